Source: an optimization exercise on an open RTL-to-GDS flow (aim: small area and a short achievable clock period). Production flows keep margins and buffers that such runs may drop. At most, simulation tests tie the RTL to the original design; equivalence was not proved. Runs are listed by start time; runs that overlapped did not see each other's results, and the first one shown may already differ from the original design. The series may have gaps, and a smaller design here may also do less where the tests do not look. For runs 2 and 3, only the layout was checked, not whether the RTL still works. No activity file was given, so power comes from the tool's default toggle rates.

<file path="flow/design.v">
`timescale 1ns / 1ps
module PPU_gen2
(
    input wire[1:0] debug_in,
    input wire clk_in,				 
    input wire rst_in,				 
    input wire[2:0] ri_sel_in,		 
    input wire ri_ncs_in,			 
    input wire ri_r_nw_in,			 
    input wire[7:0] ri_d_in,		 
    input wire[7:0] vram_d_in,		 
    output wire[2:0] debug_out,
	output reg vde,
    output reg hsync_out,			 
    output reg vsync_out,			 
    output wire[1:0] r_out,          
    output wire[1:0] g_out,          
    output wire[1:0] b_out,          
    output wire[7:0] ri_d_out,       
    output wire nvbl_out,			 
    output wire[13:0] vram_a_out,	 
    output reg[7:0] vram_d_out,		 
    output reg vram_wr_out			 
);
    reg ri_address_inc;  
    reg next_ri_address_inc;
    reg ri_address_update, next_ri_address_update;   
    reg ri_inc_sel, next_ri_inc_sel;      
    reg ri_v_name, next_ri_v_name;
    reg[4:0] ri_v_tile, next_ri_v_tile;
    reg[2:0] ri_v_fine, next_ri_v_fine;  
    reg ri_h_name, next_ri_h_name;
    reg[2:0] ri_h_fine, next_ri_h_fine;
    reg[4:0] ri_h_tile, next_ri_h_tile;  
    reg ri_background_select, next_ri_background_select;   
    reg[7:0] ri_cpu_data_out, next_ri_cpu_data_out;  
    reg ri_sprite_height, next_ri_sprite_height;     
    reg ri_sprite_select, next_ri_sprite_select;     
    reg ri_vblank, next_ri_vblank;   
    reg ri_byte_sel, next_ri_byte_sel;   
    reg[7:0] ri_read_buf, next_ri_read_buf;     
    reg ri_read_buf_update, next_ri_read_buf_update;     
    reg[7:0] ri_oam_address, next_ri_oam_address;    
    reg ri_prev_ncs;     
    reg ri_prev_vblank;  
    reg[7:0] ri_oam_d;   
    reg ri_oam_wr;   
    reg ri_bg_enable, next_ri_bg_enable;    
    reg ri_spr_enable, next_ri_spr_enable;   
    reg ri_bg_clip_enable, next_ri_bg_clip_enable;  
    reg ri_spr_clip_enable, next_ri_spr_clip_enable;     
    reg ri_nmi_enable, next_ri_nmi_enable;   
    reg ri_pram_wr;  
    wire horiz_advance;
    wire vblank;     
    wire ri_spr0_hit;
    wire ri_spr_overflow;
    wire[7:0] ri_oam_q;
    wire[7:0] ri_pram_q;
    assign debug_out = {ri_spr0_hit, ri_spr_enable, ri_bg_enable};
    always @(posedge clk_in or posedge rst_in)
    begin
        if (rst_in)
        begin
            ri_v_fine <= 3'h0;
            ri_v_tile <= 5'h00;
            ri_v_name <= 1'h0;
            ri_h_fine <= 3'h0;
            ri_h_tile <= 5'h00;
            ri_h_name <= 1'h0;
            ri_background_select <= 1'h0;
            ri_cpu_data_out <= 8'h00;
            ri_address_update <= 1'h0;
            ri_nmi_enable <= 1'h0;
            ri_sprite_height <= 1'h0;
            ri_sprite_select <= 1'h0;
            ri_inc_sel <= 1'h0;
            ri_spr_enable <= 1'h0;
            ri_bg_enable <= 1'h0;
            ri_spr_clip_enable <= 1'h0;
            ri_bg_clip_enable <= 1'h0;
            ri_vblank <= 1'h0;
            ri_byte_sel <= 1'h0;
            ri_read_buf <= 8'h00;
            ri_read_buf_update <= 1'h0;
            ri_oam_address <= 8'h00;
            ri_prev_ncs <= 1'h1;
            ri_prev_vblank <= 1'h0;
            ri_address_inc <= 1'b0;
        end
        else if(horiz_advance)
        begin
            ri_v_fine            <= next_ri_v_fine;
            ri_v_tile            <= next_ri_v_tile;
            ri_v_name             <= next_ri_v_name;
            ri_h_fine            <= next_ri_h_fine;
            ri_h_tile           <= next_ri_h_tile;
            ri_h_name             <= next_ri_h_name;
            ri_background_select             <= next_ri_background_select;
            ri_cpu_data_out     <= next_ri_cpu_data_out;
            ri_address_update <= next_ri_address_update;
            ri_nmi_enable       <= next_ri_nmi_enable;
            ri_sprite_height         <= next_ri_sprite_height;
            ri_sprite_select    <= next_ri_sprite_select;
            ri_inc_sel     <= next_ri_inc_sel;
            ri_spr_enable        <= next_ri_spr_enable;
            ri_bg_enable         <= next_ri_bg_enable;
            ri_spr_clip_enable   <= next_ri_spr_clip_enable;
            ri_bg_clip_enable    <= next_ri_bg_clip_enable;
            ri_vblank        <= next_ri_vblank;
            ri_byte_sel      <= next_ri_byte_sel;
            ri_read_buf        <= next_ri_read_buf;
            ri_read_buf_update        <= next_ri_read_buf_update;
            ri_oam_address     <= next_ri_oam_address;
            ri_prev_ncs        <= ri_ncs_in;
            ri_prev_vblank     <= vblank;
            ri_address_inc <= next_ri_address_inc;
        end
    end
    always @(*)
    begin
        next_ri_v_fine = ri_v_fine;
        next_ri_v_tile          = ri_v_tile;
        next_ri_v_name           = ri_v_name;
        next_ri_h_fine          = ri_h_fine;
        next_ri_h_tile          = ri_h_tile;
        next_ri_h_name           = ri_h_name;
        next_ri_background_select           = ri_background_select;
        next_ri_cpu_data_out   = ri_cpu_data_out;
        next_ri_nmi_enable     = ri_nmi_enable;
        next_ri_sprite_height       = ri_sprite_height;
        next_ri_sprite_select  = ri_sprite_select;
        next_ri_inc_sel   = ri_inc_sel;
        next_ri_spr_enable      = ri_spr_enable;
        next_ri_bg_enable       = ri_bg_enable;
        next_ri_spr_clip_enable = ri_spr_clip_enable;
        next_ri_bg_clip_enable  = ri_bg_clip_enable;
        next_ri_byte_sel    = ri_byte_sel;
        next_ri_oam_address   = ri_oam_address;
        vram_wr_out = 1'b0;
        vram_d_out  = 8'h00;
        ri_pram_wr = 1'b0;
        next_ri_address_inc = 1'b0;
        ri_oam_d  = 8'h00;
        ri_oam_wr = 1'b0;
        next_ri_read_buf_update = 1'b0;
        next_ri_address_update = 1'b0;
        next_ri_read_buf = (ri_read_buf_update) ? vram_d_in : ri_read_buf;
        if(~ri_prev_vblank & vblank)
            next_ri_vblank = 1'b1;
        else if(~vblank)
            next_ri_vblank = 1'b0;
        else
            next_ri_vblank = ri_vblank;
        if (ri_prev_ncs & ~ri_ncs_in)
        begin
            if (ri_r_nw_in)
            begin
                case (ri_sel_in)
                    3'h2:   
                    begin
                        next_ri_cpu_data_out = {ri_vblank, ri_spr0_hit, ri_spr_overflow, 5'b00000};
                        next_ri_byte_sel = 1'b0;
                        next_ri_vblank = 1'b0;
                    end
                    3'h4:   
                    begin
                        next_ri_cpu_data_out = ri_oam_q;
                    end
                    3'h7:   
                    begin
                        next_ri_cpu_data_out  = (vram_a_out[13:8] == 6'h3F) ? ri_pram_q : ri_read_buf;
                        next_ri_read_buf_update = 1'b1;
                        next_ri_address_inc = 1'b1;
                    end
                    default: ;
                endcase
            end
            else
            begin
                case (ri_sel_in)
                    3'h0:   
                    begin
                        next_ri_nmi_enable = ri_d_in[7];
                        next_ri_sprite_height = ri_d_in[5];
                        next_ri_background_select = ri_d_in[4];
                        next_ri_sprite_select = ri_d_in[3];
                        next_ri_inc_sel  = ri_d_in[2];
                        next_ri_v_name = ri_d_in[1];
                        next_ri_h_name = ri_d_in[0];
                    end
                    3'h1:   
                    begin
                        next_ri_spr_enable = ri_d_in[4];
                        next_ri_bg_enable = ri_d_in[3];
                        next_ri_spr_clip_enable = ~ri_d_in[2];
                        next_ri_bg_clip_enable = ~ri_d_in[1];
                    end
                    3'h3:   
                    begin
                        next_ri_oam_address = ri_d_in;
                    end
                    3'h4:   
                    begin
                        ri_oam_d = ri_d_in;
                        ri_oam_wr = 1'b1;
                        next_ri_oam_address = ri_oam_address + 8'h01;
                    end
                    3'h5:   
                    begin
                        next_ri_byte_sel = ~ri_byte_sel;
                        if (~ri_byte_sel)
                        begin
                            next_ri_h_fine = ri_d_in[2:0];
                            next_ri_h_tile = ri_d_in[7:3];
                        end
                        else
                        begin
                            next_ri_v_fine = ri_d_in[2:0];
                            next_ri_v_tile = ri_d_in[7:3];
                        end
                    end
                    3'h6:   
                    begin
                        next_ri_byte_sel = ~ri_byte_sel;
                        if (~ri_byte_sel)
                        begin
                            next_ri_v_fine = {1'b0, ri_d_in[5:4]};
                            next_ri_v_name = ri_d_in[3];
                            next_ri_h_name = ri_d_in[2];
                            next_ri_v_tile[4:3] = ri_d_in[1:0];
                        end
                        else
                        begin
                            next_ri_v_tile[2:0] = ri_d_in[7:5];
                            next_ri_h_tile = ri_d_in[4:0];
                            next_ri_address_update = 1'b1;
                        end
                    end
                    3'h7:   
                    begin
                        if (vram_a_out[13:8] == 6'h3F)
                            ri_pram_wr = 1'b1;
                        else
                            vram_wr_out = 1'b1;
                        vram_d_out = ri_d_in;
                        next_ri_address_inc = 1'b1;
                    end
                    default: ;
                endcase
            end
        end
    end
    assign ri_d_out = (~ri_ncs_in & ri_r_nw_in) ? ri_cpu_data_out : 8'h00;
    reg[9:0] vesa_col;	 
    reg[9:0] vesa_line;	 
    reg active_rows;
    reg active_render_area;
    reg active_draw_area;
    reg HSYNC;
    reg VSYNC;
    reg[2:0] horiz_scaler;
    always @(posedge clk_in or posedge rst_in)
    begin
        if(rst_in)
        begin
            vesa_col <= 0;
            vesa_line <= 0;
            active_rows <= 0;
            active_render_area <= 0;
            active_draw_area <= 0;
            horiz_scaler <= 0;
            HSYNC <= 1'b0;
            VSYNC <= 1'b0;
        end
        else
        begin
            if(vesa_col == 10'd799)
                vesa_col <= 10'h00;
            else
                vesa_col <= vesa_col + 10'h01;
            if(vesa_col == 10'd799)
            begin
                if(vesa_line == 10'd524)
                    vesa_line <= 10'h00;
                else
                    vesa_line <= vesa_line + 10'h01;
            end
            if(vesa_line == 10'h00)
                active_rows <= 1'b1;
            else if(vesa_line == 10'd480)
                active_rows <= 1'b0;
            if(active_rows && vesa_col == 10'd777)
               active_render_area <= 1'b1;
            else if(vesa_col == 10'd637)
               active_render_area <= 1'b0;
            if(active_rows && vesa_col == 10'd799)
                active_draw_area <= 1'b1;
            else if(vesa_col == 10'd639)
                active_draw_area <= 1'b0;    
            if(horiz_scaler == 3'b100)
                horiz_scaler <= 3'b000;
            else
                horiz_scaler <= horiz_scaler + 3'b001;
            if(vesa_col <= 10'd751 && vesa_col >= 10'd656)
                HSYNC <= 1'b0;
            else
                HSYNC <= 1'b1;
            if(vesa_line == 10'd491 || vesa_line == 10'd492)
                VSYNC <= 1'b0;
            else
                VSYNC <= 1'b1;
        end
    end
    assign horiz_advance = (horiz_scaler == 3'b000) | (horiz_scaler == 3'b010);
    assign vblank = ~(active_rows | active_draw_area);    
    assign nvbl_out = ~(ri_vblank & ri_nmi_enable);
    reg[7:0] NES_col;
    reg[7:0] NES_row;
    reg vert_scaler;
    reg prev_active_rows;
    always @(posedge clk_in or posedge rst_in)
    begin
        if(rst_in)
        begin
            NES_col <= 0;
            NES_row <= 0;
            vert_scaler <= 0;
            prev_active_rows <= 1'b0;
        end
        else if(horiz_advance)
        begin
            if(active_render_area)
            begin
                NES_col <= NES_col + 8'd01;
                if(NES_col == 8'd255)
                begin
                    vert_scaler <= ~vert_scaler;
                    if(vert_scaler)
                    begin
                        if(NES_row == 8'd239)
                            NES_row <= 8'h00;
                        else
                            NES_row <= NES_row + 8'h01;
                    end
                end
            end
            else if(active_rows)
            begin
                NES_col <= 8'h00;
            end
            else
            begin
                NES_col <= 8'h00;
                NES_row <= 8'h00;
                vert_scaler <= 1'b0;
            end
            prev_active_rows <= active_rows;
        end
    end
    reg v_name, next_v_name;     
    reg h_name, next_h_name;     
    reg[4:0] v_tile, next_v_tile;    
    reg[4:0] h_tile, next_h_tile;    
    reg[2:0] v_fine, next_v_fine;    
    reg[7:0] picture_address, next_picture_address;  
    reg[1:0] tile_attribute, next_tile_attribute;    
    reg[7:0] pattern_data0, next_pattern_data0;      
    reg[8:0] bg_shift3, next_bg_shift3;      
    reg[8:0] bg_shift2, next_bg_shift2;      
    reg[15:0] bg_shift1, next_bg_shift1;     
    reg[15:0] bg_shift0, next_bg_shift0;     
    reg[13:0] bg_vram_a;
    always @(posedge clk_in or posedge rst_in)
    begin
        if (rst_in)
        begin
            v_fine <= 3'h0;
            v_tile <= 5'h00;
            v_name <= 1'h0;
            h_tile <= 5'h00;
            h_name <= 1'h0;
            picture_address <= 8'h00;
            tile_attribute <= 2'h0;
            pattern_data0 <= 8'h00;
            bg_shift3 <= 9'h000;
            bg_shift2 <= 9'h000;
            bg_shift1 <= 16'h0000;
            bg_shift0 <= 16'h0000;
        end
        else if(horiz_advance)
        begin
            v_fine <= next_v_fine;
            v_tile <= next_v_tile;
            v_name <= next_v_name;
            h_tile <= next_h_tile;
            h_name <= next_h_name;
            picture_address <= next_picture_address;
            tile_attribute <= next_tile_attribute;
            pattern_data0 <= next_pattern_data0;
            bg_shift3 <= next_bg_shift3;
            bg_shift2 <= next_bg_shift2;
            bg_shift1 <= next_bg_shift1;
            bg_shift0 <= next_bg_shift0;
        end
    end
    reg update_v_count;  
    reg update_h_count;  
    reg inc_v_count;     
    reg inc_h_count;     
    always @(*)
    begin
        next_v_fine = v_fine;
        next_v_name = v_name;
        next_h_name  = h_name;
        next_v_tile = v_tile;
        next_h_tile = h_tile;
        if(ri_address_inc)
        begin
            if(ri_inc_sel)
                {next_v_fine, next_v_name, next_h_name, next_v_tile} = {v_fine, v_name, h_name, v_tile} + 10'h001;
            else
                {next_v_fine, next_v_name, next_h_name, next_v_tile, next_h_tile} = {v_fine, v_name, h_name, v_tile, h_tile} + 15'h0001;
        end
        else
        begin
            if(inc_v_count)
            begin
                if(v_fine == 3'b111 && v_tile == 5'b11101)
                begin
                    next_v_name = ~v_name;
                    next_v_tile = 5'h00;
                    next_v_fine = 3'h0;
                end
                else
                begin
                    {next_v_tile, next_v_fine} = {v_tile, v_fine} + 8'h01;
                end
            end
            if(inc_h_count)
            begin
                {next_h_name, next_h_tile} = {h_name, h_tile} + 6'h01;
            end
            if(update_v_count || ri_address_update)
            begin
                next_v_name  = ri_v_name;
                next_v_tile = ri_v_tile;
                next_v_fine = ri_v_fine;
            end
            if(update_h_count || ri_address_update)
            begin
                next_h_name  = ri_h_name;
                next_h_tile = ri_h_tile;
            end
        end
    end
    always @(*)
    begin
        next_picture_address = picture_address;
        next_tile_attribute = tile_attribute;
        next_pattern_data0 = pattern_data0;
        next_bg_shift3 = bg_shift3;
        next_bg_shift2 = bg_shift2;
        next_bg_shift1 = bg_shift1;
        next_bg_shift0 = bg_shift0;
        update_v_count = 1'b0;
        inc_v_count = 1'b0;
        update_h_count = 1'b0;
        inc_h_count = 1'b0;
        bg_vram_a = {v_fine[1:0], v_name, h_name, v_tile, h_tile};
        if(ri_bg_enable && active_rows && ~prev_active_rows)
        begin
            update_h_count = 1'b1;
            update_v_count = 1'b1;
        end
        if(ri_bg_enable && active_render_area)
        begin
            if(NES_col == 8'd255)    
            begin
                update_h_count = 1'b1;
                if(vert_scaler)     
                begin
                    if(NES_row == 8'd239)   
                        update_v_count = 1'b1;
                    else
                        inc_v_count = 1'b1;
                end
            end
            else if(NES_col[2:0] == 3'h7)
            begin
                inc_h_count = 1'b1;
            end
            next_bg_shift3 = {bg_shift3[8], bg_shift3[8:1]};
            next_bg_shift2 = {bg_shift2[8], bg_shift2[8:1]};
            next_bg_shift1 = {1'b0, bg_shift1[15:1]};
            next_bg_shift0 = {1'b0, bg_shift0[15:1]};
            if(NES_col[2:0] == 3'h7)
            begin
                next_bg_shift3[8]  = tile_attribute[1];
                next_bg_shift2[8]  = tile_attribute[0];
                next_bg_shift1[15] = vram_d_in[0];
                next_bg_shift1[14] = vram_d_in[1];
                next_bg_shift1[13] = vram_d_in[2];
                next_bg_shift1[12] = vram_d_in[3];
                next_bg_shift1[11] = vram_d_in[4];
                next_bg_shift1[10] = vram_d_in[5];
                next_bg_shift1[9] = vram_d_in[6];
                next_bg_shift1[8] = vram_d_in[7];
                next_bg_shift0[15] = pattern_data0[0];
                next_bg_shift0[14] = pattern_data0[1];
                next_bg_shift0[13] = pattern_data0[2];
                next_bg_shift0[12] = pattern_data0[3];
                next_bg_shift0[11] = pattern_data0[4];
                next_bg_shift0[10] = pattern_data0[5];
                next_bg_shift0[9] = pattern_data0[6];
                next_bg_shift0[8] = pattern_data0[7];
            end
            case (NES_col[2:0])
            3'd0:
                bg_vram_a = {2'b10, v_name, h_name, v_tile, h_tile};
            3'd1:
            begin
                bg_vram_a = {2'b10, v_name, h_name, v_tile, h_tile};
                next_picture_address = vram_d_in;
            end
            3'd2:
                bg_vram_a = {2'b10, v_name, h_name, 4'b1111, v_tile[4:2], h_tile[4:2]};
            3'd3:
            begin
                bg_vram_a = {2'b10, v_name, h_name, 4'b1111, v_tile[4:2], h_tile[4:2]};
                next_tile_attribute = vram_d_in >> {v_tile[1], h_tile[1], 1'b0};
            end
            3'd4:
                bg_vram_a = {1'b0, ri_background_select, picture_address, 1'b0, v_fine};
            3'd5:
            begin
                bg_vram_a = {1'b0, ri_background_select, picture_address, 1'b0, v_fine};
                next_pattern_data0 = vram_d_in;
            end
            3'd6:
                bg_vram_a = {1'b0, ri_background_select, picture_address, 1'b1, v_fine};
            3'd7:
            begin
                bg_vram_a = {1'b0, ri_background_select, picture_address, 1'b1, v_fine};
            end
            endcase
        end
    end
    wire clip;
    wire clip_area;
    wire[3:0] bg_palette_index;
    assign clip_area = (NES_col < 8'd16) & (|NES_col[7:3]);  
    assign clip = ri_bg_clip_enable && clip_area;
    assign bg_palette_index = (~clip & ri_bg_enable & debug_in[0]) ? {bg_shift3[ri_h_fine], bg_shift2[ri_h_fine], bg_shift1[ri_h_fine], bg_shift0[ri_h_fine]} : 4'h0;
    wire[7:0] OAM_a;
    wire[7:0] OAM_d;
    wire[7:0] OAM_q;
    wire OAM_wren;
    reg[7:0] m_OAM[255:0];
    reg[7:0] OAM_a_hold;
    always @(posedge clk_in)
    begin
        OAM_a_hold <= OAM_a;
        if(OAM_wren)
        begin
            m_OAM[OAM_a] <= OAM_d;
        end
    end
    assign OAM_q = m_OAM[OAM_a_hold];
    wire[4:0] sec_OAM_a;
    wire[7:0] sec_OAM_d;
    wire[7:0] sec_OAM_q;
    wire sec_OAM_wren;
    reg[7:0] m_sec_OAM[31:0];
	reg[4:0] sec_OAM_a_hold;
    always @(posedge clk_in)
    begin
		sec_OAM_a_hold <= sec_OAM_a;
        if(sec_OAM_wren)
        begin
            m_sec_OAM[sec_OAM_a] <= sec_OAM_d;
        end
    end
	assign sec_OAM_q = m_sec_OAM[sec_OAM_a_hold];
    reg[3:0] state;
    localparam[3:0]
		S_IDLE = 4'h0,
		S_CLEAR = 4'h1,
		S_EVALUATE = 4'h2,
		S_EVALUATE_NOP = 4'h3,
		S_LOAD_NOP = 4'h4,
		S_LOAD_REGS = 4'h5,
		S_FETCH_NOP = 4'h6,
		S_FETCH_PATTERN_LOW = 4'h7,
		S_FETCH_PATTERN_HIGH = 4'h8;
    reg[7:0] OAM_address;
    reg[5:0] sec_OAM_address;
    reg gate_sec_OAM;
    reg sec_OAM_write;
    reg[12:0] spr_vram_a;
    reg[15:0] spr_shift_low[7:0];     
    reg[15:0] spr_shift_high[7:0];    
    reg[5:0] spr_attribute[7:0];     
    reg[7:0] spr_col[7:0];           
    reg[3:0] spr_row;
    reg spr_v_invert;
    reg spr_h_invert;
    reg spr_primary_exists;  
    reg sprite_overflow;
    reg[1:0] spr_timer;
    wire[8:0] spr_y_compare;
    wire spr_in_range;
    wire spr_timer_nz;
    assign spr_y_compare = NES_row + ~OAM_q + {7'h0, vert_scaler};
    assign sec_OAM_d = ((sec_OAM_address[1:0] == 2'b00) ? spr_y_compare[7:0] : OAM_q) | {8{~gate_sec_OAM}};   
    assign spr_in_range = (~|spr_y_compare[8:4]) & (~spr_y_compare[3] | ri_sprite_height);
    assign spr_timer_nz = |spr_timer;
    assign sec_OAM_wren = sec_OAM_write;
    assign sec_OAM_a = sec_OAM_address[4:0];
    assign OAM_a = (vblank | ~ri_spr_enable) ? ri_oam_address : OAM_address;
    assign OAM_wren = (vblank | ~ri_spr_enable) ? ri_oam_wr : 1'b0;
    assign OAM_d = ri_oam_d;
    assign ri_oam_q = OAM_q;
    assign ri_spr_overflow = sprite_overflow;
    always @(posedge clk_in or posedge rst_in)
    begin
        if(rst_in)
        begin
            state <= S_IDLE;
            OAM_address <= 8'h00;
            sec_OAM_address <= 6'h00;
            gate_sec_OAM <= 1'b0;
            sec_OAM_write <= 1'b0;
            spr_vram_a <= 13'h0000;
            spr_shift_low[0] <= 16'h0000;
            spr_shift_low[1] <= 16'h0000;
            spr_shift_low[2] <= 16'h0000;
            spr_shift_low[3] <= 16'h0000;
            spr_shift_low[4] <= 16'h0000;
            spr_shift_low[5] <= 16'h0000;
            spr_shift_low[6] <= 16'h0000;
            spr_shift_low[7] <= 16'h0000;
            spr_shift_high[0] <= 16'h0000;
            spr_shift_high[1] <= 16'h0000;
            spr_shift_high[2] <= 16'h0000;
            spr_shift_high[3] <= 16'h0000;
            spr_shift_high[4] <= 16'h0000;
            spr_shift_high[5] <= 16'h0000;
            spr_shift_high[6] <= 16'h0000;
            spr_shift_high[7] <= 16'h0000;
            spr_attribute[0] <= 6'h00;
            spr_attribute[1] <= 6'h00;
            spr_attribute[2] <= 6'h00;
            spr_attribute[3] <= 6'h00;
            spr_attribute[4] <= 6'h00;
            spr_attribute[5] <= 6'h00;
            spr_attribute[6] <= 6'h00;
            spr_attribute[7] <= 6'h00;
            spr_col[0] <= 8'h00;
            spr_col[1] <= 8'h00;
            spr_col[2] <= 8'h00;
            spr_col[3] <= 8'h00;
            spr_col[4] <= 8'h00;
            spr_col[5] <= 8'h00;
            spr_col[6] <= 8'h00;
            spr_col[7] <= 8'h00;
            spr_row <= 4'h0;
            spr_v_invert <= 1'b0;
            spr_h_invert <= 1'b0;
            spr_primary_exists <= 1'b0;
            sprite_overflow <= 1'b0;
            spr_timer <= 2'b00;
        end
        else
        begin
            if(active_rows && ~prev_active_rows)
                sprite_overflow <= 1'b0;
            if(active_render_area & (|NES_row[7:0]))
            begin
                if(horiz_advance)
                begin
                    spr_col[0] <= (|spr_col[0]) ? (spr_col[0] - 8'h01) : spr_col[0];
                    spr_col[1] <= (|spr_col[1]) ? (spr_col[1] - 8'h01) : spr_col[1];
                    spr_col[2] <= (|spr_col[2]) ? (spr_col[2] - 8'h01) : spr_col[2];
                    spr_col[3] <= (|spr_col[3]) ? (spr_col[3] - 8'h01) : spr_col[3];
                    spr_col[4] <= (|spr_col[4]) ? (spr_col[4] - 8'h01) : spr_col[4];
                    spr_col[5] <= (|spr_col[5]) ? (spr_col[5] - 8'h01) : spr_col[5];
                    spr_col[6] <= (|spr_col[6]) ? (spr_col[6] - 8'h01) : spr_col[6];
                    spr_col[7] <= (|spr_col[7]) ? (spr_col[7] - 8'h01) : spr_col[7];
                    spr_shift_low[0] <= ~(|spr_col[0]) ? ({1'b0, spr_shift_low[0][15:1]}) : spr_shift_low[0];
                    spr_shift_low[1] <= ~(|spr_col[1]) ? ({1'b0, spr_shift_low[1][15:1]}) : spr_shift_low[1];
                    spr_shift_low[2] <= ~(|spr_col[2]) ? ({1'b0, spr_shift_low[2][15:1]}) : spr_shift_low[2];
                    spr_shift_low[3] <= ~(|spr_col[3]) ? ({1'b0, spr_shift_low[3][15:1]}) : spr_shift_low[3];
                    spr_shift_low[4] <= ~(|spr_col[4]) ? ({1'b0, spr_shift_low[4][15:1]}) : spr_shift_low[4];
                    spr_shift_low[5] <= ~(|spr_col[5]) ? ({1'b0, spr_shift_low[5][15:1]}) : spr_shift_low[5];
                    spr_shift_low[6] <= ~(|spr_col[6]) ? ({1'b0, spr_shift_low[6][15:1]}) : spr_shift_low[6];
                    spr_shift_low[7] <= ~(|spr_col[7]) ? ({1'b0, spr_shift_low[7][15:1]}) : spr_shift_low[7];
                    spr_shift_high[0] <= ~(|spr_col[0]) ? ({1'b0, spr_shift_high[0][15:1]}) : spr_shift_high[0];
                    spr_shift_high[1] <= ~(|spr_col[1]) ? ({1'b0, spr_shift_high[1][15:1]}) : spr_shift_high[1];
                    spr_shift_high[2] <= ~(|spr_col[2]) ? ({1'b0, spr_shift_high[2][15:1]}) : spr_shift_high[2];
                    spr_shift_high[3] <= ~(|spr_col[3]) ? ({1'b0, spr_shift_high[3][15:1]}) : spr_shift_high[3];
                    spr_shift_high[4] <= ~(|spr_col[4]) ? ({1'b0, spr_shift_high[4][15:1]}) : spr_shift_high[4];
                    spr_shift_high[5] <= ~(|spr_col[5]) ? ({1'b0, spr_shift_high[5][15:1]}) : spr_shift_high[5];
                    spr_shift_high[6] <= ~(|spr_col[6]) ? ({1'b0, spr_shift_high[6][15:1]}) : spr_shift_high[6];
                    spr_shift_high[7] <= ~(|spr_col[7]) ? ({1'b0, spr_shift_high[7][15:1]}) : spr_shift_high[7];
                end
            end
            else
            begin
                spr_shift_low[0][7:0] <= 8'h00;
                spr_shift_low[1][7:0] <= 8'h00;
                spr_shift_low[2][7:0] <= 8'h00;
                spr_shift_low[3][7:0] <= 8'h00;
                spr_shift_low[4][7:0] <= 8'h00;
                spr_shift_low[5][7:0] <= 8'h00;
                spr_shift_low[6][7:0] <= 8'h00;
                spr_shift_low[7][7:0] <= 8'h00;
                spr_shift_high[0][7:0] <= 8'h00;
                spr_shift_high[1][7:0] <= 8'h00;
                spr_shift_high[2][7:0] <= 8'h00;
                spr_shift_high[3][7:0] <= 8'h00;
                spr_shift_high[4][7:0] <= 8'h00;
                spr_shift_high[5][7:0] <= 8'h00;
                spr_shift_high[6][7:0] <= 8'h00;
                spr_shift_high[7][7:0] <= 8'h00;
            end
            if(spr_timer_nz)
                spr_timer <= spr_timer - 2'b01;
            case(state)
                S_IDLE:
                begin
                    OAM_address <= 8'h00;
                    sec_OAM_address <= 6'h00;
                    gate_sec_OAM <= 1'b0;
                    sec_OAM_write <= 1'b0;
                    if(active_render_area & ri_spr_enable)
                    begin
                        sec_OAM_write <= 1'b1;
                        state <= S_CLEAR;
                    end
                end
                S_CLEAR:
                begin
                    sec_OAM_address[4:0] <= sec_OAM_address[4:0] + 5'h01;
                    if(&sec_OAM_address[4:0])
                    begin
                        gate_sec_OAM <= 1'b1;
                        state <= S_EVALUATE;
                    end
                end
                S_EVALUATE:
                begin
                    sec_OAM_write <= 1'b0;
                    state <= S_EVALUATE_NOP;
                    if(spr_in_range | (|sec_OAM_address[1:0]))    
                    begin
                        OAM_address <= OAM_address + 8'h01;
                        sec_OAM_address <= sec_OAM_address[4:0] + 5'h01;
                        if(~(|sec_OAM_address[5:2]))
                            spr_primary_exists <= 1'b1;
                    end
                    else     
                    begin
                        OAM_address <= OAM_address + 8'h04;
                        if(~(|sec_OAM_address[5:2]))
                            spr_primary_exists <= 1'b0;
                    end
                    if(sec_OAM_address[5] && spr_in_range)
                    begin
                        sec_OAM_address <= 6'h00;
                        sprite_overflow <= 1'b1;
                        state <= S_LOAD_NOP;
                    end
                end
                S_EVALUATE_NOP:
                begin
                    sec_OAM_write <= ~sec_OAM_address[5];    
                    state <= S_EVALUATE;
                    if(OAM_address == 8'h00)     
                    begin
                        sec_OAM_write <= 1'b0;
                        sec_OAM_address <= 6'h00;
                        state <= S_LOAD_NOP;
                    end
                end
                S_LOAD_NOP:
                begin
                    if(~active_render_area)    
                        state <= S_LOAD_REGS;
                end
                S_LOAD_REGS:
                begin
                    case(sec_OAM_address[1:0])
                        2'b00:
                        begin
                            sec_OAM_address <= sec_OAM_address + 5'h01;
                            spr_row <= sec_OAM_q[3:0];   
                            state <= S_LOAD_NOP;
                        end
                        2'b01:
                        begin
                            sec_OAM_address <= sec_OAM_address + 5'h01;
                            if(ri_sprite_height)
                                spr_vram_a[12:5] <= {sec_OAM_q[0], sec_OAM_q[7:1]};
                            else
                                spr_vram_a[12:4] <= {ri_sprite_select, sec_OAM_q[7:0]};  
                            state <= S_LOAD_NOP;
                        end
                        2'b10:
                        begin
                            sec_OAM_address <= sec_OAM_address + 5'h01;
                            spr_attribute[sec_OAM_address[4:2]] <= sec_OAM_q[5:0];    
                            spr_v_invert <= sec_OAM_q[7];    
                            spr_h_invert <= sec_OAM_q[6];
                            state <= S_LOAD_NOP;
                        end
                        2'b11:
                        begin
                            spr_col[sec_OAM_address[4:2]] <= sec_OAM_q;  
                            if(ri_sprite_height)
                                spr_vram_a[4] <= spr_v_invert ^ spr_row[3];
                            spr_vram_a[2:0] <= {3{spr_v_invert}} ^ spr_row[2:0];   
                            state <= S_FETCH_PATTERN_LOW;
                        end
                    endcase
                    spr_timer <= 2'h3;
                    spr_vram_a[3] <= 1'b0;
                end
                S_FETCH_PATTERN_LOW:
                begin
                    if(~spr_timer_nz)
                    begin
                        spr_vram_a[3] <= 1'b1;
                        if(spr_h_invert)
                            spr_shift_low[sec_OAM_address[4:2]][15:8] <= vram_d_in[7:0];
                        else
                        begin
                            spr_shift_low[sec_OAM_address[4:2]][15] <= vram_d_in[0];
                            spr_shift_low[sec_OAM_address[4:2]][14] <= vram_d_in[1];
                            spr_shift_low[sec_OAM_address[4:2]][13] <= vram_d_in[2];
                            spr_shift_low[sec_OAM_address[4:2]][12] <= vram_d_in[3];
                            spr_shift_low[sec_OAM_address[4:2]][11] <= vram_d_in[4];
                            spr_shift_low[sec_OAM_address[4:2]][10] <= vram_d_in[5];
                            spr_shift_low[sec_OAM_address[4:2]][9] <= vram_d_in[6];
                            spr_shift_low[sec_OAM_address[4:2]][8] <= vram_d_in[7];
                        end
                        spr_timer <= 2'h3;
                        state <= S_FETCH_PATTERN_HIGH;
                    end
                end
                S_FETCH_PATTERN_HIGH:
                begin
                    if(~spr_timer_nz)
                    begin
                        sec_OAM_address <= sec_OAM_address + 5'h01;
                        if(spr_h_invert)
                            spr_shift_high[sec_OAM_address[4:2]][15:8] <= vram_d_in[7:0];
                        else
                        begin
                            spr_shift_high[sec_OAM_address[4:2]][15] <= vram_d_in[0];
                            spr_shift_high[sec_OAM_address[4:2]][14] <= vram_d_in[1];
                            spr_shift_high[sec_OAM_address[4:2]][13] <= vram_d_in[2];
                            spr_shift_high[sec_OAM_address[4:2]][12] <= vram_d_in[3];
                            spr_shift_high[sec_OAM_address[4:2]][11] <= vram_d_in[4];
                            spr_shift_high[sec_OAM_address[4:2]][10] <= vram_d_in[5];
                            spr_shift_high[sec_OAM_address[4:2]][9] <= vram_d_in[6];
                            spr_shift_high[sec_OAM_address[4:2]][8] <= vram_d_in[7];
                        end
                        if(&sec_OAM_address[4:2])
                            state <= S_IDLE;
                        else
                            state <= S_LOAD_NOP;
                    end
                end
                default: ;
            endcase
        end
    end
    wire[3:0] spr_palette_index;
    wire spr_priority;
    wire spr_primary;
    assign spr_palette_index = (!(ri_spr_enable & debug_in[1]) || (ri_spr_clip_enable & clip_area)) ? 4'h0 : 
        (spr_shift_high[0][0] | spr_shift_low[0][0]) ? {spr_attribute[0][1:0], spr_shift_high[0][0], spr_shift_low[0][0]} : 
        (spr_shift_high[1][0] | spr_shift_low[1][0]) ? {spr_attribute[1][1:0], spr_shift_high[1][0], spr_shift_low[1][0]} : 
        (spr_shift_high[2][0] | spr_shift_low[2][0]) ? {spr_attribute[2][1:0], spr_shift_high[2][0], spr_shift_low[2][0]} : 
        (spr_shift_high[3][0] | spr_shift_low[3][0]) ? {spr_attribute[3][1:0], spr_shift_high[3][0], spr_shift_low[3][0]} : 
        (spr_shift_high[4][0] | spr_shift_low[4][0]) ? {spr_attribute[4][1:0], spr_shift_high[4][0], spr_shift_low[4][0]} : 
        (spr_shift_high[5][0] | spr_shift_low[5][0]) ? {spr_attribute[5][1:0], spr_shift_high[5][0], spr_shift_low[5][0]} : 
        (spr_shift_high[6][0] | spr_shift_low[6][0]) ? {spr_attribute[6][1:0], spr_shift_high[6][0], spr_shift_low[6][0]} : 
        (spr_shift_high[7][0] | spr_shift_low[7][0]) ? {spr_attribute[7][1:0], spr_shift_high[7][0], spr_shift_low[7][0]} : 4'h0;
    assign spr_priority = (!(ri_spr_enable & debug_in[1]) || (ri_spr_clip_enable & clip_area)) ? 1'b0 : 
        (spr_shift_high[0][0] | spr_shift_low[0][0]) ? spr_attribute[0][5] : 
        (spr_shift_high[1][0] | spr_shift_low[1][0]) ? spr_attribute[1][5] : 
        (spr_shift_high[2][0] | spr_shift_low[2][0]) ? spr_attribute[2][5] : 
        (spr_shift_high[3][0] | spr_shift_low[3][0]) ? spr_attribute[3][5] : 
        (spr_shift_high[4][0] | spr_shift_low[4][0]) ? spr_attribute[4][5] : 
        (spr_shift_high[5][0] | spr_shift_low[5][0]) ? spr_attribute[5][5] : 
        (spr_shift_high[6][0] | spr_shift_low[6][0]) ? spr_attribute[6][5] : 
        (spr_shift_high[7][0] | spr_shift_low[7][0]) ? spr_attribute[7][5] : 1'b0;
    assign spr_primary = (!(ri_spr_enable & debug_in[1]) || (ri_spr_clip_enable & clip_area)) ? 1'b0 : 
        (spr_shift_high[0][0] | spr_shift_low[0][0]) ? spr_primary_exists : 1'b0;
    reg[5:0] palette_ram [31:0];   
    reg[4:0] pram_a_hold;    
    wire[5:0] pram_q;
    wire[4:0] pram_a;    
    wire[4:0] pram_address;  
    assign pram_a = (vblank | ~(ri_spr_enable | ri_bg_enable)) ? ((vram_a_out[4:0] & 5'h03) ? (vram_a_out[4:0]) : (vram_a_out[4:0] & 5'h0f)) : (pram_address);
    always @(posedge clk_in)
    begin
        pram_a_hold <= pram_a;
        if(ri_pram_wr)
            palette_ram[pram_a] <= vram_d_out[5:0];
    end
    assign pram_q = palette_ram[pram_a_hold];
    assign ri_pram_q = {2'b00, pram_q};
    reg[5:0] rgb_reg;
    reg[5:0] rgb_buf;
    reg spr0_hit;
    wire spr_foreground;
    wire spr_trans;
    wire bg_trans;
    assign spr_foreground  = ~spr_priority;
    assign spr_trans       = ~(|spr_palette_index[1:0]);
    assign bg_trans        = ~(|bg_palette_index[1:0]);
    assign ri_spr0_hit = spr0_hit;
    always @(posedge clk_in or posedge rst_in)
    begin
        if (rst_in)
            spr0_hit <= 1'b0;
        else
        begin
            if(active_rows & ~prev_active_rows)
                spr0_hit <= 1'b0;
            else if(spr_primary && !spr_trans && !bg_trans)
                spr0_hit <= 1'b1;
        end
    end
    assign pram_address = ((spr_foreground || bg_trans) && !spr_trans) ? {1'b1, spr_palette_index} : (!bg_trans) ? {1'b0, bg_palette_index} : 5'h00;
    always @(posedge clk_in)
    begin
    	 case (pram_q)
            6'h00: rgb_reg <= 6'o25;
            6'h01: rgb_reg <= 6'o02;
            6'h02: rgb_reg <= 6'o03;
            6'h03: rgb_reg <= 6'o22;
            6'h04: rgb_reg <= 6'o41;
            6'h05: rgb_reg <= 6'o42;
            6'h06: rgb_reg <= 6'o44;
            6'h07: rgb_reg <= 6'o45;
            6'h08: rgb_reg <= 6'o24;
            6'h09: rgb_reg <= 6'o04;
            6'h0a: rgb_reg <= 6'o10;
            6'h0b: rgb_reg <= 6'o10;
            6'h0c: rgb_reg <= 6'o05;
            6'h0d: rgb_reg <= 6'o00;
            6'h0e: rgb_reg <= 6'o00;
            6'h0f: rgb_reg <= 6'o00;
            6'h10: rgb_reg <= 6'o52;
            6'h11: rgb_reg <= 6'o13;
            6'h12: rgb_reg <= 6'o07;
            6'h13: rgb_reg <= 6'o23;
            6'h14: rgb_reg <= 6'o43;
            6'h15: rgb_reg <= 6'o62;
            6'h16: rgb_reg <= 6'o60;
            6'h17: rgb_reg <= 6'o64;
            6'h18: rgb_reg <= 6'o44;
            6'h19: rgb_reg <= 6'o30;
            6'h1a: rgb_reg <= 6'o10;
            6'h1b: rgb_reg <= 6'o11;
            6'h1c: rgb_reg <= 6'o12;
            6'h1d: rgb_reg <= 6'o00;
            6'h1e: rgb_reg <= 6'o00;
            6'h1f: rgb_reg <= 6'o00;
            6'h20: rgb_reg <= 6'o77;
            6'h21: rgb_reg <= 6'o37;
            6'h22: rgb_reg <= 6'o33;
            6'h23: rgb_reg <= 6'o67;
            6'h24: rgb_reg <= 6'o63;
            6'h25: rgb_reg <= 6'o73;
            6'h26: rgb_reg <= 6'o70;
            6'h27: rgb_reg <= 6'o71;
            6'h28: rgb_reg <= 6'o74;
            6'h29: rgb_reg <= 6'o54;
            6'h2a: rgb_reg <= 6'o14;
            6'h2b: rgb_reg <= 6'o37;
            6'h2c: rgb_reg <= 6'o17;
            6'h2d: rgb_reg <= 6'o25;
            6'h2e: rgb_reg <= 6'o00;
            6'h2f: rgb_reg <= 6'o00;
            6'h30: rgb_reg <= 6'o77;
            6'h31: rgb_reg <= 6'o57;
            6'h32: rgb_reg <= 6'o53;
            6'h33: rgb_reg <= 6'o66;
            6'h34: rgb_reg <= 6'o46;
            6'h35: rgb_reg <= 6'o72;
            6'h36: rgb_reg <= 6'o74;
            6'h37: rgb_reg <= 6'o75;
            6'h38: rgb_reg <= 6'o76;
            6'h39: rgb_reg <= 6'o55;
            6'h3a: rgb_reg <= 6'o35;
            6'h3b: rgb_reg <= 6'o37;
            6'h3c: rgb_reg <= 6'o57;
            6'h3d: rgb_reg <= 6'o52;
            6'h3e: rgb_reg <= 6'o00;
            6'h3f: rgb_reg <= 6'o00;
        endcase
    end
    always @(posedge clk_in or posedge rst_in)
    begin
        if(rst_in)
        begin
            rgb_buf <= 6'h00;
			vde <= 1'b0;
            hsync_out <= 1'b0;
            vsync_out <= 1'b0;
        end
        else
        begin
            if(~active_draw_area | (~ri_spr_enable & ~ri_bg_enable))
                rgb_buf <= 6'h00;
            else
                rgb_buf <= rgb_reg;
			vde <= active_draw_area;
            hsync_out <= HSYNC;
            vsync_out <= VSYNC;
        end
    end
    assign {r_out, g_out, b_out} = rgb_buf;
    assign vram_a_out  = (ri_spr_enable && ~active_render_area && ~vblank) ? {1'b0, spr_vram_a} : bg_vram_a;
endmodule
</file>
<file path="flow/run.sh">
#!/bin/bash
# synth_recipe.tcl (not shown) runs the flow's synth.tcl, then flattens the netlist and writes it again
# the make line also repeats each setting of config.mk as NAME=value (left out here)
make -C /OpenROAD-flow-scripts/flow DESIGN_CONFIG=/design/flow/config.mk WORK_HOME=/design/flow/orfs CLKGATE_MAP_FILE= SYNTH_SCRIPT=/design/flow/synth_recipe.tcl finish
</file>
<file path="flow/config.mk">
export PLATFORM = sky130hd
export DESIGN_NAME = PPU_gen2
export DESIGN_NICKNAME = PPU_gen2
export VERILOG_FILES = /design/flow/design.v
export SDC_FILE = /design/flow/constraint.sdc
export NUM_CORES = 4
export LEC_CHECK = 0
export CAP_MARGIN = 20
export CORE_MARGIN = 2
export CORE_UTILIZATION = 30
export SLEW_MARGIN = 20
</file>
<file path="flow/constraint.sdc">
create_clock -name core_clock -period 10.0 [get_ports {clk_in}]
set_input_delay 2.0000 -clock core_clock [delete_from_list [all_inputs] [get_ports {clk_in}]]
set_output_delay 2.0000 -clock core_clock [all_outputs]
set_load 0.01 [all_outputs]
</file>
==> results.toml, run 1 <==
[final_layout]
largest_reg_flops = 2048
final_nets = 7584
top_register = "m_OAM"
post_route_cells_drive_above_1_share_pct = 18.7
areaGrowthSynthToFinish_pct = 13.7
biggestRegsByFlops = "m_OAM (2048), m_sec_OAM (256), palette_ram (192)"

[critical_path]
crit_path_max_fanout = 24
start_kind = "input pin"
path_class = "input pin to output pin"
timing.critical_path.to_type = "output pin"
path_cells = "clkdlybuf4s50_1, and3_1, nand2_1, nor2_1, clkdlybuf4s50_1"
critical-path-top-cell-by-count = "clkdlybuf4s50_1"
cp_data_arrival_time_ns = 5.43
crit_path_max_incr_delay_ns = 1.15
cp_required_ns = 8.00
crit_slowest_cell = "clkdlybuf4s50_1"

[timing]
finClkSkew_ns = 0.0916
finalWorstPathRequiredPeriod_ns = 7.43
maxSlewHeadroom_pct = 21.3
total_count_of_max_transition_violations_in_the_final_report = 0
final-setup-viol-count = 0
finalHoldViolCount = 0
hold_ws_ns = 0.353
final_critical_path_setup_slack_ns = 2.57
fmax_mhz = 135
rsz_0062_raised_after_global_routing = "false"
layout_worst_path_cycle_share_pct = 74.3
tns_ns = 0
timing_worst_slew_pin_value_ns = 1.16

[route]
drtPass1Iterations = 6
first_iter_violations = 7835
final_antenna_net_count = 0
detail_route.drc_violations = 0
overall_routed_net_length_um = 324000
dr_total_vias = 68890
avgRoutedWirePerCell_um = 24.2
post_drt_via_cell_ratio = 5.15

[synth]
syn_area_cell_sq_um = 17.3
synth_enable_flop_cells = 2496
post_synth_inst_count = 7331
yosysSeqAreaShare_pct = 71.0
synth-main-ff-cell = "edfxtp_1"
mappedNetlistArea_sq_mm = 0.127
yosysWarnings = 5
synth_async_sr_flop_share_pct = 18.8
postSynthRegisterBits = 3104
netlist-cell-type-count = 104

[global_route]
antenna_found_initial = 14
met1_usage_pct = 19.9
globalRoute.busiestLayer = "met2"
grtUsageMet3_pct = 2.22
overall_global_routing_resource_usage_pct = 14.7
largest_net_degree_at_the_start_of_global_routing = 217
grt_first_pass_wirelength_um = 474000
grt-ovfl-total = 0
grt_pass1_vias = 69275
met2_usage_pct = 24.4

[run]
timing.max_cap.violations = 0

[clock_tree]
cts_resized = 0
clock_tree.htree_level_count = 5
clock_latency_ns = 0.92
clockRootBuffer = "clkbuf_16"
cts_hold_repair.buffers = 0
cts_num_sinks = 3104
cts_made_buffers = 311
clock_tree_from_tritoncts = "built"
ctsLongestPathBuffers = 4
path_clk_slew_ns = 0.06
cts_post_setup_buffers_inserted = 0

[floorplan]
floorplan.rows = 238
initial_utilization_pct = 30.2
io-pin-count = 69
floorplan.die_area_sq_mm = 0.428
die_h_um = 654
design.core.area_sq_mm = 0.421
die_x_um = 654

[power]
total_leakage_power_nw = 48.6
power.ir.vdd_worst_uv = 127
p_per_area_mw_per_mm2 = 202

[place]
place_worst_setup_slack_ns = 2.55
port-buffer-count = 68
hpwl_um = 204000
place.gp.congestion = 0.849

[run_status]
run_status = "timing/DRC/antenna clean"

[worst_hold_path]
min-delay-path-class = "register to register"
layer usage:
layer | vias up | routed length [um]
met4 | 0 | 10600
li1 | 29495 | -
met5 | - | 0
met3 | 518 | 21200
met1 | 36314 | 135000
met2 | 2563 | 157000
kinds of logic (layout without fill, tap and decap cells):
group / after synthesis / count (layout) / synth area share [%]
AND/OR/NAND/NOR: 1508 / 1508 / 5.23
XOR/XNOR: 53 / 53 / 0.366
multiplexers: 1039 / 1039 / 15.1
other: 1 / 28 / 0.00296
buffers and inverters: 500 / 878 / 2.06
flip-flops: 3104 / 3104 / 71.0
adder cells (fa/ha/maj): 68 / 68 / 0.682
AO/OA/AOI/OAI: 1058 / 1058 / 5.59
layout by cell type, fill, tap and decap left out, types with 20 or more instances in the layout:
cell type	count
a211oi_1	20
nand4_1	23
clkinv_1	51
xnor2_1	34
mux4_1	27
o22ai_1	198
inv_1	84
ha_1	66
o21ai_0	195
nand2b_1	36
and2_1	29
a22o_1	145
mux4_2	656
clkdlybuf4s50_1	68
o211ai_1	24
nand2_1	490
clkinv_2	56
clkbuf_16	320
nor4_1	21
nor2_1	540
a22oi_1	73
o21a_1	20
nand3_1	114
buf_4	140
nor3_1	89
nor2b_1	26
a21oi_1	186
mux2_2	80
conb_1	24
clkbuf_1	54
dfrtp_1	583
mux2i_1	269
and3_1	41
a31oi_1	30
bufinv_16	26
edfxtp_1	2496
power breakdown:
group | total [mW] | internal, mW | switching, mW
logic | 3.45 | 1.43 | 2.02
clock network | 11.6 | 6.69 | 4.95
registers | 14.0 | 13.9 | 0.145
worst paths after layout:
check / start / to / slack, ns / cells after the start
setup / recovery: ri_sel_in[1] / vram_wr_out / 2.57 / 5
hold / removal: VSYNC$_DFF_PP0_ / vsync_out$_DFF_PP0_ / 0.35 / 0
setup reg to reg: register / sec_OAM_address[1]$_DFFE_PP0P_ / 2.81 / 19
hold reg to reg: VSYNC$_DFF_PP0_ / vsync_out$_DFF_PP0_ / 0.35 / 0
max in group asynchronous: rst_in / spr_shift_low[1][5]$_DFFE_PP0P_ / 6.16 / 5
min in group asynchronous: rst_in / rgb_buf[2]$_DFF_PP0_ / 1.59 / 3
Yosys cell counts, drive strengths merged (29+ instances only):
cell type     n  area (sq um)
mux2i       271          2720
xnor2        34           298
o21ai       207          1040
a21oi       189           957
ha           66           826
buf         186          1440
clkbuf      221           833
a22oi        75           573
nor2        552          2070
a31oi        30           188
o22ai       198          1240
dfrtp       583         14600
a22o        145          1270
and3         49           307
edfxtp     2496         75000
and2         29           181
inv          87           327
nand3       114           571
nand2       496          1860
nor2b        31           201
mux2         85           957
nor3         94           470
nand2b       36           225
mux4        683         15500
worst max-delay path, delay by kind of cell:
| kind | cells | cell delay, ns |
|---|---|---|
| buf+inv | 2 | 1.77 |
| simple gates | 3 | 1.61 |
through the flow:
stage	instances	total power, mW	area, sq um	util, %
4_1_cts	13367	29.3	144000	34.2
6_report	13376	29.1	144000	34.3
3_3_place_gp	12812	17.7	134000	31.8
5_1_grt	13373	30.0	144000	34.3
2_1_floorplan	7354	16.7	127000	-
3_5_place_dp	12813	17.7	134000	31.8
final cells by class:
| class | count | area (sq um) |
|---|---|---|
| Fill cell | 39266 | 277000 |
| Inverter | 93 | 354 |
| Clock buffer | 393 | 8470 |
| Multi-Input combinational cell | 3750 | 34500 |
| Timing Repair Buffer | 231 | 2170 |
| Clock inverter | 161 | 1590 |
| Sequential cell | 3104 | 90100 |
| Tap cell | 5640 | 7060 |
| Antenna cell | 4 | 10.0 |
==> run 2, diff against run 1 <==
--- a/flow/design.v
+++ b/flow/design.v
@@ -556,15 +556,22 @@
     wire[7:0] OAM_d;
-    wire[7:0] OAM_q;
+    reg[7:0] OAM_q;
     wire OAM_wren;
     reg[7:0] m_OAM[255:0];
-    reg[7:0] OAM_a_hold;
+    wire[15:0] OAM_sel_hi = 16'h0001 << OAM_a[7:4];
+    wire[15:0] OAM_sel_lo = 16'h0001 << OAM_a[3:0];
+    reg[7:0] OAM_rd;
+    integer oi;
+    always @(*)
+    begin
+        OAM_rd = 8'h00;
+        for(oi = 0; oi < 256; oi = oi + 1)
+            OAM_rd = OAM_rd | (m_OAM[oi] & {8{OAM_sel_hi[oi >> 4] & OAM_sel_lo[oi & 15]}});
+    end
     always @(posedge clk_in)
     begin
-        OAM_a_hold <= OAM_a;
-        if(OAM_wren)
-        begin
-            m_OAM[OAM_a] <= OAM_d;
-        end
+        OAM_q <= OAM_wren ? OAM_d : OAM_rd;
+        for(oi = 0; oi < 256; oi = oi + 1)
+            if(OAM_wren & OAM_sel_hi[oi >> 4] & OAM_sel_lo[oi & 15])
+                m_OAM[oi] <= OAM_d;
     end
-    assign OAM_q = m_OAM[OAM_a_hold];
     wire[4:0] sec_OAM_a;
@@ -573,13 +580,25 @@
     wire sec_OAM_wren;
-    reg[7:0] m_sec_OAM[31:0];
-	reg[4:0] sec_OAM_a_hold;
+    reg[3:0] m_sec_y[7:0];
+    reg[7:0] m_sec_tile[7:0];
+    reg[4:0] m_sec_attr[7:0];
+    reg[7:0] m_sec_x[7:0];
+    reg[4:0] sec_attr_q;
     always @(posedge clk_in)
     begin
-		sec_OAM_a_hold <= sec_OAM_a;
         if(sec_OAM_wren)
         begin
-            m_sec_OAM[sec_OAM_a] <= sec_OAM_d;
+            case(sec_OAM_a[1:0])
+                2'b00: m_sec_y[sec_OAM_a[4:2]] <= sec_OAM_d[3:0];
+                2'b01: m_sec_tile[sec_OAM_a[4:2]] <= sec_OAM_d;
+                2'b10: m_sec_attr[sec_OAM_a[4:2]] <= {sec_OAM_d[7:5], sec_OAM_d[1:0]};
+                2'b11: m_sec_x[sec_OAM_a[4:2]] <= sec_OAM_d;
+            endcase
         end
     end
-	assign sec_OAM_q = m_sec_OAM[sec_OAM_a_hold];
+    always @(*)
+        sec_attr_q = m_sec_attr[sec_OAM_a[4:2]];
+    assign sec_OAM_q = (sec_OAM_a[1:0] == 2'b00) ? {4'h0, m_sec_y[sec_OAM_a[4:2]]} :
+                       (sec_OAM_a[1:0] == 2'b01) ? m_sec_tile[sec_OAM_a[4:2]] :
+                       (sec_OAM_a[1:0] == 2'b10) ? {sec_attr_q[4:2], 3'b000, sec_attr_q[1:0]} :
+                       m_sec_x[sec_OAM_a[4:2]];
     reg[3:0] state;
@@ -910,6 +929,6 @@
         pram_a_hold <= pram_a;
-        if(ri_pram_wr)
+        if(ri_pram_wr && !(pram_a[4] && pram_a[1:0] == 2'b00))
             palette_ram[pram_a] <= vram_d_out[5:0];
     end
-    assign pram_q = palette_ram[pram_a_hold];
+    assign pram_q = (pram_a_hold[4] && pram_a_hold[1:0] == 2'b00) ? 6'h00 : palette_ram[pram_a_hold];
     assign ri_pram_q = {2'b00, pram_q};
--- a/flow/config.mk
+++ b/flow/config.mk
@@ -9,3 +9,4 @@
 export CORE_MARGIN = 2
-export CORE_UTILIZATION = 30
+export CORE_UTILIZATION = 45
+export SETUP_SLACK_MARGIN = 4.5
 export SLEW_MARGIN = 20
==> run 2 against run 1 <==
Utilization up 18 points. Fmax up 25%. Count of clock-buffer cells in the layout up 29. Global-route usage up 31 points. Routed wire length up 98%. Sequential share of layout area down 0.41 points. Synthesized cell count up 13%. Setup slack better by 1.5 ns. Non-clock buffer count up 302. Critical endpoint is now OAM_q[4]$_DFF_P_. Worst hold slack better by 0.0069 ns.
==> results.toml, run 2 <==
[run_status]
run_status = "timing/DRC/antenna clean"

[timing]
fmax_mhz = 168
finClkSkew_ns = 0.0876
final-setup-viol-count = 0
tns_ns = 0
finalWorstPathRequiredPeriod_ns = 5.96
maxSlewHeadroom_pct = 4.49
rsz_0062_raised_after_global_routing = "true"
timing_worst_slew_pin_value_ns = 1.43
finalHoldViolCount = 0
total_count_of_max_transition_violations_in_the_final_report = 0
layout_worst_path_cycle_share_pct = 59.6

[route]
met3_length_um = 96300
routed-wl-met2_um = 262000
post_drt_via_cell_ratio = 7.34
first_iter_violations = 18297
final_antenna_net_count = 0
avgRoutedWirePerCell_um = 50.9
drtPass1Iterations = 9
detail_route.wirelength.met1_um = 214000
overall_routed_net_length_um = 640000
highest_routing_layer_actually_used = "met5"
dr_total_vias = 92378
detail_route.drc_violations = 0

[synth]
post_synth_inst_count = 8300
yosysSeqAreaShare_pct = 71.9
synth_top_family_by_area = "compound AO/OA/AOI/OAI gates"
synth_top_area_share_pct = 59.7
synthXorXnorAreaFrac_pct = 0.485
postSynthRegisterBits = 3043
synth-main-ff-cell = "edfxtp_1"
mappedNetlistArea_sq_mm = 0.123
dominant_cell_type_by_area_after_synthesis = "edfxtp_1"
synth.cells.most_frequent = "2440 x edfxtp_1, 629 x nand2_1, 593 x nor2_1"
post-synth-top-count-cell = "edfxtp_1"
synth_async_sr_flop_share_pct = 19.2
synthAdderAreaFrac_pct = 0.726
netlist-cell-type-count = 92
synth_top_cells_by_area = "edfxtp_1 60%, dfrtp_1 12%, a22oi_1 3.0%, mux4_2 2.2%, nand2_1 1.9%"
synth_enable_flop_cells = 2440
synthMuxAreaShare_pct = 5.04
yosysWarnings = 6
synth_compound_area_share_pct = 12.2
syn_area_cell_sq_um = 14.8
basic_gate_share_of_the_synthesized_area_counting_and_or_nand_and_nor_cells_pct = 7.62

[power]
power.ir.vdd_worst_uv = 149
p_per_area_mw_per_mm2 = 205
total_leakage_power_nw = 48.1

[critical_path]
cp_data_arrival_time_ns = 6.82
cp_required_ns = 10.86
critical_path.reg2reg.startpoint = "OAM_address[7]$_DFFE_PP0P_"
termination_of_the_worst_setup_path = "OAM_q[4]$_DFF_P_"
path_cells = "nand4bb_1, mux2_2, buf_4, nor2_1, a32oi_1, nand4_1, nor4_2, nand2_1, nor4_1, a31oi_1"
critical-path-top-delay-family = "simple AND/OR/NAND/NOR gates"
r2r_end = "OAM_q[4]$_DFF_P_"
path_depth = 10
timing.critical_path.from = "OAM_address[7]$_DFFE_PP0P_"
path_class = "register to register"
crit_slowest_cell = "nor4_2"
timing.critical_path.to_type = "register"
critical_path.n_buffers_inverters = 1
crit_path_max_fanout = 22
worst-r2r-cell-count = 10
ff2ff_setup_slack_ns = 4.04
start_kind = "register"
crit_path_max_incr_delay_ns = 0.86

[clock_tree]
path_clk_slew_ns = 0.06
clock_tree_from_tritoncts = "built"
clock_tree.htree_level_count = 5
cts_hold_repair.buffers = 0
cts_made_buffers = 329
cts_num_sinks = 3043
ctsLongestPathBuffers = 4
clock_latency_ns = 1.02
clockRootBuffer = "clkbuf_16"

[floorplan]
io-pin-count = 69
die_h_um = 526
floorplan.rows = 191
design.core.area_sq_mm = 0.271
floorplan.die_area_sq_mm = 0.277
die_x_um = 526
initial_utilization_pct = 45.3

[global_route]
grt-ovfl-total = 0
overall_global_routing_resource_usage_pct = 45.6
grt_pass1_vias = 83462
grt_first_pass_wirelength_um = 826000
largest_net_degree_at_the_start_of_global_routing = 155
antenna_found_initial = 96

[final_layout]
final_nets = 8772
biggestRegsByFlops = "m_OAM (2048), palette_ram (192)"
fin_cells = 12582
mostFrequentLayoutCells = "2440 x edfxtp_1, 620 x nand2_1, 577 x dfrtp_1, 507 x nor2_1, 492 x a22oi_1"
mostFrequentLayoutCell = "edfxtp_1"
top_register = "m_OAM"
largest_reg_flops = 2048
areaGrowthSynthToFinish_pct = 15.9
post_route_cells_drive_above_1_share_pct = 16.5
filler_cell_count = 22261
final_util_pct = 52.5

[run]
timing.max_cap.violations = 0

[worst_hold_path]
min-delay-path-class = "register to register"

[place]
port-buffer-count = 68
placed_cells = 11864
hpwl_um = 439000
place.gp.congestion = 1.14
run 2: repair_timing:
action                                  in CTS  in global routing
buffers inserted                            25                  5
resized for setup                           85                 21
gates cloned                                 7                  0
pin swaps                                    8                  8
endpoints found under the setup margin      68                 24
run 2: logic make-up after synthesis:
family / after synthesis
DFF: 3043
AOI/OAI and AO/OA: 2079
and+or+nand+nor: 1987
buffers and inverters: 602
muxes: 450
adders and majority gates: 70
xor gates and xnor gates: 68
other: 1
run 2: where the power goes:
group / leakage, nW / switching [mW] / internal (mW) / total (mW)
clock network: 5.17 / 5.32 / 6.98 / 12.3
logic: 12.0 / 2.26 / 0.783 / 3.04
registers: 31.0 / 0.204 / 13.6 / 13.8
run 2: final cells by class:
cell class	instances	area [sq um]	area share, %
flip-flops and latches	3043	88300	62.0
well taps	3570	4470	3.14
inverters	90	342	0.240
multi-input cells	4680	33700	23.7
diodes	76	190	0.134
repair buffers	533	4770	3.36
clock inverters	168	1730	1.21
clock buffers	422	8830	6.21
run 2: worst min-delay path by stage:
stage / start / end / slack (ns) / cells past startpoint
after global routing: VSYNC$_DFF_PP0_ / vsync_out$_DFF_PP0_ / 0.37 / 0
after CTS: VSYNC$_DFF_PP0_ / vsync_out$_DFF_PP0_ / 0.36 / 0
after detailed placement: VSYNC$_DFF_PP0_ / vsync_out$_DFF_PP0_ / 0.35 / 0
after floorplan: HSYNC$_DFF_PP0_ / hsync_out$_DFF_PP0_ / 0.33 / 0
after global placement: VSYNC$_DFF_PP0_ / vsync_out$_DFF_PP0_ / 0.34 / 0
final: VSYNC$_DFF_PP0_ / vsync_out$_DFF_PP0_ / 0.36 / 0
run 2: stage by stage:
stage,setup slack [ns],power [mW],area [sq um],hold slack (ns)
6_report,4.04,29.2,142000,0.360
3_5_place_dp,2.45,16.8,131000,0.347
5_1_grt,4.44,29.5,142000,0.370
4_1_cts,4.50,28.9,142000,0.357
3_3_place_gp,2.67,16.8,130000,0.336
2_1_floorplan,0.0414,15.2,123000,0.331
run 2: routing by layer:
layer,global-route usage (%),vias up
li1,-,34034
met1,53.4,47070
met2,62.8,8853
met3,21.6,2395
met4,38.4,26
met5,1.42,-
run 2: worst register-to-register path, cell delays in order (launching register included):
cell and delay (ns):
dfrtp_1 0.83, nand4bb_1 0.57, mux2_2 0.52, buf_4 0.59, nor2_1 0.27, a32oi_1 0.72, nand4_1 0.25, nor4_2 0.86
nand2_1 0.38, nor4_1 0.70, a31oi_1 0.18
==> run 3, diff against run 2 <==
--- a/flow/design.v
+++ b/flow/design.v
@@ -54,2 +54,3 @@
     wire horiz_advance;
+    wire vram_pal;       
     wire vblank;     
@@ -171,3 +172,3 @@
                     begin
-                        next_ri_cpu_data_out  = (vram_a_out[13:8] == 6'h3F) ? ri_pram_q : ri_read_buf;
+                        next_ri_cpu_data_out  = vram_pal ? ri_pram_q : ri_read_buf;
                         next_ri_read_buf_update = 1'b1;
@@ -241,3 +242,3 @@
                     begin
-                        if (vram_a_out[13:8] == 6'h3F)
+                        if (vram_pal)
                             ri_pram_wr = 1'b1;
@@ -254,2 +255,6 @@
     assign ri_d_out = (~ri_ncs_in & ri_r_nw_in) ? ri_cpu_data_out : 8'h00;
+    wire ri_spr_enable_nx = horiz_advance ? next_ri_spr_enable : ri_spr_enable;
+    wire ri_bg_enable_nx = horiz_advance ? next_ri_bg_enable : ri_bg_enable;
+    wire ri_background_select_nx = horiz_advance ? next_ri_background_select : ri_background_select;
+    wire[7:0] ri_oam_address_nx = horiz_advance ? next_ri_oam_address : ri_oam_address;
     reg[9:0] vesa_col;	 
@@ -262,2 +267,12 @@
     reg[2:0] horiz_scaler;
+    wire col_last = (vesa_col == 10'd799);
+    wire[9:0] vesa_col_nx = col_last ? 10'h00 : vesa_col + 10'h01;
+    wire[9:0] vesa_line_nx = col_last ? ((vesa_line == 10'd524) ? 10'h00 : vesa_line + 10'h01) : vesa_line;
+    wire active_rows_nx = (vesa_line == 10'h00) ? 1'b1 : (vesa_line == 10'd480) ? 1'b0 : active_rows;
+    wire active_render_nx = (active_rows && vesa_col == 10'd777) ? 1'b1 : (vesa_col == 10'd637) ? 1'b0 : active_render_area;
+    wire active_draw_nx = (active_rows && col_last) ? 1'b1 : (vesa_col == 10'd639) ? 1'b0 : active_draw_area;
+    wire[2:0] horiz_scaler_nx = (horiz_scaler == 3'b100) ? 3'b000 : horiz_scaler + 3'b001;
+    wire vblank_nx = ~(active_rows_nx | active_draw_nx);
+    reg vblank_r;
+    reg horiz_advance_r;
     always @(posedge clk_in or posedge rst_in)
@@ -274,2 +289,4 @@
             VSYNC <= 1'b0;
+            vblank_r <= 1'b1;
+            horiz_advance_r <= 1'b1;
         end
@@ -277,29 +294,10 @@
         begin
-            if(vesa_col == 10'd799)
-                vesa_col <= 10'h00;
-            else
-                vesa_col <= vesa_col + 10'h01;
-            if(vesa_col == 10'd799)
-            begin
-                if(vesa_line == 10'd524)
-                    vesa_line <= 10'h00;
-                else
-                    vesa_line <= vesa_line + 10'h01;
-            end
-            if(vesa_line == 10'h00)
-                active_rows <= 1'b1;
-            else if(vesa_line == 10'd480)
-                active_rows <= 1'b0;
-            if(active_rows && vesa_col == 10'd777)
-               active_render_area <= 1'b1;
-            else if(vesa_col == 10'd637)
-               active_render_area <= 1'b0;
-            if(active_rows && vesa_col == 10'd799)
-                active_draw_area <= 1'b1;
-            else if(vesa_col == 10'd639)
-                active_draw_area <= 1'b0;    
-            if(horiz_scaler == 3'b100)
-                horiz_scaler <= 3'b000;
-            else
-                horiz_scaler <= horiz_scaler + 3'b001;
+            vesa_col <= vesa_col_nx;
+            vesa_line <= vesa_line_nx;
+            active_rows <= active_rows_nx;
+            active_render_area <= active_render_nx;
+            active_draw_area <= active_draw_nx;
+            horiz_scaler <= horiz_scaler_nx;
+            vblank_r <= vblank_nx;
+            horiz_advance_r <= (horiz_scaler_nx == 3'b000) | (horiz_scaler_nx == 3'b010);
             if(vesa_col <= 10'd751 && vesa_col >= 10'd656)
@@ -314,4 +312,4 @@
     end
-    assign horiz_advance = (horiz_scaler == 3'b000) | (horiz_scaler == 3'b010);
-    assign vblank = ~(active_rows | active_draw_area);    
+    assign horiz_advance = horiz_advance_r;
+    assign vblank = vblank_r;    
     assign nvbl_out = ~(ri_vblank & ri_nmi_enable);
@@ -360,2 +358,3 @@
     end
+    wire[7:0] NES_col_nx = ~horiz_advance ? NES_col : active_render_area ? NES_col + 8'd01 : 8'h00;
     reg v_name, next_v_name;     
@@ -548,2 +547,22 @@
     end
+    wire v_name_nx = horiz_advance ? next_v_name : v_name;
+    wire h_name_nx = horiz_advance ? next_h_name : h_name;
+    wire[4:0] v_tile_nx = horiz_advance ? next_v_tile : v_tile;
+    wire[4:0] h_tile_nx = horiz_advance ? next_h_tile : h_tile;
+    wire[2:0] v_fine_nx = horiz_advance ? next_v_fine : v_fine;
+    wire[7:0] picture_address_nx = horiz_advance ? next_picture_address : picture_address;
+    reg[13:0] bg_vram_a_nx;
+    always @(*)
+    begin
+        bg_vram_a_nx = {v_fine_nx[1:0], v_name_nx, h_name_nx, v_tile_nx, h_tile_nx};
+        if(ri_bg_enable_nx && active_render_nx)
+        begin
+            case (NES_col_nx[2:1])
+            2'd0: bg_vram_a_nx = {2'b10, v_name_nx, h_name_nx, v_tile_nx, h_tile_nx};
+            2'd1: bg_vram_a_nx = {2'b10, v_name_nx, h_name_nx, 4'b1111, v_tile_nx[4:2], h_tile_nx[4:2]};
+            2'd2: bg_vram_a_nx = {1'b0, ri_background_select_nx, picture_address_nx, 1'b0, v_fine_nx};
+            2'd3: bg_vram_a_nx = {1'b0, ri_background_select_nx, picture_address_nx, 1'b1, v_fine_nx};
+            endcase
+        end
+    end
     wire clip;
@@ -554,3 +573,2 @@
     assign bg_palette_index = (~clip & ri_bg_enable & debug_in[0]) ? {bg_shift3[ri_h_fine], bg_shift2[ri_h_fine], bg_shift1[ri_h_fine], bg_shift0[ri_h_fine]} : 4'h0;
-    wire[7:0] OAM_a;
     wire[7:0] OAM_d;
@@ -559,12 +577,20 @@
     reg[7:0] m_OAM[255:0];
-    wire[15:0] OAM_sel_hi = 16'h0001 << OAM_a[7:4];
-    wire[15:0] OAM_sel_lo = 16'h0001 << OAM_a[3:0];
+    reg[15:0] OAM_sel_hi;
+    reg[15:0] OAM_sel_lo;
+    reg[7:0] OAM_grp[15:0];
     reg[7:0] OAM_rd;
-    integer oi;
+    integer oi, oj;
     always @(*)
     begin
+        for(oi = 0; oi < 16; oi = oi + 1)
+        begin
+            OAM_grp[oi] = 8'h00;
+            for(oj = 0; oj < 16; oj = oj + 1)
+                OAM_grp[oi] = OAM_grp[oi] | (m_OAM[oi * 16 + oj] & {8{OAM_sel_lo[oj]}});
+        end
         OAM_rd = 8'h00;
-        for(oi = 0; oi < 256; oi = oi + 1)
-            OAM_rd = OAM_rd | (m_OAM[oi] & {8{OAM_sel_hi[oi >> 4] & OAM_sel_lo[oi & 15]}});
+        for(oi = 0; oi < 16; oi = oi + 1)
+            OAM_rd = OAM_rd | (OAM_grp[oi] & {8{OAM_sel_hi[oi]}});
     end
+    wire[15:0] OAM_wr_hi = OAM_sel_hi & {16{OAM_wren}};
     always @(posedge clk_in)
@@ -573,3 +599,3 @@
         for(oi = 0; oi < 256; oi = oi + 1)
-            if(OAM_wren & OAM_sel_hi[oi >> 4] & OAM_sel_lo[oi & 15])
+            if(OAM_wr_hi[oi >> 4] & OAM_sel_lo[oi & 15])
                 m_OAM[oi] <= OAM_d;
@@ -629,2 +655,4 @@
     reg[1:0] spr_timer;
+    reg[7:0] OAM_address_nx;
+    reg[12:0] spr_vram_a_nx;
     wire[8:0] spr_y_compare;
@@ -638,5 +666,22 @@
     assign sec_OAM_a = sec_OAM_address[4:0];
-    assign OAM_a = (vblank | ~ri_spr_enable) ? ri_oam_address : OAM_address;
-    assign OAM_wren = (vblank | ~ri_spr_enable) ? ri_oam_wr : 1'b0;
-    assign OAM_d = ri_oam_d;
+    wire OAM_cpu_nx = vblank_nx | ~ri_spr_enable_nx;
+    reg OAM_cpu_r;
+    wire[7:0] OAM_a_nx = OAM_cpu_nx ? ri_oam_address_nx : OAM_address_nx;
+    always @(posedge clk_in or posedge rst_in)
+    begin
+        if(rst_in)
+        begin
+            OAM_cpu_r <= 1'b1;
+            OAM_sel_hi <= 16'h0001;
+            OAM_sel_lo <= 16'h0001;
+        end
+        else
+        begin
+            OAM_cpu_r <= OAM_cpu_nx;
+            OAM_sel_hi <= 16'h0001 << OAM_a_nx[7:4];
+            OAM_sel_lo <= 16'h0001 << OAM_a_nx[3:0];
+        end
+    end
+    assign OAM_wren = OAM_cpu_r ? ri_oam_wr : 1'b0;
+    assign OAM_d = ri_d_in;     
     assign ri_oam_q = OAM_q;
@@ -694,2 +739,4 @@
         begin
+            OAM_address <= OAM_address_nx;
+            spr_vram_a <= spr_vram_a_nx;
             if(active_rows && ~prev_active_rows)
@@ -750,3 +797,2 @@
                 begin
-                    OAM_address <= 8'h00;
                     sec_OAM_address <= 6'h00;
@@ -775,3 +821,2 @@
                     begin
-                        OAM_address <= OAM_address + 8'h01;
                         sec_OAM_address <= sec_OAM_address[4:0] + 5'h01;
@@ -782,3 +827,2 @@
                     begin
-                        OAM_address <= OAM_address + 8'h04;
                         if(~(|sec_OAM_address[5:2]))
@@ -821,6 +865,2 @@
                             sec_OAM_address <= sec_OAM_address + 5'h01;
-                            if(ri_sprite_height)
-                                spr_vram_a[12:5] <= {sec_OAM_q[0], sec_OAM_q[7:1]};
-                            else
-                                spr_vram_a[12:4] <= {ri_sprite_select, sec_OAM_q[7:0]};  
                             state <= S_LOAD_NOP;
@@ -838,5 +878,2 @@
                             spr_col[sec_OAM_address[4:2]] <= sec_OAM_q;  
-                            if(ri_sprite_height)
-                                spr_vram_a[4] <= spr_v_invert ^ spr_row[3];
-                            spr_vram_a[2:0] <= {3{spr_v_invert}} ^ spr_row[2:0];   
                             state <= S_FETCH_PATTERN_LOW;
@@ -845,3 +882,2 @@
                     spr_timer <= 2'h3;
-                    spr_vram_a[3] <= 1'b0;
                 end
@@ -851,3 +887,2 @@
                     begin
-                        spr_vram_a[3] <= 1'b1;
                         if(spr_h_invert)
@@ -897,2 +932,37 @@
     end
+    always @(*)
+    begin
+        OAM_address_nx = OAM_address;
+        spr_vram_a_nx = spr_vram_a;
+        case(state)
+            S_IDLE:
+                OAM_address_nx = 8'h00;
+            S_EVALUATE:
+                OAM_address_nx = (spr_in_range | (|sec_OAM_address[1:0])) ? OAM_address + 8'h01 : OAM_address + 8'h04;
+            S_LOAD_REGS:
+            begin
+                case(sec_OAM_address[1:0])
+                    2'b01:
+                    begin
+                        if(ri_sprite_height)
+                            spr_vram_a_nx[12:5] = {sec_OAM_q[0], sec_OAM_q[7:1]};
+                        else
+                            spr_vram_a_nx[12:4] = {ri_sprite_select, sec_OAM_q[7:0]};
+                    end
+                    2'b11:
+                    begin
+                        if(ri_sprite_height)
+                            spr_vram_a_nx[4] = spr_v_invert ^ spr_row[3];
+                        spr_vram_a_nx[2:0] = {3{spr_v_invert}} ^ spr_row[2:0];
+                    end
+                    default: ;
+                endcase
+                spr_vram_a_nx[3] = 1'b0;
+            end
+            S_FETCH_PATTERN_LOW:
+                if(~spr_timer_nz)
+                    spr_vram_a_nx[3] = 1'b1;
+            default: ;
+        endcase
+    end
     wire[3:0] spr_palette_index;
@@ -925,3 +995,11 @@
     wire[4:0] pram_address;  
-    assign pram_a = (vblank | ~(ri_spr_enable | ri_bg_enable)) ? ((vram_a_out[4:0] & 5'h03) ? (vram_a_out[4:0]) : (vram_a_out[4:0] & 5'h0f)) : (pram_address);
+    reg pram_cpu_r;
+    always @(posedge clk_in or posedge rst_in)
+    begin
+        if(rst_in)
+            pram_cpu_r <= 1'b1;
+        else
+            pram_cpu_r <= vblank_nx | ~(ri_spr_enable_nx | ri_bg_enable_nx);
+    end
+    assign pram_a = pram_cpu_r ? ((vram_a_out[4:0] & 5'h03) ? (vram_a_out[4:0]) : (vram_a_out[4:0] & 5'h0f)) : (pram_address);
     always @(posedge clk_in)
@@ -930,3 +1008,3 @@
         if(ri_pram_wr && !(pram_a[4] && pram_a[1:0] == 2'b00))
-            palette_ram[pram_a] <= vram_d_out[5:0];
+            palette_ram[pram_a] <= ri_d_in[5:0];     
     end
@@ -1047,3 +1125,12 @@
     assign {r_out, g_out, b_out} = rgb_buf;
-    assign vram_a_out  = (ri_spr_enable && ~active_render_area && ~vblank) ? {1'b0, spr_vram_a} : bg_vram_a;
+    reg[13:0] vram_a_r;
+    always @(posedge clk_in or posedge rst_in)
+    begin
+        if(rst_in)
+            vram_a_r <= 14'h0000;
+        else
+            vram_a_r <= (ri_spr_enable_nx && ~active_render_nx && ~vblank_nx) ? {1'b0, spr_vram_a_nx} : bg_vram_a_nx;
+    end
+    assign vram_a_out = vram_a_r;
+    assign vram_pal = (vram_a_r[13:8] == 6'h3F);
 endmodule
--- a/flow/config.mk
+++ b/flow/config.mk
@@ -9,4 +9,6 @@
 export CORE_MARGIN = 2
-export CORE_UTILIZATION = 45
-export SETUP_SLACK_MARGIN = 4.5
+export CORE_UTILIZATION = 40
+export CTS_BUF_LIST = sky130_fd_sc_hd__clkbuf_8
+export CTS_CLUSTER_SIZE = 30
+export SETUP_SLACK_MARGIN = 5
 export SLEW_MARGIN = 20
==> run 3 against run 2 <==
Power shrank 7.2%. Utilization decreased by 7.4 points. Worst hold slack better by 0.055 ns. Clock skew up 0.091 ns. Synthesized area down 0.80%. Sequential cell count grew 46. Global-route usage shrank 23 points. Register-to-register slack improved by 1.2 ns. Critical path depth down 5. Cell count fell by 0.29%. Non-clock buffer count fell by 305. Highest routed layer unchanged. Setup slack gained 1.0 ns.
==> results.toml, run 3 <==
[synth]
synth-main-ff-cell = "edfxtp_1"
syn_area_cell_sq_um = 15.3
postSynthRegisterBits = 3089
post_synth_inst_count = 7937
yosysSeqAreaShare_pct = 73.4
dominant_cell_type_by_area_after_synthesis = "edfxtp_1"
synth_top_area_share_pct = 60.1
yosysWarnings = 7
synth_enable_flop_cells = 2436
netlist-cell-type-count = 102
synth.cells.most_frequent = "2436 x edfxtp_1, 627 x dfrtp_1, 580 x nand2_1"
post-synth-top-count-cell = "edfxtp_1"
synth_top_cells_by_area = "edfxtp_1 60%, dfrtp_1 13%, a22o_1 2.8%, a221oi_1 2.6%, a22oi_1 2.2%"
synth_async_sr_flop_share_pct = 20.5
mappedNetlistArea_sq_mm = 0.122

[final_layout]
post_route_cells_drive_above_1_share_pct = 12.5
areaGrowthSynthToFinish_pct = 12.0
largest_reg_flops = 2048
mostFrequentLayoutCell = "edfxtp_1"
biggestRegsByFlops = "m_OAM (2048), palette_ram (188)"
mostFrequentLayoutCells = "2436 x edfxtp_1, 610 x dfrtp_1, 580 x nand2_1, 510 x clkbuf_8, 388 x a22o_1"
final_util_pct = 45.1
top_register = "m_OAM"
final_nets = 8241

[place]
hpwl_um = 212000
place.gp.congestion = 0.902
port-buffer-count = 68

[critical_path]
timing.critical_path.to_type = "output pin"
crit_slowest_cell = "dlygate4sd2_1"
ff2ff_setup_slack_ns = 5.28
path_class = "input pin to output pin"
crit_path_max_fanout = 5
critical_path.reg2reg.startpoint = "OAM_sel_lo[14]$_DFF_PP0_"
crit_path_max_incr_delay_ns = 0.25
r2r_end = "OAM_q[7]$_DFF_P_"
worst-r2r-cell-count = 8
critical_path.n_buffers_inverters = 3
cp_required_ns = 8.00
start_kind = "input pin"
critical-path-top-delay-family = "buffers and inverters"
timing.critical_path.from = "ri_sel_in[2]"
path_cells = "dlygate4sd2_1, buf_6, and3_4, and3_1, clkdlybuf4s15_2"
cp_data_arrival_time_ns = 2.96

[global_route]
met2_usage_pct = 34.8
grt-ovfl-total = 0
overall_global_routing_resource_usage_pct = 22.3
met1_usage_pct = 31.4
antenna_found_initial = 13
globalRoute.busiestLayer = "met2"
grtUsageMet3_pct = 4.86
grt_pass1_vias = 74465
largest_net_degree_at_the_start_of_global_routing = 184
grt_first_pass_wirelength_um = 515000

[timing]
rsz_0062_raised_after_global_routing = "false"
maxSlewHeadroom_pct = 19.2
final-setup-viol-count = 0
fmax_mhz = 201
finalWorstPathRequiredPeriod_ns = 4.96
timing_worst_slew_pin_value_ns = 1.20
finalHoldViolCount = 0
finClkSkew_ns = 0.179
layout_worst_path_cycle_share_pct = 49.6
total_count_of_max_transition_violations_in_the_final_report = 0

[run]
timing.max_cap.violations = 0

[worst_hold_path]
holdCritStartpoint = "HSYNC$_DFF_PP0_"
min_path_cells = 0
min-delay-path-class = "register to register"
timing.hold.worst_endpoint = "hsync_out$_DFF_PP0_"

[run_status]
run_status = "timing/DRC/antenna clean"

[power]
sw_frac_of_total_pct = 26.4
total_power_of_the_final_layout_mw = 27.1
power.ir.vdd_worst_uv = 112
power.net_switching_mw = 7.16
clockPowerShare_pct = 37.8
p_per_area_mw_per_mm2 = 199
seq_power_share_pct = 52.5
total_leakage_power_nw = 47.5
power_report.internal_total_mw = 19.9
power_frac_comb_pct = 9.7

[floorplan]
io-pin-count = 69
die_x_um = 556
floorplan.die_area_sq_mm = 0.309
design.core.area_sq_mm = 0.303
initial_utilization_pct = 40.2
floorplan.rows = 202
die_h_um = 556

[clock_tree]
cts_made_buffers = 480
clock_latency_ns = 1.20
clock_tree.htree_level_count = 5
cts_hold_repair.buffers = 0
clock_tree_from_tritoncts = "built"
path_clk_slew_ns = 0.06
clockRootBuffer = "clkbuf_8"
cts_num_sinks = 3089
ctsLongestPathBuffers = 4

[route]
drtPass1Iterations = 8
avgRoutedWirePerCell_um = 28.2
post_drt_via_cell_ratio = 6.06
overall_routed_net_length_um = 353000
dr_total_vias = 76002
final_antenna_net_count = 0
detail_route.drc_violations = 0
first_iter_violations = 10183
==> run 3: timing repair <==
| action | in CTS | in global routing |
|---|---|---|
| gates resized for setup | 62 | 7 |
| pin swaps | 2 | 0 |
| setup buffers | 8 | 0 |
| setup endpoints to repair | 17 | 11 |
| cloned | 3 | 0 |
==> run 3: power by group through the flow <==
stage | clock network, mW | registers, mW | logic (mW)
6_report | 10.2 | 14.2 | 2.63
4_1_cts | 10.4 | 14.2 | 2.59
2_1_floorplan | 0 | 14.3 | 1.51
3_3_place_gp | 0 | 14.5 | 2.57
3_5_place_dp | 0 | 14.5 | 2.58
5_1_grt | 11.0 | 14.2 | 2.76
==> run 3: routing by layer <==
layer | up-vias | routed length [um]
li1 | 32161 | -
met1 | 38710 | 144000
met2 | 4464 | 163000
met3 | 661 | 36300
met4 | 6 | 9980
met5 | - | 41
==> run 3: worst max-delay path by stage <==
| stage | to | slack, ns | cells past startpoint |
|---|---|---|---|
| 6_report | vram_d_out[6] | 5.04 | 5 |
| 5_1_grt | vram_d_out[7] | 5.01 | 5 |
| 4_1_cts | vram_wr_out | 4.96 | 4 |
| 3_5_place_dp | vram_d_out[4] | 4.05 | 4 |
| 3_3_place_gp | vram_d_out[7] | 4.14 | 4 |
| 2_1_floorplan | HSYNC$_DFF_PP0_ | -0.65 | 1 |
==> run 3: layout make-up <==
class	count	area, sq um
repair buffers	228	2200
multi-input cells	4246	30200
well taps	3978	4980
diodes	8	20.0
clock inverters	386	2240
inverters	101	383
fillers	26370	166000
clock buffers	509	7010
flip-flops and latches	3089	89500
==> run 3: cells by family after synthesis <==
group | share of synthesized area [%]
other | 0.00308
AND/OR/NAND/NOR | 7.12
flip-flops | 73.4
multiplexers | 4.44
buffers and inverters | 2.00
adder cells (fa/ha/maj) | 0.731
AO/OA/AOI/OAI | 11.8
XOR/XNOR | 0.489
==> run 3: metrics by stage <==
step	area, sq um	setup slack [ns]	std cells	TNS, ns	hold slack [ns]
6_report	136000	5.04	12545	0	0.415
5_1_grt	136000	5.01	12540	0	0.434
2_1_floorplan	122000	-0.653	7956	-409.49	0.331
3_3_place_gp	127000	4.14	11629	0	0.413
4_1_cts	136000	4.96	12537	0	0.407
3_5_place_dp	127000	4.05	11631	0	0.410
==> run 4, diff against run 3 <==
--- a/flow/design.v
+++ b/flow/design.v
@@ -645,6 +645,2 @@
     reg[12:0] spr_vram_a;
-    reg[15:0] spr_shift_low[7:0];     
-    reg[15:0] spr_shift_high[7:0];    
-    reg[5:0] spr_attribute[7:0];     
-    reg[7:0] spr_col[7:0];           
     reg[3:0] spr_row;
@@ -698,38 +694,2 @@
             spr_vram_a <= 13'h0000;
-            spr_shift_low[0] <= 16'h0000;
-            spr_shift_low[1] <= 16'h0000;
-            spr_shift_low[2] <= 16'h0000;
-            spr_shift_low[3] <= 16'h0000;
-            spr_shift_low[4] <= 16'h0000;
-            spr_shift_low[5] <= 16'h0000;
-            spr_shift_low[6] <= 16'h0000;
-            spr_shift_low[7] <= 16'h0000;
-            spr_shift_high[0] <= 16'h0000;
-            spr_shift_high[1] <= 16'h0000;
-            spr_shift_high[2] <= 16'h0000;
-            spr_shift_high[3] <= 16'h0000;
-            spr_shift_high[4] <= 16'h0000;
-            spr_shift_high[5] <= 16'h0000;
-            spr_shift_high[6] <= 16'h0000;
-            spr_shift_high[7] <= 16'h0000;
-            spr_attribute[0] <= 6'h00;
-            spr_attribute[1] <= 6'h00;
-            spr_attribute[2] <= 6'h00;
-            spr_attribute[3] <= 6'h00;
-            spr_attribute[4] <= 6'h00;
-            spr_attribute[5] <= 6'h00;
-            spr_attribute[6] <= 6'h00;
-            spr_attribute[7] <= 6'h00;
-            spr_col[0] <= 8'h00;
-            spr_col[1] <= 8'h00;
-            spr_col[2] <= 8'h00;
-            spr_col[3] <= 8'h00;
-            spr_col[4] <= 8'h00;
-            spr_col[5] <= 8'h00;
-            spr_col[6] <= 8'h00;
-            spr_col[7] <= 8'h00;
-            spr_row <= 4'h0;
-            spr_v_invert <= 1'b0;
-            spr_h_invert <= 1'b0;
-            spr_primary_exists <= 1'b0;
             sprite_overflow <= 1'b0;
@@ -743,51 +703,2 @@
                 sprite_overflow <= 1'b0;
-            if(active_render_area & (|NES_row[7:0]))
-            begin
-                if(horiz_advance)
-                begin
-                    spr_col[0] <= (|spr_col[0]) ? (spr_col[0] - 8'h01) : spr_col[0];
-                    spr_col[1] <= (|spr_col[1]) ? (spr_col[1] - 8'h01) : spr_col[1];
-                    spr_col[2] <= (|spr_col[2]) ? (spr_col[2] - 8'h01) : spr_col[2];
-                    spr_col[3] <= (|spr_col[3]) ? (spr_col[3] - 8'h01) : spr_col[3];
-                    spr_col[4] <= (|spr_col[4]) ? (spr_col[4] - 8'h01) : spr_col[4];
-                    spr_col[5] <= (|spr_col[5]) ? (spr_col[5] - 8'h01) : spr_col[5];
-                    spr_col[6] <= (|spr_col[6]) ? (spr_col[6] - 8'h01) : spr_col[6];
-                    spr_col[7] <= (|spr_col[7]) ? (spr_col[7] - 8'h01) : spr_col[7];
-                    spr_shift_low[0] <= ~(|spr_col[0]) ? ({1'b0, spr_shift_low[0][15:1]}) : spr_shift_low[0];
-                    spr_shift_low[1] <= ~(|spr_col[1]) ? ({1'b0, spr_shift_low[1][15:1]}) : spr_shift_low[1];
-                    spr_shift_low[2] <= ~(|spr_col[2]) ? ({1'b0, spr_shift_low[2][15:1]}) : spr_shift_low[2];
-                    spr_shift_low[3] <= ~(|spr_col[3]) ? ({1'b0, spr_shift_low[3][15:1]}) : spr_shift_low[3];
-                    spr_shift_low[4] <= ~(|spr_col[4]) ? ({1'b0, spr_shift_low[4][15:1]}) : spr_shift_low[4];
-                    spr_shift_low[5] <= ~(|spr_col[5]) ? ({1'b0, spr_shift_low[5][15:1]}) : spr_shift_low[5];
-                    spr_shift_low[6] <= ~(|spr_col[6]) ? ({1'b0, spr_shift_low[6][15:1]}) : spr_shift_low[6];
-                    spr_shift_low[7] <= ~(|spr_col[7]) ? ({1'b0, spr_shift_low[7][15:1]}) : spr_shift_low[7];
-                    spr_shift_high[0] <= ~(|spr_col[0]) ? ({1'b0, spr_shift_high[0][15:1]}) : spr_shift_high[0];
-                    spr_shift_high[1] <= ~(|spr_col[1]) ? ({1'b0, spr_shift_high[1][15:1]}) : spr_shift_high[1];
-                    spr_shift_high[2] <= ~(|spr_col[2]) ? ({1'b0, spr_shift_high[2][15:1]}) : spr_shift_high[2];
-                    spr_shift_high[3] <= ~(|spr_col[3]) ? ({1'b0, spr_shift_high[3][15:1]}) : spr_shift_high[3];
-                    spr_shift_high[4] <= ~(|spr_col[4]) ? ({1'b0, spr_shift_high[4][15:1]}) : spr_shift_high[4];
-                    spr_shift_high[5] <= ~(|spr_col[5]) ? ({1'b0, spr_shift_high[5][15:1]}) : spr_shift_high[5];
-                    spr_shift_high[6] <= ~(|spr_col[6]) ? ({1'b0, spr_shift_high[6][15:1]}) : spr_shift_high[6];
-                    spr_shift_high[7] <= ~(|spr_col[7]) ? ({1'b0, spr_shift_high[7][15:1]}) : spr_shift_high[7];
-                end
-            end
-            else
-            begin
-                spr_shift_low[0][7:0] <= 8'h00;
-                spr_shift_low[1][7:0] <= 8'h00;
-                spr_shift_low[2][7:0] <= 8'h00;
-                spr_shift_low[3][7:0] <= 8'h00;
-                spr_shift_low[4][7:0] <= 8'h00;
-                spr_shift_low[5][7:0] <= 8'h00;
-                spr_shift_low[6][7:0] <= 8'h00;
-                spr_shift_low[7][7:0] <= 8'h00;
-                spr_shift_high[0][7:0] <= 8'h00;
-                spr_shift_high[1][7:0] <= 8'h00;
-                spr_shift_high[2][7:0] <= 8'h00;
-                spr_shift_high[3][7:0] <= 8'h00;
-                spr_shift_high[4][7:0] <= 8'h00;
-                spr_shift_high[5][7:0] <= 8'h00;
-                spr_shift_high[6][7:0] <= 8'h00;
-                spr_shift_high[7][7:0] <= 8'h00;
-            end
             if(spr_timer_nz)
@@ -822,4 +733,2 @@
                         sec_OAM_address <= sec_OAM_address[4:0] + 5'h01;
-                        if(~(|sec_OAM_address[5:2]))
-                            spr_primary_exists <= 1'b1;
                     end
@@ -827,4 +736,2 @@
                     begin
-                        if(~(|sec_OAM_address[5:2]))
-                            spr_primary_exists <= 1'b0;
                     end
@@ -859,3 +766,2 @@
                             sec_OAM_address <= sec_OAM_address + 5'h01;
-                            spr_row <= sec_OAM_q[3:0];   
                             state <= S_LOAD_NOP;
@@ -870,5 +776,2 @@
                             sec_OAM_address <= sec_OAM_address + 5'h01;
-                            spr_attribute[sec_OAM_address[4:2]] <= sec_OAM_q[5:0];    
-                            spr_v_invert <= sec_OAM_q[7];    
-                            spr_h_invert <= sec_OAM_q[6];
                             state <= S_LOAD_NOP;
@@ -877,3 +780,2 @@
                         begin
-                            spr_col[sec_OAM_address[4:2]] <= sec_OAM_q;  
                             state <= S_FETCH_PATTERN_LOW;
@@ -887,15 +789,2 @@
                     begin
-                        if(spr_h_invert)
-                            spr_shift_low[sec_OAM_address[4:2]][15:8] <= vram_d_in[7:0];
-                        else
-                        begin
-                            spr_shift_low[sec_OAM_address[4:2]][15] <= vram_d_in[0];
-                            spr_shift_low[sec_OAM_address[4:2]][14] <= vram_d_in[1];
-                            spr_shift_low[sec_OAM_address[4:2]][13] <= vram_d_in[2];
-                            spr_shift_low[sec_OAM_address[4:2]][12] <= vram_d_in[3];
-                            spr_shift_low[sec_OAM_address[4:2]][11] <= vram_d_in[4];
-                            spr_shift_low[sec_OAM_address[4:2]][10] <= vram_d_in[5];
-                            spr_shift_low[sec_OAM_address[4:2]][9] <= vram_d_in[6];
-                            spr_shift_low[sec_OAM_address[4:2]][8] <= vram_d_in[7];
-                        end
                         spr_timer <= 2'h3;
@@ -909,15 +798,2 @@
                         sec_OAM_address <= sec_OAM_address + 5'h01;
-                        if(spr_h_invert)
-                            spr_shift_high[sec_OAM_address[4:2]][15:8] <= vram_d_in[7:0];
-                        else
-                        begin
-                            spr_shift_high[sec_OAM_address[4:2]][15] <= vram_d_in[0];
-                            spr_shift_high[sec_OAM_address[4:2]][14] <= vram_d_in[1];
-                            spr_shift_high[sec_OAM_address[4:2]][13] <= vram_d_in[2];
-                            spr_shift_high[sec_OAM_address[4:2]][12] <= vram_d_in[3];
-                            spr_shift_high[sec_OAM_address[4:2]][11] <= vram_d_in[4];
-                            spr_shift_high[sec_OAM_address[4:2]][10] <= vram_d_in[5];
-                            spr_shift_high[sec_OAM_address[4:2]][9] <= vram_d_in[6];
-                            spr_shift_high[sec_OAM_address[4:2]][8] <= vram_d_in[7];
-                        end
                         if(&sec_OAM_address[4:2])
@@ -967,2 +843,81 @@
     end
+    wire spr_shift_area = active_render_area & (|NES_row[7:0]);
+    wire spr_fetch_low = (state == S_FETCH_PATTERN_LOW) & ~spr_timer_nz;
+    wire spr_fetch_high = (state == S_FETCH_PATTERN_HIGH) & ~spr_timer_nz;
+    wire spr_load_regs = (state == S_LOAD_REGS);
+    wire[7:0] spr_pattern = spr_h_invert ? vram_d_in : {vram_d_in[0], vram_d_in[1], vram_d_in[2], vram_d_in[3], vram_d_in[4], vram_d_in[5], vram_d_in[6], vram_d_in[7]};
+    wire[7:0] spr_bit_low;       
+    wire[7:0] spr_bit_high;      
+    wire[7:0] spr_pal0;          
+    wire[7:0] spr_pal1;          
+    wire[7:0] spr_prio;          
+    genvar gk;
+    generate
+        for(gk = 0; gk < 8; gk = gk + 1)
+        begin : g_spr
+            reg[7:0] low_hi;     
+            reg[7:0] low_lo;     
+            reg[7:0] high_hi;    
+            reg[7:0] high_lo;    
+            reg[7:0] col;        
+            reg[5:0] attr;       
+            wire sel_k = (sec_OAM_address[4:2] == gk);
+            wire shift_k = spr_shift_area & horiz_advance & ~(|col);
+            always @(posedge clk_in or posedge rst_in)
+            begin
+                if(rst_in)
+                begin
+                    low_hi <= 8'h00;
+                    high_hi <= 8'h00;
+                end
+                else
+                begin
+                    if(spr_fetch_low & sel_k)
+                        low_hi <= spr_pattern;
+                    else if(shift_k)
+                        low_hi <= {1'b0, low_hi[7:1]};
+                    if(spr_fetch_high & sel_k)
+                        high_hi <= spr_pattern;
+                    else if(shift_k)
+                        high_hi <= {1'b0, high_hi[7:1]};
+                end
+            end
+            always @(posedge clk_in)
+            begin
+                if(~spr_shift_area)
+                begin
+                    low_lo <= 8'h00;
+                    high_lo <= 8'h00;
+                end
+                else if(shift_k)
+                begin
+                    low_lo <= {low_hi[0], low_lo[7:1]};
+                    high_lo <= {high_hi[0], high_lo[7:1]};
+                end
+                if(spr_load_regs & (sec_OAM_address[1:0] == 2'b11) & sel_k)
+                    col <= sec_OAM_q;    
+                else if(spr_shift_area & horiz_advance & (|col))
+                    col <= col - 8'h01;
+                if(spr_load_regs & (sec_OAM_address[1:0] == 2'b10) & sel_k)
+                    attr <= sec_OAM_q[5:0];    
+            end
+            assign spr_bit_low[gk] = low_lo[0];
+            assign spr_bit_high[gk] = high_lo[0];
+            assign spr_pal0[gk] = attr[0];
+            assign spr_pal1[gk] = attr[1];
+            assign spr_prio[gk] = attr[5];
+        end
+    endgenerate
+    always @(posedge clk_in)
+    begin
+        if(spr_load_regs & (sec_OAM_address[1:0] == 2'b00))
+            spr_row <= sec_OAM_q[3:0];   
+        if(spr_load_regs & (sec_OAM_address[1:0] == 2'b10))
+        begin
+            spr_v_invert <= sec_OAM_q[7];
+            spr_h_invert <= sec_OAM_q[6];
+        end
+        if((state == S_EVALUATE) & ~(|sec_OAM_address[5:2]))
+            spr_primary_exists <= spr_in_range | (|sec_OAM_address[1:0]);
+    end
     wire[3:0] spr_palette_index;
@@ -971,21 +926,21 @@
     assign spr_palette_index = (!(ri_spr_enable & debug_in[1]) || (ri_spr_clip_enable & clip_area)) ? 4'h0 : 
-        (spr_shift_high[0][0] | spr_shift_low[0][0]) ? {spr_attribute[0][1:0], spr_shift_high[0][0], spr_shift_low[0][0]} : 
-        (spr_shift_high[1][0] | spr_shift_low[1][0]) ? {spr_attribute[1][1:0], spr_shift_high[1][0], spr_shift_low[1][0]} : 
-        (spr_shift_high[2][0] | spr_shift_low[2][0]) ? {spr_attribute[2][1:0], spr_shift_high[2][0], spr_shift_low[2][0]} : 
-        (spr_shift_high[3][0] | spr_shift_low[3][0]) ? {spr_attribute[3][1:0], spr_shift_high[3][0], spr_shift_low[3][0]} : 
-        (spr_shift_high[4][0] | spr_shift_low[4][0]) ? {spr_attribute[4][1:0], spr_shift_high[4][0], spr_shift_low[4][0]} : 
-        (spr_shift_high[5][0] | spr_shift_low[5][0]) ? {spr_attribute[5][1:0], spr_shift_high[5][0], spr_shift_low[5][0]} : 
-        (spr_shift_high[6][0] | spr_shift_low[6][0]) ? {spr_attribute[6][1:0], spr_shift_high[6][0], spr_shift_low[6][0]} : 
-        (spr_shift_high[7][0] | spr_shift_low[7][0]) ? {spr_attribute[7][1:0], spr_shift_high[7][0], spr_shift_low[7][0]} : 4'h0;
+        (spr_bit_high[0] | spr_bit_low[0]) ? {spr_pal1[0], spr_pal0[0], spr_bit_high[0], spr_bit_low[0]} : 
+        (spr_bit_high[1] | spr_bit_low[1]) ? {spr_pal1[1], spr_pal0[1], spr_bit_high[1], spr_bit_low[1]} : 
+        (spr_bit_high[2] | spr_bit_low[2]) ? {spr_pal1[2], spr_pal0[2], spr_bit_high[2], spr_bit_low[2]} : 
+        (spr_bit_high[3] | spr_bit_low[3]) ? {spr_pal1[3], spr_pal0[3], spr_bit_high[3], spr_bit_low[3]} : 
+        (spr_bit_high[4] | spr_bit_low[4]) ? {spr_pal1[4], spr_pal0[4], spr_bit_high[4], spr_bit_low[4]} : 
+        (spr_bit_high[5] | spr_bit_low[5]) ? {spr_pal1[5], spr_pal0[5], spr_bit_high[5], spr_bit_low[5]} : 
+        (spr_bit_high[6] | spr_bit_low[6]) ? {spr_pal1[6], spr_pal0[6], spr_bit_high[6], spr_bit_low[6]} : 
+        (spr_bit_high[7] | spr_bit_low[7]) ? {spr_pal1[7], spr_pal0[7], spr_bit_high[7], spr_bit_low[7]} : 4'h0;
     assign spr_priority = (!(ri_spr_enable & debug_in[1]) || (ri_spr_clip_enable & clip_area)) ? 1'b0 : 
-        (spr_shift_high[0][0] | spr_shift_low[0][0]) ? spr_attribute[0][5] : 
-        (spr_shift_high[1][0] | spr_shift_low[1][0]) ? spr_attribute[1][5] : 
-        (spr_shift_high[2][0] | spr_shift_low[2][0]) ? spr_attribute[2][5] : 
-        (spr_shift_high[3][0] | spr_shift_low[3][0]) ? spr_attribute[3][5] : 
-        (spr_shift_high[4][0] | spr_shift_low[4][0]) ? spr_attribute[4][5] : 
-        (spr_shift_high[5][0] | spr_shift_low[5][0]) ? spr_attribute[5][5] : 
-        (spr_shift_high[6][0] | spr_shift_low[6][0]) ? spr_attribute[6][5] : 
-        (spr_shift_high[7][0] | spr_shift_low[7][0]) ? spr_attribute[7][5] : 1'b0;
+        (spr_bit_high[0] | spr_bit_low[0]) ? spr_prio[0] : 
+        (spr_bit_high[1] | spr_bit_low[1]) ? spr_prio[1] : 
+        (spr_bit_high[2] | spr_bit_low[2]) ? spr_prio[2] : 
+        (spr_bit_high[3] | spr_bit_low[3]) ? spr_prio[3] : 
+        (spr_bit_high[4] | spr_bit_low[4]) ? spr_prio[4] : 
+        (spr_bit_high[5] | spr_bit_low[5]) ? spr_prio[5] : 
+        (spr_bit_high[6] | spr_bit_low[6]) ? spr_prio[6] : 
+        (spr_bit_high[7] | spr_bit_low[7]) ? spr_prio[7] : 1'b0;
     assign spr_primary = (!(ri_spr_enable & debug_in[1]) || (ri_spr_clip_enable & clip_area)) ? 1'b0 : 
-        (spr_shift_high[0][0] | spr_shift_low[0][0]) ? spr_primary_exists : 1'b0;
+        (spr_bit_high[0] | spr_bit_low[0]) ? spr_primary_exists : 1'b0;
     reg[5:0] palette_ram [31:0];   
--- a/flow/config.mk
+++ b/flow/config.mk
@@ -10,4 +10,5 @@
 export CORE_UTILIZATION = 40
-export CTS_BUF_LIST = sky130_fd_sc_hd__clkbuf_8
-export CTS_CLUSTER_SIZE = 30
+export CTS_BUF_LIST = sky130_fd_sc_hd__clkbuf_16
+export CTS_CLUSTER_DIAMETER = 80
+export CTS_CLUSTER_SIZE = 24
 export SETUP_SLACK_MARGIN = 5
==> run 4 against run 3 <==
Utilization is 1.5 points lower. Clock skew is 0.066 ns lower. Worst hold slack worse by 0.063 ns. Via count is 2.9% lower. Sequential share of layout area is 2.3 points higher. Clock power is 29% lower. Global-route usage is 0.72 points lower. Cell count is 4.1% lower. Combinational power is 35% lower.
==> results.toml, run 4 <==
[power]
p_per_area_mw_per_mm2 = 176
seq_power_share_pct = 61.4
power.ir.vdd_worst_uv = 127
power_frac_comb_pct = 7.3
total_power_of_the_final_layout_mw = 23.1
power.net_switching_mw = 5.52
total_leakage_power_nw = 44.2
sw_frac_of_total_pct = 23.9
clockPowerShare_pct = 31.3
power_report.internal_total_mw = 17.6

[floorplan]
floorplan.die_area_sq_mm = 0.308
initial_utilization_pct = 40.2
io-pin-count = 69
design.core.area_sq_mm = 0.303
die_x_um = 555
floorplan.rows = 202
die_h_um = 555

[critical_path]
critical-path-top-delay-family = "buffers and inverters"
path_class = "input pin to output pin"
critical_path.n_buffers_inverters = 5
critical_path.reg2reg.startpoint = "g_spr[6].high_lo[0]$_SDFFE_PN0P_"
cp_data_arrival_time_ns = 3.00
path_cells = "buf_8, buf_12, nand3_4, nor3_4, buf_4, buf_4, and2_1, buf_2"
start_kind = "input pin"
critical-path-top-cell-by-count = "buf_4"
r2r_end = "palette_ram[0][2]$_DFFE_PP_"
cp_required_ns = 8.00
crit_path_max_incr_delay_ns = 0.23
timing.critical_path.to_type = "output pin"
ff2ff_setup_slack_ns = 5.45
worst-r2r-cell-count = 9
crit_path_max_fanout = 7
crit_slowest_cell = "nor3_4"

[clock_tree]
clock_tree_from_tritoncts = "built"
clock_latency_ns = 0.93
cts_hold_repair.buffers = 0
cts_num_sinks = 3093
ctsLongestPathBuffers = 4
cts_made_buffers = 160
clock_tree.htree_level_count = 4
path_clk_slew_ns = 0.10
clockRootBuffer = "clkbuf_16"

[synth]
netlist-cell-type-count = 105
synth-main-ff-cell = "edfxtp_1"
post_synth_inst_count = 8112
postSynthRegisterBits = 3093
synth.cells.most_frequent = "2535 x edfxtp_1, 666 x nand2_1, 424 x a22o_1"
synth_top_cells_by_area = "edfxtp_1 63%, dfrtp_1 8.3%, a22o_1 3.1%, a221oi_1 3.0%, dfxtp_1 2.4%"
yosysWarnings = 3
synth_top_area_share_pct = 62.6
yosysSeqAreaShare_pct = 73.5
post-synth-top-count-cell = "edfxtp_1"
synth_async_sr_flop_share_pct = 13.3
dominant_cell_type_by_area_after_synthesis = "edfxtp_1"
syn_area_cell_sq_um = 15.0
mappedNetlistArea_sq_mm = 0.122
synth_enable_flop_cells = 2535

[timing]
maxSlewHeadroom_pct = 23.9
layout_worst_path_cycle_share_pct = 50.0
final-setup-viol-count = 0
finalHoldViolCount = 0
fmax_mhz = 200
rsz_0062_raised_after_global_routing = "true"
finClkSkew_ns = 0.113
total_count_of_max_transition_violations_in_the_final_report = 0
timing_worst_slew_pin_value_ns = 1.13
finalWorstPathRequiredPeriod_ns = 5.00
tns_ns = 0

[global_route]
grt_first_pass_wirelength_um = 498000
grt-ovfl-total = 0
largest_net_degree_at_the_start_of_global_routing = 174
antenna_found_initial = 16
grt_pass1_vias = 70649
overall_global_routing_resource_usage_pct = 21.6

[route]
drtPass1Iterations = 8
detail_route.drc_violations = 0
overall_routed_net_length_um = 342000
first_iter_violations = 10162
dr_total_vias = 73770
post_drt_via_cell_ratio = 6.13
avgRoutedWirePerCell_um = 28.4
final_antenna_net_count = 0

[worst_hold_path]
min_path_cells = 0
timing.hold.worst_endpoint = "vsync_out$_DFF_PP0_"
min-delay-path-class = "register to register"
holdCritStartpoint = "VSYNC$_DFF_PP0_"

[final_layout]
largest_reg_flops = 2048
top_register = "m_OAM"
filler_cell_count = 26503
post_route_cells_drive_above_1_share_pct = 7.82
areaGrowthSynthToFinish_pct = 8.36
mostFrequentLayoutCells = "2535 x edfxtp_1, 666 x nand2_1, 424 x a22o_1, 422 x a221oi_1, 384 x dfrtp_1"
mostFrequentLayoutCell = "edfxtp_1"
final_nets = 8059
biggestRegsByFlops = "m_OAM (2048), palette_ram (192)"

[place]
hpwl_um = 209000
place.gp.congestion = 0.898
port-buffer-count = 68

[run]
timing.max_cap.violations = 0

[run_status]
run_status = "timing/DRC/antenna clean"
-- run 4: cell count changes in the layout (fill, tap and decap cells not counted), sizes merged, moves of 95 or more --
cell	delta
clkbuf	-341
clkinv	-187
dfrtp	-223
dfxtp	+128
edfxtp	+99
inv	-99
o21ai	+95
o22ai	-137
-- run 4: cells by family (layout without fill, tap and decap cells) --
group / Yosys count / count (layout) / synth area share, %
simple gates: 1865 / 1865 / 7.42
buf+inv: 662 / 571 / 2.11
flops: 3093 / 3093 / 73.5
fa+ha+maj: 69 / 69 / 0.722
xor+xnor: 76 / 76 / 0.547
compound gates: 1999 / 1999 / 12.1
mux: 347 / 347 / 3.60
other cells: 1 / 28 / 0.00308
-- run 4: how the worst max path moves through the flow --
stage | start | end | slack [ns] | depth (start not counted)
after floorplan | rst_in | HSYNC$_DFF_PP0_ | 2.47 | 1
after global placement | ri_sel_in[1] | vram_d_out[2] | 3.59 | 5
after detailed placement | ri_sel_in[1] | vram_d_out[0] | 3.49 | 5
after CTS | debug_in[0] | palette_ram[3][0]$_DFFE_PP_ | 4.78 | 10
after global routing | debug_in[0] | palette_ram[2][2]$_DFFE_PP_ | 4.85 | 10
final | ri_sel_in[0] | vram_d_out[4] | 5.00 | 8
-- run 4: metal layers --
metal / vias to the layer above / track usage (%) / wire length [um]
li1: 31532 / - / -
met1: 37672 / 31.5 / 143000
met2: 4130 / 33.3 / 156000
met3: 432 / 4.00 / 34300
met4: 4 / 5.23 / 8580
met5: - / 0 / 27
-- run 4: what timing repair did --
item | in CTS | in global routing
pin swaps | 2 | 2
buffers inserted | 7 | 3
gates resized for setup | 75 | 23
endpoints found under the setup margin | 90 | 59
gates cloned | 1 | 0
-- run 4: worst reg2reg max path: cells and delay by family, from the launching register on --
kind	cells	cell delay [ns]
simple gates	4	2.04
compound gates	5	1.72
flops	1	0.44
-- run 4: power groups by stage --
| stage | Clock [mW] | Sequential (mW) | Combinational, mW |
|---|---|---|---|
| after floorplan | 0 | 14.3 | 0.943 |
| after global placement | 0 | 14.5 | 1.64 |
| after detailed placement | 0 | 14.5 | 1.66 |
| after CTS | 7.34 | 14.2 | 1.67 |
| after global routing | 7.78 | 14.2 | 1.80 |
| final | 7.24 | 14.2 | 1.70 |
-- run 4: cell type report --
class | instances | area, sq um | area share, %
inverter | 107 | 405 | 0.308
timing repair buffer | 223 | 2170 | 1.65
clock inverter | 77 | 587 | 0.445
clock buffer | 164 | 4100 | 3.11
sequential | 3093 | 89400 | 67.9
tap | 3978 | 4980 | 3.78
antenna | 4 | 10.0 | 0.00760
multi-input combinational | 4380 | 30100 | 22.8
-- run 4: through the flow --
| step | util (%) | hold WS (ns) | setup slack (ns) | cells | instance area, sq um |
|---|---|---|---|---|---|
| finish | 43.5 | 0.352 | 5.00 | 12026 | 132000 |
| global route | 43.5 | 0.367 | 4.85 | 12023 | 132000 |
| CTS | 43.4 | 0.356 | 4.78 | 12012 | 131000 |
| detailed placement | 41.8 | 0.336 | 3.49 | 11763 | 127000 |
| global placement | 41.8 | 0.334 | 3.59 | 11763 | 127000 |
| floorplan | - | 0.331 | 2.47 | 8135 | 122000 |
==> run 5, diff against run 4 <==
--- a/flow/config.mk
+++ b/flow/config.mk
@@ -10,5 +10,5 @@
 export CORE_UTILIZATION = 40
-export CTS_BUF_LIST = sky130_fd_sc_hd__clkbuf_16
-export CTS_CLUSTER_DIAMETER = 80
-export CTS_CLUSTER_SIZE = 24
+export CTS_BUF_LIST = sky130_fd_sc_hd__clkbuf_8
+export CTS_CLUSTER_DIAMETER = 60
+export CTS_CLUSTER_SIZE = 16
 export SETUP_SLACK_MARGIN = 5
==> run 5 against run 4 <==
Still clean. Synthesized area did not move. Worst hold slack got worse by 0.038 ns. Routed wire length rose by 0.61%. Die area unchanged. Non-clock buffer count shrank 2. Register-to-register slack improved by 0.06 ns. Largest cell class unchanged. Highest routed layer unchanged.
==> results.toml, run 5 <==
[run_status]
run_status = "timing/DRC/antenna clean"

[timing]
final_critical_path_setup_slack_ns = 5.02
final-setup-viol-count = 0
finalWorstPathRequiredPeriod_ns = 4.98
timing_worst_slew_pin_value_ns = 1.21
rsz_0062_raised_after_global_routing = "true"
layout_worst_path_cycle_share_pct = 49.8
finalHoldViolCount = 0
maxSlewHeadroom_pct = 19.4
fmax_mhz = 201
tns_ns = 0
total_count_of_max_transition_violations_in_the_final_report = 0
hold_ws_ns = 0.314
finClkSkew_ns = 0.209

[floorplan]
floorplan.die_area_sq_mm = 0.308
die_h_um = 555
design.core.area_sq_mm = 0.303
initial_utilization_pct = 40.2
die_x_um = 555
io-pin-count = 69
floorplan.rows = 202

[synth]
dominant_cell_type_by_area_after_synthesis = "edfxtp_1"
synth.cells.most_frequent = "2535 x edfxtp_1, 666 x nand2_1, 424 x a22o_1"
yosysWarnings = 3
yosysSeqAreaShare_pct = 73.5
syn_area_cell_sq_um = 15.0
mappedNetlistArea_sq_mm = 0.122
post_synth_inst_count = 8112
synth_top_cells_by_area = "edfxtp_1 63%, dfrtp_1 8.3%, a22o_1 3.1%, a221oi_1 3.0%, dfxtp_1 2.4%"
postSynthRegisterBits = 3093
synth_enable_flop_cells = 2535
netlist-cell-type-count = 105
synth-main-ff-cell = "edfxtp_1"
post-synth-top-count-cell = "edfxtp_1"
synth_async_sr_flop_share_pct = 13.3
synth_top_area_share_pct = 62.6

[run]
timing.max_cap.violations = 0

[route]
final_antenna_net_count = 0
drtPass1Iterations = 7
avgRoutedWirePerCell_um = 28.3
overall_routed_net_length_um = 344000
dr_total_vias = 74088
first_iter_violations = 10374
detail_route.drc_violations = 0
post_drt_via_cell_ratio = 6.10

[global_route]
overall_global_routing_resource_usage_pct = 21.7
antenna_found_initial = 14
largest_net_degree_at_the_start_of_global_routing = 174
grt_first_pass_wirelength_um = 501000
grt_pass1_vias = 71400
grt-ovfl-total = 0

[power]
power_report.internal_total_mw = 17.0
total_leakage_power_nw = 44.0
power_frac_comb_pct = 7.5
total_power_of_the_final_layout_mw = 22.6
power.net_switching_mw = 5.59
sw_frac_of_total_pct = 24.7
seq_power_share_pct = 62.8
clockPowerShare_pct = 29.7
p_per_area_mw_per_mm2 = 172
power.ir.vdd_worst_uv = 127

[place]
place.gp.congestion = 0.898
hpwl_um = 209000
port-buffer-count = 68
place_worst_setup_slack_ns = 3.49

[clock_tree]
ctsLongestPathBuffers = 4
cts_num_sinks = 3093
cts_made_buffers = 238
clock_latency_ns = 1.14
clock_tree.htree_level_count = 4
path_clk_slew_ns = 0.09
cts_hold_repair.buffers = 0
clockRootBuffer = "clkbuf_8"
clock_tree_from_tritoncts = "built"

[final_layout]
top_register = "m_OAM"
biggestRegsByFlops = "m_OAM (2048), palette_ram (192)"
mostFrequentLayoutCells = "2535 x edfxtp_1, 666 x nand2_1, 424 x a22o_1, 422 x a221oi_1, 384 x dfrtp_1"
final_nets = 8135
mostFrequentLayoutCell = "edfxtp_1"
post_route_cells_drive_above_1_share_pct = 8.96
largest_reg_flops = 2048
register_area_sq_mm = 0.0894
filler_cell_count = 26534
areaGrowthSynthToFinish_pct = 7.95
multi_input_area_sq_mm = 0.0301

[critical_path]
cp_required_ns = 8.00
timing.critical_path.to_type = "output pin"
path_class = "input pin to output pin"
cp_data_arrival_time_ns = 2.98
crit_path_max_fanout = 7
start_kind = "input pin"

[worst_hold_path]
min-delay-path-class = "register to register"
==> run 5: cell types whose count changed in the layout (fill, tap and decap cells not counted), moves of 5 or more <==
cell and delta:
bufinv_16 +5, clkbuf_16 -164, clkbuf_8 +246, clkinv_4 +10, clkinv_8 -5, clkinvlp_4 +11, inv_1 +10
==> run 5: cells by family after synthesis <==
logic type / after synthesis / share of synthesized area (%)
buf+inv: 662 / 2.11
fa+ha+maj: 69 / 0.722
flops: 3093 / 73.5
xor+xnor: 76 / 0.547
mux: 347 / 3.60
simple gates: 1865 / 7.42
compound gates: 1999 / 12.1
other cells: 1 / 0.00308
==> run 5: worst paths after layout <==
path                                                       start                     endpoint  slack, ns  cells after the start
worst max-delay path                                ri_sel_in[0]                vram_d_out[0]       5.02                      7
worst min-delay path                             VSYNC$_DFF_PP0_          vsync_out$_DFF_PP0_       0.31                      0
min in group asynchronous                                 rst_in     bg_shift1[7]$_DFFE_PP0P_       1.54                      3
max in group asynchronous                                 rst_in      OAM_sel_lo[1]$_DFF_PP0_       6.80                      4
worst max register to register  g_spr[6].high_lo[0]$_SDFFE_PN0P_  palette_ram[2][0]$_DFFE_PP_       5.51                      9
worst min register to register                   VSYNC$_DFF_PP0_          vsync_out$_DFF_PP0_       0.31                      0
==> run 5: critical path: stages <==
cell	delay, ns
buf_4	0.12
buf_12	0.10
nand3_4	0.10
nor3_4	0.24
buf_4	0.15
and2_1	0.12
clkbuf_2	0.14
==> run 5: per-stage QoR <==
stage                     cell area, sq um  utilization [%]  cells
after floorplan                     122000                -   8135
after CTS                           131000             43.3  12129
final                               131000             43.4  12141
after global placement              127000             41.8  11763
after global routing                131000             43.4  12140
after detailed placement            127000             41.8  11763
==> run 5: power by group through the flow <==
stage / clock network, mW / logic [mW] / registers [mW]
after floorplan: 0 / 0.943 / 14.3
after global placement: 0 / 1.64 / 14.5
after detailed placement: 0 / 1.66 / 14.5
after CTS: 6.83 / 1.67 / 14.2
after global routing: 7.27 / 1.79 / 14.2
final: 6.71 / 1.70 / 14.2
==> run 5: area by class of cell <==
type | instances | share of cell area (%)
timing repair buffer | 221 | 1.62
antenna | 4 | 0.00762
clock inverter | 112 | 0.661
multi-input combinational | 4380 | 22.9
tap | 3978 | 3.79
inverter | 107 | 0.309
sequential | 3093 | 68.1
clock buffer | 246 | 2.58
==> run 5: routing by layer <==
| metal | vias to the layer above | global-route usage, % | share of wire, % |
|---|---|---|---|
| met2 | 4055 | 33.3 | 45 |
| met3 | 554 | 4.23 | 10 |
| met5 | - | 0 | 0.020 |
| li1 | 31686 | - | - |
| met1 | 37783 | 31.5 | 42 |
| met4 | 10 | 5.57 | 2.7 |
==> run 5: what timing repair did <==
action                                  4_1_cts  5_1_grt
cloned                                        1        0
pin swaps                                     2        1
buffers inserted                              7        0
gates resized for setup                      73        8
endpoints found under the setup margin       23       16
==> run 6, diff against run 5 <==
==> flow/flow/run.sh (new file) <==
#!/bin/bash
# Own flow: the standard synthesis (standard.sh synth, unchanged), then the combinational
# logic between the registers is mapped again by ABC for area (registers, their names and cell
# types kept as the standard synthesis made them), then the standard layout steps.
# Each tool's full output goes to a log file of its own in the work folder.
set -euo pipefail
cd "$(dirname "$0")/.."
WORK=$PWD
RES=$WORK/orfs/results/${FLOW_PLATFORM:-sky130hd}/PPU_gen2/base
LIB=$FLOW_HOME/platforms/sky130hd/lib/sky130_fd_sc_hd__tt_025C_1v80.lib

bash standard.sh synth > flow_synth.log 2>&1
cp $RES/1_2_yosys.v $WORK/standard_synth.v

# the register cell types of the standard netlist stay black boxes that ABC cannot touch
SEQ=$(grep -oE '^\s*sky130_fd_sc_hd__(df|edf|sdf|dl)[a-z0-9_]+' $WORK/standard_synth.v | sort -u | tr -d ' ' | tr '\n' ' ')
cat > $WORK/remap.ys <<EOF
read_liberty -ignore_miss_func $LIB
blackbox $SEQ sky130_fd_sc_hd__conb_1
read_verilog $WORK/standard_synth.v
hierarchy -check -top $FLOW_TOP
setattr -set keep 1 t:sky130_fd_sc_hd__df* t:sky130_fd_sc_hd__edf* t:sky130_fd_sc_hd__sdf* t:sky130_fd_sc_hd__dl*
flatten
rename -hide w:*.*
opt -purge
abc -liberty $LIB -dont_use sky130_fd_sc_hd__probe_p_8 -dont_use sky130_fd_sc_hd__probec_p_8 -dont_use sky130_fd_sc_hd__lpflow_bleeder_1 -dont_use sky130_fd_sc_hd__lpflow_clkbufkapwr_1 -dont_use sky130_fd_sc_hd__lpflow_clkbufkapwr_16 -dont_use sky130_fd_sc_hd__lpflow_clkbufkapwr_2 -dont_use sky130_fd_sc_hd__lpflow_clkbufkapwr_4 -dont_use sky130_fd_sc_hd__lpflow_clkbufkapwr_8 -dont_use sky130_fd_sc_hd__lpflow_clkinvkapwr_1 -dont_use sky130_fd_sc_hd__lpflow_clkinvkapwr_16 -dont_use sky130_fd_sc_hd__lpflow_clkinvkapwr_2 -dont_use sky130_fd_sc_hd__lpflow_clkinvkapwr_4 -dont_use sky130_fd_sc_hd__lpflow_clkinvkapwr_8 -dont_use sky130_fd_sc_hd__lpflow_decapkapwr_12 -dont_use sky130_fd_sc_hd__lpflow_decapkapwr_3 -dont_use sky130_fd_sc_hd__lpflow_decapkapwr_4 -dont_use sky130_fd_sc_hd__lpflow_decapkapwr_6 -dont_use sky130_fd_sc_hd__lpflow_decapkapwr_8 -dont_use sky130_fd_sc_hd__lpflow_inputiso0n_1 -dont_use sky130_fd_sc_hd__lpflow_inputiso0p_1 -dont_use sky130_fd_sc_hd__lpflow_inputiso1n_1 -dont_use sky130_fd_sc_hd__lpflow_inputiso1p_1 -dont_use sky130_fd_sc_hd__lpflow_inputisolatch_1 -dont_use sky130_fd_sc_hd__lpflow_isobufsrc_1 -dont_use sky130_fd_sc_hd__lpflow_isobufsrc_16 -dont_use sky130_fd_sc_hd__lpflow_isobufsrc_2 -dont_use sky130_fd_sc_hd__lpflow_isobufsrc_4 -dont_use sky130_fd_sc_hd__lpflow_isobufsrc_8 -dont_use sky130_fd_sc_hd__lpflow_isobufsrckapwr_16 -dont_use sky130_fd_sc_hd__lpflow_lsbuf_lh_hl_isowell_tap_1 -dont_use sky130_fd_sc_hd__lpflow_lsbuf_lh_hl_isowell_tap_2 -dont_use sky130_fd_sc_hd__lpflow_lsbuf_lh_hl_isowell_tap_4 -dont_use sky130_fd_sc_hd__lpflow_lsbuf_lh_isowell_4 -dont_use sky130_fd_sc_hd__lpflow_lsbuf_lh_isowell_tap_1 -dont_use sky130_fd_sc_hd__lpflow_lsbuf_lh_isowell_tap_2 -dont_use sky130_fd_sc_hd__lpflow_lsbuf_lh_isowell_tap_4 -dont_use sky130_fd_sc_hd__fill_1 -dont_use sky130_fd_sc_hd__fill_2 -dont_use sky130_fd_sc_hd__fill_4 -dont_use sky130_fd_sc_hd__fill_8
opt_clean -purge
hilomap -singleton -hicell sky130_fd_sc_hd__conb_1 HI -locell sky130_fd_sc_hd__conb_1 LO
insbuf -buf sky130_fd_sc_hd__buf_4 A X
splitnets
opt_clean -purge
rename -enumerate -pattern remap_% w:\$* c:\$*
tee -o $WORK/remap_stat.txt stat -liberty $LIB
write_verilog -noattr -nohex -nodec $WORK/remapped.v
EOF
yosys -s $WORK/remap.ys > flow_remap.log 2>&1
cat > $WORK/remap_check.ys <<EOF
read_liberty -lib $LIB
read_verilog $WORK/remapped.v
hierarchy -check -top $FLOW_TOP
check -assert -mapped
EOF
yosys -s $WORK/remap_check.ys > flow_remap_check.log 2>&1

grep -oE '^\s*sky130_fd_sc_hd__(df|edf|sdf|dl)[a-z0-9_]+\s+\S+' $WORK/standard_synth.v | awk '{print $1, $2}' | sort > $WORK/regs_standard.txt
grep -oE '^\s*sky130_fd_sc_hd__(df|edf|sdf|dl)[a-z0-9_]+\s+\S+' $WORK/remapped.v | awk '{print $1, $2}' | sort > $WORK/regs_remapped.txt
cmp $WORK/regs_standard.txt $WORK/regs_remapped.txt

# the layout steps read the remapped netlist in place of the standard one
cp $WORK/remapped.v $RES/1_2_yosys.v
rm -f $RES/1_synth.odb
bash standard.sh finish > flow_layout.log 2>&1
==> flow/standard.sh (new file) <==
#!/bin/bash
# synth_recipe.tcl (not shown) runs the flow's synth.tcl, then flattens the netlist and writes it again
# the make line also repeats each setting of config.mk as NAME=value (left out here)
make -C /OpenROAD-flow-scripts/flow DESIGN_CONFIG=/design/flow/config.mk WORK_HOME=/design/flow/orfs CLKGATE_MAP_FILE= SYNTH_SCRIPT=/design/flow/synth_recipe.tcl "${@:-finish}"
removed: flow/run.sh
==> run 6 against run 5 <==
Combinational power is 68% higher. Routed wire length up 1.5%. Utilization rose by 0.67 points. Cell count down 2.5%. Largest cell class unchanged. Synthesized area down 5.1%. Sequential power about the same. Clock power down 3.9%. Power rose by 3.9%. Worst hold slack better by 0.049 ns. Fmax down 1.2%. Global-route usage is 1.4 points higher.
==> results.toml, run 6 <==
[clock_tree]
cts_made_buffers = 227
path_clk_slew_ns = 0.10
clock_tree.htree_level_count = 4
clock_latency_ns = 1.08
cts_hold_repair.buffers = 0
clock_tree_from_tritoncts = "built"
cts_num_sinks = 3069
ctsLongestPathBuffers = 4
clockRootBuffer = "clkbuf_8"

[critical_path]
worst-r2r-cell-count = 9
r2r_end = "OAM_q[4]$_DFF_P_"
crit_path_max_fanout = 76
critical-path-top-cell-by-count = "nand4_1"
cp_data_arrival_time_ns = 5.94
critical_path.reg2reg.startpoint = "OAM_sel_lo[15]$_DFF_PP0_"
crit_slowest_cell = "a2111oi_0"
timing.critical_path.to_type = "register"
start_kind = "register"
cp_required_ns = 10.89
crit_path_max_incr_delay_ns = 0.87
path_cells = "buf_12, buf_4, a222oi_1, nand4_1, o21ai_0, nand3_1, a2111oi_0, nand4_1, o22a_1"
path_class = "register to register"
ff2ff_setup_slack_ns = 4.96

[route]
avgRoutedWirePerCell_um = 29.5
post_drt_via_cell_ratio = 6.37
detail_route.wirelength.met1_um = 140000
detail_route.drc_violations = 0
drtPass1Iterations = 15
first_iter_violations = 13214
highest_routing_layer_actually_used = "met5"
dr_total_vias = 75393
final_antenna_net_count = 0
met3_length_um = 41300
overall_routed_net_length_um = 349000
routed-wl-met2_um = 158000

[global_route]
grt-ovfl-total = 0
grt_pass1_vias = 70862
grt_first_pass_wirelength_um = 505000
antenna_found_initial = 16
largest_net_degree_at_the_start_of_global_routing = 155
overall_global_routing_resource_usage_pct = 23.0

[timing]
finalWorstPathRequiredPeriod_ns = 5.04
finClkSkew_ns = 0.162
final-setup-viol-count = 0
total_count_of_max_transition_violations_in_the_final_report = 0
final_critical_path_setup_slack_ns = 4.96
hold_ws_ns = 0.364
fmax_mhz = 198
finalHoldViolCount = 0
timing_worst_slew_pin_value_ns = 1.19
rsz_0062_raised_after_global_routing = "false"
layout_worst_path_cycle_share_pct = 50.4
maxSlewHeadroom_pct = 19.4
tns_ns = 0

[power]
power.net_switching_mw = 6.38
power.ir.vdd_worst_uv = 116
power_report.internal_total_mw = 17.1
power_frac_comb_pct = 12.2
total_power_of_the_final_layout_mw = 23.5
clockPowerShare_pct = 27.5
total_leakage_power_nw = 42.6
seq_power_share_pct = 60.4
sw_frac_of_total_pct = 27.2
p_per_area_mw_per_mm2 = 186

[place]
placement.cell_area_sq_mm = 0.122
place_worst_setup_slack_ns = 3.95
placed_cells = 11469
port-buffer-count = 68
place.gp.congestion = 0.926
hpwl_um = 212000

[floorplan]
io-pin-count = 69
floorplan.die_area_sq_mm = 0.293
initial_utilization_pct = 40.1
floorplan.rows = 197
die_h_um = 541
die_x_um = 541
design.core.area_sq_mm = 0.287

[run_status]
run_status = "timing/DRC/antenna clean"

[final_layout]
areaGrowthSynthToFinish_pct = 9.69
top_register = "m_OAM"
biggestRegsByFlops = "m_OAM (2048), palette_ram (168)"
largest_reg_flops = 2048
post_route_cells_drive_above_1_share_pct = 6.62
final_util_pct = 44.0
filler_cell_count = 25276
mostFrequentLayoutCell = "edfxtp_1"
mostFrequentLayoutCells = "2511 x edfxtp_1, 608 x nor2_1, 576 x nand2_1, 442 x a222oi_1, 412 x a22oi_1"
final_nets = 7956
fin_cells = 11836
postLayoutCellArea_sq_mm = 0.127

[worst_hold_path]
min_path_cells = 0
min-delay-path-class = "register to register"
timing.hold.worst_endpoint = "hsync_out$_DFF_PP0_"
holdCritStartpoint = "HSYNC$_DFF_PP0_"

[synth]
post_synth_inst_count = 7453
mappedNetlistArea_sq_mm = 0.115
syn_area_cell_sq_um = 15.5
yosysWarnings = 3

[run]
timing.max_cap.violations = 0
-- run 6: power groups by stage --
stage / clock network (mW) / logic [mW] / registers [mW]
floorplan: 0 / 1.21 / 14.5
global placement: 0 / 2.75 / 14.5
detailed placement: 0 / 2.76 / 14.5
CTS: 6.55 / 2.77 / 14.2
global route: 6.98 / 2.97 / 14.2
finish: 6.45 / 2.86 / 14.2
-- run 6: critical path: cells and delay by family, from the launching register on --
| kind | cells | cell delay (ns) |
|---|---|---|
| buffers and inverters | 2 | 0.73 |
| and+or+nand+nor | 3 | 1.07 |
| AOI/OAI and AO/OA | 4 | 2.24 |
| DFF | 1 | 0.70 |
-- run 6: repair_timing --
action                                  CTS  global route
pin swaps                                 3             2
buffers inserted                          7             2
cloned                                    2             0
endpoints found under the setup margin   17            28
resized for setup                        55             7
-- run 6: final cells by class --
cell class,instances,area (sq um),area share (%)
repair buffers,250,2220,1.76
multi-input cells,4331,26700,21.1
flip-flops and latches,3069,88700,70.1
diodes,9,22.5,0.0178
clock inverters,113,774,0.612
clock buffers,231,3180,2.51
inverters,52,221,0.175
well taps,3781,4730,3.74
-- run 6: worst max-delay path by stage --
stage	from	endpoint	slack [ns]	cells after the start
finish	OAM_sel_lo[15]$_DFF_PP0_	OAM_q[4]$_DFF_P_	4.96	9
global route	ri_ncs_in	vram_d_out[7]	5.00	5
CTS	ri_ncs_in	ri_d_out[5]	5.00	4
detailed placement	ri_r_nw_in	vram_d_out[5]	3.95	4
global placement	ri_r_nw_in	vram_wr_out	4.03	4
floorplan	ri_ncs_in	vram_wr_out	5.02	2
-- run 6: layer usage --
metal  GRT usage [%]  vias up
met1            33.6    38200
met3            4.55      601
li1                -    31477
met4            6.38       10
met2            35.1     5105
met5               0        -
==> run 7, diff against run 6 <==
--- a/flow/flow/run.sh
+++ b/flow/flow/run.sh
@@ -51,2 +51,2 @@
 rm -f $RES/1_synth.odb
-bash standard.sh finish > flow_layout.log 2>&1
+bash standard.sh "BUFFER_PORTS_ARGS=-buffer_cell sky130_fd_sc_hd__buf_4" finish > flow_layout.log 2>&1
--- a/flow/config.mk
+++ b/flow/config.mk
@@ -7,3 +7,3 @@
 export LEC_CHECK = 0
-export CAP_MARGIN = 20
+export CAP_MARGIN = 10
 export CORE_MARGIN = 2
@@ -14,2 +14,2 @@
 export SETUP_SLACK_MARGIN = 5
-export SLEW_MARGIN = 20
+export SLEW_MARGIN = 10
==> run 7 against run 6 <==
Utilization down 0.17 points. Largest cell class unchanged. Highest routed layer unchanged. Still clean on timing, DRC and antenna. Critical endpoint is now OAM_q[3]$_DFF_P_. First-iteration DRC count fell by 2.1%. Routed wire length fell by 1.1%. Fmax rose by 2.6%.
==> results.toml, run 7 <==
[run_status]
run_status = "timing/DRC/antenna clean"

[final_layout]
largest_reg_flops = 2048
register_area_sq_mm = 0.0887
biggestRegsByFlops = "m_OAM (2048), palette_ram (168)"
mostFrequentLayoutCells = "2511 x edfxtp_1, 610 x nor2_1, 579 x nand2_1, 442 x a222oi_1, 412 x a22oi_1"
multi_input_area_sq_mm = 0.0266
filler_cell_count = 25345
mostFrequentLayoutCell = "edfxtp_1"
post_route_cells_drive_above_1_share_pct = 6.96
top_register = "m_OAM"
areaGrowthSynthToFinish_pct = 9.27
final_nets = 7936

[place]
hpwl_um = 208000
port-buffer-count = 68
place.gp.congestion = 0.908

[global_route]
met1_usage_pct = 32.8
met2_usage_pct = 34.9
grt-ovfl-total = 0
grtUsageMet3_pct = 4.43
largest_net_degree_at_the_start_of_global_routing = 186
grt_first_pass_wirelength_um = 499000
globalRoute.busiestLayer = "met2"
grt_pass1_vias = 70747
overall_global_routing_resource_usage_pct = 22.8
antenna_found_initial = 11

[critical_path]
r2r_end = "OAM_q[3]$_DFF_P_"
crit_path_max_fanout = 43
path_class = "register to register"
timing.critical_path.to_type = "register"
start_kind = "register"
ff2ff_setup_slack_ns = 5.08
cp_required_ns = 10.90
critical_path.reg2reg.startpoint = "OAM_sel_lo[10]$_DFF_PP0_"
worst-r2r-cell-count = 9
cp_data_arrival_time_ns = 5.82

[synth]
yosysWarnings = 3
syn_area_cell_sq_um = 15.5
post_synth_inst_count = 7453
mappedNetlistArea_sq_mm = 0.115

[floorplan]
floorplan.rows = 197
initial_utilization_pct = 40.1
die_h_um = 541
die_x_um = 541
design.core.area_sq_mm = 0.287
io-pin-count = 69
floorplan.die_area_sq_mm = 0.293

[timing]
hold_ws_ns = 0.410
finalWorstPathRequiredPeriod_ns = 4.92
layout_worst_path_cycle_share_pct = 49.2
fmax_mhz = 203
tns_ns = 0
finClkSkew_ns = 0.180
finalHoldViolCount = 0
timing_worst_slew_pin_value_ns = 1.27
total_count_of_max_transition_violations_in_the_final_report = 0
rsz_0062_raised_after_global_routing = "false"
final-setup-viol-count = 0
maxSlewHeadroom_pct = 15.0

[power]
total_leakage_power_nw = 42.4
power.ir.vdd_worst_uv = 118
power_frac_comb_pct = 12.2
power_report.internal_total_mw = 17.0
sw_frac_of_total_pct = 27.2
power.net_switching_mw = 6.35
seq_power_share_pct = 60.9
p_per_area_mw_per_mm2 = 185
clockPowerShare_pct = 26.9

[route]
first_iter_violations = 12932
detail_route.drc_violations = 0
final_antenna_net_count = 0
drtPass1Iterations = 12
post_drt_via_cell_ratio = 6.33
dr_total_vias = 74754
overall_routed_net_length_um = 345000
avgRoutedWirePerCell_um = 29.2

[worst_hold_path]
min-delay-path-class = "register to register"
timing.hold.worst_endpoint = "rgb_buf[5]$_DFF_PP0_"
holdCritStartpoint = "rgb_reg[5]$_DFF_P_"
min_path_cells = 1

[clock_tree]
clock_latency_ns = 1.10
cts_post_setup_buffers_inserted = 0
clock_tree.htree_level_count = 4
cts_made_buffers = 225
path_clk_slew_ns = 0.11
ctsLongestPathBuffers = 4
clock_tree_from_tritoncts = "built"
cts_num_sinks = 3069
clockRootBuffer = "clkbuf_8"

[run]
timing.max_cap.violations = 0
## run 7: per-stage QoR
step / instances / worst slack, ns / cell area (sq um) / util [%] / power [mW]
global route: 11810 / 5.06 / 126000 / 43.9 / 24.0
finish: 11811 / 5.08 / 126000 / 43.9 / 23.3
detailed placement: 11464 / 4.41 / 122000 / 42.5 / 17.2
CTS: 11802 / 5.04 / 126000 / 43.8 / 23.3
global placement: 11464 / 4.45 / 122000 / 42.5 / 17.2
floorplan: 7453 / 5.02 / 115000 / - / 15.7
## run 7: timing repair
| action | 4_1_cts | 5_1_grt |
|---|---|---|
| hold buffers | 0 | 0 |
| endpoints found under the setup margin | 0 | 13 |
| resized for setup | 0 | 3 |
## run 7: area by class of cell
cell class | instances | area share (%)
flip-flops and latches | 3069 | 70.4
multi-input cells | 4329 | 21.1
well taps | 3781 | 3.75
clock buffers | 234 | 2.55
repair buffers | 234 | 1.57
clock inverters | 104 | 0.446
inverters | 52 | 0.176
diodes | 8 | 0.0159
## run 7: power by group through the flow
stage                     clock, mW  sequential [mW]  combinational [mW]
after CTS                      6.37             14.2                2.74
after global placement            0             14.5                2.74
after detailed placement          0             14.5                2.74
after floorplan                   0             14.5                1.21
after global routing           6.81             14.2                2.95
final                          6.27             14.2                2.84
## run 7: worst max path at each step
stage,to,from,depth (start not counted),slack [ns]
detailed placement,OAM_sel_hi[5]$_DFF_PP0_,ri_ncs_in,12,4.41
global placement,OAM_sel_hi[13]$_DFF_PP0_,ri_ncs_in,12,4.45
finish,OAM_q[3]$_DFF_P_,OAM_sel_lo[10]$_DFF_PP0_,9,5.08
floorplan,vram_wr_out,ri_ncs_in,2,5.02
CTS,vram_d_out[5],ri_sel_in[2],4,5.04
global route,OAM_sel_hi[7]$_DFF_PP0_,horiz_advance_r$_DFF_PP1_,12,5.06
## run 7: worst max-delay path: stages, from the launching register on
cell and delay, ns:
dfrtp_4 0.72, buf_4 0.45, a22oi_1 0.25, nand3_1 0.12
a221oi_1 0.38, nand4_1 0.27, a222oi_1 1.14, nand4_1 0.59
nor4_2 0.58, a21oi_1 0.16
## run 7: layer usage
| layer | up-vias | wire, um | part of all wire [%] |
|---|---|---|---|
| li1 | 31419 | - | - |
| met1 | 37803 | 139000 | 40 |
| met2 | 4890 | 155000 | 45 |
| met3 | 636 | 40000 | 12 |
| met4 | 6 | 11100 | 3.2 |
| met5 | - | 45 | 0.013 |
==> run 8, diff against run 7 <==
--- a/flow/design.v
+++ b/flow/design.v
@@ -945,3 +945,3 @@
         (spr_bit_high[0] | spr_bit_low[0]) ? spr_primary_exists : 1'b0;
-    reg[5:0] palette_ram [31:0];   
+    wire[191:0] palette_ram;   
     reg[4:0] pram_a_hold;    
@@ -960,8 +960,22 @@
     always @(posedge clk_in)
-    begin
         pram_a_hold <= pram_a;
-        if(ri_pram_wr && !(pram_a[4] && pram_a[1:0] == 2'b00))
-            palette_ram[pram_a] <= ri_d_in[5:0];     
-    end
-    assign pram_q = (pram_a_hold[4] && pram_a_hold[1:0] == 2'b00) ? 6'h00 : palette_ram[pram_a_hold];
+    genvar gp;
+    generate
+        for(gp = 0; gp < 32; gp = gp + 1)
+        begin : g_pal
+            if((gp >= 16) && (gp % 4 == 0))
+            begin : g_none
+                assign palette_ram[gp * 6 +: 6] = 6'h00;
+            end
+            else
+            begin : g_entry
+                reg[5:0] entry;
+                always @(posedge clk_in)
+                    if(ri_pram_wr && (pram_a == gp))
+                        entry <= ri_d_in[5:0];     
+                assign palette_ram[gp * 6 +: 6] = entry;
+            end
+        end
+    endgenerate
+    assign pram_q = palette_ram[pram_a_hold * 6 +: 6];
     assign ri_pram_q = {2'b00, pram_q};
--- a/flow/flow/run.sh
+++ b/flow/flow/run.sh
@@ -3,3 +3,4 @@
 # logic between the registers is mapped again by ABC for area (registers, their names and cell
-# types kept as the standard synthesis made them), then the standard layout steps.
+# types kept as the standard synthesis made them), then the standard layout steps, with the
+# ports buffered by buf_4 cells instead of the default port buffer cell.
 # Each tool's full output goes to a log file of its own in the work folder.
==> run 8 against run 7 <==
Combinational power is 25% lower. Worst hold slack better by 0.035 ns. Largest cell class unchanged. Utilization is 0.24 points higher. Sequential share of layout area is 0.090 points higher. Highest routed layer unchanged. Global-route usage is 0.22 points lower. Critical path type is now input pin to output pin. Cell count is 1.6% lower. Die area is 0.33% lower.
==> results.toml, run 8 <==
[final_layout]
register_area_sq_mm = 0.0887
mostFrequentLayoutCells = "2511 x edfxtp_1, 594 x nor2_1, 513 x nand2_1, 471 x a222oi_1, 414 x a21oi_1"
biggestRegsByFlops = "m_OAM (2048), g_pal.g_entry.entry (168)"
filler_cell_count = 25051
multi_input_area_sq_mm = 0.0262
final_nets = 7770
largest_reg_flops = 2048
post_route_cells_drive_above_1_share_pct = 7.65
areaGrowthSynthToFinish_pct = 9.49
top_register = "m_OAM"
postLayoutCellArea_sq_mm = 0.126
final_util_pct = 44.1
mostFrequentLayoutCell = "edfxtp_1"

[clock_tree]
cts_made_buffers = 231
path_clk_slew_ns = 0.10
cts_num_sinks = 3069
clock_tree_from_tritoncts = "built"
clockRootBuffer = "clkbuf_8"
clock_latency_ns = 1.06
ctsLongestPathBuffers = 4
clock_tree.htree_level_count = 4

[timing]
tns_ns = 0
rsz_0062_raised_after_global_routing = "true"
timing_worst_slew_pin_value_ns = 1.25
final-setup-viol-count = 0
total_count_of_max_transition_violations_in_the_final_report = 0
hold_ws_ns = 0.445
layout_worst_path_cycle_share_pct = 50.0
finalHoldViolCount = 0
finalWorstPathRequiredPeriod_ns = 5.00
finClkSkew_ns = 0.174
maxSlewHeadroom_pct = 16.1
fmax_mhz = 200
final_critical_path_setup_slack_ns = 5.00

[power]
p_per_area_mw_per_mm2 = 180
total_leakage_power_nw = 42.4
power_frac_comb_pct = 9.5
sw_frac_of_total_pct = 25.6
power.ir.vdd_worst_uv = 120
clockPowerShare_pct = 28.2
power_report.internal_total_mw = 16.8
seq_power_share_pct = 62.3
power.net_switching_mw = 5.78

[global_route]
grtUsageMet3_pct = 3.82
met1_usage_pct = 33.0
antenna_found_initial = 13
met2_usage_pct = 34.6
largest_net_degree_at_the_start_of_global_routing = 170
grt_first_pass_wirelength_um = 492000
overall_global_routing_resource_usage_pct = 22.5
grt-ovfl-total = 0
grt_pass1_vias = 69844
globalRoute.busiestLayer = "met2"

[place]
place.gp.congestion = 0.917
placement.cell_area_sq_mm = 0.122
port-buffer-count = 68
place_worst_setup_slack_ns = 4.50
hpwl_um = 209000

[critical_path]
critical_path.reg2reg.startpoint = "OAM_q[0]$_DFF_P_"
crit_path_max_incr_delay_ns = 0.19
ff2ff_setup_slack_ns = 5.18
crit_path_max_fanout = 5
critical-path-top-cell-by-count = "buf_6"
cp_required_ns = 8.00
path_class = "input pin to output pin"
start_kind = "input pin"
path_cells = "buf_8, nor2b_4, nand4_1, buf_6, nor2_4, and2_4, buf_6"
crit_slowest_cell = "nor2_4"
cp_data_arrival_time_ns = 3.00
worst-r2r-cell-count = 13
r2r_end = "OAM_sel_hi[5]$_DFF_PP0_"
timing.critical_path.to_type = "output pin"

[floorplan]
die_h_um = 540
floorplan.rows = 196
floorplan.die_area_sq_mm = 0.292
initial_utilization_pct = 40.3
design.core.area_sq_mm = 0.285
io-pin-count = 69
die_x_um = 540

[synth]
syn_area_cell_sq_um = 15.8
yosysWarnings = 3
mappedNetlistArea_sq_mm = 0.115
post_synth_inst_count = 7268

[route]
first_iter_violations = 13464
dr_total_vias = 74143
final_antenna_net_count = 0
drtPass1Iterations = 11
post_drt_via_cell_ratio = 6.38
avgRoutedWirePerCell_um = 29.3
detail_route.drc_violations = 0
overall_routed_net_length_um = 340000

[worst_hold_path]
min-delay-path-class = "register to register"
min_path_cells = 2
holdCritStartpoint = "g_spr[0].high_lo[1]$_SDFFE_PN0P_"
timing.hold.worst_endpoint = "g_spr[0].high_lo[0]$_SDFFE_PN0P_"

[run]
timing.max_cap.violations = 0

[run_status]
run_status = "timing/DRC/antenna clean"
-- run 8: how the worst max path moves through the flow --
stage                          from                        to  slack, ns
after detailed placement  ri_ncs_in             vram_d_out[7]       4.50
after floorplan           ri_ncs_in  OAM_sel_lo[15]$_DFF_PP0_       4.99
after global routing      ri_ncs_in             vram_d_out[1]       4.98
after CTS                 ri_ncs_in               vram_wr_out       4.90
final                     ri_ncs_in             vram_d_out[6]       5.00
after global placement    ri_ncs_in             vram_d_out[6]       4.51
-- run 8: metal layers --
layer,wire length (um),up-vias,share of wire (%)
met2,154000,4956,45
met4,9890,2,2.9
met1,137000,37769,40
met3,38700,557,11
li1,-,30859,-
met5,15,-,0.0044
-- run 8: repair_timing --
item	4_1_cts	5_1_grt
resized for setup	4	27
gates cloned	0	1
pin swaps	1	1
hold buffers	0	0
buffers inserted	2	0
setup endpoints to repair	33	46
-- run 8: cell type report --
type / count / share of cell area (%)
sequential: 3069 / 70.5
multi-input combinational: 4117 / 20.8
tap: 3762 / 3.74
clock buffer: 239 / 2.61
timing repair buffer: 246 / 1.65
clock inverter: 96 / 0.496
inverter: 80 / 0.259
antenna: 10 / 0.0199
-- run 8: power groups by stage --
stage          clock (mW)  sequential [mW]  combinational (mW)
2_1_floorplan           0             14.4               0.919
3_3_place_gp            0             14.4                2.07
3_5_place_dp            0             14.4                2.07
4_1_cts              6.47             14.1                2.08
5_1_grt              6.92             14.1                2.23
6_report             6.37             14.1                2.14
-- run 8: per-stage QoR --
stage | power (mW) | cells
5_1_grt | 23.2 | 11611
6_report | 22.6 | 11619
3_3_place_gp | 16.4 | 11271
2_1_floorplan | 15.3 | 7268
3_5_place_dp | 16.4 | 11271
4_1_cts | 22.6 | 11608
-- run 8: worst max-delay path: cells and delay by family --
kind                   cells  cell delay [ns]
AND/OR/NAND/NOR            4             0.60
buffers and inverters      3             0.39
==> run 9, diff against run 8 <==
==> flow/run.sh (new file) <==
#!/bin/bash
# synth_recipe.tcl (not shown) runs the flow's synth.tcl, then flattens the netlist and writes it again
# the make line also repeats each setting of config.mk as NAME=value (left out here)
make -C /OpenROAD-flow-scripts/flow DESIGN_CONFIG=/design/flow/config.mk WORK_HOME=/design/flow/orfs CLKGATE_MAP_FILE= SYNTH_SCRIPT=/design/flow/synth_recipe.tcl finish
--- a/flow/config.mk
+++ b/flow/config.mk
@@ -7,3 +7,3 @@
 export LEC_CHECK = 0
-export CAP_MARGIN = 10
+export CAP_MARGIN = 20
 export CORE_MARGIN = 2
@@ -14,2 +14,2 @@
 export SETUP_SLACK_MARGIN = 5
-export SLEW_MARGIN = 10
+export SLEW_MARGIN = 20
removed: flow/flow/run.sh
removed: flow/standard.sh
==> run 9 against run 8 <==
Register-to-register slack better by 0.10 ns. Non-clock buffer count fell by 7. Utilization decreased by 0.66 points. Count of clock-buffer cells in the layout rose by 10. Synthesized area up 5.4%. Via count increased by 1.0%. Combinational power increased by 5%. Synthesized cell count rose by 13%. Setup slack gained 0.065 ns. Clock power up about 10%. Clock skew shrank 0.057 ns. Final area rose by 4.2%. Critical endpoint unchanged. Largest power group unchanged. Highest routed layer unchanged.
==> results.toml, run 9 <==
[final_layout]
areaGrowthSynthToFinish_pct = 8.26
mostFrequentLayoutCell = "edfxtp_1"
mostFrequentLayoutCells = "2511 x edfxtp_1, 711 x nand2_1, 490 x a22oi_1, 414 x o21ai_0, 387 x dfrtp_1"
final_nets = 8211
largest_reg_flops = 2048
postLayoutCellArea_sq_mm = 0.131
biggestRegsByFlops = "m_OAM (2048), g_pal.g_entry.entry (168)"
filler_cell_count = 26699
post_route_cells_drive_above_1_share_pct = 9.21
top_register = "m_OAM"

[power]
power_report.internal_total_mw = 17.3
p_per_area_mw_per_mm2 = 178
power.ir.vdd_worst_uv = 119
total_leakage_power_nw = 43.7
seq_power_share_pct = 60.4
power.net_switching_mw = 6.05
sw_frac_of_total_pct = 25.9
power_frac_comb_pct = 9.6
clockPowerShare_pct = 30.1

[synth]
synth_top_area_share_pct = 62.2
dominant_cell_type_by_area_after_synthesis = "edfxtp_1"
syn_area_cell_sq_um = 14.8
yosysWarnings = 3
synth_enable_flop_cells = 2511
postSynthRegisterBits = 3069
netlist-cell-type-count = 117
yosysSeqAreaShare_pct = 73.1
synth-main-ff-cell = "edfxtp_1"
synth_async_sr_flop_share_pct = 13.4
synth_top_cells_by_area = "edfxtp_1 62%, dfrtp_1 8.3%, a22oi_1 3.0%, dfxtp_1 2.4%, a221oi_1 2.3%"
synth.cells.most_frequent = "2511 x edfxtp_1, 712 x nand2_1, 490 x a22oi_1"
post_synth_inst_count = 8193
post-synth-top-count-cell = "edfxtp_1"
mappedNetlistArea_sq_mm = 0.121

[floorplan]
initial_utilization_pct = 40.1
die_x_um = 554
io-pin-count = 69
floorplan.die_area_sq_mm = 0.307
design.core.area_sq_mm = 0.302
die_h_um = 554
floorplan.rows = 202

[global_route]
overall_global_routing_resource_usage_pct = 21.9
grt-ovfl-total = 0
grt_pass1_vias = 72274
grt_first_pass_wirelength_um = 504000
antenna_found_initial = 12
largest_net_degree_at_the_start_of_global_routing = 170

[critical_path]
path_cells = "buf_2, nand2b_4, nor3_4, buf_6, and2_1, clkbuf_2"
timing.critical_path.to_type = "output pin"
crit_path_max_incr_delay_ns = 0.20
crit_slowest_cell = "nor3_4"
cp_data_arrival_time_ns = 2.93
cp_required_ns = 8.00
crit_path_max_fanout = 6
start_kind = "input pin"
path_class = "input pin to output pin"

[place]
place.gp.congestion = 0.909
placement.cell_area_sq_mm = 0.126
hpwl_um = 212000
port-buffer-count = 68

[clock_tree]
clock_tree_from_tritoncts = "built"
cts_made_buffers = 244
clockRootBuffer = "clkbuf_8"
path_clk_slew_ns = 0.10
clock_latency_ns = 1.11
cts_num_sinks = 3069
ctsLongestPathBuffers = 4
cts_hold_repair.buffers = 0
clock_tree.htree_level_count = 4

[route]
dr_total_vias = 74902
first_iter_violations = 10820
avgRoutedWirePerCell_um = 28.4
detail_route.drc_violations = 0
post_drt_via_cell_ratio = 6.12
overall_routed_net_length_um = 347000
final_antenna_net_count = 0
drtPass1Iterations = 8

[worst_hold_path]
min-delay-path-class = "register to register"

[run_status]
run_status = "timing/DRC/antenna clean"

[timing]
finalHoldViolCount = 0
finClkSkew_ns = 0.117
rsz_0062_raised_after_global_routing = "false"
tns_ns = 0
layout_worst_path_cycle_share_pct = 49.3
maxSlewHeadroom_pct = 14.0
fmax_mhz = 203
total_count_of_max_transition_violations_in_the_final_report = 0
finalWorstPathRequiredPeriod_ns = 4.93
final-setup-viol-count = 0
timing_worst_slew_pin_value_ns = 1.28

[run]
timing.max_cap.violations = 0
-- run 9: changes by cell type in the layout (fill, tap and decap cells not counted), moves of 80 or more --
cell      previous run  this run
a22o_1              34       309
nand2_1            513       711
mux2i_1             42       200
a22oi_1            410       490
a222oi_1           471         3
inv_1               58       149
a221oi_1            63       320
o21ai_0            285       414
a21oi_1            414       183
nor2_1             594       327
-- run 9: through the flow --
step                      power, mW  setup WS [ns]  utilization, %  cells  hold WS [ns]
after global routing           24.1           4.99            43.4  12230         0.377
after detailed placement       16.6           3.26            41.8  11827         0.345
after global placement         16.6           3.28            41.8  11827         0.342
after CTS                      23.4           5.00            43.4  12218         0.369
after floorplan                15.5           2.47               -   8193         0.331
final                          23.4           5.07            43.4  12236         0.364
-- run 9: layout make-up --
class	instances	area (sq um)	share of cell area, %
Sequential cell	3069	88700	67.6
Multi-Input combinational cell	4446	30100	23.0
Tap cell	3978	4980	3.79
Clock buffer	249	3430	2.61
Timing Repair Buffer	239	2270	1.73
Clock inverter	131	1250	0.956
Inverter	117	450	0.343
Antenna cell	7	17.5	0.0134
-- run 9: kinds of logic (layout without fill, tap and decap cells) --
| logic type | count (synthesis) | in the layout | share of synthesized area [%] |
|---|---|---|---|
| AO/OA/AOI/OAI | 2025 | 2025 | 12.1 |
| XOR/XNOR | 74 | 74 | 0.535 |
| adder cells (fa/ha/maj) | 69 | 69 | 0.725 |
| buffers and inverters | 680 | 736 | 2.19 |
| flip-flops | 3069 | 3069 | 73.1 |
| multiplexers | 326 | 326 | 3.34 |
| other | 0 | 7 | 0 |
| AND/OR/NAND/NOR | 1950 | 1952 | 7.94 |
-- run 9: final timing paths --
check / start / to / slack, ns / depth (start not counted)
worst min-delay path: HSYNC$_DFF_PP0_ / hsync_out$_DFF_PP0_ / 0.36 / 0
worst max register to register: g_spr[1].high_lo[0]$_SDFFE_PN0P_ / g_pal[23].g_entry.entry[2]$_DFFE_PP_ / 5.28 / 8
worst max-delay path: ri_ncs_in / vram_d_out[6] / 5.07 / 6
worst min register to register: HSYNC$_DFF_PP0_ / hsync_out$_DFF_PP0_ / 0.36 / 0
max in group asynchronous: rst_in / OAM_sel_lo[11]$_DFF_PP0_ / 6.92 / 4
min in group asynchronous: rst_in / g_spr[3].high_hi[3]$_DFFE_PP0P_ / 1.53 / 3
-- run 9: worst max-delay path, delay by kind of cell --
kind | cells | cell delay (ns)
and+or+nand+nor | 3 | 0.51
buffers and inverters | 3 | 0.41
-- run 9: power by group through the flow --
stage / clock network, mW / registers, mW / logic (mW)
after CTS: 7.15 / 14.1 / 2.20
after detailed placement: 0 / 14.4 / 2.19
final: 7.03 / 14.1 / 2.24
after floorplan: 0 / 14.2 / 1.29
after global placement: 0 / 14.4 / 2.17
after global routing: 7.57 / 14.1 / 2.36
-- run 9: layer usage --
metal	vias up	part of all wire [%]	GRT usage [%]
met5	-	0.015	0
met4	8	2.9	6.40
met3	557	10	4.50
met2	4383	45	33.6
met1	38006	41	31.3
li1	31948	-	-
-- run 9: timing repair --
action                                  in CTS  in global routing
endpoints found under the setup margin     102                  8
buffers inserted                             9                  2
cloned                                       2                  0
pin swaps                                    3                  2
endpoints found under the hold margin        0                  0
gates resized for setup                     67                  8
==> run 10, diff against run 9 <==
==> flow/flow/run.sh: back to that of run 8 <==
==> flow/standard.sh (new file) <==
#!/bin/bash
# synth_recipe.tcl (not shown) runs the flow's synth.tcl, then flattens the netlist and writes it again
# the make line also repeats each setting of config.mk as NAME=value (left out here)
make -C /OpenROAD-flow-scripts/flow DESIGN_CONFIG=/design/flow/config.mk WORK_HOME=/design/flow/orfs CLKGATE_MAP_FILE= SYNTH_SCRIPT=/design/flow/synth_recipe.tcl "${@:-finish}"
--- a/flow/config.mk
+++ b/flow/config.mk
@@ -7,5 +7,5 @@
 export LEC_CHECK = 0
-export CAP_MARGIN = 20
+export CAP_MARGIN = 10
 export CORE_MARGIN = 2
-export CORE_UTILIZATION = 40
+export CORE_UTILIZATION = 48
 export CTS_BUF_LIST = sky130_fd_sc_hd__clkbuf_8
@@ -14,2 +14,2 @@
 export SETUP_SLACK_MARGIN = 5
-export SLEW_MARGIN = 20
+export SLEW_MARGIN = 10
removed: flow/run.sh
==> run 10 against run 9 <==
Setup slack worse by 0.0081 ns. Sequential power hardly changed. Still clean on timing, DRC and antenna. Final area is 4.6% lower. Largest power group unchanged. Sequential cell count unchanged.
==> results.toml, run 10 <==
[run_status]
run_status = "timing/DRC/antenna clean"

[timing]
rsz_0062_raised_after_global_routing = "true"
total_count_of_max_transition_violations_in_the_final_report = 0
tns_ns = 0
timing_worst_slew_pin_value_ns = 1.26
hold_ws_ns = 0.360
finClkSkew_ns = 0.0648
maxSlewHeadroom_pct = 15.2
fmax_mhz = 202
layout_worst_path_cycle_share_pct = 49.4
finalWorstPathRequiredPeriod_ns = 4.94
finalHoldViolCount = 0
final-setup-viol-count = 0

[critical_path]
cp_data_arrival_time_ns = 2.94
start_kind = "input pin"
crit_path_max_fanout = 4
r2r_end = "OAM_sel_hi[4]$_DFF_PP0_"
path_class = "input pin to output pin"
worst-r2r-cell-count = 13
timing.critical_path.to_type = "output pin"
critical_path.reg2reg.startpoint = "OAM_q[0]$_DFF_P_"
cp_required_ns = 8.00
ff2ff_setup_slack_ns = 5.29

[worst_hold_path]
min-delay-path-class = "register to register"
holdCritStartpoint = "VSYNC$_DFF_PP0_"
timing.hold.worst_endpoint = "vsync_out$_DFF_PP0_"
min_path_cells = 0

[global_route]
antenna_found_initial = 12
largest_net_degree_at_the_start_of_global_routing = 148
grt_first_pass_wirelength_um = 497000
grt-ovfl-total = 0
overall_global_routing_resource_usage_pct = 27.6
grt_pass1_vias = 70892

[clock_tree]
cts_hold_repair.buffers = 0
cts_num_sinks = 3069
cts_made_buffers = 223
clockRootBuffer = "clkbuf_8"
path_clk_slew_ns = 0.10
clock_tree_from_tritoncts = "built"
ctsLongestPathBuffers = 3
clock_tree.htree_level_count = 4
clock_latency_ns = 1.04

[place]
placed_cells = 10673
placement.cell_area_sq_mm = 0.121
port-buffer-count = 68
hpwl_um = 209000
place.gp.congestion = 0.907

[final_layout]
postLayoutCellArea_sq_mm = 0.125
mostFrequentLayoutCells = "2511 x edfxtp_1, 595 x nor2_1, 513 x nand2_1, 471 x a222oi_1, 414 x a21oi_1"
top_register = "m_OAM"
areaGrowthSynthToFinish_pct = 8.82
filler_cell_count = 19420
post_route_cells_drive_above_1_share_pct = 7.63
fin_cells = 11028
mostFrequentLayoutCell = "edfxtp_1"
biggestRegsByFlops = "m_OAM (2048), g_pal.g_entry.entry (168)"
largest_reg_flops = 2048
final_nets = 7759

[route]
drtPass1Iterations = 10
met3_length_um = 40000
detail_route.wirelength.met1_um = 135000
overall_routed_net_length_um = 343000
routed-wl-met2_um = 156000
highest_routing_layer_actually_used = "met5"
avgRoutedWirePerCell_um = 31.1
first_iter_violations = 13188
final_antenna_net_count = 0
post_drt_via_cell_ratio = 6.71
dr_total_vias = 74046
detail_route.drc_violations = 0

[floorplan]
initial_utilization_pct = 48.3
floorplan.die_area_sq_mm = 0.243
die_x_um = 493
io-pin-count = 69
die_h_um = 493
floorplan.rows = 179
design.core.area_sq_mm = 0.238

[power]
p_per_area_mw_per_mm2 = 180
power.ir.vdd_worst_uv = 134
total_power_of_the_final_layout_mw = 22.6
total_leakage_power_nw = 42.3

[run]
timing.max_cap.violations = 0

[synth]
syn_area_cell_sq_um = 15.8
post_synth_inst_count = 7268
yosysWarnings = 3
mappedNetlistArea_sq_mm = 0.115
## run 10: cell count changes in the layout (fill, tap and decap cells not counted), sizes merged, moves of 58 or more
cell / previous run / this run
a21oi: 185 / 414
a221oi: 320 / 63
a222oi: 3 / 471
a22o: 309 / 34
a22oi: 490 / 410
clkinv: 44 / 102
ha: 67 / 0
inv: 176 / 79
mux2i: 202 / 50
nand2: 712 / 513
nor2: 330 / 597
o21ai: 435 / 287
## run 10: worst max path at each step
| stage | start | end | slack, ns | cells past startpoint |
|---|---|---|---|---|
| after floorplan | ri_ncs_in | OAM_sel_lo[15]$_DFF_PP0_ | 4.99 | 10 |
| after global placement | debug_in[1] | g_pal[12].g_entry.entry[3]$_DFFE_PP_ | 4.54 | 7 |
| after detailed placement | debug_in[1] | g_pal[12].g_entry.entry[3]$_DFFE_PP_ | 4.46 | 7 |
| after CTS | ri_ncs_in | vram_d_out[3] | 5.00 | 6 |
| after global routing | g_spr[6].low_lo[0]$_SDFFE_PN0P_ | g_pal[29].g_entry.entry[1]$_DFFE_PP_ | 5.00 | 11 |
| final | ri_ncs_in | vram_d_out[5] | 5.06 | 6 |
## run 10: worst max-delay path, cell delays in order
cell and delay (ns):
buf_4 0.13, nor2b_4 0.12, nand4_1 0.21, nor2_2 0.21, and2_0 0.16, buf_4 0.12
## run 10: where the power goes
group          switching [mW]  total, mW  internal, mW
Combinational            1.50       2.12         0.621
Sequential              0.221       14.1          13.9
Clock                    4.06       6.36          2.30
Total                    5.78       22.6          16.8
## run 10: what timing repair did
item                       4_1_cts  5_1_grt
pin swaps                        2        2
resized for setup                6        6
gates cloned                     1        0
setup endpoints to repair       48       31
setup buffers                    2        0
## run 10: stage by stage
step / util (%) / setup slack, ns
finish: 52.6 / 5.06
global route: 52.6 / 5.00
CTS: 52.5 / 5.00
detailed placement: 50.9 / 4.46
global placement: 50.9 / 4.54
floorplan: - / 4.99
## run 10: final cells by class
type	count	area, sq um	area share [%]
tap	3167	3960	3.17
antenna	6	15.0	0.0120
clock inverter	115	793	0.634
timing repair buffer	243	1990	1.59
inverter	80	327	0.261
multi-input combinational	4117	26200	20.9
clock buffer	231	3180	2.54
sequential	3069	88700	70.9
## run 10: layer usage
| metal | GRT usage [%] | up-vias |
|---|---|---|
| met3 | 5.66 | 661 |
| met5 | 0 | - |
| met4 | 8.91 | 8 |
| li1 | - | 30848 |
| met1 | 39.8 | 37571 |
| met2 | 42.1 | 4958 |
==> run 11, diff against run 10 <==
--- a/flow/config.mk
+++ b/flow/config.mk
@@ -9,3 +9,3 @@
 export CORE_MARGIN = 2
-export CORE_UTILIZATION = 48
+export CORE_UTILIZATION = 40
 export CTS_BUF_LIST = sky130_fd_sc_hd__clkbuf_8
@@ -13,2 +13,3 @@
 export CTS_CLUSTER_SIZE = 16
+export PLACE_DENSITY = 0.7
 export SETUP_SLACK_MARGIN = 5
==> run 11 against run 10 <==
Fmax shrank 0.81%. Cell count grew 5.1%. Setup slack lost 0.041 ns. Clock power shrank 2%. Sequential power is essentially flat. Worst hold slack lost 0.0045 ns. Routed wire length shrank 4.3%.
==> results.toml, run 11 <==
[timing]
final_critical_path_setup_slack_ns = 5.02
finalHoldViolCount = 0
finClkSkew_ns = 0.158
rsz_0062_raised_after_global_routing = "true"
timing_worst_slew_pin_value_ns = 1.39
layout_worst_path_cycle_share_pct = 49.8
tns_ns = 0
maxSlewHeadroom_pct = 6.05
total_count_of_max_transition_violations_in_the_final_report = 0
final-setup-viol-count = 0
fmax_mhz = 201
finalWorstPathRequiredPeriod_ns = 4.98

[final_layout]
final_util_pct = 44.0
largest_reg_flops = 2048
top_register = "m_OAM"
fin_cells = 11586
mostFrequentLayoutCells = "2511 x edfxtp_1, 595 x nor2_1, 512 x nand2_1, 471 x a222oi_1, 412 x a21oi_1"
mostFrequentLayoutCell = "edfxtp_1"
areaGrowthSynthToFinish_pct = 9.30
post_route_cells_drive_above_1_share_pct = 7.33
biggestRegsByFlops = "m_OAM (2048), g_pal.g_entry.entry (168)"
filler_cell_count = 24815
final_nets = 7747

[worst_hold_path]
holdCritStartpoint = "VSYNC$_DFF_PP0_"
min_path_cells = 0
timing.hold.worst_endpoint = "vsync_out$_DFF_PP0_"
min-delay-path-class = "register to register"

[power]
total_leakage_power_nw = 42.2
seq_power_share_pct = 63.0
power_frac_comb_pct = 9.2
clockPowerShare_pct = 27.8
total_power_of_the_final_layout_mw = 22.4
power.ir.vdd_worst_uv = 122
sw_frac_of_total_pct = 25.4
power.net_switching_mw = 5.68
power_report.internal_total_mw = 16.7
p_per_area_mw_per_mm2 = 178

[floorplan]
die_x_um = 540
initial_utilization_pct = 40.3
floorplan.die_area_sq_mm = 0.292
die_h_um = 540
design.core.area_sq_mm = 0.285
io-pin-count = 69
floorplan.rows = 196

[critical_path]
crit_path_max_fanout = 3
ff2ff_setup_slack_ns = 5.23
start_kind = "input pin"
worst-r2r-cell-count = 13
critical_path.reg2reg.startpoint = "OAM_q[1]$_DFF_P_"
r2r_end = "OAM_sel_hi[4]$_DFF_PP0_"
path_class = "input pin to output pin"
cp_data_arrival_time_ns = 2.98
timing.critical_path.to_type = "output pin"
cp_required_ns = 8.00

[global_route]
grt_first_pass_wirelength_um = 479000
overall_global_routing_resource_usage_pct = 21.7
antenna_found_initial = 13
largest_net_degree_at_the_start_of_global_routing = 191
grt-ovfl-total = 0
grt_pass1_vias = 69953

[route]
avgRoutedWirePerCell_um = 28.4
final_antenna_net_count = 0
routed-wl-met2_um = 148000
dr_total_vias = 74371
drtPass1Iterations = 20
post_drt_via_cell_ratio = 6.42
highest_routing_layer_actually_used = "met5"
first_iter_violations = 14389
overall_routed_net_length_um = 329000
detail_route.wirelength.met1_um = 123000
met3_length_um = 45800
detail_route.drc_violations = 0

[clock_tree]
cts_num_sinks = 3069
clockRootBuffer = "clkbuf_8"
cts_made_buffers = 229
path_clk_slew_ns = 0.09
cts_hold_repair.buffers = 0
ctsLongestPathBuffers = 4
clock_latency_ns = 1.07
clock_tree.htree_level_count = 4
clock_tree_from_tritoncts = "built"

[place]
port-buffer-count = 68
place.gp.congestion = 0.923
placed_cells = 11246
hpwl_um = 199000
place_worst_setup_slack_ns = 4.45

[synth]
syn_area_cell_sq_um = 15.8
yosysWarnings = 3
mappedNetlistArea_sq_mm = 0.115
post_synth_inst_count = 7268

[run_status]
run_status = "timing/DRC/antenna clean"

[run]
timing.max_cap.violations = 0
-- run 11: through the flow --
stage	hold slack (ns)	instance area (sq um)
3_3_place_gp	0.332	122000
3_5_place_dp	0.335	122000
4_1_cts	0.357	126000
6_report	0.355	126000
5_1_grt	0.371	126000
2_1_floorplan	0.331	115000
-- run 11: how the worst max path moves through the flow --
stage / startpoint / to / slack [ns] / cells after the start
after floorplan: ri_ncs_in / OAM_sel_lo[15]$_DFF_PP0_ / 4.99 / 10
after global placement: ri_ncs_in / vram_d_out[4] / 4.53 / 6
after detailed placement: ri_ncs_in / vram_d_out[1] / 4.45 / 6
after CTS: ri_ncs_in / vram_d_out[1] / 4.93 / 8
after global routing: ri_ncs_in / vram_d_out[2] / 4.97 / 8
final: ri_ncs_in / vram_wr_out / 5.02 / 6
-- run 11: layer usage --
layer,track usage (%),vias to the layer above
li1,-,30784
met2,33.4,5797
met3,4.85,680
met4,6.74,4
met5,0,-
met1,30.7,37106
-- run 11: what timing repair did --
| item | 4_1_cts | 5_1_grt |
|---|---|---|
| gates cloned | 0 | 0 |
| pin swaps | 2 | 1 |
| setup endpoints to repair | 33 | 25 |
| buffers inserted | 4 | 3 |
| gates resized for setup | 15 | 27 |
| endpoints found under the hold margin | 0 | 0 |
-- run 11: final cells by class --
cell class	count	area (sq um)	area share (%)
diodes	7	17.5	0.0139
clock buffers	235	3230	2.57
clock inverters	91	542	0.431
inverters	80	327	0.260
multi-input cells	4116	26200	20.8
flip-flops and latches	3069	88700	70.6
well taps	3762	4710	3.75
repair buffers	226	1990	1.58
-- run 11: worst max-delay path, cell delays in order --
cell and delay (ns):
buf_8 0.11, nor2b_4 0.10, nand4_1 0.11, buf_6 0.17, nor3_1 0.29, buf_4 0.19
-- run 11: power by group through the flow --
| stage | registers, mW | logic, mW | clock network (mW) |
|---|---|---|---|
| after detailed placement | 14.4 | 1.97 | 0 |
| final | 14.1 | 2.06 | 6.22 |
| after floorplan | 14.4 | 0.919 | 0 |
| after global placement | 14.4 | 1.95 | 0 |
| after global routing | 14.1 | 2.14 | 6.73 |
| after CTS | 14.1 | 1.98 | 6.28 |

[separate check: timing with driven ports]
No port has a modelled driver above. Below, the same layouts with a new extraction and two added sets of constraints.
Step 1 sets driving cells, clkbuf_16 on the clock port and buf_2 on the other inputs (assumed; they add their load-dependent delay and slew).
Step 2 also shifts input and output timing later by t, the mid clock arrival at the registers, as if the neighbouring blocks saw the same clock.
a / b / c = ideal / step 1 / step 2; a / b = the first two.
run | shift t [ns] | setup WS [ns] | latest minus earliest clock arrival (ns)
run 1 | 0.981 | 2.575 / 2.522 / 2.522 | 0.092 / 0.092
run 2 | 1.065 | 4.039 / 4.039 / 3.583 | 0.094 / 0.093
run 3 | 1.177 | 5.035 / 4.985 / 4.388 | 0.227 / 0.227
run 4 | 0.954 | 4.999 / 4.938 / 4.154 | 0.150 / 0.150
run 5 | 1.139 | 5.016 / 4.979 / 4.170 | 0.220 / 0.221
run 6 | 1.095 | 4.955 / 4.955 / 4.253 | 0.205 / 0.205
run 7 | 1.108 | 5.083 / 5.038 / 4.303 | 0.202 / 0.203
run 8 | 1.087 | 5.000 / 4.783 / 4.458 | 0.217 / 0.217
run 9 | 1.153 | 5.065 / 4.762 / 4.162 | 0.137 / 0.137
run 10 | 1.094 | 5.057 / 5.034 / 4.413 | 0.066 / 0.067
run 11 | 1.095 | 5.017 / 4.827 / 4.408 | 0.185 / 0.185
After both steps setup and hold are still met in every run listed. For run 9, which loses most, drivers alone change the setup slack by -0.303 ns; drivers and shift together by -0.903 ns.
